From an optimization exercise on the open Yosys and OpenROAD flow, aimed at small area; shortcuts taken in it are not production practice.
The RTL was checked by simulation tests, not by an equivalence proof against the original design.
Order is by start time. A run may have started before the one above it ended, and the first run may already hold edits.
Some runs may be left out. An edit can pass the tests and still lose a function that they never use.
The clock port is modelled as an ideal driver; clocking choices that lean on that would not hold on a real chip.
Power is estimated from default activity; no workload was simulated.

<file path="flow/run.sh">
#!/bin/bash
# synth_recipe.tcl (not shown) runs the flow's synth.tcl, then flattens the netlist and writes it again
# the make line also repeats each setting of config.mk as NAME=value (left out here)
make -C /OpenROAD-flow-scripts/flow DESIGN_CONFIG=/design/flow/config.mk WORK_HOME=/design/flow/orfs CLKGATE_MAP_FILE= SYNTH_SCRIPT=/design/flow/synth_recipe.tcl finish
</file>
<file path="flow/design.v">
module RAM_set (
    input      [4:0] c,
    input      [2:0] r,
    output reg [6:0] col
);
  always @(*) begin
    case ({c, r})
      8'd1: col = 7'b0111110;
      8'd2: col = 7'b1010001;
      8'd3: col = 7'b1001001;
      8'd4: col = 7'b1000101;
      8'd5: col = 7'b0111110;
      8'd10: col = 7'b1000010;
      8'd11: col = 7'b1111111;
      8'd12: col = 7'b1000000;
      8'd17: col = 7'b1000010;
      8'd18: col = 7'b1100001;
      8'd19: col = 7'b1010001;
      8'd20: col = 7'b1001001;
      8'd21: col = 7'b1000110;
      8'd25: col = 7'b0100010;
      8'd26: col = 7'b1000001;
      8'd27: col = 7'b1001001;
      8'd28: col = 7'b1001001;
      8'd29: col = 7'b0110110;
      8'd33: col = 7'b0011000;
      8'd34: col = 7'b0010100;
      8'd35: col = 7'b0010010;
      8'd36: col = 7'b1111111;
      8'd37: col = 7'b0010000;
      8'd41: col = 7'b0100111;
      8'd42: col = 7'b1000101;
      8'd43: col = 7'b1000101;
      8'd44: col = 7'b1000101;
      8'd45: col = 7'b0111001;
      8'd49: col = 7'b0111110;
      8'd50: col = 7'b1001001;
      8'd51: col = 7'b1001001;
      8'd52: col = 7'b1001001;
      8'd53: col = 7'b0110010;
      8'd57: col = 7'b1100001;
      8'd58: col = 7'b0010001;
      8'd59: col = 7'b0001001;
      8'd60: col = 7'b0000101;
      8'd61: col = 7'b0000011;
      8'd65: col = 7'b0110110;
      8'd66: col = 7'b1001001;
      8'd67: col = 7'b1001001;
      8'd68: col = 7'b1001001;
      8'd69: col = 7'b0110110;
      8'd73: col = 7'b0100110;
      8'd74: col = 7'b1001001;
      8'd75: col = 7'b1001001;
      8'd76: col = 7'b1001001;
      8'd77: col = 7'b0111110;
      8'd81: col = 7'b1111100;
      8'd82: col = 7'b0010010;
      8'd83: col = 7'b0010001;
      8'd84: col = 7'b0010010;
      8'd85: col = 7'b1111100;
      8'd89: col = 7'b1111111;
      8'd90: col = 7'b1001001;
      8'd91: col = 7'b1001001;
      8'd92: col = 7'b1001001;
      8'd93: col = 7'b0110110;
      8'd97: col = 7'b0111110;
      8'd98: col = 7'b1000001;
      8'd99: col = 7'b1000001;
      8'd100: col = 7'b1000001;
      8'd101: col = 7'b0100010;
      8'd105: col = 7'b1111111;
      8'd106: col = 7'b1000001;
      8'd107: col = 7'b1000001;
      8'd108: col = 7'b1000001;
      8'd109: col = 7'b0111110;
      8'd113: col = 7'b1111111;
      8'd114: col = 7'b1001001;
      8'd115: col = 7'b1001001;
      8'd116: col = 7'b1001001;
      8'd117: col = 7'b1000001;
      8'd121: col = 7'b1111111;
      8'd122: col = 7'b0001001;
      8'd123: col = 7'b0001001;
      8'd124: col = 7'b0001001;
      8'd125: col = 7'b0000001;
      8'd129: col = 7'b0111110;
      8'd130: col = 7'b1000001;
      8'd131: col = 7'b1000001;
      8'd132: col = 7'b1000001;
      8'd133: col = 7'b0111110;
      8'd137: col = 7'b1111111;
      8'd138: col = 7'b0000010;
      8'd139: col = 7'b0000100;
      8'd140: col = 7'b0001000;
      8'd141: col = 7'b1111111;
      8'd145: col = 7'b0100110;
      8'd146: col = 7'b1001001;
      8'd147: col = 7'b1001001;
      8'd148: col = 7'b1001001;
      8'd149: col = 7'b0110010;
      8'd153: col = 7'b1111111;
      8'd154: col = 7'b0000010;
      8'd155: col = 7'b0001100;
      8'd156: col = 7'b0000010;
      8'd157: col = 7'b1111111;
      8'd161: col = 7'b0000001;
      8'd162: col = 7'b0000001;
      8'd163: col = 7'b1111111;
      8'd164: col = 7'b0000001;
      8'd165: col = 7'b0000001;
      8'd169: col = 7'b1111111;
      8'd170: col = 7'b0001001;
      8'd171: col = 7'b0011001;
      8'd172: col = 7'b0101001;
      8'd173: col = 7'b1000110;
      8'd177: col = 7'b0011111;
      8'd178: col = 7'b0100000;
      8'd179: col = 7'b1000000;
      8'd180: col = 7'b0100000;
      8'd181: col = 7'b0011111;
      default: col = 7'b0000000;
    endcase
  end
endmodule
module vga_top (
    input             clk,
    input             rst,
    input      [31:0] record,
    input      [ 6:0] state,
    output     [ 3:0] red,
    output     [ 3:0] green,
    output     [ 3:0] blue,
    output            hs,
    output            vs
);
  reg [1:0] ph;
  reg [6:0] q;
  reg [2:0] r;
  reg [9:0] v;
  reg       pix;
  reg       colr;
  wire step = (ph == 2'd1);
  wire hend = (q == 7'd119) && (r == 3'd2);
  always @(posedge clk or negedge rst)
    if (!rst) ph <= 2'd0;
    else ph <= ph + 2'd1;
  always @(posedge clk or negedge rst)
    if (!rst) begin
      q <= 7'd5;
      r <= 3'd1;
    end else if (step) begin
      if (hend) begin
        q <= 7'd5;
        r <= 3'd1;
      end else if (r == 3'd6) begin
        q <= q + 7'd1;
        r <= 3'd0;
      end else r <= r + 3'd1;
    end
  always @(posedge clk or negedge rst)
    if (!rst) v <= 10'd0;
    else if (step) begin
      if (v == 10'd524) v <= 10'd0;
      else if (hend) v <= v + 10'd1;
    end
  assign hs = (q > 7'd18) || (q == 7'd18 && r == 3'd6);
  assign vs = (v >= 10'd2);
  reg [4:0] wcode;
  always @(*) begin
    case (state)
      7'b1100010:
        case (q)
          7'd50: wcode = 5'd10;
          7'd52: wcode = 5'd16;
          7'd53: wcode = 5'd17;
          default: wcode = 5'd31;
        endcase
      7'b1000001:
        case (q)
          7'd50: wcode = 5'd10;
          7'd52: wcode = 5'd16;
          7'd53: wcode = 5'd15;
          7'd54: wcode = 5'd15;
          default: wcode = 5'd31;
        endcase
      7'b0110010:
        case (q)
          7'd50: wcode = 5'd18;
          7'd52: wcode = 5'd16;
          7'd53: wcode = 5'd17;
          default: wcode = 5'd31;
        endcase
      7'b0010001:
        case (q)
          7'd50: wcode = 5'd18;
          7'd52: wcode = 5'd16;
          7'd53: wcode = 5'd15;
          7'd54: wcode = 5'd15;
          default: wcode = 5'd31;
        endcase
      7'b0001001:
        case (q)
          7'd50: wcode = 5'd19;
          7'd52: wcode = 5'd16;
          7'd53: wcode = 5'd15;
          7'd54: wcode = 5'd15;
          default: wcode = 5'd31;
        endcase
      7'b0101010:
        case (q)
          7'd50: wcode = 5'd19;
          7'd52: wcode = 5'd16;
          7'd53: wcode = 5'd17;
          default: wcode = 5'd31;
        endcase
      7'b0101011:
        case (q)
          7'd50: wcode = 5'd19;
          7'd52: wcode = 5'd16;
          7'd53: wcode = 5'd17;
          7'd55: wcode = 5'd18;
          7'd56: wcode = 5'd20;
          7'd57: wcode = 5'd10;
          7'd58: wcode = 5'd21;
          7'd59: wcode = 5'd20;
          default: wcode = 5'd31;
        endcase
      7'b0101100:
        case (q)
          7'd50: wcode = 5'd19;
          7'd52: wcode = 5'd16;
          7'd53: wcode = 5'd17;
          7'd55: wcode = 5'd19;
          7'd56: wcode = 5'd16;
          7'd57: wcode = 5'd22;
          7'd58: wcode = 5'd14;
          default: wcode = 5'd31;
        endcase
      default: wcode = 5'd31;
    endcase
  end
  reg [3:0] nib;
  always @(*) begin
    case (q[2:0])
      3'd0: nib = record[31:28];
      3'd1: nib = record[27:24];
      3'd2: nib = record[23:20];
      3'd3: nib = record[19:16];
      3'd4: nib = record[15:12];
      3'd5: nib = record[11:8];
      3'd6: nib = record[7:4];
      default: nib = record[3:0];
    endcase
  end
  wire       recslot = (q[6:3] == 4'd5);
  wire       wslot = (q >= 7'd50) && (q <= 7'd59);
  wire [4:0] code = recslot ? {1'b0, nib} : (wslot ? wcode : 5'd31);
  wire [6:0] col;
  RAM_set u_font (
      .c  (code),
      .r  (r),
      .col(col)
  );
  wire [9:0] row = v - 10'd35;
  wire vin = (v >= 10'd35) && (v <= 10'd41);
  wire fbit = vin && col[row[2:0]];
  always @(posedge clk)
    if (ph[1] || !wslot) pix <= fbit;
  always @(posedge clk or negedge rst)
    if (!rst) colr <= 1'b0;
    else if (step) colr <= pix;
  assign red = {4{colr}};
  assign green = {4{colr}};
  assign blue = {4{colr}};
endmodule
</file>
<file path="flow/constraint.sdc">
create_clock -name core_clock -period 10.0 [get_ports {clk}]
set_input_delay 2.0000 -clock core_clock [delete_from_list [all_inputs] [get_ports {clk}]]
set_output_delay 2.0000 -clock core_clock [all_outputs]
set_load 0.01 [all_outputs]
</file>
<file path="flow/config.mk">
export PLATFORM = sky130hd
export DESIGN_NAME = vga_top
export DESIGN_NICKNAME = vga_top
export VERILOG_FILES = /design/flow/design.v
export SDC_FILE = /design/flow/constraint.sdc
export NUM_CORES = 4
export LEC_CHECK = 0
export CAP_MARGIN = 20
export CORE_MARGIN = 2
export CORE_UTILIZATION = 40
export SLEW_MARGIN = 20
</file>
==> run notes, run 1 <==
outcome=finished clean; number of buffers on the longest clock path=2; cell with the largest stage delay on the worst path=sky130_fd_sc_hd__nor4b_1; relative max-transition margin=34.6%; Tmin final=5960 ps; flop2flop setup slack=4880 ps; CP required=10030 ps; post-route fraction of the period consumed by the critical path=59.6%; Antenna Cells=0; maximum operating frequency=0.168 GHz; highest-count cells in the layout ignoring fill and taps=53 x sky130_fd_sc_hd__clkdlybuf4s50_1, 42 x sky130_fd_sc_hd__nand2_1, 39 x sky130_fd_sc_hd__nor2_1, 36 x sky130_fd_sc_hd__o21ai_0, 27 x sky130_fd_sc_hd__a21oi_1; io pins=55; net count after synthesis=552; initial antenna violation count=0; hold buffer count at cts=0; Vias/cell=6.47; Yosys cell types=73; unrepaired setup endpoints after global routing=false; DRT Wirelength=11.5 mm; top fanout value on the critical path=45; predominant post-synthesis flop cell=sky130_fd_sc_hd__dfrtp_1; post-synthesis instance area=3640 sq um; kind of end point of the critical path=flop; first-iteration detailed-routing DRC count=385; Power Dens Cells=44.9 nW/um^2; Remaining Overflow, GRT=0; clock sink count=24; GRT Util Overall=23.4%; count of input and output buffers=54; DIE AREA=9880 sq um; DR WL/cell=18.6 um; number of stages on the worst hold path=1; Final HPWL DP=8.52 mm; proportion of layout cells with a drive suffix above 1=4.92%; number of synthesized flops with an enable pin=1; number of levels in the clock H-tree=1; number of hold-slack violations in the final timing report=0; number of nets in the layout=567; count of mapped cells out of synthesis=494; type of the setup path with the least slack=in2reg; worst min-delay path class=reg2reg; number of maximum-capacitance violations=0; Final setup viols=0; sequential fraction of the synthesis area=16.7%; overall die height=99.4 um; cts bufs inserted=3; hold path endpoint=ph[0]$_DFF_PN0_; delay of the slowest cell on the worst path=680 ps; total via count after detailed routing=3986; maximum VDD drop=60.1 uV; Die X=99.4 um; final antenna-violating net count=0; share of async-settable or async-resettable flops after synthesis=95.8%; number of global-route vias before repair=3839; effective utilization at floorplan=41.5%; met3 track demand over resource in global routing=1.48%; buffer type at the clock tree root=sky130_fd_sc_hd__clkbuf_8; path depth of the worst reg2reg path=13; hold path startpoint=ph[0]$_DFF_PN0_; worst hold slack after final layout=433 ps; worst reg2reg path startpoint=q[0]$_DFFE_PN1P_; reported leakage power=1.59 nW; most common cell after layout, fill and taps aside=sky130_fd_sc_hd__clkdlybuf4s50_1; average footprint of a synthesized cell=7.37 sq um; Cell Chain, Critical Path=clkdlybuf4s50_1, and4bb_2, nand2_1, nor3_1, nor4b_1, a31oi_4, buf_4, nor2_1, mux2i_1, a221o_1, a311oi_1, a221o_1, o221a_1; top cell type's share of synthesized area=13.7%; largest cells by area after synthesis=sky130_fd_sc_hd__dfrtp_1 14%, sky130_fd_sc_hd__ha_1 5.8%, sky130_fd_sc_hd__o21ai_0 4.9%, sky130_fd_sc_hd__nand2_1 4.3%, sky130_fd_sc_hd__nor2_1 4.0%; Pre-Repair DR Iteration Count=7; number of post-CTS setup repair buffers=0; wire length of the first global-routing pass=19.2 mm; weighted congestion reported at the end of routability-driven placement=0.975; setup tns final=0 ps; r2r endpoint=pix$_DFFE_PP_; Synth-to-Final Area Change=13.8%; transition time at the pin with the least slew margin=971 ps; met1 global-route usage=34.0%; Core Area=8760 sq um; met2 usage=37.8%; TritonCTS clock tree=done; routing layer with the top usage in global route=met2; number of standard-cell rows in the floorplan=34; clock-pin slew reported for the worst setup and hold paths after clock tree synthesis=80 ps; worst-skew pair later-pin latency=270 ps; post-synthesis cell type with the largest combined area=sky130_fd_sc_hd__dfrtp_1; number of gates resized after CTS=0; DRC violations left=0; warning count from the yosys run=2; Critical Path AT=5990 ps; CP most frequent cell=sky130_fd_sc_hd__a221o_1; Post-Route Skew=5.10 ps; number of max-slew violations in the final report=0; register bit total from synthesis=24; sort of element at the start of the critical path=input pin; pin count of the biggest net entering global routing=46
## cells in the mapped netlist, types with 4 or more instances
master / count
sky130_fd_sc_hd__mux2i_1: 10
sky130_fd_sc_hd__o31ai_1: 4
sky130_fd_sc_hd__ha_1: 17
sky130_fd_sc_hd__inv_1: 20
sky130_fd_sc_hd__clkbuf_1: 17
sky130_fd_sc_hd__o2111ai_1: 5
sky130_fd_sc_hd__a21oi_1: 27
sky130_fd_sc_hd__nor3b_1: 8
sky130_fd_sc_hd__o22ai_1: 4
sky130_fd_sc_hd__nand3_1: 13
sky130_fd_sc_hd__xor2_1: 6
sky130_fd_sc_hd__a222oi_1: 4
sky130_fd_sc_hd__o21a_1: 4
sky130_fd_sc_hd__nor4_1: 7
sky130_fd_sc_hd__a221o_1: 6
sky130_fd_sc_hd__buf_2: 16
sky130_fd_sc_hd__xnor2_1: 7
sky130_fd_sc_hd__and2_1: 5
sky130_fd_sc_hd__buf_4: 15
sky130_fd_sc_hd__a21boi_0: 4
sky130_fd_sc_hd__a31oi_1: 10
sky130_fd_sc_hd__a311oi_1: 4
sky130_fd_sc_hd__nand4_1: 10
sky130_fd_sc_hd__and3b_1: 5
sky130_fd_sc_hd__nor3_1: 17
sky130_fd_sc_hd__nor2b_1: 6
sky130_fd_sc_hd__o21ai_0: 36
sky130_fd_sc_hd__a22oi_1: 4
sky130_fd_sc_hd__nor2_1: 39
sky130_fd_sc_hd__o211ai_1: 5
sky130_fd_sc_hd__nand2_1: 42
sky130_fd_sc_hd__a211oi_1: 12
sky130_fd_sc_hd__and3_1: 6
sky130_fd_sc_hd__dfrtp_1: 20
sky130_fd_sc_hd__a22o_1: 4
sky130_fd_sc_hd__o221ai_1: 6
sky130_fd_sc_hd__nand2b_1: 8
## flip-flops by register name, indices dropped and copies added (netlist names)
signal	count
colr	1
ph	2
pix	1
q	7
r	3
v	10
## metrics by stage
step           std cells  power (mW)  area, sq um  util, %  worst slack, ps
3_5_place_dp         612       0.129         4100     46.8             3870
5_1_grt              616       0.194         4140     47.3             3810
2_1_floorplan        494       0.109         3640        -             4880
6_report             616       0.186         4140     47.3             4040
4_1_cts              616       0.189         4150     47.3             4160
3_3_place_gp         612       0.128         4100     46.8             3930
## metal layers
layer	vias up	part of all wire (%)	routed length, um
met2	170	45	5200
met5	-	0	0
li1	1895	-	-
met3	20	6.3	720
met4	0	1.5	169
met1	1901	47	5370
## power breakdown
group / internal, mW / total, mW / switching [mW]
Clock: 0.0285 / 0.0589 / 0.0304
Sequential: 0.0975 / 0.0975 / 0
Combinational: 0.0183 / 0.0294 / 0.0111
## layout make-up
| class | instances | area, sq um |
|---|---|---|
| Inverter | 21 | 78.8 |
| Sequential cell | 24 | 609 |
| Tap cell | 108 | 135 |
| Clock buffer | 4 | 45.0 |
| Timing Repair Buffer | 59 | 573 |
| Multi-Input combinational cell | 400 | 2700 |
| Fill cell | 887 | 4620 |
## kinds of logic (layout without fill, tap and decap cells)
group	count (synthesis)	after routing	share of synthesized area, %
simple gates	191	191	28.8
compound gates	167	167	32.9
buf+inv	70	84	9.31
flops	24	24	16.7
fa+ha+maj	17	17	5.84
xor+xnor	13	13	3.13
mux	12	12	3.37
## how the worst max path moves through the flow
stage | start | to | depth (start not counted)
floorplan | state[4] | pix$_DFFE_PP_ | 11
global placement | state[4] | pix$_DFFE_PP_ | 13
detailed placement | state[4] | pix$_DFFE_PP_ | 13
CTS | state[4] | pix$_DFFE_PP_ | 13
global route | state[0] | pix$_DFFE_PP_ | 12
finish | state[4] | pix$_DFFE_PP_ | 13
## critical path: cells and delay by family
kind | cells | cell delay, ps
multiplexers | 1 | 340
AND/OR/NAND/NOR | 5 | 1670
AO/OA/AOI/OAI | 5 | 1010
buffers and inverters | 2 | 940
==> run 2: changes to the inputs <==
==> flow/flow/run.sh (new file) <==
#!/bin/bash
set -uo pipefail
W=$PWD
{
  echo 'proc abc {args} {'
  echo '  set i [lsearch -exact $args -script]'
  echo '  if {$i >= 0} { set args [lreplace $args [expr {$i + 1}] [expr {$i + 1}] $::env(OWN_ABC_SCRIPT)] }'
  echo '  yosys abc {*}$args'
  echo '}'
  cat "$W/synth_recipe.tcl"
} > "$W/own_synth.tcl"
sed -E "s#'?SYNTH_SCRIPT=[^ ]*#SYNTH_SCRIPT=$W/own_synth.tcl#" "$W/standard.sh" > "$W/own_standard.sh"
export OWN_ABC_SCRIPT="$W/flow/area.abc"
export BUFFER_PORTS_ARGS="-buffer_cell sky130_fd_sc_hd__buf_1"
for t in synth floorplan place cts route finish; do
  echo "== $t"
  if ! bash "$W/own_standard.sh" "$t" > "$W/log_$t.txt" 2>&1; then
    echo "step $t failed"
    tail -40 "$W/log_$t.txt"
    exit 1
  fi
done
ls -l "$W/out"
==> flow/flow/area.abc (new file) <==
strash
&get -n
&deepsyn -T 60
&put
dch -f
amap
topo
==> flow/standard.sh (new file) <==
#!/bin/bash
# synth_recipe.tcl (not shown) runs the flow's synth.tcl, then flattens the netlist and writes it again
# the make line also repeats each setting of config.mk as NAME=value (left out here)
make -C /OpenROAD-flow-scripts/flow DESIGN_CONFIG=/design/flow/config.mk WORK_HOME=/design/flow/orfs CLKGATE_MAP_FILE= SYNTH_SCRIPT=/design/flow/synth_recipe.tcl "${@:-finish}"
removed: flow/run.sh
==> run 2 against run 1 <==
Compared with the run above: clock-buffer cell count unchanged; still clean on timing, DRC and antenna; die area down 26%; fmax decreased by 1.7%; highest routed layer unchanged; clock skew decreased by 1.7 ps; sequential cell count is the same.
==> run notes, run 2 <==
first-iteration detailed-routing DRC count=295 (was 385); post-route cell area=2960 sq um (was 4140 sq um); maximum operating frequency=0.165 GHz (was 0.168 GHz); total chip power=0.195 mW (was 0.186 mW); most common cell after layout, fill and taps aside=sky130_fd_sc_hd__clkinv_1 (was sky130_fd_sc_hd__clkdlybuf4s50_1); Vias/cell=6.16 (was 6.47); DRC violations left=0 (unchanged); number of nets in the layout=501 (was 567); post-route fraction of the period consumed by the critical path=60.6% (was 59.6%); kind of end point of the critical path=flop (unchanged); DIE AREA=7310 sq um (was 9880 sq um); Yosys cell types=42 (was 73); register bit total from synthesis=24 (unchanged); DR WL/cell=16.4 um (was 18.6 um); clock-pin slew reported for the worst setup and hold paths after clock tree synthesis=90 ps (was 80 ps); Die X=85.5 um (was 99.4 um); effective utilization at floorplan=41.6% (was 41.5%); transition time at the pin with the least slew margin=951 ps (was 971 ps); sort of element at the start of the critical path=input pin (unchanged); GRT Util Overall=23.5% (was 23.4%); Antenna Cells=0 (unchanged); Synth-to-Final Area Change=11.5% (was 13.8%); number of hold-slack violations in the final timing report=0 (unchanged); unrepaired setup endpoints after global routing=false (unchanged); Tmin final=6060 ps (was 5960 ps); Core Area=6390 sq um (was 8760 sq um); CP required=10050 ps (was 10030 ps); dominant cell by count in the synthesized netlist=sky130_fd_sc_hd__clkinv_1 (was sky130_fd_sc_hd__nand2_1); top fanout value on the critical path=12 (was 45); number of standard-cell rows in the floorplan=29 (was 34); number of gates resized after CTS=0 (unchanged); sequential fraction of the synthesis area=22.9% (was 16.7%); hold buffer count at cts=0 (unchanged); top cell type's share of synthesized area=18.8% (was 13.7%); weighted congestion reported at the end of routability-driven placement=1.04 (was 0.975); io pins=55 (unchanged); outcome=finished clean (unchanged); maximum VDD drop=69.2 uV (was 60.1 uV); delay of the slowest cell on the worst path=700 ps (was 680 ps); flip-flop count of the largest register, all copies and words added=10 (unchanged); number of maximum-capacitance violations=0 (unchanged); routed wire length on met2=3.82 mm (was 5.20 mm); Post-Route Skew=3.38 ps (was 5.10 ps); buffer type at the clock tree root=sky130_fd_sc_hd__clkbuf_8 (unchanged); cts bufs inserted=3 (unchanged); register ranked first by flip-flop count=v (unchanged); leading cell types by count after synthesis=62 x sky130_fd_sc_hd__clkinv_1, 60 x sky130_fd_sc_hd__nor2_1, 36 x sky130_fd_sc_hd__o21ai_0 (was 42 x sky130_fd_sc_hd__nand2_1, 39 x sky130_fd_sc_hd__nor2_1, 36 x sky130_fd_sc_hd__o21ai_0); warning count from the yosys run=2 (unchanged); net count after synthesis=450 (was 552); relative max-transition margin=36.0% (was 34.6%); final antenna-violating net count=0 (unchanged); number of levels in the clock H-tree=1 (unchanged); overall die height=85.5 um (was 99.4 um); Cell Chain, Critical Path=buf_1, nor2_1, a21oi_1, nand2_1, a211oi_1, nand2b_1, o22ai_1, clkinv_1, nor2_1, clkinv_1, o221ai_1, nand2_1, o2111a_1, a2111oi_0, o21ai_0, o21a_1, a2111oi_0 (was clkdlybuf4s50_1, and4bb_2, nand2_1, nor3_1, nor4b_1, a31oi_4, buf_4, nor2_1, mux2i_1, a221o_1, a311oi_1, a221o_1, o221a_1); proportion of layout cells with a drive suffix above 1=2.49% (was 4.92%); Pre-Repair DR Iteration Count=5 (was 7); number of max-slew violations in the final report=0 (unchanged); largest cells by area after synthesis=sky130_fd_sc_hd__dfrtp_1 19%, sky130_fd_sc_hd__clkinv_1 8.8%, sky130_fd_sc_hd__nor2_1 8.5%, sky130_fd_sc_hd__ha_1 8.0%, sky130_fd_sc_hd__o21ai_0 6.8% (was sky130_fd_sc_hd__dfrtp_1 14%, sky130_fd_sc_hd__ha_1 5.8%, sky130_fd_sc_hd__o21ai_0 4.9%, sky130_fd_sc_hd__nand2_1 4.3%, sky130_fd_sc_hd__nor2_1 4.0%); predominant post-synthesis flop cell=sky130_fd_sc_hd__dfrtp_1 (unchanged); Power Dens Cells=65.7 nW/um^2 (was 44.9 nW/um^2); Final setup viols=0 (unchanged); DRT Wirelength=8.50 mm (was 11.5 mm); setup tns final=0 ps (unchanged); count of mapped cells out of synthesis=392 (was 494); number of buffers on the longest clock path=2 (unchanged); post-synthesis cell type with the largest combined area=sky130_fd_sc_hd__dfrtp_1 (unchanged); met3 routed WL=627 um (was 720 um); TritonCTS clock tree=done (unchanged); pin count of the biggest net entering global routing=24 (was 46); Critical Path AT=6110 ps (was 5990 ps); average footprint of a synthesized cell=6.78 sq um (was 7.37 sq um); reported leakage power=1.10 nW (was 1.59 nW); detailed-route wire length on metal 1=3.68 mm (was 5.37 mm); wire length of the first global-routing pass=13.9 mm (was 19.2 mm); number of post-CTS setup repair buffers=0 (unchanged); clock sink count=24 (unchanged); count of input and output buffers=54 (unchanged); total via count after detailed routing=3195 (was 3986); number of global-route vias before repair=2870 (was 3839); number of synthesized flops with an enable pin=1 (unchanged); Top Metal Used=met4 (unchanged); type of the setup path with the least slack=in2reg (unchanged); Remaining Overflow, GRT=0 (unchanged); worst hold slack after final layout=458 ps (was 433 ps); top flop regs=v (10), q (7), r (3) (unchanged); Final HPWL DP=6.72 mm (was 8.52 mm); worst min-delay path class=reg2reg (unchanged); highest-count cells in the layout ignoring fill and taps=62 x sky130_fd_sc_hd__clkinv_1, 60 x sky130_fd_sc_hd__nor2_1, 54 x sky130_fd_sc_hd__buf_1, 36 x sky130_fd_sc_hd__o21ai_0, 34 x sky130_fd_sc_hd__nand2_1 (was 53 x sky130_fd_sc_hd__clkdlybuf4s50_1, 42 x sky130_fd_sc_hd__nand2_1, 39 x sky130_fd_sc_hd__nor2_1, 36 x sky130_fd_sc_hd__o21ai_0, 27 x sky130_fd_sc_hd__a21oi_1); share of async-settable or async-resettable flops after synthesis=95.8% (unchanged); initial antenna violation count=0 (unchanged); worst-skew pair later-pin latency=270 ps (about the same); final core occ=46.4% (was 47.3%); Placed Area=2900 sq um (was 4100 sq um); cell with the largest stage delay on the worst path=sky130_fd_sc_hd__o22ai_1 (was sky130_fd_sc_hd__nor4b_1); post-synthesis instance area=2660 sq um (was 3640 sq um)
-- run 2: cell types whose count changed in the layout (fill, tap and decap cells not counted), moves of 10 or more --
cell	previous run	this run
sky130_fd_sc_hd__buf_1	0	54
sky130_fd_sc_hd__inv_1	20	0
sky130_fd_sc_hd__clkdlybuf4s50_1	53	0
sky130_fd_sc_hd__mux2i_1	10	0
sky130_fd_sc_hd__clkinv_1	1	62
sky130_fd_sc_hd__nor2_1	39	60
-- run 2: per-stage QoR --
stage	setup WS (ps)	instances
4_1_cts	4100	519
3_3_place_gp	3950	515
5_1_grt	3510	519
3_5_place_dp	3840	515
2_1_floorplan	4670	392
6_report	3940	519
-- run 2: logic make-up (layout without fill, tap and decap cells) --
logic type	count (synthesis)	after routing	share of synthesized area [%]
buf+inv	74	124	12.1
simple gates	136	136	22.1
fa+ha+maj	17	17	8.00
flops	24	24	22.9
compound gates	141	141	34.8
-- run 2: power by group --
| part | leakage [nW] | total, mW | internal [mW] | switching [mW] |
|---|---|---|---|---|
| Combinational | 0.754 | 0.0202 | 0.00804 | 0.0122 |
| Clock | 0.0339 | 0.0769 | 0.0435 | 0.0334 |
| Sequential | 0.314 | 0.0975 | 0.0975 | 0 |
| Total | 1.10 | 0.195 | 0.149 | 0.0456 |
-- run 2: worst max-delay path: cells and delay by family --
family          cells  cell delay (ps)
simple gates        5              790
compound gates      9             2480
buf+inv             3              810
-- run 2: final timing paths --
kind / startpoint / endpoint / slack (ps) / cells after the start
setup / recovery: state[1] / pix$_DFFE_PP_ / 3940 / 17
hold / removal: ph[0]$_DFF_PN0_ / ph[0]$_DFF_PN0_ / 460 / 1
setup reg to reg: q[0]$_DFFE_PN1P_ / pix$_DFFE_PP_ / 4570 / 18
hold reg to reg: ph[0]$_DFF_PN0_ / ph[0]$_DFF_PN0_ / 460 / 1
max in group asynchronous: rst / r[0]$_DFFE_PN1P_ / 8040 / 2
min in group asynchronous: rst / v[0]$_DFFE_PN0P_ / 1680 / 2
-- run 2: layout make-up --
| class | instances | area, sq um |
|---|---|---|
| Inverter | 62 | 233 |
| Fill cell | 663 | 3420 |
| Tap cell | 77 | 96.3 |
| Multi-Input combinational cell | 294 | 1730 |
| Sequential cell | 24 | 609 |
| Clock buffer | 4 | 66.3 |
| Timing Repair Buffer | 58 | 233 |
-- run 2: layer usage --
metal  GRT usage (%)  up-vias
li1                -     1508
met1            31.7     1466
met2            37.5      183
met3            4.04       38
met4            9.24        0
met5               0        -
==> run 3: changes to the inputs <==
==> flow/design.v (replaced) <==
module RAM_set (
    input  [4:0] c,
    input  [2:0] r,
    output [6:0] col
);
  reg [6:0] colr;
  always @(*) begin
    case ({c, r})
      8'd1: colr = 7'b0111110;
      8'd2: colr = 7'b1010001;
      8'd3: colr = 7'b1001001;
      8'd4: colr = 7'b1000101;
      8'd5: colr = 7'b0111110;
      8'd10: colr = 7'b1000010;
      8'd11: colr = 7'b1111111;
      8'd12: colr = 7'b1000000;
      8'd17: colr = 7'b1000010;
      8'd18: colr = 7'b1100001;
      8'd19: colr = 7'b1010001;
      8'd20: colr = 7'b1001001;
      8'd21: colr = 7'b1000110;
      8'd25: colr = 7'b0100010;
      8'd26: colr = 7'b1000001;
      8'd27: colr = 7'b1001001;
      8'd28: colr = 7'b1001001;
      8'd29: colr = 7'b0110110;
      8'd33: colr = 7'b0011000;
      8'd34: colr = 7'b0010100;
      8'd35: colr = 7'b0010010;
      8'd36: colr = 7'b1111111;
      8'd37: colr = 7'b0010000;
      8'd41: colr = 7'b0100111;
      8'd42: colr = 7'b1000101;
      8'd43: colr = 7'b1000101;
      8'd44: colr = 7'b1000101;
      8'd45: colr = 7'b0111001;
      8'd49: colr = 7'b0111110;
      8'd50: colr = 7'b1001001;
      8'd51: colr = 7'b1001001;
      8'd52: colr = 7'b1001001;
      8'd53: colr = 7'b0110010;
      8'd57: colr = 7'b1100001;
      8'd58: colr = 7'b0010001;
      8'd59: colr = 7'b0001001;
      8'd60: colr = 7'b0000101;
      8'd61: colr = 7'b0000011;
      8'd65: colr = 7'b0110110;
      8'd66: colr = 7'b1001001;
      8'd67: colr = 7'b1001001;
      8'd68: colr = 7'b1001001;
      8'd69: colr = 7'b0110110;
      8'd73: colr = 7'b0100110;
      8'd74: colr = 7'b1001001;
      8'd75: colr = 7'b1001001;
      8'd76: colr = 7'b1001001;
      8'd77: colr = 7'b0111110;
      8'd81: colr = 7'b1111100;
      8'd82: colr = 7'b0010010;
      8'd83: colr = 7'b0010001;
      8'd84: colr = 7'b0010010;
      8'd85: colr = 7'b1111100;
      8'd89: colr = 7'b1111111;
      8'd90: colr = 7'b1001001;
      8'd91: colr = 7'b1001001;
      8'd92: colr = 7'b1001001;
      8'd93: colr = 7'b0110110;
      8'd97: colr = 7'b0111110;
      8'd98: colr = 7'b1000001;
      8'd99: colr = 7'b1000001;
      8'd100: colr = 7'b1000001;
      8'd101: colr = 7'b0100010;
      8'd105: colr = 7'b1111111;
      8'd106: colr = 7'b1000001;
      8'd107: colr = 7'b1000001;
      8'd108: colr = 7'b1000001;
      8'd109: colr = 7'b0111110;
      8'd113: colr = 7'b1111111;
      8'd114: colr = 7'b1001001;
      8'd115: colr = 7'b1001001;
      8'd116: colr = 7'b1001001;
      8'd117: colr = 7'b1000001;
      8'd121: colr = 7'b1111111;
      8'd122: colr = 7'b0001001;
      8'd123: colr = 7'b0001001;
      8'd124: colr = 7'b0001001;
      8'd125: colr = 7'b0000001;
      8'd129: colr = 7'b0111110;
      8'd130: colr = 7'b1000001;
      8'd131: colr = 7'b1000001;
      8'd132: colr = 7'b1000001;
      8'd133: colr = 7'b0111110;
      8'd137: colr = 7'b1111111;
      8'd138: colr = 7'b0000010;
      8'd139: colr = 7'b0000100;
      8'd140: colr = 7'b0001000;
      8'd141: colr = 7'b1111111;
      8'd145: colr = 7'b0100110;
      8'd146: colr = 7'b1001001;
      8'd147: colr = 7'b1001001;
      8'd148: colr = 7'b1001001;
      8'd149: colr = 7'b0110010;
      8'd153: colr = 7'b1111111;
      8'd154: colr = 7'b0000010;
      8'd155: colr = 7'b0001100;
      8'd156: colr = 7'b0000010;
      8'd157: colr = 7'b1111111;
      8'd161: colr = 7'b0000001;
      8'd162: colr = 7'b0000001;
      8'd163: colr = 7'b1111111;
      8'd164: colr = 7'b0000001;
      8'd165: colr = 7'b0000001;
      8'd169: colr = 7'b1111111;
      8'd170: colr = 7'b0001001;
      8'd171: colr = 7'b0011001;
      8'd172: colr = 7'b0101001;
      8'd173: colr = 7'b1000110;
      8'd177: colr = 7'b0011111;
      8'd178: colr = 7'b0100000;
      8'd179: colr = 7'b1000000;
      8'd180: colr = 7'b0100000;
      8'd181: colr = 7'b0011111;
      default: colr = 7'b0000000;
    endcase
  end
  assign col = colr;
endmodule
module vga_top (
    input         clk,
    input         rst,
    input  [31:0] record,
    input  [ 6:0] state,
    output [ 3:0] red,
    output [ 3:0] green,
    output [ 3:0] blue,
    output        hs,
    output        vs
);
  reg [1:0] ph;
  reg [6:0] q;
  reg [2:0] r;
  reg [9:0] vv;
  reg       pix;
  reg       colr;
  wire step = (ph == 2'd1);
  wire hend = (q == 7'd119) && (r == 3'd2);
  wire rlast = (r == 3'd6);
  reg [2:0] rn;
  always @(*) begin
    case (r)
      3'd0: rn = 3'd1;
      3'd1: rn = 3'd2;
      3'd2: rn = 3'd3;
      3'd3: rn = 3'd4;
      3'd4: rn = 3'd5;
      3'd5: rn = 3'd6;
      3'd6: rn = 3'd0;
      3'd7: rn = 3'd0;
    endcase
  end
  always @(posedge clk or negedge rst)
    if (!rst) ph <= 2'd0;
    else ph <= ph + 2'd1;
  always @(posedge clk or negedge rst)
    if (!rst) begin
      q <= 7'd5;
      r <= 3'd1;
    end else if (step) begin
      if (hend) begin
        q <= 7'd5;
        r <= 3'd1;
      end else begin
        if (rlast) q <= q + 7'd1;
        r <= rn;
      end
    end
  always @(posedge clk or negedge rst)
    if (!rst) vv <= 10'd0;
    else if (step) begin
      if (vv == 10'd524) vv <= 10'd0;
      else if (hend) vv <= vv + 10'd1;
    end
  assign hs = (q > 7'd18) || (q == 7'd18 && r == 3'd6);
  assign vs = (vv >= 10'd2);
  wire vin = (vv >= 10'd35) && (vv <= 10'd41);
  wire recslot = (q >= 7'd40) && (q <= 7'd47);
  wire wslot = (q >= 7'd50) && (q <= 7'd59);
  reg [3:0] nib;
  always @(*) begin
    case (q[2:0])
      3'd0: nib = record[31:28];
      3'd1: nib = record[27:24];
      3'd2: nib = record[23:20];
      3'd3: nib = record[19:16];
      3'd4: nib = record[15:12];
      3'd5: nib = record[11:8];
      3'd6: nib = record[7:4];
      3'd7: nib = record[3:0];
    endcase
  end
  reg [2:0] row;
  always @(*) begin
    case (vv[2:0])
      3'd3: row = 3'd0;
      3'd4: row = 3'd1;
      3'd5: row = 3'd2;
      3'd6: row = 3'd3;
      3'd7: row = 3'd4;
      3'd0: row = 3'd5;
      3'd1: row = 3'd6;
      3'd2: row = 3'd7;
    endcase
  end
  wire [6:0] col;
  RAM_set u_font (
      .c  ({1'b0, nib}),
      .r  (r),
      .col(col)
  );
  reg [3:0] cls;
  always @(*) begin
    case (state)
      7'b1100010: cls = 4'd0;
      7'b1000001: cls = 4'd1;
      7'b0110010: cls = 4'd2;
      7'b0010001: cls = 4'd3;
      7'b0001001: cls = 4'd4;
      7'b0101010: cls = 4'd5;
      7'b0101011: cls = 4'd6;
      7'b0101100: cls = 4'd7;
      default: cls = 4'd15;
    endcase
  end
  reg [6:0] wcol;
  always @(*) begin
    case ({cls, q, r})
      14'd401: wcol = 7'b1111100;
      14'd402: wcol = 7'b0010010;
      14'd403: wcol = 7'b0010001;
      14'd404: wcol = 7'b0010010;
      14'd405: wcol = 7'b1111100;
      14'd417: wcol = 7'b0111110;
      14'd418: wcol = 7'b1000001;
      14'd419: wcol = 7'b1000001;
      14'd420: wcol = 7'b1000001;
      14'd421: wcol = 7'b0111110;
      14'd425: wcol = 7'b1111111;
      14'd426: wcol = 7'b0000010;
      14'd427: wcol = 7'b0000100;
      14'd428: wcol = 7'b0001000;
      14'd429: wcol = 7'b1111111;
      14'd1425: wcol = 7'b1111100;
      14'd1426: wcol = 7'b0010010;
      14'd1427: wcol = 7'b0010001;
      14'd1428: wcol = 7'b0010010;
      14'd1429: wcol = 7'b1111100;
      14'd1441: wcol = 7'b0111110;
      14'd1442: wcol = 7'b1000001;
      14'd1443: wcol = 7'b1000001;
      14'd1444: wcol = 7'b1000001;
      14'd1445: wcol = 7'b0111110;
      14'd1449: wcol = 7'b1111111;
      14'd1450: wcol = 7'b0001001;
      14'd1451: wcol = 7'b0001001;
      14'd1452: wcol = 7'b0001001;
      14'd1453: wcol = 7'b0000001;
      14'd1457: wcol = 7'b1111111;
      14'd1458: wcol = 7'b0001001;
      14'd1459: wcol = 7'b0001001;
      14'd1460: wcol = 7'b0001001;
      14'd1461: wcol = 7'b0000001;
      14'd2449: wcol = 7'b0100110;
      14'd2450: wcol = 7'b1001001;
      14'd2451: wcol = 7'b1001001;
      14'd2452: wcol = 7'b1001001;
      14'd2453: wcol = 7'b0110010;
      14'd2465: wcol = 7'b0111110;
      14'd2466: wcol = 7'b1000001;
      14'd2467: wcol = 7'b1000001;
      14'd2468: wcol = 7'b1000001;
      14'd2469: wcol = 7'b0111110;
      14'd2473: wcol = 7'b1111111;
      14'd2474: wcol = 7'b0000010;
      14'd2475: wcol = 7'b0000100;
      14'd2476: wcol = 7'b0001000;
      14'd2477: wcol = 7'b1111111;
      14'd3473: wcol = 7'b0100110;
      14'd3474: wcol = 7'b1001001;
      14'd3475: wcol = 7'b1001001;
      14'd3476: wcol = 7'b1001001;
      14'd3477: wcol = 7'b0110010;
      14'd3489: wcol = 7'b0111110;
      14'd3490: wcol = 7'b1000001;
      14'd3491: wcol = 7'b1000001;
      14'd3492: wcol = 7'b1000001;
      14'd3493: wcol = 7'b0111110;
      14'd3497: wcol = 7'b1111111;
      14'd3498: wcol = 7'b0001001;
      14'd3499: wcol = 7'b0001001;
      14'd3500: wcol = 7'b0001001;
      14'd3501: wcol = 7'b0000001;
      14'd3505: wcol = 7'b1111111;
      14'd3506: wcol = 7'b0001001;
      14'd3507: wcol = 7'b0001001;
      14'd3508: wcol = 7'b0001001;
      14'd3509: wcol = 7'b0000001;
      14'd4497: wcol = 7'b1111111;
      14'd4498: wcol = 7'b0000010;
      14'd4499: wcol = 7'b0001100;
      14'd4500: wcol = 7'b0000010;
      14'd4501: wcol = 7'b1111111;
      14'd4513: wcol = 7'b0111110;
      14'd4514: wcol = 7'b1000001;
      14'd4515: wcol = 7'b1000001;
      14'd4516: wcol = 7'b1000001;
      14'd4517: wcol = 7'b0111110;
      14'd4521: wcol = 7'b1111111;
      14'd4522: wcol = 7'b0001001;
      14'd4523: wcol = 7'b0001001;
      14'd4524: wcol = 7'b0001001;
      14'd4525: wcol = 7'b0000001;
      14'd4529: wcol = 7'b1111111;
      14'd4530: wcol = 7'b0001001;
      14'd4531: wcol = 7'b0001001;
      14'd4532: wcol = 7'b0001001;
      14'd4533: wcol = 7'b0000001;
      14'd5521: wcol = 7'b1111111;
      14'd5522: wcol = 7'b0000010;
      14'd5523: wcol = 7'b0001100;
      14'd5524: wcol = 7'b0000010;
      14'd5525: wcol = 7'b1111111;
      14'd5537: wcol = 7'b0111110;
      14'd5538: wcol = 7'b1000001;
      14'd5539: wcol = 7'b1000001;
      14'd5540: wcol = 7'b1000001;
      14'd5541: wcol = 7'b0111110;
      14'd5545: wcol = 7'b1111111;
      14'd5546: wcol = 7'b0000010;
      14'd5547: wcol = 7'b0000100;
      14'd5548: wcol = 7'b0001000;
      14'd5549: wcol = 7'b1111111;
      14'd6545: wcol = 7'b1111111;
      14'd6546: wcol = 7'b0000010;
      14'd6547: wcol = 7'b0001100;
      14'd6548: wcol = 7'b0000010;
      14'd6549: wcol = 7'b1111111;
      14'd6561: wcol = 7'b0111110;
      14'd6562: wcol = 7'b1000001;
      14'd6563: wcol = 7'b1000001;
      14'd6564: wcol = 7'b1000001;
      14'd6565: wcol = 7'b0111110;
      14'd6569: wcol = 7'b1111111;
      14'd6570: wcol = 7'b0000010;
      14'd6571: wcol = 7'b0000100;
      14'd6572: wcol = 7'b0001000;
      14'd6573: wcol = 7'b1111111;
      14'd6585: wcol = 7'b0100110;
      14'd6586: wcol = 7'b1001001;
      14'd6587: wcol = 7'b1001001;
      14'd6588: wcol = 7'b1001001;
      14'd6589: wcol = 7'b0110010;
      14'd6593: wcol = 7'b0000001;
      14'd6594: wcol = 7'b0000001;
      14'd6595: wcol = 7'b1111111;
      14'd6596: wcol = 7'b0000001;
      14'd6597: wcol = 7'b0000001;
      14'd6601: wcol = 7'b1111100;
      14'd6602: wcol = 7'b0010010;
      14'd6603: wcol = 7'b0010001;
      14'd6604: wcol = 7'b0010010;
      14'd6605: wcol = 7'b1111100;
      14'd6609: wcol = 7'b1111111;
      14'd6610: wcol = 7'b0001001;
      14'd6611: wcol = 7'b0011001;
      14'd6612: wcol = 7'b0101001;
      14'd6613: wcol = 7'b1000110;
      14'd6617: wcol = 7'b0000001;
      14'd6618: wcol = 7'b0000001;
      14'd6619: wcol = 7'b1111111;
      14'd6620: wcol = 7'b0000001;
      14'd6621: wcol = 7'b0000001;
      14'd7569: wcol = 7'b1111111;
      14'd7570: wcol = 7'b0000010;
      14'd7571: wcol = 7'b0001100;
      14'd7572: wcol = 7'b0000010;
      14'd7573: wcol = 7'b1111111;
      14'd7585: wcol = 7'b0111110;
      14'd7586: wcol = 7'b1000001;
      14'd7587: wcol = 7'b1000001;
      14'd7588: wcol = 7'b1000001;
      14'd7589: wcol = 7'b0111110;
      14'd7593: wcol = 7'b1111111;
      14'd7594: wcol = 7'b0000010;
      14'd7595: wcol = 7'b0000100;
      14'd7596: wcol = 7'b0001000;
      14'd7597: wcol = 7'b1111111;
      14'd7609: wcol = 7'b1111111;
      14'd7610: wcol = 7'b0000010;
      14'd7611: wcol = 7'b0001100;
      14'd7612: wcol = 7'b0000010;
      14'd7613: wcol = 7'b1111111;
      14'd7617: wcol = 7'b0111110;
      14'd7618: wcol = 7'b1000001;
      14'd7619: wcol = 7'b1000001;
      14'd7620: wcol = 7'b1000001;
      14'd7621: wcol = 7'b0111110;
      14'd7625: wcol = 7'b0011111;
      14'd7626: wcol = 7'b0100000;
      14'd7627: wcol = 7'b1000000;
      14'd7628: wcol = 7'b0100000;
      14'd7629: wcol = 7'b0011111;
      14'd7633: wcol = 7'b1111111;
      14'd7634: wcol = 7'b1001001;
      14'd7635: wcol = 7'b1001001;
      14'd7636: wcol = 7'b1001001;
      14'd7637: wcol = 7'b1000001;
      default: wcol = 7'b0000000;
    endcase
  end
  wire fbit = vin && (recslot ? col[row] : wslot && wcol[row]);
  always @(posedge clk)
    if (ph[1] || !wslot) pix <= fbit;
  always @(posedge clk or negedge rst)
    if (!rst) colr <= 1'b0;
    else if (step) colr <= pix;
  assign red = {4{colr}};
  assign green = {4{colr}};
  assign blue = {4{colr}};
endmodule
--- a/flow/flow/run.sh
+++ b/flow/flow/run.sh
@@ -1,3 +1,12 @@
 #!/bin/bash
+# Own layout flow: the standard ORFS flow (standard.sh, synth_recipe.tcl)
+# with these changes:
+#  - synthesis maps the logic with an area-oriented ABC script (flow/area.abc)
+#    instead of ORFS's speed script, and leaves adders as plain gates for ABC
+#    (no extract_fa); the rest of synthesis is the standard flow's synth_recipe.tcl
+#    (same registers, flatten and rename);
+#  - port buffers are buf_1 cells;
+#  - CTS without dummy loads, with small clock buffers.
+# Each step's full output goes to log_<step>.txt in the work folder.
 set -uo pipefail
 W=$PWD
@@ -8,4 +17,5 @@
   echo '  yosys abc {*}$args'
   echo '}'
+  echo 'proc extract_fa {args} { puts "extract_fa skipped" }'
   cat "$W/synth_recipe.tcl"
 } > "$W/own_synth.tcl"
@@ -13,4 +23,5 @@
 export OWN_ABC_SCRIPT="$W/flow/area.abc"
 export BUFFER_PORTS_ARGS="-buffer_cell sky130_fd_sc_hd__buf_1"
+export CTS_ARGS="-sink_clustering_enable -repair_clock_nets -dont_use_dummy_load -buf_list sky130_fd_sc_hd__clkbuf_4 -sink_clustering_size 30 -sink_clustering_max_diameter 100"
 for t in synth floorplan place cts route finish; do
   echo "== $t"
==> flow/flow/area.abc (replaced) <==
strash
&get -n
&deepsyn -T 240
&put
dch -f
amap
topo
--- a/flow/config.mk
+++ b/flow/config.mk
@@ -6,6 +6,6 @@
 export NUM_CORES = 4
 export LEC_CHECK = 0
-export CAP_MARGIN = 20
+export CAP_MARGIN = 0
 export CORE_MARGIN = 2
 export CORE_UTILIZATION = 40
-export SLEW_MARGIN = 20
+export SLEW_MARGIN = 0
==> run 3 against run 2 <==
Compared with the run above: final cell count shrank 8.3%; sequential share of layout area rose by 3.1 points; sequential cell count unchanged; critical path type unchanged; largest cell class unchanged.
==> run notes, run 3 <==
CP required=10160 ps (was 10050 ps); hold buffer count at cts=0 (unchanged); register ranked first by flip-flop count=vv (was v); leading cell types by count after synthesis=74 x sky130_fd_sc_hd__nor2_1, 64 x sky130_fd_sc_hd__clkinv_1, 33 x sky130_fd_sc_hd__nand2_1 (was 62 x sky130_fd_sc_hd__clkinv_1, 60 x sky130_fd_sc_hd__nor2_1, 36 x sky130_fd_sc_hd__o21ai_0); type of the setup path with the least slack=in2reg (unchanged); worst-skew pair later-pin latency=300 ps (was 270 ps); cts bufs inserted=3 (unchanged); number of global-route vias before repair=2588 (was 2870); number of stages on the worst hold path=1 (unchanged); net count after synthesis=398 (was 450); Yosys cell types=42 (unchanged); relative max-transition margin=38.5% (was 36.0%); Remaining Overflow, GRT=0 (unchanged); number of buffers on the longest clock path=2 (unchanged); hold path endpoint=ph[0]$_DFF_PN0_ (unchanged); clock-pin slew reported for the worst setup and hold paths after clock tree synthesis=120 ps (was 90 ps); main combinational cell family by area after synthesis=compound AO/OA/AOI/OAI gates (unchanged); final antenna-violating net count=0 (unchanged); Die X=80.4 um (was 85.5 um); Pre-Repair DR Iteration Count=5 (unchanged); top cell type's share of synthesized area=21.5% (was 18.8%); io pins=55 (unchanged); Vias/cell=5.77 (was 6.16); average footprint of a synthesized cell=6.53 sq um (was 6.78 sq um); Power Dens Cells=62.2 nW/um^2 (was 65.7 nW/um^2); transition time at the pin with the least slew margin=910 ps (was 951 ps); post-synthesis compound-gate area fraction=31.0% (was 34.8%); Post-Route Skew=3.16 ps (was 3.38 ps); count of input and output buffers=54 (unchanged); Critical Path AT=5390 ps (was 6110 ps); pin count of the biggest net entering global routing=24 (unchanged); hold path startpoint=ph[0]$_DFF_PN0_ (unchanged); maximum VDD drop=76.3 uV (was 69.2 uV); Final setup viols=0 (unchanged); number of max-slew violations in the final report=0 (unchanged); Antenna Cells=0 (unchanged); worst hold slack after final layout=499 ps (was 458 ps); number of hold-slack violations in the final timing report=0 (unchanged); maximum operating frequency=0.191 GHz (was 0.165 GHz); DRC violations left=0 (unchanged); most common cell after layout, fill and taps aside=sky130_fd_sc_hd__nor2_1 (was sky130_fd_sc_hd__clkinv_1); count of mapped cells out of synthesis=357 (was 392); post-synthesis simple-gate area fraction=28.8% (was 22.1%); clock sink count=24 (unchanged); multiplexer share of the synthesized area=0% (unchanged); proportion of layout cells with a drive suffix above 1=1.98% (was 2.49%); number of gates resized after CTS=0 (unchanged); setup tns final=0 ps (unchanged); highest-count cells in the layout ignoring fill and taps=74 x sky130_fd_sc_hd__nor2_1, 64 x sky130_fd_sc_hd__clkinv_1, 54 x sky130_fd_sc_hd__buf_1, 33 x sky130_fd_sc_hd__nand2_1, 25 x sky130_fd_sc_hd__a21oi_1 (was 62 x sky130_fd_sc_hd__clkinv_1, 60 x sky130_fd_sc_hd__nor2_1, 54 x sky130_fd_sc_hd__buf_1, 36 x sky130_fd_sc_hd__o21ai_0, 34 x sky130_fd_sc_hd__nand2_1); number of synthesized flops with an enable pin=1 (unchanged); flop2flop setup slack=5480 ps (was 4570 ps); first-iteration detailed-routing DRC count=315 (was 295); Core Area=5570 sq um (was 6390 sq um); Tmin final=5240 ps (was 6060 ps); Synth-to-Final Area Change=10.3% (was 11.5%); DR WL/cell=14.9 um (was 16.4 um); post-synthesis share of cell area spent on full adders, half adders and majority gates=0% (was 8.00%); worst reg2reg path startpoint=q[1]$_DFFE_PN0P_ (was q[0]$_DFFE_PN1P_); r2r endpoint=pix$_DFFE_PP_ (unchanged); reported leakage power=0.892 nW (was 1.10 nW); warning count from the yosys run=2 (unchanged); number of nets in the layout=447 (was 501); post-route fraction of the period consumed by the critical path=52.4% (was 60.6%); share of async-settable or async-resettable flops after synthesis=95.8% (unchanged); dominant cell by count in the synthesized netlist=sky130_fd_sc_hd__nor2_1 (was sky130_fd_sc_hd__clkinv_1); wire length of the first global-routing pass=11.9 mm (was 13.9 mm); initial antenna violation count=0 (unchanged); top flop regs=vv (10), q (7), r (3) (was v (10), q (7), r (3)); outcome=finished clean (unchanged); path depth of the worst reg2reg path=16 (was 18); DIE AREA=6460 sq um (was 7310 sq um); number of post-CTS setup repair buffers=0 (unchanged); Final HPWL DP=5.64 mm (was 6.72 mm); buffer type at the clock tree root=sky130_fd_sc_hd__clkbuf_4 (was sky130_fd_sc_hd__clkbuf_8); DRT Wirelength=7.09 mm (was 8.50 mm); top fanout value on the critical path=6 (was 12); sequential fraction of the synthesis area=26.1% (was 22.9%); flip-flop count of the largest register, all copies and words added=10 (unchanged); overall die height=80.4 um (was 85.5 um); total via count after detailed routing=2748 (was 3195); TritonCTS clock tree=done (unchanged); number of levels in the clock H-tree=1 (unchanged); largest cells by area after synthesis=sky130_fd_sc_hd__dfrtp_1 21%, sky130_fd_sc_hd__nor2_1 12%, sky130_fd_sc_hd__clkinv_1 10%, sky130_fd_sc_hd__a21oi_1 5.4%, sky130_fd_sc_hd__nand2_1 5.3% (was sky130_fd_sc_hd__dfrtp_1 19%, sky130_fd_sc_hd__clkinv_1 8.8%, sky130_fd_sc_hd__nor2_1 8.5%, sky130_fd_sc_hd__ha_1 8.0%, sky130_fd_sc_hd__o21ai_0 6.8%); kind of end point of the critical path=flop (unchanged); register bit total from synthesis=24 (unchanged); number of standard-cell rows in the floorplan=27 (was 29); sort of element at the start of the critical path=input pin (unchanged); weighted congestion reported at the end of routability-driven placement=0.933 (was 1.04); xor and xnor area share after synthesis=0% (unchanged); predominant post-synthesis flop cell=sky130_fd_sc_hd__dfrtp_1 (unchanged); number of maximum-capacitance violations=0 (unchanged); worst min-delay path class=reg2reg (unchanged); post-synthesis instance area=2330 sq um (was 2660 sq um); GRT Util Overall=22.8% (was 23.5%); unrepaired setup endpoints after global routing=false (unchanged); post-synthesis cell type with the largest combined area=sky130_fd_sc_hd__dfrtp_1 (unchanged); effective utilization at floorplan=41.8% (was 41.6%)
-- run 3: cell types whose count changed after synthesis, sizes merged, moves of 5 or more --
cell and change:
o221ai +6, o21ai -20, nor2 +14, ha -17, o22ai -6, o21a -5, a21oi -6
-- run 3: logic make-up (layout without fill, tap and decap cells) --
group / after synthesis / count (layout)
and+or+nand+nor: 155 / 155
AOI/OAI and AO/OA: 102 / 102
buffers and inverters: 76 / 123
DFF: 24 / 24
-- run 3: worst max-delay path by stage --
stage | startpoint | endpoint | slack, ps | depth (start not counted)
floorplan | record[9] | pix$_DFFE_PP_ | 5150 | 15
global placement | record[9] | pix$_DFFE_PP_ | 4580 | 16
detailed placement | record[9] | pix$_DFFE_PP_ | 4490 | 16
CTS | record[9] | pix$_DFFE_PP_ | 4810 | 16
global route | record[9] | pix$_DFFE_PP_ | 4150 | 16
finish | record[9] | pix$_DFFE_PP_ | 4760 | 16
-- run 3: per-layer routing --
layer	up-vias	GRT usage, %	share of wire (%)
met2	141	38.9	45
met1	1234	30.1	45
li1	1355	-	-
met5	-	0	0
met3	18	2.36	7.2
met4	0	7.63	2.2
-- run 3: critical path: stages --
cell and delay (ps):
sky130_fd_sc_hd__buf_1 70, sky130_fd_sc_hd__and3_1 170, sky130_fd_sc_hd__o41ai_1 840, sky130_fd_sc_hd__clkinv_1 370, sky130_fd_sc_hd__nor2_1 400, sky130_fd_sc_hd__nor2_1 140
sky130_fd_sc_hd__nor2_1 160, sky130_fd_sc_hd__nand2_1 100, sky130_fd_sc_hd__a21oi_1 140, sky130_fd_sc_hd__nor4_1 70, sky130_fd_sc_hd__nor2b_1 150, sky130_fd_sc_hd__a2111oi_0 300
sky130_fd_sc_hd__a31oi_1 80, sky130_fd_sc_hd__o21ai_0 180, sky130_fd_sc_hd__a21oi_1 90, sky130_fd_sc_hd__nor3_1 120
-- run 3: report_power, final --
group	total (mW)	internal, mW	switching [mW]
Clock	0.0405	0.0141	0.0264
Sequential	0.0976	0.0976	0
Combinational	0.0220	0.00830	0.0137
Total	0.160	0.120	0.0401
-- run 3: layout make-up --
cell class	count	area (sq um)
inverter	64	240
fill	601	3000
multi-input combinational	257	1390
clock buffer	3	22.5
tap	72	90.1
sequential	24	609
timing repair buffer	56	218
-- run 3: metrics by stage --
step | total power [mW] | instance area (sq um) | worst slack [ps] | util, % | std cells
after floorplan | 0.110 | 2330 | 5150 | - | 357
after global placement | 0.121 | 2550 | 4580 | 45.7 | 473
after detailed placement | 0.121 | 2550 | 4490 | 45.7 | 473
after CTS | 0.162 | 2570 | 4810 | 46.2 | 476
after global routing | 0.171 | 2570 | 4150 | 46.2 | 476
final | 0.160 | 2570 | 4760 | 46.2 | 476
==> run 4: changes to the inputs <==
==> flow/design.v (replaced) <==
module RAM_set (
    input [31:0] record,
    input [6:0] state,
    input colr,
    input [1:0] ph,
    input pix,
    input [6:0] q,
    input [2:0] r,
    input [9:0] vv,
    output d_pix,
    output e_pix,
    output d_q_0,
    output d_q_1,
    output d_q_2,
    output d_q_3,
    output d_q_4,
    output d_q_5,
    output d_q_6,
    output d_vv_0,
    output d_vv_1,
    output d_vv_2,
    output d_vv_3,
    output d_vv_4,
    output d_vv_5,
    output d_vv_6,
    output d_vv_7,
    output d_vv_8,
    output d_vv_9,
    output d_ph_0,
    output d_ph_1,
    output hs,
    output vs
);
  wire n44;
  wire n45;
  wire n47;
  wire n49;
  wire n50;
  wire n51;
  wire n52;
  wire n54;
  wire n56;
  wire n58;
  wire n60;
  wire n61;
  wire n64;
  wire n65;
  wire n66;
  wire n68;
  wire n70;
  wire n71;
  wire n74;
  wire n75;
  wire n77;
  wire n79;
  wire n80;
  wire n81;
  wire n82;
  wire n84;
  wire n85;
  wire n86;
  wire n87;
  wire n88;
  wire n89;
  wire n90;
  wire n91;
  wire n92;
  wire n93;
  wire n94;
  wire n95;
  wire n96;
  wire n97;
  wire n98;
  wire n99;
  wire n100;
  wire n101;
  wire n102;
  wire n103;
  wire n104;
  wire n105;
  wire n106;
  wire n107;
  wire n108;
  wire n109;
  wire n110;
  wire n111;
  wire n112;
  wire n113;
  wire n114;
  wire n115;
  wire n116;
  wire n117;
  wire n118;
  wire n119;
  wire n120;
  wire n121;
  wire n122;
  wire n123;
  wire n124;
  wire n125;
  wire n126;
  wire n127;
  wire n128;
  wire n129;
  wire n130;
  wire n131;
  wire n132;
  wire n133;
  wire n134;
  wire n135;
  wire n136;
  wire n137;
  wire n138;
  wire n139;
  wire n140;
  wire n141;
  wire n142;
  wire n143;
  wire n144;
  wire n145;
  wire n146;
  wire n147;
  wire n148;
  wire n149;
  wire n150;
  wire n151;
  wire n152;
  wire n153;
  wire n154;
  wire n155;
  wire n156;
  wire n157;
  wire n158;
  wire n159;
  wire n160;
  wire n161;
  wire n162;
  wire n163;
  wire n164;
  wire n165;
  wire n166;
  wire n167;
  wire n168;
  wire n169;
  wire n170;
  wire n172;
  wire n173;
  wire n174;
  wire n175;
  wire n176;
  wire n177;
  wire n178;
  wire n179;
  wire n180;
  wire n181;
  wire n182;
  wire n183;
  wire n184;
  wire n185;
  wire n186;
  wire n187;
  wire n188;
  wire n189;
  wire n190;
  wire n191;
  wire n192;
  wire n193;
  wire n194;
  wire n195;
  wire n196;
  wire n197;
  wire n198;
  wire n199;
  wire n200;
  wire n201;
  wire n202;
  wire n203;
  wire n204;
  wire n205;
  wire n206;
  wire n207;
  wire n208;
  wire n209;
  wire n210;
  wire n211;
  wire n212;
  wire n213;
  wire n214;
  wire n215;
  wire n216;
  wire n217;
  wire n218;
  wire n219;
  wire n220;
  wire n221;
  wire n222;
  wire n223;
  wire n224;
  wire n225;
  wire n226;
  wire n227;
  wire n228;
  wire n229;
  wire n230;
  wire n231;
  wire n232;
  wire n233;
  wire n234;
  wire n235;
  wire n236;
  wire n237;
  wire n238;
  wire n239;
  wire n240;
  wire n241;
  wire n242;
  wire n243;
  wire n244;
  wire n245;
  wire n246;
  wire n247;
  wire n248;
  wire n249;
  wire n250;
  wire n251;
  wire n252;
  wire n253;
  wire n254;
  wire n255;
  wire n256;
  wire n257;
  wire n258;
  wire n259;
  wire n260;
  wire n261;
  wire n262;
  wire n263;
  wire n264;
  wire n265;
  wire n266;
  wire n267;
  wire n268;
  wire n269;
  wire n270;
  wire n271;
  wire n272;
  wire n273;
  wire n274;
  wire n275;
  wire n276;
  wire n277;
  wire n278;
  wire n279;
  wire n280;
  wire n281;
  wire n286;
  wire n288;
  wire n289;
  wire n291;
  wire n292;
  wire n293;
  wire n294;
  wire n295;
  wire n296;
  wire n298;
  wire n299;
  wire n300;
  wire n301;
  wire n302;
  wire n303;
  wire n304;
  wire n305;
  wire n306;
  wire n307;
  wire n308;
  wire n309;
  wire n310;
  wire n311;
  wire n312;
  wire n313;
  wire n314;
  wire n315;
  wire n316;
  wire n317;
  wire n318;
  wire n319;
  wire n320;
  wire n321;
  wire n322;
  wire n323;
  wire n324;
  wire n325;
  wire n326;
  wire n327;
  wire n328;
  wire n329;
  wire n330;
  wire n331;
  wire n332;
  wire n333;
  wire n334;
  wire n335;
  wire n336;
  wire n337;
  wire n338;
  wire n339;
  wire n340;
  wire n341;
  wire n342;
  wire n343;
  wire n344;
  wire n345;
  wire n346;
  wire n347;
  wire n348;
  wire n349;
  wire n350;
  wire n351;
  wire n352;
  wire n353;
  wire n354;
  assign n47 = (~ph[0]);
  assign n49 = (~n47&~ph[1]);
  assign n50 = (~n49);
  assign n51 = (~n47) | (~ph[1]);
  assign n52 = (~n50) | (~n51);
  assign n54 = (~q[6]);
  assign n56 = (~n54) | (~q[5]);
  assign n58 = (~q[3]);
  assign n60 = (~q[2]);
  assign n61 = (~n58) | (~n60);
  assign n64 = (~q[1]&~n61) | (~q[4]);
  assign n65 = (~q[3]&~n56&~n64) | (~q[2]&~n56&~n64);
  assign n66 = (ph[1]) | (~n65);
  assign n68 = (~vv[0]);
  assign n70 = (~vv[1]);
  assign n71 = (~n68&~n70);
  assign n74 = (~vv[3]&~n71&~vv[2]);
  assign n75 = (~vv[2]);
  assign n77 = (~r[0]);
  assign n79 = (~r[1]);
  assign n80 = (~q[1]);
  assign n81 = (~n58&~state[2]);
  assign n82 = (~n80&~n81);
  assign n84 = (~q[0]);
  assign n85 = (~n84&~q[1]);
  assign n86 = (~n85);
  assign n87 = (~n58&~n86);
  assign n88 = (~state[5]);
  assign n89 = (~n84&~n80);
  assign n90 = (~state[0]&~state[2]);
  assign n91 = (state[6]) | (state[4]);
  assign n92 = (~state[3]);
  assign n93 = (~state[2]);
  assign n94 = (~state[6]) | (~state[4]);
  assign n95 = (~n92) | (~n93) | (~n94);
  assign n96 = (~n91) | (~n95);
  assign n97 = (~state[0]&~state[5]);
  assign n98 = (~state[2]&~n88);
  assign n99 = (~state[0]);
  assign n100 = (~n58&~n99) | (~n93&~n99);
  assign n101 = (~q[3]&~state[0]) | (~q[3]&~n92) | (~n99&~state[0]) | (~n99&~n92);
  assign n102 = (~state[1]) | (~n98) | (~n101);
  assign n103 = (~state[1]&~n97&~n98&~n100) | (~n102);
  assign n104 = (~state[3]&~n91) | (~n96) | (~n65) | (~n103);
  assign n105 = (n89&n90) | (q[0]&n88) | (n104);
  assign n106 = (~n58&~n56&~q[4]);
  assign n107 = (~n84&~record[17]) | (~n84&~n89) | (~n80&~record[17]) | (~record[29]&~record[17]) | (~n80&~n89) | (~record[29]&~n89);
  assign n108 = (~q[0]&~n80);
  assign n109 = (~record[21]&~record[25]) | (~record[21]&~n85) | (~n108&~record[25]) | (~n108&~n85);
  assign n110 = (~q[2]) | (~n106);
  assign n111 = (n84&n80&record[13]) | (record[5]&n108);
  assign n112 = (record[1]&n89) | (record[9]&n85) | (n111);
  assign n113 = (~n110&~n112);
  assign n114 = (~n60&~n113) | (~n106&~n113) | (~n107&~n113) | (~n109&~n113);
  assign n115 = (~n82&~n87&~n105) | (~n114);
  assign n116 = (~n79&~n115);
  assign n117 = (~n106);
  assign n118 = (~n84) | (~n80) | (~record[28]);
  assign n119 = (~record[16]&~record[24]) | (~record[16]&~n85) | (~n89&~record[24]) | (~n89&~n85);
  assign n120 = (~record[20]&~q[2]) | (~n108&~q[2]);
  assign n121 = (~n84&~n60) | (~n80&~n60) | (~record[12]&~n60);
  assign n122 = (~record[4]&~record[0]&~record[8]) | (~record[4]&~record[0]&~n85) | (~record[4]&~n89&~record[8]) | (~n108&~record[0]&~record[8]) | (~record[4]&~n89&~n85) | (~n108&~record[0]&~n85) | (~n108&~n89&~record[8]) | (~n108&~n89&~n85);
  assign n123 = (~n118&~n121) | (~n118&~n122) | (~n119&~n121) | (~n120&~n121) | (~n119&~n122) | (~n120&~n122);
  assign n124 = (~n108);
  assign n125 = (~q[2]&~n81);
  assign n126 = (~n92&~n61) | (~q[3]&~n86);
  assign n127 = (~state[2]&~n126) | (~n89&~n126);
  assign n128 = (~n124&~n125) | (~n127);
  assign n129 = (~n105&~n128) | (~n117&~n123);
  assign n130 = (~n129);
  assign n131 = (~n84) | (~n80);
  assign n132 = (~n89);
  assign n133 = (record[2]&record[6]&q[2]) | (n132&record[6]&q[2]) | (record[2]&n124&q[2]) | (n132&n124&q[2]);
  assign n134 = (~record[10]&~n86) | (~record[14]&~n131) | (~n133);
  assign n135 = (record[26]&record[18]&n60) | (n86&record[18]&n60) | (record[26]&n132&n60) | (n86&n132&n60);
  assign n136 = (~record[22]&~n124) | (~record[30]&~n131) | (~n135);
  assign n137 = (~q[2]) | (~n124);
  assign n138 = (~n58) | (~n60) | (~n84);
  assign n139 = (~n84&~state[2]);
  assign n140 = (~q[0]&~n93);
  assign n141 = (~n139&~n140) | (~n80);
  assign n142 = (~n137&~n105) | (~n138&~n105) | (~n141&~n105);
  assign n143 = (~n106&~n142) | (~n134&~n142) | (~n136&~n142);
  assign n144 = (~n143);
  assign n145 = (~n130&~n144);
  assign n146 = (~n115&~n144);
  assign n147 = (~n146);
  assign n148 = (~n77&~r[1]);
  assign n149 = (~n147) | (~n148);
  assign n150 = (~n145&~n149);
  assign n151 = (~n130&~n115);
  assign n152 = (~n115);
  assign n153 = (~n129&~n152);
  assign n154 = (~n151&~n153);
  assign n155 = (~n77&~n79);
  assign n156 = (~n155);
  assign n157 = (~n154) | (~n156);
  assign n158 = (~state[6]&~n61);
  assign n159 = (~q[2]&~n89&~n158) | (~state[5]&~n89&~n158);
  assign n160 = (~n139&~n82) | (~n159);
  assign n161 = (~n104&~n160) | (~n117);
  assign n162 = (~n161);
  assign n163 = (~n162) | (~n142);
  assign n164 = (~n148);
  assign n165 = (~n130&~n164);
  assign n166 = (~n115&~n165);
  assign n167 = (~r[1]&~n152);
  assign n168 = (~n166&~n167);
  assign n169 = (~n163&~n168);
  assign n170 = (~n153);
  assign n172 = (~r[0]) | (~r[2]);
  assign n173 = (~n170&~n172);
  assign n174 = (~n161&~n142&~n166&~n173);
  assign n175 = (~n169&~n174) | (~n150&~n157);
  assign n176 = (~n77&~n116&~n175);
  assign n177 = (~n172&~n163);
  assign n178 = (~r[1]&~r[2]);
  assign n179 = (~n178);
  assign n180 = (~r[1]) | (~r[2]);
  assign n181 = (~r[0]&~n179) | (~n180);
  assign n182 = (~vv[1]&~vv[2]);
  assign n183 = (~vv[2]&~n182) | (~n71&~n182);
  assign n184 = (~r[0]&~r[1]);
  assign n185 = (~record[27]&~n86);
  assign n186 = (~record[19]&~n132);
  assign n187 = (~record[23]&~n124);
  assign n188 = (~record[31]&~n131);
  assign n189 = (~n185&~n186&~n187&~n188);
  assign n190 = (~record[11]&~n86);
  assign n191 = (~record[3]&~n132);
  assign n192 = (~record[15]&~n131);
  assign n193 = (~record[7]&~n124);
  assign n194 = (~n190&~n191&~n192&~n193);
  assign n195 = (~q[2]&~n117&~n189) | (~n110&~n194);
  assign n196 = (~n195);
  assign n197 = (~n196&~n143);
  assign n198 = (~n197);
  assign n199 = (~n152&~r[0]&~n198) | (~n152&~n154&~n198) | (~n184&~r[0]&~n198) | (~n184&~n154&~n198);
  assign n200 = (~n163);
  assign n201 = (~r[0]&~n115);
  assign n202 = (~n198&~n201);
  assign n203 = (~n200&~n202) | (~n156);
  assign n204 = (~n162&~n199&~n203);
  assign n205 = (~r[2]);
  assign n206 = (~n196&~n144);
  assign n207 = (~n206);
  assign n208 = (~r[0]&~n130);
  assign n209 = (~n152&~n208);
  assign n210 = (~n205&~n207&~n209&~n201);
  assign n211 = (~r[2]&~n129);
  assign n212 = (~n77&~n211);
  assign n213 = (~n207&~n212) | (~n163);
  assign n214 = (~n162&~n195);
  assign n215 = (~n205&~n147) | (~n214);
  assign n216 = (~n154&~n207) | (~n215);
  assign n217 = (n148&n213) | (n210&n213) | (n148&n216) | (n210&n216);
  assign n218 = (~n174);
  assign n219 = (~n167);
  assign n220 = (~n129&~n219);
  assign n221 = (~n129&~n220) | (~n155&~n220);
  assign n222 = (~n218&~n221) | (~n68);
  assign n223 = (~n151);
  assign n224 = (~n162&~n199);
  assign n225 = (~r[0]&~n200&~n223&~n224);
  assign n226 = (~n204&~n217&~n222&~n225);
  assign n227 = (~n129&~n148);
  assign n228 = (~n163&~n165&~n227) | (~n75);
  assign n229 = (~r[0]) | (~n162);
  assign n230 = (~n229&~n221);
  assign n231 = (~n223&~n143);
  assign n232 = (~n164) | (~n231);
  assign n233 = (~n129&~n207);
  assign n234 = (~n184&~n116) | (~n129);
  assign n235 = (~n143&~n196) | (~n234&~n196);
  assign n236 = (~n214&~n233&~n235) | (~n232&~n233&~n235);
  assign n237 = (~n130&~n236) | (~n179&~n236) | (~n146&~n236);
  assign n238 = (n149&n237) | (n231&n237);
  assign n239 = (~n68&~n228&~n230&~n238);
  assign n240 = (~n181&~n183&~n226&~n239);
  assign n241 = (~n75&~n176&~n177) | (~n240);
  assign n242 = (~n178&~n150) | (~n214);
  assign n243 = (~n164&~n231) | (~n232);
  assign n244 = (~n115&~n77&~n243) | (~n115&~n233&~n243) | (~n143&~n77&~n243) | (~n143&~n233&~n243);
  assign n245 = (~n129&~n116) | (~n195);
  assign n246 = (~n231);
  assign n247 = (~n244&~n245) | (~n144&~n242) | (~n246);
  assign n248 = (~r[2]&~n170) | (~n150);
  assign n249 = (~n198) | (~n248);
  assign n250 = (~n151&~n153) | (~n155);
  assign n251 = (~n184&~n211&~n157) | (~n197) | (~n250);
  assign n252 = (~n247&~n249) | (~n161) | (~n251);
  assign n253 = (~r[0]&~n240) | (~n211&~n240);
  assign n254 = (~n241&~n253) | (~n252&~n253);
  assign n255 = (n178&n247) | (n235&n247);
  assign n256 = (~n244&~n173&~n255) | (~n224);
  assign n257 = (~n116&~n167);
  assign n258 = (~n145&~n220) | (~n257&~n220);
  assign n259 = (~n258&~n229);
  assign n260 = (~n115&~n259) | (~n213&~n259);
  assign n261 = (~n244&~n260);
  assign n262 = (~n151&~n75) | (~n178&~n75);
  assign n263 = (~r[0]) | (~n142);
  assign n264 = (~n129&~n263) | (~vv[0]);
  assign n265 = (~n184&~n264) | (~n233&~n264);
  assign n266 = (~n172&~n198) | (~n219&~n198);
  assign n267 = (~n75&~n266) | (~n170);
  assign n268 = (~n197&~n262) | (~n265) | (~n242) | (~n267);
  assign n269 = (~n181);
  assign n270 = (n215) | (~n243) | (~n250);
  assign n271 = (~n68) | (~n70);
  assign n272 = (~n271&~n210&~n259);
  assign n273 = (~n258&~n208) | (~n203&~n208);
  assign n274 = (~n206&~n258) | (~n205&~n207) | (~n273);
  assign n275 = (~n164) | (~n237);
  assign n276 = (~n147&~n162&~n195) | (~n156&~n162&~n195);
  assign n277 = (~n174&~n276&~n233&~n228);
  assign n278 = (~n270&~n275) | (~n270&~n277) | (~n272&~n275) | (~n274&~n275) | (~n272&~n277) | (~n274&~n277);
  assign n279 = (~n261&~n268) | (~n269) | (~n183) | (~n278);
  assign n280 = (n68&vv[1]&n175&n256) | (n279);
  assign n281 = (~n254&n280);
  assign n286 = (vv[7]) | (vv[6]) | (vv[8]) | (vv[4]);
  assign n288 = (vv[9]) | (n286);
  assign n289 = (~n182);
  assign n291 = (~vv[5]);
  assign n292 = (~vv[3]&~n291) | (~n289&~n291);
  assign n293 = (~n74&~n281&~n288&n292);
  assign n45 = (vv[3]) | (vv[5]) | (n289) | (n288);
  assign n294 = (~r[0]&~n180);
  assign n295 = (~n138&~n294);
  assign n296 = (~q[5]);
  assign n44 = (~n64&~n295) | (~n54) | (~n296);
  assign n298 = (colr&pix) | (n49&pix) | (colr&n50) | (n49&n50);
  assign n299 = (~vv[4]);
  assign n300 = (~n77) | (~n180);
  assign n301 = (~q[4]);
  assign n302 = (~q[3]&~n54&~n301&~n296);
  assign n303 = (q[2]&n89&n302) | (n79) | (n300);
  assign n304 = (~n79&~n49) | (~n50&~n164) | (~n303);
  assign n305 = (~n79&~n300&~n304);
  assign n306 = (~vv[0]) | (~n305);
  assign n307 = (~n70&~n306&~n75);
  assign n308 = (~vv[3]) | (~n307);
  assign n309 = (~n299&~n308);
  assign n310 = (~n309);
  assign n311 = (~n291&~n310);
  assign n312 = (~n291&~n311) | (~n310&~n311);
  assign n313 = (~n299&~n309) | (~n308&~n309);
  assign n314 = (~vv[9]) | (~vv[2]) | (~vv[3]) | (~n291);
  assign n315 = (n50) | (n271) | (n314) | (n286);
  assign n316 = (~vv[3]&~n307) | (~n315&~n307);
  assign n317 = (~vv[3]&~n316) | (~n307&~n316);
  assign n318 = (~n70&~n306);
  assign n319 = (~vv[2]&~n318) | (~n315&~n318);
  assign n320 = (~n307&~n319);
  assign n321 = (~n70&~n318) | (~n306&~n318);
  assign n322 = (vv[0]&n306&n315) | (n305&n306&n315);
  assign n323 = (~n49) | (~n294);
  assign n324 = (~n132&~n323);
  assign n325 = (~q[2]) | (~n324);
  assign n326 = (~n58&~n325);
  assign n327 = (~n326);
  assign n328 = (~n301&~n327);
  assign n329 = (~q[5]&~n328);
  assign n330 = (~n305&~n328);
  assign n331 = (~n296&~n330);
  assign n332 = (~n329&~n331);
  assign n333 = (~n301&~n305&~n328) | (~n327&~n305&~n328);
  assign n334 = (~n58&~n326) | (~n325&~n326);
  assign n335 = (~n50&~n156);
  assign n336 = (n50&r[2]) | (n180&r[2]) | (n50&n335) | (n180&n335);
  assign n337 = (q[2]&n325) | (n324&n325);
  assign n338 = (~n56&~n330) | (~n54&~n331);
  assign n339 = (~n84&~n323);
  assign n340 = (~q[1]&~n339);
  assign n341 = (~n305&~n340&~n324);
  assign n342 = (~vv[8]);
  assign n343 = (~vv[7]);
  assign n344 = (~vv[6]) | (~n311);
  assign n345 = (~n343&~n344);
  assign n346 = (~n345);
  assign n347 = (~n342&~n346);
  assign n348 = (~vv[9]&~n347) | (~n315);
  assign n349 = (~vv[9]&~n348) | (~n347&~n348);
  assign n350 = (~n84&~n339) | (~n323&~n339);
  assign n351 = (~n50&~n300) | (~n77&~n49);
  assign n352 = (~n342&~n347) | (~n346&~n347);
  assign n353 = (~n343&~n345) | (~n344&~n345);
  assign n354 = (vv[6]&n344) | (n311&n344);
  assign d_pix = n293;
  assign e_pix = n66;
  assign d_q_0 = n350;
  assign d_q_1 = n341;
  assign d_q_2 = n337;
  assign d_q_3 = n334;
  assign d_q_4 = n333;
  assign d_q_5 = n332;
  assign d_q_6 = n338;
  assign d_vv_0 = n322;
  assign d_vv_1 = n321;
  assign d_vv_2 = n320;
  assign d_vv_3 = n317;
  assign d_vv_4 = n313;
  assign d_vv_5 = n312;
  assign d_vv_6 = n354;
  assign d_vv_7 = n353;
  assign d_vv_8 = n352;
  assign d_vv_9 = n349;
  assign d_ph_0 = n47;
  assign d_ph_1 = n52;
  assign hs = n44;
  assign vs = n45;
endmodule
module vga_top (
    input         clk,
    input         rst,
    input  [31:0] record,
    input  [ 6:0] state,
    output [ 3:0] red,
    output [ 3:0] green,
    output [ 3:0] blue,
    output        hs,
    output        vs
);
  reg [1:0] ph;
  reg pix;
  reg [6:0] q;
  reg [9:0] vv;
  reg colr;
  reg [2:0] r;
  wire d_pix;
  wire e_pix;
  wire d_q_0;
  wire d_q_1;
  wire d_q_2;
  wire d_q_3;
  wire d_q_4;
  wire d_q_5;
  wire d_q_6;
  wire d_vv_0;
  wire d_vv_1;
  wire d_vv_2;
  wire d_vv_3;
  wire d_vv_4;
  wire d_vv_5;
  wire d_vv_6;
  wire d_vv_7;
  wire d_vv_8;
  wire d_vv_9;
  wire d_ph_0;
  wire d_ph_1;
  RAM_set u_logic (
      .record(record),
      .state(state),
      .colr(colr),
      .ph(ph),
      .pix(pix),
      .q(q),
      .r(r),
      .vv(vv),
      .d_pix(d_pix),
      .e_pix(e_pix),
      .d_q_0(d_q_0),
      .d_q_1(d_q_1),
      .d_q_2(d_q_2),
      .d_q_3(d_q_3),
      .d_q_4(d_q_4),
      .d_q_5(d_q_5),
      .d_q_6(d_q_6),
      .d_vv_0(d_vv_0),
      .d_vv_1(d_vv_1),
      .d_vv_2(d_vv_2),
      .d_vv_3(d_vv_3),
      .d_vv_4(d_vv_4),
      .d_vv_5(d_vv_5),
      .d_vv_6(d_vv_6),
      .d_vv_7(d_vv_7),
      .d_vv_8(d_vv_8),
      .d_vv_9(d_vv_9),
      .d_ph_0(d_ph_0),
      .d_ph_1(d_ph_1),
      .hs(hs),
      .vs(vs)
  );
  always @(posedge clk) if (e_pix) pix <= d_pix;
  always @(posedge clk or negedge rst) if (!rst) q[0] <= 1'b1; else q[0] <= d_q_0;
  always @(posedge clk or negedge rst) if (!rst) q[1] <= 1'b0; else q[1] <= d_q_1;
  always @(posedge clk or negedge rst) if (!rst) q[2] <= 1'b1; else q[2] <= d_q_2;
  always @(posedge clk or negedge rst) if (!rst) q[3] <= 1'b0; else q[3] <= d_q_3;
  always @(posedge clk or negedge rst) if (!rst) q[4] <= 1'b0; else q[4] <= d_q_4;
  always @(posedge clk or negedge rst) if (!rst) q[5] <= 1'b0; else q[5] <= d_q_5;
  always @(posedge clk or negedge rst) if (!rst) q[6] <= 1'b0; else q[6] <= d_q_6;
  always @(posedge clk or negedge rst) if (!rst) vv[0] <= 1'b0; else vv[0] <= d_vv_0;
  always @(posedge clk or negedge rst) if (!rst) vv[1] <= 1'b0; else vv[1] <= d_vv_1;
  always @(posedge clk or negedge rst) if (!rst) vv[2] <= 1'b0; else vv[2] <= d_vv_2;
  always @(posedge clk or negedge rst) if (!rst) vv[3] <= 1'b0; else vv[3] <= d_vv_3;
  always @(posedge clk or negedge rst) if (!rst) vv[4] <= 1'b0; else vv[4] <= d_vv_4;
  always @(posedge clk or negedge rst) if (!rst) vv[5] <= 1'b0; else vv[5] <= d_vv_5;
  always @(posedge clk or negedge rst) if (!rst) vv[6] <= 1'b0; else vv[6] <= d_vv_6;
  always @(posedge clk or negedge rst) if (!rst) vv[7] <= 1'b0; else vv[7] <= d_vv_7;
  always @(posedge clk or negedge rst) if (!rst) vv[8] <= 1'b0; else vv[8] <= d_vv_8;
  always @(posedge clk or negedge rst) if (!rst) vv[9] <= 1'b0; else vv[9] <= d_vv_9;
  always @(posedge clk or negedge rst) if (!rst) ph[0] <= 1'b0; else ph[0] <= d_ph_0;
  always @(posedge clk or negedge rst) if (!rst) ph[1] <= 1'b0; else ph[1] <= d_ph_1;
  always @(posedge clk or negedge rst)
    if (!rst) colr <= 1'b0;
    else if (ph == 2'd1) colr <= pix;
  always @(posedge clk or negedge rst)
    if (!rst) r <= 3'd1;
    else if (ph == 2'd1) r <= (q == 7'd119 && r == 3'd2) ? 3'd1 : (r == 3'd6) ? 3'd0 : r + 3'd1;
  assign red[0] = colr;
  assign red[1] = colr;
  assign red[2] = colr;
  assign red[3] = colr;
  assign green[0] = colr;
  assign green[1] = colr;
  assign green[2] = colr;
  assign green[3] = colr;
  assign blue[0] = colr;
  assign blue[1] = colr;
  assign blue[2] = colr;
  assign blue[3] = colr;
endmodule
--- a/flow/flow/run.sh
+++ b/flow/flow/run.sh
@@ -3,7 +3,7 @@
 # with these changes:
 #  - synthesis maps the logic with an area-oriented ABC script (flow/area.abc)
-#    instead of ORFS's speed script, and leaves adders as plain gates for ABC
-#    (no extract_fa); the rest of synthesis is the standard flow's synth_recipe.tcl
-#    (same registers, flatten and rename);
+#    instead of ORFS's speed script (the RTL's logic is already optimised, see
+#    gen/) and leaves adders as plain gates (no extract_fa); the rest of
+#    synthesis is the standard flow's synth_recipe.tcl (same registers, flatten and rename);
 #  - port buffers are buf_1 cells;
 #  - CTS without dummy loads, with small clock buffers.
@@ -23,5 +23,5 @@
 export OWN_ABC_SCRIPT="$W/flow/area.abc"
 export BUFFER_PORTS_ARGS="-buffer_cell sky130_fd_sc_hd__buf_1"
-export CTS_ARGS="-sink_clustering_enable -repair_clock_nets -dont_use_dummy_load -buf_list sky130_fd_sc_hd__clkbuf_4 -sink_clustering_size 30 -sink_clustering_max_diameter 100"
+export CTS_ARGS="-sink_clustering_enable -repair_clock_nets -dont_use_dummy_load -buf_list sky130_fd_sc_hd__clkbuf_8 -sink_clustering_size 30 -sink_clustering_max_diameter 100"
 for t in synth floorplan place cts route finish; do
   echo "== $t"
==> flow/flow/area.abc (replaced) <==
strash
dch -f
amap
topo
--- a/flow/config.mk
+++ b/flow/config.mk
@@ -8,4 +8,4 @@
 export CAP_MARGIN = 0
 export CORE_MARGIN = 2
-export CORE_UTILIZATION = 40
+export CORE_UTILIZATION = 65
 export SLEW_MARGIN = 0
==> run 4 against run 3 <==
Compared with the run above: via count decreased by 0.95%; clock power increased by 38%; total power increased by 4.1%; clock-buffer cell count unchanged; synthesized cell count decreased by 5.3%; sequential share of layout area increased by 1.2 points; routed wire length decreased by 7.2%; sequential cell count unchanged; fmax decreased by 24%; critical endpoint unchanged; largest cell class unchanged.
==> run notes, run 4 <==
Vias/cell=6.30 (was 5.77); instance count on the critical path=25 (was 16); crit path buf inv count=5 (was 2); DR WL/cell=15.2 um (was 14.9 um); effective utilization at floorplan=66.9% (was 41.8%); sort of element at the start of the critical path=input pin (unchanged); cell with the largest stage delay on the worst path=sky130_fd_sc_hd__o31ai_1 (was sky130_fd_sc_hd__o41ai_1); predominant post-synthesis flop cell=sky130_fd_sc_hd__dfrtp_1 (unchanged); minimum setup slack after placement=3000 ps (was 4490 ps); number of hold-slack violations in the final timing report=0 (unchanged); DRT Wirelength=6.58 mm (was 7.09 mm); pin count of the biggest net entering global routing=24 (unchanged); transition time at the pin with the least slew margin=999 ps (was 910 ps); number of nets in the layout=429 (was 447); number of standard-cell rows in the floorplan=21 (was 27); flip-flop count of the largest register, all copies and words added=10 (unchanged); total via count after detailed routing=2722 (was 2748); unrepaired setup endpoints after global routing=false (unchanged); kind of end point of the critical path=flop (unchanged); top cell type's share of synthesized area=22.6% (was 21.5%); cts bufs inserted=3 (unchanged); hold path startpoint=ph[0]$_DFF_PN0_ (unchanged); type of the setup path with the least slack=in2reg (unchanged); DIE AREA=3890 sq um (was 6460 sq um); share of async-settable or async-resettable flops after synthesis=95.8% (unchanged); register ranked first by flip-flop count=vv (unchanged); number of post-CTS setup repair buffers=0 (unchanged); TritonCTS clock tree=done (unchanged); most common cell after layout, fill and taps aside=sky130_fd_sc_hd__nor2_1 (unchanged); buffer type at the clock tree root=sky130_fd_sc_hd__clkbuf_8 (was sky130_fd_sc_hd__clkbuf_4); reported leakage power=0.917 nW (was 0.892 nW); multi-input combinational cell area=1340 sq um (was 1390 sq um); count of mapped cells out of synthesis=338 (was 357); number of maximum-capacitance violations=0 (unchanged); final antenna-violating net count=0 (unchanged); met3 routed WL=597 um (was 507 um); Antenna Cells=0 (unchanged); register bit total from synthesis=24 (unchanged); count of input and output buffers=54 (unchanged); CP most frequent cell=sky130_fd_sc_hd__clkinv_1 (was sky130_fd_sc_hd__nor2_1); register cell area after layout=609 sq um (unchanged); number of global-route vias before repair=2455 (was 2588); post-synthesis instance area=2220 sq um (was 2330 sq um); proportion of layout cells with a drive suffix above 1=2.33% (was 1.98%); Top Metal Used=met4 (unchanged); top fanout value on the critical path=9 (was 6); clock-pin slew reported for the worst setup and hold paths after clock tree synthesis=80 ps (was 120 ps); worst reg2reg path startpoint=q[2]$_DFF_PN1_ (was q[1]$_DFFE_PN0P_); Power Dens Cells=68.0 nW/um^2 (was 62.2 nW/um^2); routed wire length on met2=3.23 mm (was 3.22 mm); weighted congestion reported at the end of routability-driven placement=1.08 (was 0.933); Core Area=3310 sq um (was 5570 sq um); overall die height=62.4 um (was 80.4 um); number of levels in the clock H-tree=1 (unchanged); GRT Util Overall=34.5% (was 22.8%); average footprint of a synthesized cell=6.56 sq um (was 6.53 sq um); Tmin final=6910 ps (was 5240 ps); detailed-route wire length on metal 1=2.55 mm (was 3.21 mm); Yosys cell types=41 (was 42); clock sink count=24 (unchanged); fill cell instance count of the final layout=283 (was 601); post-route fraction of the period consumed by the critical path=69.1% (was 52.4%); r2r endpoint=pix$_DFFE_PP_ (unchanged); setup tns final=0 ps (unchanged); number of buffers on the longest clock path=2 (unchanged); Post-Route Skew=11.6 ps (was 3.16 ps); sequential fraction of the synthesis area=27.5% (was 26.1%); top flop regs=vv (10), q (7), r (3) (unchanged); largest delay contributor family on the critical path=compound AO/OA/AOI/OAI gates (unchanged); DRC violations left=0 (unchanged); initial antenna violation count=0 (unchanged); delay of the slowest cell on the worst path=820 ps (was 840 ps); dominant cell by count in the synthesized netlist=sky130_fd_sc_hd__nor2_1 (unchanged); relative max-transition margin=32.8% (was 38.5%); Pre-Repair DR Iteration Count=5 (unchanged); hold path endpoint=ph[0]$_DFF_PN0_ (unchanged); outcome=finished clean (unchanged); Critical Path AT=6920 ps (was 5390 ps); io pins=55 (unchanged); net count after synthesis=379 (was 398); largest cells by area after synthesis=sky130_fd_sc_hd__dfrtp_1 23%, sky130_fd_sc_hd__nor2_1 16%, sky130_fd_sc_hd__clkinv_1 7.8%, sky130_fd_sc_hd__a21oi_1 4.5%, sky130_fd_sc_hd__nand2_1 4.2% (was sky130_fd_sc_hd__dfrtp_1 21%, sky130_fd_sc_hd__nor2_1 12%, sky130_fd_sc_hd__clkinv_1 10%, sky130_fd_sc_hd__a21oi_1 5.4%, sky130_fd_sc_hd__nand2_1 5.3%); number of max-slew violations in the final report=0 (unchanged); maximum VDD drop=65.8 uV (was 76.3 uV); post-layout worst setup margin=3090 ps (was 4760 ps); CP required=10010 ps (was 10160 ps); number of gates resized after CTS=0 (unchanged); maximum operating frequency=0.145 GHz (was 0.191 GHz); highest-count cells in the layout ignoring fill and taps=93 x sky130_fd_sc_hd__nor2_1, 54 x sky130_fd_sc_hd__buf_1, 46 x sky130_fd_sc_hd__clkinv_1, 25 x sky130_fd_sc_hd__nand2_1 (was 74 x sky130_fd_sc_hd__nor2_1, 64 x sky130_fd_sc_hd__clkinv_1, 54 x sky130_fd_sc_hd__buf_1, 33 x sky130_fd_sc_hd__nand2_1, 25 x sky130_fd_sc_hd__a21oi_1); worst-skew pair later-pin latency=270 ps (was 300 ps); first-iteration detailed-routing DRC count=365 (was 315); warning count from the yosys run=1 (was 2); number of stages on the worst hold path=1 (unchanged); Die X=62.4 um (was 80.4 um); total chip power=0.167 mW (was 0.160 mW); wire length of the first global-routing pass=11.0 mm (was 11.9 mm); hold buffer count at cts=0 (unchanged); number of synthesized flops with an enable pin=1 (unchanged); Final HPWL DP=5.21 mm (was 5.64 mm); path depth of the worst reg2reg path=26 (was 16); leading cell types by count after synthesis=93 x sky130_fd_sc_hd__nor2_1, 46 x sky130_fd_sc_hd__clkinv_1, 25 x sky130_fd_sc_hd__nand2_1 (was 74 x sky130_fd_sc_hd__nor2_1, 64 x sky130_fd_sc_hd__clkinv_1, 33 x sky130_fd_sc_hd__nand2_1); worst min-delay path class=reg2reg (unchanged); flop2flop setup slack=4050 ps (was 5480 ps); Remaining Overflow, GRT=0 (unchanged); Synth-to-Final Area Change=10.6% (was 10.3%); post-synthesis cell type with the largest combined area=sky130_fd_sc_hd__dfrtp_1 (unchanged); Final setup viols=0 (unchanged)
[run 4: cell families after synthesis]
family | Yosys count | share of synthesized area, %
AND/OR/NAND/NOR | 162 | 31.7
AO/OA/AOI/OAI | 93 | 28.6
buffers and inverters | 58 | 11.9
flip-flops | 24 | 27.5
XOR/XNOR | 1 | 0.395
[run 4: metal layers]
layer,track usage [%],up-vias
met1,43.0,1214
li1,-,1290
met5,0,-
met2,61.1,193
met3,5.23,25
met4,11.9,0
[run 4: worst max-delay path by stage]
stage,end,start
final,pix$_DFFE_PP_,state[2]
after global placement,pix$_DFFE_PP_,state[2]
after CTS,pix$_DFFE_PP_,state[2]
after global routing,pix$_DFFE_PP_,state[2]
after floorplan,pix$_DFFE_PP_,state[2]
after detailed placement,pix$_DFFE_PP_,state[2]
[run 4: where the power goes]
part | internal, mW | switching (mW)
Combinational | 0.00633 | 0.00713
Sequential | 0.0975 | 0
Clock | 0.0269 | 0.0287
Total | 0.131 | 0.0359
[run 4: through the flow]
step                      hold slack [ps]  cells  instance area, sq um  util, %
after detailed placement              455    429                  2410     72.8
final                                 473    432                  2450     74.0
after floorplan                       434    338                  2220        -
after CTS                             473    432                  2450     74.0
after global placement                444    429                  2410     72.8
after global routing                  485    432                  2450     74.0
[run 4: cell type report]
class,count,area share (%)
flip-flops and latches,24,24.9
well taps,46,2.35
multi-input cells,256,54.9
inverters,46,7.05
clock buffers,3,1.69
repair buffers,57,9.19
==> run 5: changes to the inputs <==
==> flow/design.v (replaced) <==
module RAM_set (
    input [31:0] record,
    input [6:0] state,
    input colr,
    input [1:0] ph,
    input pix,
    input [6:0] q,
    input [2:0] r,
    input [9:0] vv,
    output d_pix,
    output e_pix,
    output d_q_0,
    output d_q_1,
    output d_q_2,
    output d_q_3,
    output d_q_4,
    output d_q_5,
    output d_q_6,
    output d_vv_0,
    output d_vv_1,
    output d_vv_2,
    output d_vv_3,
    output d_vv_4,
    output d_vv_5,
    output d_vv_6,
    output d_vv_7,
    output d_vv_8,
    output d_vv_9,
    output d_ph_0,
    output d_ph_1,
    output hs,
    output vs
);
  wire n44;
  wire n45;
  wire n47;
  wire n49;
  wire n50;
  wire n51;
  wire n52;
  wire n55;
  wire n56;
  wire n59;
  wire n61;
  wire n63;
  wire n64;
  wire n65;
  wire n67;
  wire n69;
  wire n70;
  wire n73;
  wire n74;
  wire n75;
  wire n77;
  wire n79;
  wire n81;
  wire n82;
  wire n83;
  wire n84;
  wire n86;
  wire n87;
  wire n88;
  wire n89;
  wire n90;
  wire n91;
  wire n92;
  wire n93;
  wire n94;
  wire n95;
  wire n96;
  wire n97;
  wire n98;
  wire n99;
  wire n100;
  wire n101;
  wire n102;
  wire n103;
  wire n104;
  wire n105;
  wire n106;
  wire n107;
  wire n108;
  wire n109;
  wire n110;
  wire n111;
  wire n112;
  wire n113;
  wire n114;
  wire n115;
  wire n116;
  wire n117;
  wire n118;
  wire n119;
  wire n120;
  wire n121;
  wire n122;
  wire n123;
  wire n124;
  wire n125;
  wire n126;
  wire n127;
  wire n128;
  wire n129;
  wire n130;
  wire n131;
  wire n132;
  wire n133;
  wire n134;
  wire n135;
  wire n136;
  wire n137;
  wire n138;
  wire n139;
  wire n140;
  wire n141;
  wire n142;
  wire n143;
  wire n144;
  wire n145;
  wire n146;
  wire n147;
  wire n148;
  wire n149;
  wire n150;
  wire n151;
  wire n152;
  wire n153;
  wire n154;
  wire n155;
  wire n156;
  wire n157;
  wire n158;
  wire n159;
  wire n160;
  wire n161;
  wire n162;
  wire n163;
  wire n164;
  wire n165;
  wire n166;
  wire n167;
  wire n168;
  wire n169;
  wire n170;
  wire n171;
  wire n172;
  wire n173;
  wire n174;
  wire n175;
  wire n176;
  wire n177;
  wire n178;
  wire n179;
  wire n180;
  wire n181;
  wire n182;
  wire n183;
  wire n184;
  wire n185;
  wire n186;
  wire n187;
  wire n188;
  wire n189;
  wire n190;
  wire n191;
  wire n192;
  wire n193;
  wire n194;
  wire n195;
  wire n196;
  wire n197;
  wire n198;
  wire n199;
  wire n200;
  wire n201;
  wire n202;
  wire n203;
  wire n204;
  wire n205;
  wire n206;
  wire n207;
  wire n208;
  wire n209;
  wire n210;
  wire n211;
  wire n212;
  wire n213;
  wire n214;
  wire n215;
  wire n216;
  wire n217;
  wire n218;
  wire n219;
  wire n220;
  wire n221;
  wire n222;
  wire n223;
  wire n224;
  wire n225;
  wire n226;
  wire n227;
  wire n228;
  wire n229;
  wire n230;
  wire n231;
  wire n232;
  wire n233;
  wire n234;
  wire n235;
  wire n236;
  wire n237;
  wire n238;
  wire n239;
  wire n240;
  wire n241;
  wire n242;
  wire n243;
  wire n244;
  wire n245;
  wire n246;
  wire n247;
  wire n248;
  wire n249;
  wire n250;
  wire n251;
  wire n252;
  wire n253;
  wire n254;
  wire n255;
  wire n256;
  wire n257;
  wire n258;
  wire n259;
  wire n260;
  wire n261;
  wire n262;
  wire n263;
  wire n264;
  wire n265;
  wire n266;
  wire n267;
  wire n268;
  wire n269;
  wire n270;
  wire n271;
  wire n272;
  wire n273;
  wire n274;
  wire n275;
  wire n276;
  wire n277;
  wire n278;
  wire n279;
  wire n280;
  wire n285;
  wire n287;
  wire n288;
  wire n290;
  wire n291;
  wire n292;
  wire n293;
  wire n294;
  wire n295;
  wire n297;
  wire n298;
  wire n299;
  wire n300;
  wire n301;
  wire n302;
  wire n303;
  wire n304;
  wire n305;
  wire n306;
  wire n307;
  wire n308;
  wire n309;
  wire n310;
  wire n311;
  wire n312;
  wire n313;
  wire n314;
  wire n315;
  wire n316;
  wire n317;
  wire n318;
  wire n319;
  wire n320;
  wire n321;
  wire n322;
  wire n323;
  wire n324;
  wire n325;
  wire n326;
  wire n327;
  wire n328;
  wire n329;
  wire n330;
  wire n331;
  wire n332;
  wire n333;
  wire n334;
  wire n335;
  wire n336;
  wire n337;
  wire n338;
  wire n339;
  wire n340;
  wire n341;
  wire n342;
  wire n343;
  wire n344;
  wire n345;
  wire n346;
  wire n347;
  wire n348;
  wire n349;
  wire n350;
  wire n351;
  wire n352;
  wire n353;
  wire n354;
  wire n355;
  wire n356;
  assign n47 = (~ph[0]);
  assign n49 = (~n47&~ph[1]);
  assign n50 = (~n49);
  assign n51 = (~n47) | (~ph[1]);
  assign n52 = (~n50) | (~n51);
  assign n55 = (~q[3]&~q[2]);
  assign n56 = (~n55);
  assign n59 = (~q[1]&~n56) | (~q[4]);
  assign n61 = (~q[6]);
  assign n63 = (~n61) | (~q[5]);
  assign n64 = (q[3]&q[2]) | (n59) | (n63);
  assign n65 = (ph[1]) | (n64);
  assign n67 = (~vv[0]);
  assign n69 = (~vv[1]);
  assign n70 = (~n67&~n69);
  assign n73 = (~vv[3]&~n70&~vv[2]);
  assign n74 = (~vv[1]&~vv[2]);
  assign n75 = (~vv[2]&~n74) | (~n70&~n74);
  assign n77 = (~r[0]);
  assign n79 = (~n77&~r[1]);
  assign n81 = (~r[1]&~r[2]);
  assign n82 = (~q[3]);
  assign n83 = (~n82&~n63&~q[4]);
  assign n84 = (~n83);
  assign n86 = (~q[0]);
  assign n87 = (~q[1]);
  assign n88 = (~n86) | (~n87);
  assign n89 = (~record[13]&~n88);
  assign n90 = (~n86) | (~q[1]);
  assign n91 = (~q[0]) | (~q[1]);
  assign n92 = (~record[1]&~n91) | (~record[5]&~n90);
  assign n93 = (~n86&~q[1]);
  assign n94 = (~n93);
  assign n95 = (~record[9]&~n94) | (~q[2]);
  assign n96 = (~n89&~n92&~n95);
  assign n97 = (~record[17]&~n91);
  assign n98 = (~record[21]&~n90) | (~record[29]&~n88);
  assign n99 = (~q[2]);
  assign n100 = (~record[25]&~n94) | (~n99);
  assign n101 = (~n97&~n98&~n100);
  assign n102 = (~state[2]);
  assign n103 = (~n87&~state[0]);
  assign n104 = (~state[5]);
  assign n105 = (~n102&~n104) | (~n103&~n104);
  assign n106 = (~state[3]);
  assign n107 = (~state[6]&~state[4]);
  assign n108 = (~state[6]) | (~state[4]);
  assign n109 = (~n106&~n107) | (~n102&~n107) | (~n108&~n107);
  assign n110 = (~n82) | (~state[0]);
  assign n111 = (~state[0]) | (~n106);
  assign n112 = (~n82&~state[0]) | (~state[1]) | (~state[5]) | (~n111);
  assign n113 = (~state[1]&~state[5]&~n110) | (~n112);
  assign n114 = (~state[0]&~n104&~n102&~state[1]);
  assign n115 = (~n102&~n114) | (~n113&~n114);
  assign n116 = (~n106&~n109&~n64&~n115) | (~n107&~n109&~n64&~n115);
  assign n117 = (~n86&~n105) | (~n116);
  assign n118 = (~n82&~state[2]) | (~q[1]);
  assign n119 = (~n82&~n94) | (~n118);
  assign n120 = (~n84&~n96&~n101) | (~n117&~n119);
  assign n121 = (~n120);
  assign n122 = (record[6]&record[14]&q[2]) | (n90&record[14]&q[2]) | (record[6]&n88&q[2]) | (n90&n88&q[2]);
  assign n123 = (~record[2]&~n91) | (~record[10]&~n94) | (~n122);
  assign n124 = (~record[30]&~n88);
  assign n125 = (~record[18]&~n91) | (~record[22]&~n90);
  assign n126 = (~q[2]&~n124&~n125);
  assign n127 = (~record[26]&~n94) | (~n126);
  assign n128 = (~q[0]&~n102) | (~n99);
  assign n129 = (~n86&~n102&~n90) | (~n86&~n102&~n128) | (~n86&~n93&~n90) | (~n55&~n102&~n90) | (~n86&~n93&~n128) | (~n55&~n102&~n128) | (~n55&~n93&~n90) | (~n55&~n93&~n128);
  assign n130 = (~n117&~n129);
  assign n131 = (~n83&~n130) | (~n123&~n130) | (~n127&~n130);
  assign n132 = (~record[0]&~n91);
  assign n133 = (~record[8]&~n94) | (~record[12]&~n88);
  assign n134 = (~n99&~n132&~n133);
  assign n135 = (~record[4]&~n90) | (~n134);
  assign n136 = (record[16]&record[24]&n99) | (n91&record[24]&n99) | (record[16]&n94&n99) | (n91&n94&n99);
  assign n137 = (~record[20]&~n90) | (~record[28]&~n88) | (~n136);
  assign n138 = (~n106&~n56) | (~q[3]&~n94);
  assign n139 = (~n102&~n91);
  assign n140 = (~q[3]&~q[2]) | (~n102&~q[2]);
  assign n141 = (~n90&~n140);
  assign n142 = (~n138&~n139&~n141&~n117);
  assign n143 = (~n83&~n142) | (~n135&~n142) | (~n137&~n142);
  assign n144 = (~n121) | (~n131) | (~n143);
  assign n145 = (~record[31]&~n88);
  assign n146 = (~record[27]&~n94);
  assign n147 = (~record[23]&~n90);
  assign n148 = (~record[19]&~n91) | (~n99);
  assign n149 = (~n145&~n146&~n147&~n148);
  assign n150 = (~record[3]&~n91);
  assign n151 = (~record[11]&~n94);
  assign n152 = (~record[7]&~n90);
  assign n153 = (~record[15]&~n88) | (~q[2]);
  assign n154 = (~n150&~n151&~n152&~n153);
  assign n155 = (~n84&~n149&~n154);
  assign n156 = (~n155);
  assign n157 = (~r[0]&~r[1]);
  assign n158 = (~r[1]);
  assign n159 = (~n158&~n120);
  assign n160 = (~n157&~n159);
  assign n161 = (~n131&~n156);
  assign n162 = (~n161);
  assign n163 = (~n143&~n156&~n160) | (~n162);
  assign n164 = (~n86&~state[2]) | (~n118);
  assign n165 = (n99&state[6]&n91) | (n104&state[6]&n91) | (n99&n56&n91) | (n104&n56&n91);
  assign n166 = (~n164&~n83) | (~n165&~n83) | (~n116&~n83);
  assign n167 = (~n166&~n155);
  assign n168 = (~n143);
  assign n169 = (~n131);
  assign n170 = (~n169&~n156);
  assign n171 = (~n170);
  assign n172 = (~n168&~n171);
  assign n173 = (~n79);
  assign n174 = (~n120&~n143&~n131);
  assign n175 = (~n173) | (~n174);
  assign n176 = (n167&n175) | (n172&n175);
  assign n177 = (~n163&~n176) | (~n81&~n144);
  assign n178 = (~n166);
  assign n179 = (~n143&~n173);
  assign n180 = (~n120&~n179);
  assign n181 = (~n121&~n168);
  assign n182 = (~n181);
  assign n183 = (~r[2]);
  assign n184 = (~n77&~n183);
  assign n185 = (~n184);
  assign n186 = (~n182&~n185);
  assign n187 = (~n178&~n130&~n180&~n186);
  assign n188 = (~n187);
  assign n189 = (~n121) | (~n131);
  assign n190 = (~n77&~n158);
  assign n191 = (~n190);
  assign n192 = (~n189) | (~n191);
  assign n193 = (~n167&~n172) | (~n192&~n172);
  assign n194 = (~n143) | (~n173);
  assign n195 = (~n166) | (~n130);
  assign n196 = (~n195&~n179);
  assign n197 = (~n194&~vv[2]) | (~n196&~vv[2]);
  assign n198 = (n79&n188&n193&n197) | (n177&n188&n193&n197);
  assign n199 = (~r[1]) | (~r[2]);
  assign n200 = (~n77) | (~n81);
  assign n201 = (~n199) | (~n200);
  assign n202 = (~n198&~n201);
  assign n203 = (~r[0]&~n143);
  assign n204 = (~r[2]&~n203) | (~n170&~n203);
  assign n205 = (~r[1]&~n121);
  assign n206 = (~n205);
  assign n207 = (~n143&~n169);
  assign n208 = (~n207) | (~n206);
  assign n209 = (~n159&~n208) | (~n168&~n206);
  assign n210 = (~n209);
  assign n211 = (~n195);
  assign n212 = (~r[0]&~n120);
  assign n213 = (~n162&~n212);
  assign n214 = (~n211&~n213) | (~n191);
  assign n215 = (~n209&~n214) | (~n171&~n210);
  assign n216 = (~n120&~n143);
  assign n217 = (~n181&~n216);
  assign n218 = (~n217&~n191);
  assign n219 = (~n183&~n189) | (~n167);
  assign n220 = (n173&n175) | (n174&n175);
  assign n221 = (~n121&~n203);
  assign n222 = (~n183&~n171&~n212&~n221);
  assign n223 = (~n67) | (~n69);
  assign n224 = (~r[0]) | (~n166);
  assign n225 = (~n210&~n224);
  assign n226 = (~n222&~n223&~n225);
  assign n227 = (~n218&~n219&~n220) | (~n226);
  assign n228 = (~n204&~n227) | (~n215&~n227);
  assign n229 = (~n79) | (~n189);
  assign n230 = (~n229&~n207);
  assign n231 = (n81&n167) | (n230&n167);
  assign n232 = (~vv[2]);
  assign n233 = (~n216&~n232) | (~n81&~n232);
  assign n234 = (~r[0]&~n157) | (~r[0]&~n170) | (~n130&~n157) | (~n130&~n170);
  assign n235 = (~vv[2]&~n162) | (~n185&~n162) | (~n206&~n162);
  assign n236 = (~n182&~n67) | (~n235&~n67);
  assign n237 = (~n168&~n234) | (~n161&~n233) | (~n236);
  assign n238 = (n121&n220) | (n169&n220);
  assign n239 = (~n77&n238) | (~n172&n238);
  assign n240 = (~r[2]&~n168);
  assign n241 = (~n77&~n240);
  assign n242 = (~n171&~n241) | (~n195);
  assign n243 = (~n120&~n225) | (~n242&~n225);
  assign n244 = (~n239&~n243);
  assign n245 = (~n231&~n237&~n244);
  assign n246 = (~n228&~n245);
  assign n247 = (~n217) | (~n191);
  assign n248 = (~n180&~n205);
  assign n249 = (~n195&~n248);
  assign n250 = (~n249&~n187) | (~n230&~n247);
  assign n251 = (~r[0]&~n158&~n156&~n144);
  assign n252 = (~n143&~n156&~n238);
  assign n253 = (~n131&~n174&~n251&~n252) | (~n231&~n174&~n251&~n252);
  assign n254 = (~n81&~n163);
  assign n255 = (~n253&~n254);
  assign n256 = (~n121&~r[0]&~n162) | (~n121&~n217&~n162) | (~n157&~r[0]&~n162) | (~n157&~n217&~n162);
  assign n257 = (~n166&~n256);
  assign n258 = (~n186&~n239&~n255) | (~n257);
  assign n259 = (~n67) | (~vv[1]) | (~n250) | (~n258);
  assign n260 = (~n75) | (~n202) | (~n246) | (~n259);
  assign n261 = (~r[2]&~n182) | (~n230);
  assign n262 = (~n157&~n247&~n240);
  assign n263 = (~n162&~n262&~n218);
  assign n264 = (~n162&~n166&~n263) | (~n261&~n166&~n263) | (~n253&~n166&~n263);
  assign n265 = (~n77&~r[2]);
  assign n266 = (~n143&~n168) | (~n143&~n190) | (~n205&~n168) | (~n205&~n190);
  assign n267 = (~n166&~n256&~n214) | (~n188&~n266);
  assign n268 = (~n77) | (~n195) | (~n216);
  assign n269 = (~n217&~n171) | (~n219);
  assign n270 = (~n242&~n269) | (~n79&~n222);
  assign n271 = (~n257&~n268) | (~n270);
  assign n272 = (~n267&~n271) | (~n67);
  assign n273 = (~n216&~n229);
  assign n274 = (~n177&~n273) | (~n224&~n266) | (~n197);
  assign n275 = (~vv[0]) | (~n274);
  assign n276 = (~n77&~n159&~n250);
  assign n277 = (~n184&~n232&~n276&~n264) | (~n211&~n232&~n276&~n264);
  assign n278 = (~n272&~n75&~n201&~n277) | (~n275&~n75&~n201&~n277);
  assign n279 = (~n264&~n278) | (~n265&~n278) | (~n143&~n278);
  assign n280 = (n260&n279);
  assign n285 = (vv[7]) | (vv[6]) | (vv[8]) | (vv[4]);
  assign n287 = (vv[9]) | (n285);
  assign n288 = (~n74);
  assign n290 = (~vv[5]);
  assign n291 = (~vv[3]&~n290) | (~n288&~n290);
  assign n292 = (~n73&~n280&~n287&n291);
  assign n45 = (vv[3]) | (vv[5]) | (n288) | (n287);
  assign n293 = (~r[0]&~n199);
  assign n294 = (~q[0]&~n56&~n293);
  assign n295 = (~q[5]);
  assign n44 = (~n59&~n294) | (~n61) | (~n295);
  assign n297 = (colr&pix) | (n49&pix) | (colr&n50) | (n49&n50);
  assign n298 = (~vv[4]);
  assign n299 = (~n77) | (~r[1]) | (~n183);
  assign n300 = (~q[6]) | (~q[4]) | (~q[5]);
  assign n301 = (~q[3]&~n99&~n91&~n300);
  assign n302 = (~n77&~n50);
  assign n303 = (~r[1]) | (~n49);
  assign n304 = (~r[1]&~n302) | (~n303);
  assign n305 = (~n299&~n301) | (~n304);
  assign n306 = (~n299&~n305);
  assign n307 = (~vv[0]) | (~n306);
  assign n308 = (~n69&~n307&~n232);
  assign n309 = (~vv[3]) | (~n308);
  assign n310 = (~n298&~n309);
  assign n311 = (~n310);
  assign n312 = (~n290&~n311);
  assign n313 = (~n290&~n312) | (~n311&~n312);
  assign n314 = (~n298&~n310) | (~n309&~n310);
  assign n315 = (~vv[9]) | (~vv[2]) | (~vv[3]) | (~n290);
  assign n316 = (n50) | (n223) | (n315) | (n285);
  assign n317 = (~vv[3]&~n308) | (~n316&~n308);
  assign n318 = (~vv[3]&~n317) | (~n308&~n317);
  assign n319 = (~n69&~n307);
  assign n320 = (~vv[2]&~n319) | (~n316&~n319);
  assign n321 = (~n308&~n320);
  assign n322 = (~n69&~n319) | (~n307&~n319);
  assign n323 = (vv[0]&n307&n316) | (n306&n307&n316);
  assign n324 = (~n49) | (~n293);
  assign n325 = (~n91&~n324);
  assign n326 = (~q[2]) | (~n325);
  assign n327 = (~n326);
  assign n328 = (q[3]&n327&q[4]);
  assign n329 = (~q[5]&~n328);
  assign n330 = (~n306&~n328);
  assign n331 = (~n295&~n330);
  assign n332 = (~n329&~n331);
  assign n333 = (~n82&~n326);
  assign n334 = (q[4]&n330) | (n333&n330);
  assign n335 = (~n82&~n333) | (~n326&~n333);
  assign n336 = (~n265&~n303);
  assign n337 = (~n183&~n336) | (~n303&~n336);
  assign n338 = (~q[2]&~n325);
  assign n339 = (~n327&~n338);
  assign n340 = (~n63&~n330) | (~n61&~n331);
  assign n341 = (~n86&~n324);
  assign n342 = (~q[1]&~n341);
  assign n343 = (~n306&~n342&~n325);
  assign n344 = (~vv[8]);
  assign n345 = (~vv[7]);
  assign n346 = (~vv[6]) | (~n312);
  assign n347 = (~n345&~n346);
  assign n348 = (~n347);
  assign n349 = (~n344&~n348);
  assign n350 = (~vv[9]&~n349) | (~n316);
  assign n351 = (~vv[9]&~n350) | (~n349&~n350);
  assign n352 = (~n86&~n341) | (~n324&~n341);
  assign n353 = (~n77&~n302&~n293) | (~n50&~n302&~n293);
  assign n354 = (~n344&~n349) | (~n348&~n349);
  assign n355 = (~n345&~n347) | (~n346&~n347);
  assign n356 = (vv[6]&n346) | (n312&n346);
  assign d_pix = n292;
  assign e_pix = n65;
  assign d_q_0 = n352;
  assign d_q_1 = n343;
  assign d_q_2 = n339;
  assign d_q_3 = n335;
  assign d_q_4 = n334;
  assign d_q_5 = n332;
  assign d_q_6 = n340;
  assign d_vv_0 = n323;
  assign d_vv_1 = n322;
  assign d_vv_2 = n321;
  assign d_vv_3 = n318;
  assign d_vv_4 = n314;
  assign d_vv_5 = n313;
  assign d_vv_6 = n356;
  assign d_vv_7 = n355;
  assign d_vv_8 = n354;
  assign d_vv_9 = n351;
  assign d_ph_0 = n47;
  assign d_ph_1 = n52;
  assign hs = n44;
  assign vs = n45;
endmodule
module vga_top (
    input         clk,
    input         rst,
    input  [31:0] record,
    input  [ 6:0] state,
    output [ 3:0] red,
    output [ 3:0] green,
    output [ 3:0] blue,
    output        hs,
    output        vs
);
  reg [1:0] ph;
  reg pix;
  reg [6:0] q;
  reg [9:0] vv;
  reg colr;
  reg [2:0] r;
  wire d_pix;
  wire e_pix;
  wire d_q_0;
  wire d_q_1;
  wire d_q_2;
  wire d_q_3;
  wire d_q_4;
  wire d_q_5;
  wire d_q_6;
  wire d_vv_0;
  wire d_vv_1;
  wire d_vv_2;
  wire d_vv_3;
  wire d_vv_4;
  wire d_vv_5;
  wire d_vv_6;
  wire d_vv_7;
  wire d_vv_8;
  wire d_vv_9;
  wire d_ph_0;
  wire d_ph_1;
  RAM_set u_logic (
      .record(record),
      .state(state),
      .colr(colr),
      .ph(ph),
      .pix(pix),
      .q(q),
      .r(r),
      .vv(vv),
      .d_pix(d_pix),
      .e_pix(e_pix),
      .d_q_0(d_q_0),
      .d_q_1(d_q_1),
      .d_q_2(d_q_2),
      .d_q_3(d_q_3),
      .d_q_4(d_q_4),
      .d_q_5(d_q_5),
      .d_q_6(d_q_6),
      .d_vv_0(d_vv_0),
      .d_vv_1(d_vv_1),
      .d_vv_2(d_vv_2),
      .d_vv_3(d_vv_3),
      .d_vv_4(d_vv_4),
      .d_vv_5(d_vv_5),
      .d_vv_6(d_vv_6),
      .d_vv_7(d_vv_7),
      .d_vv_8(d_vv_8),
      .d_vv_9(d_vv_9),
      .d_ph_0(d_ph_0),
      .d_ph_1(d_ph_1),
      .hs(hs),
      .vs(vs)
  );
  always @(posedge clk) if (e_pix) pix <= d_pix;
  always @(posedge clk or negedge rst) if (!rst) q[0] <= 1'b1; else q[0] <= d_q_0;
  always @(posedge clk or negedge rst) if (!rst) q[1] <= 1'b0; else q[1] <= d_q_1;
  always @(posedge clk or negedge rst) if (!rst) q[2] <= 1'b1; else q[2] <= d_q_2;
  always @(posedge clk or negedge rst) if (!rst) q[3] <= 1'b0; else q[3] <= d_q_3;
  always @(posedge clk or negedge rst) if (!rst) q[4] <= 1'b0; else q[4] <= d_q_4;
  always @(posedge clk or negedge rst) if (!rst) q[5] <= 1'b0; else q[5] <= d_q_5;
  always @(posedge clk or negedge rst) if (!rst) q[6] <= 1'b0; else q[6] <= d_q_6;
  always @(posedge clk or negedge rst) if (!rst) vv[0] <= 1'b0; else vv[0] <= d_vv_0;
  always @(posedge clk or negedge rst) if (!rst) vv[1] <= 1'b0; else vv[1] <= d_vv_1;
  always @(posedge clk or negedge rst) if (!rst) vv[2] <= 1'b0; else vv[2] <= d_vv_2;
  always @(posedge clk or negedge rst) if (!rst) vv[3] <= 1'b0; else vv[3] <= d_vv_3;
  always @(posedge clk or negedge rst) if (!rst) vv[4] <= 1'b0; else vv[4] <= d_vv_4;
  always @(posedge clk or negedge rst) if (!rst) vv[5] <= 1'b0; else vv[5] <= d_vv_5;
  always @(posedge clk or negedge rst) if (!rst) vv[6] <= 1'b0; else vv[6] <= d_vv_6;
  always @(posedge clk or negedge rst) if (!rst) vv[7] <= 1'b0; else vv[7] <= d_vv_7;
  always @(posedge clk or negedge rst) if (!rst) vv[8] <= 1'b0; else vv[8] <= d_vv_8;
  always @(posedge clk or negedge rst) if (!rst) vv[9] <= 1'b0; else vv[9] <= d_vv_9;
  always @(posedge clk or negedge rst) if (!rst) ph[0] <= 1'b0; else ph[0] <= d_ph_0;
  always @(posedge clk or negedge rst) if (!rst) ph[1] <= 1'b0; else ph[1] <= d_ph_1;
  always @(posedge clk or negedge rst)
    if (!rst) colr <= 1'b0;
    else if (ph == 2'd1) colr <= pix;
  always @(posedge clk or negedge rst)
    if (!rst) r <= 3'd1;
    else if (ph == 2'd1) r <= (q == 7'd119 && r == 3'd2) ? 3'd1 : (r == 3'd6) ? 3'd0 : r + 3'd1;
  assign red[0] = colr;
  assign red[1] = colr;
  assign red[2] = colr;
  assign red[3] = colr;
  assign green[0] = colr;
  assign green[1] = colr;
  assign green[2] = colr;
  assign green[3] = colr;
  assign blue[0] = colr;
  assign blue[1] = colr;
  assign blue[2] = colr;
  assign blue[3] = colr;
endmodule
==> run 5 against run 4 <==
Compared with the run above: routed wire length shrank 0.44%; largest power group unchanged; still clean on timing, DRC and antenna; critical endpoint unchanged; final cell count shrank 3.2%; register-to-register slack gained 640 ps.
==> run notes, run 5 <==
outcome=finished clean (unchanged); count of mapped cells out of synthesis=325 (was 338); highest-count cells in the layout ignoring fill and taps=78 x sky130_fd_sc_hd__nor2_1, 54 x sky130_fd_sc_hd__buf_1, 44 x sky130_fd_sc_hd__clkinv_1, 23 x sky130_fd_sc_hd__o21ai_0 (was 93 x sky130_fd_sc_hd__nor2_1, 54 x sky130_fd_sc_hd__buf_1, 46 x sky130_fd_sc_hd__clkinv_1, 25 x sky130_fd_sc_hd__nand2_1); Power Dens Cells=68.3 nW/um^2 (was 68.0 nW/um^2); buffer type at the clock tree root=sky130_fd_sc_hd__clkbuf_8 (unchanged); number of hold-slack violations in the final timing report=0 (unchanged); DRT Wirelength=6.55 mm (was 6.58 mm); number of post-CTS setup repair buffers=0 (unchanged); DIE AREA=3840 sq um (was 3890 sq um); register cell area after layout=609 sq um (unchanged); Die X=62.0 um (was 62.4 um); flip-flop count of the largest register, all copies and words added=10 (unchanged); post-layout worst setup margin=3740 ps (was 3090 ps); sw frac=21.0% (was 21.5%); worst min-delay path class=reg2reg (unchanged); Net Switching=0.0345 mW (was 0.0359 mW); type of the setup path with the least slack=in2reg (unchanged); Reg power frac=59.3% (was 58.5%); share of async-settable or async-resettable flops after synthesis=95.8% (unchanged); final antenna-violating net count=0 (unchanged); predominant post-synthesis flop cell=sky130_fd_sc_hd__dfrtp_1 (unchanged); number of standard-cell rows in the floorplan=21 (unchanged); Post-Route Skew=15.1 ps (was 11.6 ps); Pre-Repair DR Iteration Count=7 (was 5); number of maximum-capacitance violations=0 (unchanged); Synth-to-Final Area Change=10.4% (was 10.6%); effective utilization at floorplan=66.5% (was 66.9%); fill cell instance count of the final layout=258 (was 283); wire length of the first global-routing pass=10.9 mm (was 11.0 mm); clock-pin slew reported for the worst setup and hold paths after clock tree synthesis=80 ps (about the same); flop2flop setup slack=4690 ps (was 4050 ps); part of the power in combinational logic=7.6% (was 8.1%); reported leakage power=0.907 nW (was 0.917 nW); unrepaired setup endpoints after global routing=false (unchanged); number of max-slew violations in the final report=0 (unchanged); io pins=55 (unchanged); Tmin final=6260 ps (was 6910 ps); kind of end point of the critical path=flop (unchanged); pin count of the biggest net entering global routing=24 (unchanged); initial antenna violation count=0 (unchanged); post-synthesis instance area=2180 sq um (was 2220 sq um); proportion of layout cells with a drive suffix above 1=2.15% (was 2.33%); Final setup viols=0 (unchanged); Vias/cell=6.45 (was 6.30); number of buffers on the longest clock path=2 (unchanged); total chip power=0.165 mW (was 0.167 mW); Clk pwr share=33.1% (was 33.4%); TritonCTS clock tree=done (unchanged); DR WL/cell=15.7 um (was 15.2 um); Final HPWL DP=4.93 mm (was 5.21 mm); warning count from the yosys run=1 (unchanged); register bit total from synthesis=24 (unchanged); worst-skew pair later-pin latency=270 ps (about the same); maximum VDD drop=95.5 uV (was 65.8 uV); Remaining Overflow, GRT=0 (unchanged); relative max-transition margin=47.4% (was 32.8%); top fanout value on the critical path=10 (was 9); weighted congestion reported at the end of routability-driven placement=1.16 (was 1.08); largest cells by area after synthesis=sky130_fd_sc_hd__dfrtp_1 23%, sky130_fd_sc_hd__nor2_1 13%, sky130_fd_sc_hd__clkinv_1 7.6%, sky130_fd_sc_hd__o21ai_0 5.3%, sky130_fd_sc_hd__nor3_1 4.1% (was sky130_fd_sc_hd__dfrtp_1 23%, sky130_fd_sc_hd__nor2_1 16%, sky130_fd_sc_hd__clkinv_1 7.8%, sky130_fd_sc_hd__a21oi_1 4.5%, sky130_fd_sc_hd__nand2_1 4.2%); register ranked first by flip-flop count=vv (unchanged); hold buffer count at cts=0 (unchanged); clock sink count=24 (unchanged); most common cell after layout, fill and taps aside=sky130_fd_sc_hd__nor2_1 (unchanged); Core Area=3280 sq um (was 3310 sq um); dpl cells=415 (was 429); GRT Util Overall=37.5% (was 34.5%); minimum setup slack after placement=3670 ps (was 3000 ps); top flop regs=vv (10), q (7), r (3) (unchanged); Antenna Cells=0 (unchanged); transition time at the pin with the least slew margin=782 ps (was 999 ps); multi-input combinational cell area=1320 sq um (was 1340 sq um); CP required=10020 ps (was 10010 ps); number of synthesized flops with an enable pin=1 (unchanged); total via count after detailed routing=2695 (was 2722); Yosys cell types=45 (was 41); Final Non-Filler Cells=418 (was 432); net count after synthesis=366 (was 379); setup tns final=0 ps (unchanged); top cell type's share of synthesized area=22.9% (was 22.6%); first-iteration detailed-routing DRC count=380 (was 365); internal power component=0.130 mW (was 0.131 mW); count of input and output buffers=54 (unchanged); sequential fraction of the synthesis area=27.9% (was 27.5%); DRC violations left=0 (unchanged); number of gates resized after CTS=0 (unchanged); post-route fraction of the period consumed by the critical path=62.6% (was 69.1%); number of nets in the layout=415 (was 429); overall die height=62.0 um (was 62.4 um); number of levels in the clock H-tree=1 (unchanged); leading cell types by count after synthesis=78 x sky130_fd_sc_hd__nor2_1, 44 x sky130_fd_sc_hd__clkinv_1, 23 x sky130_fd_sc_hd__o21ai_0 (was 93 x sky130_fd_sc_hd__nor2_1, 46 x sky130_fd_sc_hd__clkinv_1, 25 x sky130_fd_sc_hd__nand2_1); post-synthesis cell type with the largest combined area=sky130_fd_sc_hd__dfrtp_1 (unchanged); average footprint of a synthesized cell=6.72 sq um (was 6.56 sq um); cts bufs inserted=3 (unchanged); maximum operating frequency=0.160 GHz (was 0.145 GHz); sort of element at the start of the critical path=input pin (unchanged); Critical Path AT=6280 ps (was 6920 ps); number of global-route vias before repair=2425 (was 2455); dominant cell by count in the synthesized netlist=sky130_fd_sc_hd__nor2_1 (unchanged)
-- run 5: changes by cell type after synthesis, sizes merged, moves of 3 or more --
cell | before | now
a211oi | 1 | 5
nor3 | 15 | 18
a21oi | 20 | 16
o21ai | 15 | 23
nand2 | 25 | 20
nor2 | 93 | 78
o32ai | 0 | 4
-- run 5: final timing paths --
| check | start | to | cells after the start |
|---|---|---|---|
| max | state[0] | pix$_DFFE_PP_ | 21 |
| min | ph[0]$_DFF_PN0_ | ph[0]$_DFF_PN0_ | 1 |
| max reg2reg | q[2]$_DFF_PN1_ | pix$_DFFE_PP_ | 22 |
| min reg2reg | ph[0]$_DFF_PN0_ | ph[0]$_DFF_PN0_ | 1 |
| max in group asynchronous | rst | q[0]$_DFF_PN1_ | 2 |
| min in group asynchronous | rst | vv[1]$_DFF_PN0_ | 2 |
-- run 5: final cells by class --
class | count | area share (%)
Clock buffer | 3 | 1.71
Inverter | 44 | 6.85
Multi-Input combinational cell | 245 | 54.7
Sequential cell | 24 | 25.3
Tap cell | 46 | 2.39
Timing Repair Buffer | 56 | 9.03
-- run 5: kinds of logic (layout without fill, tap and decap cells) --
logic type / count (synthesis) / in the layout / share of synthesized area [%]
simple gates: 143 / 143 / 28.8
compound gates: 101 / 101 / 31.2
buf+inv: 56 / 103 / 11.7
flops: 24 / 24 / 27.9
xor+xnor: 1 / 1 / 0.401
-- run 5: per-layer routing --
layer | GRT usage (%) | wire, um | vias up
met4 | 14.0 | 205 | 0
met2 | 61.5 | 3110 | 166
li1 | - | - | 1271
met3 | 4.76 | 575 | 26
met5 | 0 | 0 | -
met1 | 50.8 | 2660 | 1232
-- run 5: power groups by stage --
stage	sequential (mW)	combinational, mW	clock (mW)
2_1_floorplan	0.0994	0.00372	0
3_3_place_gp	0.0994	0.0120	0
3_5_place_dp	0.0994	0.0124	0
4_1_cts	0.0976	0.0125	0.0542
5_1_grt	0.0975	0.0146	0.0589
6_report	0.0976	0.0126	0.0545
-- run 5: worst max-delay path: stages --
cell	delay (ps)
sky130_fd_sc_hd__buf_1	100
sky130_fd_sc_hd__clkinv_1	120
sky130_fd_sc_hd__a2111oi_0	420
sky130_fd_sc_hd__a41oi_1	80
sky130_fd_sc_hd__a221oi_1	390
sky130_fd_sc_hd__o221ai_1	230
sky130_fd_sc_hd__a2111oi_0	370
sky130_fd_sc_hd__a31oi_1	240
sky130_fd_sc_hd__nor2_1	350
sky130_fd_sc_hd__clkinv_1	170
sky130_fd_sc_hd__nor2_1	140
sky130_fd_sc_hd__o21ai_0	110
sky130_fd_sc_hd__a21oi_1	180
sky130_fd_sc_hd__o31ai_1	100
sky130_fd_sc_hd__o311ai_0	590
sky130_fd_sc_hd__o221a_1	290
sky130_fd_sc_hd__nor4b_1	50
sky130_fd_sc_hd__nor2_1	100
sky130_fd_sc_hd__clkinv_1	60
sky130_fd_sc_hd__nor2b_1	110
sky130_fd_sc_hd__nor4b_1	70
-- run 5: stage by stage --
stage               hold slack (ps)  util (%)  area (sq um)
floorplan                       434         -          2180
global placement                442      72.2          2370
detailed placement              446      72.2          2370
CTS                             474      73.4          2410
global route                    495      73.4          2410
finish                          476      73.4          2410
==> run 6: changes to the inputs <==
--- a/flow/flow/run.sh
+++ b/flow/flow/run.sh
@@ -7,5 +7,7 @@
 #    synthesis is the standard flow's synth_recipe.tcl (same registers, flatten and rename);
 #  - port buffers are buf_1 cells;
-#  - CTS without dummy loads, with small clock buffers.
+#  - CTS without dummy loads, with clkbuf_8 buffers; after CTS the root
+#    buffer, which drives only the leaf buffers, is shrunk to clkbuf_2
+#    (flow/root.tcl).
 # Each step's full output goes to log_<step>.txt in the work folder.
 set -uo pipefail
@@ -24,5 +26,21 @@
 export BUFFER_PORTS_ARGS="-buffer_cell sky130_fd_sc_hd__buf_1"
 export CTS_ARGS="-sink_clustering_enable -repair_clock_nets -dont_use_dummy_load -buf_list sky130_fd_sc_hd__clkbuf_8 -sink_clustering_size 30 -sink_clustering_max_diameter 100"
-for t in synth floorplan place cts route finish; do
+run_step() {
+  echo "== $1"
+  if ! bash "$W/own_standard.sh" "$1" > "$W/log_$1.txt" 2>&1; then
+    echo "step $1 failed"
+    tail -40 "$W/log_$1.txt"
+    exit 1
+  fi
+}
+R="$W/orfs/results/$FLOW_PLATFORM/vga_top/base"
+for t in synth floorplan place cts; do run_step "$t"; done
+echo "== root clock buffer"
+if ! LIB_FILE="$FLOW_HOME/platforms/sky130hd/lib/sky130_fd_sc_hd__tt_025C_1v80.lib" \
+  ODB_IN="$R/4_cts.odb" ODB_OUT="$R/4_cts.odb" ROOT_CELL=sky130_fd_sc_hd__clkbuf_2 \
+  openroad -no_init -exit "$W/flow/root.tcl" > "$W/log_rootbuf.txt" 2>&1; then
+  echo "root buffer step failed"; tail -40 "$W/log_rootbuf.txt"; exit 1
+fi
+for t in route finish; do
   echo "== $t"
   if ! bash "$W/own_standard.sh" "$t" > "$W/log_$t.txt" 2>&1; then
==> flow/flow/root.tcl (new file) <==
# Shrink the clock tree's root buffer: it drives only the leaf clock buffers.
read_liberty $::env(LIB_FILE)
read_db $::env(ODB_IN)
set block [ord::get_db_block]
set root ""
foreach inst [$block getInsts] {
  set m [[$inst getMaster] getName]
  if {[string match "sky130_fd_sc_hd__clkbuf_*" $m]} {
    set net [[$inst findITerm A] getNet]
    if {$net ne "NULL" && [llength [$net getBTerms]] > 0} { set root $inst }
  }
}
if {$root ne ""} {
  puts "root clock buffer [$root getName] ([[$root getMaster] getName]) -> $::env(ROOT_CELL)"
  replace_cell [$root getName] $::env(ROOT_CELL)
}
write_db $::env(ODB_OUT)
==> run 6 against run 5 <==
Compared with the run above: largest cell class unchanged; first-iteration DRC count fell by 1.3%; core utilization decreased by 0.27 points; sequential share of layout area is 0.092 points higher; highest routed layer unchanged; critical path type unchanged; final cell count is the same; hold slack improved by 3.5 ps; still clean on timing, DRC and antenna; critical endpoint unchanged.
==> run notes, run 6 <==
number of gates resized after CTS=0 (unchanged); DRC violations left=0 (unchanged); hold path endpoint=ph[0]$_DFF_PN0_ (unchanged); maximum operating frequency=0.160 GHz (about the same); Vias/cell=6.54 (was 6.45); path depth of the worst reg2reg path=23 (was 22); weighted congestion reported at the end of routability-driven placement=1.16 (unchanged); predominant post-synthesis flop cell=sky130_fd_sc_hd__dfrtp_1 (unchanged); DR WL/cell=15.8 um (was 15.7 um); number of buffers on the longest clock path=2 (unchanged); Synth-to-Final Area Change=9.97% (was 10.4%); Tmin final=6230 ps (was 6260 ps); first-iteration detailed-routing DRC count=375 (was 380); Antenna Cells=0 (unchanged); number of post-CTS setup repair buffers=0 (unchanged); number of levels in the clock H-tree=1 (unchanged); kind of end point of the critical path=flop (unchanged); number of standard-cell rows in the floorplan=21 (unchanged); clock-pin slew reported for the worst setup and hold paths after clock tree synthesis=80 ps (about the same); relative max-transition margin=46.3% (was 47.4%); DIE AREA=3840 sq um (unchanged); r2r endpoint=pix$_DFFE_PP_ (unchanged); Die X=62.0 um (unchanged); net count after synthesis=366 (unchanged); count of mapped cells out of synthesis=325 (unchanged); final antenna-violating net count=0 (unchanged); proportion of layout cells with a drive suffix above 1=2.15% (unchanged); worst reg2reg path startpoint=q[2]$_DFF_PN1_ (unchanged); outcome=finished clean (unchanged); hold buffer count at cts=0 (unchanged); Post-Route Skew=14.1 ps (was 15.1 ps); pin count of the biggest net entering global routing=24 (unchanged); warning count from the yosys run=1 (unchanged); number of max-slew violations in the final report=0 (unchanged); top flop regs=vv (10), q (7), r (3) (unchanged); Final setup viols=0 (unchanged); number of maximum-capacitance violations=0 (unchanged); number of hold-slack violations in the final timing report=0 (unchanged); hold path startpoint=ph[0]$_DFF_PN0_ (unchanged); highest-count cells in the layout ignoring fill and taps=78 x sky130_fd_sc_hd__nor2_1, 54 x sky130_fd_sc_hd__buf_1, 44 x sky130_fd_sc_hd__clkinv_1, 23 x sky130_fd_sc_hd__o21ai_0 (unchanged); Pre-Repair DR Iteration Count=6 (was 7); cts bufs inserted=3 (unchanged); worst-skew pair later-pin latency=290 ps (was 270 ps); unrepaired setup endpoints after global routing=false (unchanged); share of async-settable or async-resettable flops after synthesis=95.8% (unchanged); largest cells by area after synthesis=sky130_fd_sc_hd__dfrtp_1 23%, sky130_fd_sc_hd__nor2_1 13%, sky130_fd_sc_hd__clkinv_1 7.6%, sky130_fd_sc_hd__o21ai_0 5.3%, sky130_fd_sc_hd__nor3_1 4.1% (unchanged); reported leakage power=0.904 nW (was 0.907 nW); flip-flop count of the largest register, all copies and words added=10 (unchanged); overall die height=62.0 um (unchanged); wire length of the first global-routing pass=10.9 mm (about the same); number of global-route vias before repair=2422 (was 2425); clock sink count=24 (unchanged); post-route fraction of the period consumed by the critical path=62.3% (was 62.6%); register ranked first by flip-flop count=vv (unchanged); transition time at the pin with the least slew margin=798 ps (was 782 ps); dpl cells=415 (unchanged); maximum VDD drop=95.6 uV (was 95.5 uV); Remaining Overflow, GRT=0 (unchanged); number of synthesized flops with an enable pin=1 (unchanged); setup tns final=0 ps (unchanged); most common cell after layout, fill and taps aside=sky130_fd_sc_hd__nor2_1 (unchanged); register bit total from synthesis=24 (unchanged); TritonCTS clock tree=done (unchanged); post-synthesis cell type with the largest combined area=sky130_fd_sc_hd__dfrtp_1 (unchanged); total via count after detailed routing=2734 (was 2695); Final HPWL DP=4.93 mm (unchanged); dominant cell by count in the synthesized netlist=sky130_fd_sc_hd__nor2_1 (unchanged); average footprint of a synthesized cell=6.72 sq um (unchanged); Core Area=3280 sq um (unchanged); post-synthesis instance area=2180 sq um (unchanged); sort of element at the start of the critical path=input pin (unchanged); top cell type's share of synthesized area=22.9% (unchanged); total chip power=0.158 mW (was 0.165 mW); type of the setup path with the least slack=in2reg (unchanged); effective utilization at floorplan=66.5% (unchanged); CP required=10100 ps (was 10020 ps); number of stages on the worst hold path=1 (unchanged); count of input and output buffers=54 (unchanged); Final Non-Filler Cells=418 (unchanged); io pins=55 (unchanged); worst min-delay path class=reg2reg (unchanged); top fanout value on the critical path=10 (unchanged); buffer type at the clock tree root=sky130_fd_sc_hd__clkbuf_8 (unchanged); flop2flop setup slack=4660 ps (was 4690 ps); Critical Path AT=6330 ps (was 6280 ps); DRT Wirelength=6.61 mm (was 6.55 mm); GRT Util Overall=37.4% (was 37.5%); number of nets in the layout=415 (unchanged); initial antenna violation count=0 (unchanged); Power Dens Cells=65.9 nW/um^2 (was 68.3 nW/um^2); sequential fraction of the synthesis area=27.9% (unchanged); leading cell types by count after synthesis=78 x sky130_fd_sc_hd__nor2_1, 44 x sky130_fd_sc_hd__clkinv_1, 23 x sky130_fd_sc_hd__o21ai_0 (unchanged); Yosys cell types=45 (unchanged)
run 6: cell count changes in the layout (fill, tap and decap cells not counted):
cell,before,now
sky130_fd_sc_hd__clkbuf_2,0,1
sky130_fd_sc_hd__clkbuf_8,3,2
run 6: critical path, cell delays in order:
cell and delay [ps]:
sky130_fd_sc_hd__buf_1 100, sky130_fd_sc_hd__clkinv_1 120, sky130_fd_sc_hd__a2111oi_0 420, sky130_fd_sc_hd__a41oi_1 80
sky130_fd_sc_hd__a221oi_1 400, sky130_fd_sc_hd__o221ai_1 240, sky130_fd_sc_hd__a2111oi_0 360, sky130_fd_sc_hd__a31oi_1 240
sky130_fd_sc_hd__nor2_1 390, sky130_fd_sc_hd__clkinv_1 180, sky130_fd_sc_hd__nor2_1 140, sky130_fd_sc_hd__nand2_1 90
sky130_fd_sc_hd__o21ai_0 100, sky130_fd_sc_hd__a21oi_1 90, sky130_fd_sc_hd__o31ai_1 290, sky130_fd_sc_hd__o311ai_0 250
sky130_fd_sc_hd__o221a_1 180, sky130_fd_sc_hd__nor4b_1 250, sky130_fd_sc_hd__nor2_1 70, sky130_fd_sc_hd__clkinv_1 50
sky130_fd_sc_hd__nor2b_1 40, sky130_fd_sc_hd__nor4b_1 270
run 6: worst max path at each step:
stage	depth (start not counted)	slack, ps	start	to
after floorplan	19	4250	state[0]	pix$_DFFE_PP_
after global placement	21	3770	state[0]	pix$_DFFE_PP_
after detailed placement	22	3670	state[0]	pix$_DFFE_PP_
after CTS	21	3920	state[0]	pix$_DFFE_PP_
after global routing	22	3130	state[0]	pix$_DFFE_PP_
final	22	3770	state[0]	pix$_DFFE_PP_
run 6: report_power, final:
part           switching, mW  leakage, nW  total (mW)  internal (mW)
clock network         0.0275       0.0185      0.0482         0.0207
logic                0.00691        0.571      0.0126        0.00568
registers                  0        0.314      0.0976         0.0975
run 6: cell families after synthesis:
| logic type | after synthesis | share of synthesized area (%) |
|---|---|---|
| AOI/OAI and AO/OA | 101 | 31.2 |
| and+or+nand+nor | 143 | 28.8 |
| xor gates and xnor gates | 1 | 0.401 |
| DFF | 24 | 27.9 |
| buffers and inverters | 56 | 11.7 |
run 6: area by class of cell:
class	instances	area (sq um)
Clock buffer	3	32.5
Fill cell	261	882
Inverter	44	165
Multi-Input combinational cell	245	1320
Sequential cell	24	609
Tap cell	46	57.6
Timing Repair Buffer	56	218
run 6: routing by layer:
metal / vias to the layer above / track usage (%) / part of all wire [%] / routed length, um
met5: - / 0 / 0 / 0
met1: 1232 / 50.8 / 39 / 2610
li1: 1267 / - / - / -
met2: 202 / 61.5 / 47 / 3100
met4: 0 / 14.0 / 3.6 / 237
met3: 33 / 4.14 / 10 / 661
run 6: metrics by stage:
| step | hold slack (ps) | instance area (sq um) | setup WS [ps] | util [%] |
|---|---|---|---|---|
| floorplan | 434 | 2180 | 4250 | - |
| global placement | 442 | 2370 | 3770 | 72.2 |
| detailed placement | 446 | 2370 | 3670 | 72.2 |
| CTS | 474 | 2410 | 3920 | 73.4 |
| global route | 495 | 2400 | 3130 | 73.1 |
| finish | 480 | 2400 | 3770 | 73.1 |
==> run 7: changes to the inputs <==
--- a/flow/flow/run.sh
+++ b/flow/flow/run.sh
@@ -10,4 +10,8 @@
 #    buffer, which drives only the leaf buffers, is shrunk to clkbuf_2
 #    (flow/root.tcl).
+#  - the logic network ABC maps in synthesis is flow/logic.blif, an ABC
+#    optimisation (gen/opt.py) of the very network this synthesis hands to
+#    ABC; the flow checks that network's MD5 first (abc_in.blif) and falls
+#    back to mapping it as it is (flow/area.abc) if it is not the expected one.
 # Each step's full output goes to log_<step>.txt in the work folder.
 set -uo pipefail
@@ -23,5 +27,7 @@
 } > "$W/own_synth.tcl"
 sed -E "s#'?SYNTH_SCRIPT=[^ ]*#SYNTH_SCRIPT=$W/own_synth.tcl#" "$W/standard.sh" > "$W/own_standard.sh"
-export OWN_ABC_SCRIPT="$W/flow/area.abc"
+ABC_IN_MD5=b71cb3d5de529e66695d4dc3b07acef7
+printf 'write_blif %s\nread_blif %s\nstrash\ndch -f\namap\ntopo\n' "$W/abc_in.blif" "$W/flow/logic.blif" > "$W/best.abc"
+export OWN_ABC_SCRIPT="$W/best.abc"
 export BUFFER_PORTS_ARGS="-buffer_cell sky130_fd_sc_hd__buf_1"
 export CTS_ARGS="-sink_clustering_enable -repair_clock_nets -dont_use_dummy_load -buf_list sky130_fd_sc_hd__clkbuf_8 -sink_clustering_size 30 -sink_clustering_max_diameter 100"
@@ -35,5 +41,14 @@
 }
 R="$W/orfs/results/$FLOW_PLATFORM/vga_top/base"
-for t in synth floorplan place cts; do run_step "$t"; done
+run_step synth
+got=$(tail -n +2 "$W/abc_in.blif" | md5sum | cut -d' ' -f1)
+if [[ "$got" != "$ABC_IN_MD5" ]]; then
+  echo "ABC input $got is not the one flow/logic.blif was made from: mapping it as it is"
+  mv "$W/log_synth.txt" "$W/log_synth_first.txt"
+  rm -rf "$W/orfs"
+  export OWN_ABC_SCRIPT="$W/flow/area.abc"
+  run_step synth
+fi
+for t in floorplan place cts; do run_step "$t"; done
 echo "== root clock buffer"
 if ! LIB_FILE="$FLOW_HOME/platforms/sky130hd/lib/sky130_fd_sc_hd__tt_025C_1v80.lib" \
==> flow/flow/logic.blif (new file) <==
.model netlist
.inputs ys__n1 ys__n6 ys__n8 ys__n9 ys__n11 ys__n12 ys__n14 ys__n16 ys__n19 \
 ys__n22 ys__n23 ys__n29 ys__n30 ys__n34 ys__n48 ys__n50 ys__n64 ys__n67 \
 ys__n124 ys__n126 ys__n128 ys__n132 ys__n137 ys__n139 ys__n141 ys__n145 \
 ys__n166 ys__n168 ys__n171 ys__n173 ys__n180 ys__n182 ys__n185 ys__n186 \
 ys__n205 ys__n210 ys__n212 ys__n215 ys__n218 ys__n223 ys__n225 ys__n228 \
 ys__n231 ys__n238 ys__n240 ys__n243 ys__n244 ys__n259 ys__n261 ys__n264 \
 ys__n266 ys__n334 ys__n412 ys__n428 ys__n501 ys__n502 ys__n504 ys__n506 \
 ys__n508 ys__n511 ys__n512 ys__n621 ys__n622
.outputs ys__n413 ys__n517 ys__n543 ys__n551 ys__n552 ys__n556 ys__n566 \
 ys__n567 ys__n570 ys__n575 ys__n578 ys__n579 ys__n586 ys__n587 ys__n592 \
 ys__n595 ys__n596 ys__n600 ys__n610 ys__n611 ys__n612 ys__n613 ys__n614 \
 ys__n618 ys__n619 ys__n620 ys__n623
.names ys__n11 ys__n16 new_n91
01 1
.names ys__n67 new_n91 new_n92
01 1
.names ys__n34 new_n92 new_n93
10 1
.names ys__n12 new_n93 new_n94
10 1
.names ys__n50 ys__n67 new_n95
01 1
.names ys__n64 new_n95 new_n96
10 1
.names ys__n14 ys__n67 new_n97
10 1
.names ys__n11 ys__n34 new_n98
01 1
.names new_n97 new_n98 new_n99
01 1
.names new_n96 new_n99 new_n100
11 1
.names ys__n14 ys__n67 new_n101
01 1
.names ys__n34 new_n101 new_n102
00 1
.names ys__n11 ys__n67 new_n103
11 1
.names ys__n64 new_n98 new_n104
00 1
.names new_n103 new_n104 new_n105
01 1
.names new_n102 new_n105 new_n106
01 1
.names new_n100 new_n106 new_n107
00 1
.names ys__n14 ys__n30 new_n108
00 1
.names ys__n16 new_n108 new_n109
01 1
.names ys__n19 new_n109 new_n110
10 1
.names ys__n14 ys__n30 new_n111
11 1
.names ys__n22 ys__n23 new_n112
01 1
.names new_n111 new_n112 new_n113
01 1
.names new_n110 new_n113 new_n114
11 1
.names ys__n29 ys__n48 new_n115
00 1
.names ys__n11 new_n115 new_n116
00 1
.names ys__n50 new_n116 new_n117
00 1
.names ys__n50 new_n115 new_n118
10 1
.names ys__n29 ys__n48 new_n119
11 1
.names new_n118 new_n119 new_n120
00 1
.names new_n117 new_n120 new_n121
01 1
.names new_n114 new_n121 new_n122
11 1
.names new_n107 new_n122 new_n123
01 1
.names new_n94 new_n123 new_n124
01 1
.names ys__n11 ys__n12 new_n125
01 1
.names ys__n11 ys__n12 new_n126
10 1
.names new_n125 new_n126 new_n127
00 1
.names ys__n16 new_n127 new_n128
00 1
.names ys__n12 new_n108 new_n129
01 1
.names ys__n12 ys__n16 new_n130
01 1
.names ys__n30 new_n130 new_n131
10 1
.names new_n129 new_n131 new_n132
00 1
.names new_n128 new_n132 new_n133
01 1
.names new_n124 new_n133 new_n134
10 1
.names ys__n12 ys__n16 new_n135
10 1
.names ys__n259 new_n135 new_n136
01 1
.names ys__n30 new_n136 new_n137
00 1
.names ys__n12 ys__n16 new_n138
11 1
.names ys__n264 new_n138 new_n139
01 1
.names ys__n266 new_n130 new_n140
01 1
.names ys__n12 ys__n16 new_n141
00 1
.names ys__n261 new_n141 new_n142
01 1
.names new_n140 new_n142 new_n143
00 1
.names new_n139 new_n143 new_n144
01 1
.names new_n137 new_n144 new_n145
11 1
.names ys__n14 ys__n19 new_n146
10 1
.names new_n112 new_n146 new_n147
11 1
.names ys__n238 new_n138 new_n148
01 1
.names ys__n30 new_n148 new_n149
10 1
.names ys__n244 new_n130 new_n150
01 1
.names ys__n240 new_n135 new_n151
01 1
.names ys__n243 new_n141 new_n152
01 1
.names new_n151 new_n152 new_n153
00 1
.names new_n150 new_n153 new_n154
01 1
.names new_n149 new_n154 new_n155
11 1
.names new_n147 new_n155 new_n156
10 1
.names new_n145 new_n156 new_n157
01 1
.names new_n134 new_n157 new_n158
00 1
.names ys__n218 new_n138 new_n159
01 1
.names ys__n30 new_n159 new_n160
00 1
.names ys__n210 new_n141 new_n161
01 1
.names ys__n212 new_n135 new_n162
01 1
.names ys__n215 new_n130 new_n163
01 1
.names new_n162 new_n163 new_n164
00 1
.names new_n161 new_n164 new_n165
01 1
.names new_n160 new_n165 new_n166
11 1
.names ys__n225 new_n135 new_n167
01 1
.names ys__n30 new_n167 new_n168
10 1
.names ys__n223 new_n138 new_n169
01 1
.names ys__n228 new_n130 new_n170
01 1
.names ys__n231 new_n141 new_n171
01 1
.names new_n170 new_n171 new_n172
00 1
.names new_n169 new_n172 new_n173
01 1
.names new_n168 new_n173 new_n174
11 1
.names new_n147 new_n174 new_n175
10 1
.names new_n166 new_n175 new_n176
01 1
.names new_n158 new_n176 new_n177
01 1
.names ys__n11 ys__n14 new_n178
01 1
.names ys__n16 new_n178 new_n179
10 1
.names new_n125 new_n179 new_n180
00 1
.names ys__n29 new_n108 new_n181
01 1
.names ys__n30 ys__n34 new_n182
11 1
.names new_n138 new_n182 new_n183
00 1
.names new_n181 new_n183 new_n184
01 1
.names new_n180 new_n184 new_n185
01 1
.names new_n123 new_n185 new_n186
11 1
.names new_n147 new_n186 new_n187
00 1
.names new_n176 new_n187 new_n188
00 1
.names ys__n186 new_n138 new_n189
01 1
.names ys__n30 new_n189 new_n190
00 1
.names ys__n185 new_n135 new_n191
01 1
.names ys__n180 new_n130 new_n192
01 1
.names ys__n182 new_n141 new_n193
01 1
.names new_n192 new_n193 new_n194
00 1
.names new_n191 new_n194 new_n195
01 1
.names new_n190 new_n195 new_n196
11 1
.names ys__n171 new_n135 new_n197
01 1
.names ys__n30 new_n197 new_n198
10 1
.names ys__n166 new_n130 new_n199
01 1
.names ys__n173 new_n141 new_n200
01 1
.names ys__n168 new_n138 new_n201
01 1
.names new_n200 new_n201 new_n202
00 1
.names new_n199 new_n202 new_n203
01 1
.names new_n198 new_n203 new_n204
11 1
.names new_n147 new_n204 new_n205
10 1
.names new_n196 new_n205 new_n206
01 1
.names ys__n30 new_n178 new_n207
00 1
.names new_n130 new_n207 new_n208
10 1
.names ys__n11 new_n138 new_n209
11 1
.names ys__n30 ys__n50 new_n210
01 1
.names new_n135 new_n210 new_n211
00 1
.names ys__n14 new_n211 new_n212
00 1
.names new_n209 new_n212 new_n213
00 1
.names new_n208 new_n213 new_n214
01 1
.names new_n124 new_n214 new_n215
11 1
.names new_n206 new_n215 new_n216
00 1
.names new_n158 new_n216 new_n217
10 1
.names ys__n8 ys__n9 new_n218
10 1
.names ys__n132 new_n135 new_n219
01 1
.names ys__n30 new_n219 new_n220
10 1
.names ys__n124 new_n141 new_n221
01 1
.names ys__n128 new_n130 new_n222
01 1
.names ys__n126 new_n138 new_n223
01 1
.names new_n222 new_n223 new_n224
00 1
.names new_n221 new_n224 new_n225
01 1
.names new_n220 new_n225 new_n226
11 1
.names ys__n145 new_n135 new_n227
01 1
.names ys__n30 new_n227 new_n228
00 1
.names ys__n137 new_n138 new_n229
01 1
.names ys__n141 new_n141 new_n230
01 1
.names ys__n139 new_n130 new_n231
01 1
.names new_n230 new_n231 new_n232
00 1
.names new_n229 new_n232 new_n233
01 1
.names new_n228 new_n233 new_n234
11 1
.names new_n147 new_n234 new_n235
10 1
.names new_n226 new_n235 new_n236
01 1
.names ys__n14 new_n135 new_n237
11 1
.names new_n179 new_n237 new_n238
00 1
.names new_n124 new_n238 new_n239
11 1
.names new_n236 new_n239 new_n240
00 1
.names new_n158 new_n240 new_n241
11 1
.names new_n218 new_n241 new_n242
10 1
.names new_n217 new_n242 new_n243
01 1
.names ys__n9 ys__n205 new_n244
00 1
.names new_n243 new_n244 new_n245
00 1
.names new_n188 new_n245 new_n246
10 1
.names new_n158 new_n246 new_n247
11 1
.names ys__n9 new_n240 new_n248
11 1
.names new_n158 new_n176 new_n249
11 1
.names new_n216 new_n249 new_n250
11 1
.names ys__n8 new_n250 new_n251
01 1
.names new_n248 new_n251 new_n252
11 1
.names new_n216 new_n240 new_n253
01 1
.names new_n158 new_n253 new_n254
01 1
.names new_n216 new_n218 new_n255
01 1
.names new_n240 new_n255 new_n256
10 1
.names new_n176 new_n216 new_n257
10 1
.names new_n256 new_n257 new_n258
01 1
.names new_n254 new_n258 new_n259
00 1
.names new_n252 new_n259 new_n260
01 1
.names new_n247 new_n260 new_n261
01 1
.names ys__n8 ys__n9 new_n262
00 1
.names new_n248 new_n262 new_n263
00 1
.names new_n257 new_n263 new_n264
10 1
.names new_n177 new_n264 new_n265
00 1
.names new_n244 new_n265 new_n266
01 1
.names new_n261 new_n266 new_n267
00 1
.names new_n216 new_n240 new_n268
10 1
.names ys__n9 new_n240 new_n269
00 1
.names ys__n8 ys__n205 new_n270
11 1
.names ys__n1 new_n270 new_n271
10 1
.names new_n269 new_n271 new_n272
01 1
.names new_n268 new_n272 new_n273
00 1
.names new_n267 new_n273 new_n274
10 1
.names ys__n1 new_n274 new_n275
10 1
.names new_n177 new_n275 new_n276
00 1
.names ys__n8 new_n187 new_n277
11 1
.names ys__n9 new_n268 new_n278
01 1
.names new_n217 new_n269 new_n279
10 1
.names new_n248 new_n279 new_n280
01 1
.names new_n278 new_n280 new_n281
00 1
.names new_n277 new_n281 new_n282
10 1
.names new_n134 new_n187 new_n283
11 1
.names ys__n205 new_n216 new_n284
01 1
.names ys__n8 new_n284 new_n285
10 1
.names new_n249 new_n285 new_n286
10 1
.names new_n283 new_n286 new_n287
00 1
.names new_n240 new_n287 new_n288
00 1
.names new_n282 new_n288 new_n289
00 1
.names new_n218 new_n254 new_n290
01 1
.names new_n218 new_n254 new_n291
10 1
.names new_n290 new_n291 new_n292
00 1
.names new_n158 new_n240 new_n293
10 1
.names new_n251 new_n293 new_n294
00 1
.names new_n292 new_n294 new_n295
11 1
.names new_n289 new_n295 new_n296
00 1
.names new_n177 new_n273 new_n297
11 1
.names ys__n9 new_n251 new_n298
01 1
.names ys__n8 new_n134 new_n299
11 1
.names new_n216 new_n299 new_n300
11 1
.names ys__n334 new_n300 new_n301
10 1
.names new_n298 new_n301 new_n302
01 1
.names new_n297 new_n302 new_n303
01 1
.names new_n246 new_n303 new_n304
01 1
.names new_n296 new_n304 new_n305
01 1
.names new_n276 new_n305 new_n306
01 1
.names new_n253 new_n268 new_n307
00 1
.names ys__n8 new_n307 new_n308
11 1
.names new_n240 new_n262 new_n309
11 1
.names new_n177 new_n309 new_n310
10 1
.names new_n308 new_n310 new_n311
01 1
.names new_n187 new_n311 new_n312
00 1
.names new_n268 new_n270 new_n313
11 1
.names new_n295 new_n313 new_n314
00 1
.names new_n267 new_n314 new_n315
01 1
.names new_n312 new_n315 new_n316
10 1
.names new_n256 new_n269 new_n317
00 1
.names new_n283 new_n317 new_n318
10 1
.names new_n134 new_n187 new_n319
01 1
.names new_n256 new_n319 new_n320
01 1
.names new_n313 new_n320 new_n321
01 1
.names new_n318 new_n321 new_n322
00 1
.names ys__n8 ys__n9 new_n323
11 1
.names new_n307 new_n323 new_n324
10 1
.names new_n243 new_n324 new_n325
01 1
.names new_n322 new_n325 new_n326
00 1
.names ys__n6 ys__n334 new_n327
10 1
.names new_n326 new_n327 new_n328
01 1
.names new_n316 new_n328 new_n329
01 1
.names new_n188 new_n250 new_n330
00 1
.names new_n290 new_n330 new_n331
00 1
.names new_n265 new_n331 new_n332
10 1
.names new_n216 new_n244 new_n333
10 1
.names new_n241 new_n333 new_n334
11 1
.names new_n332 new_n334 new_n335
00 1
.names new_n218 new_n335 new_n336
01 1
.names new_n216 new_n218 new_n337
10 1
.names new_n255 new_n283 new_n338
01 1
.names new_n337 new_n338 new_n339
01 1
.names ys__n1 new_n339 new_n340
00 1
.names new_n241 new_n323 new_n341
00 1
.names new_n188 new_n341 new_n342
10 1
.names new_n250 new_n342 new_n343
00 1
.names new_n321 new_n343 new_n344
01 1
.names new_n340 new_n344 new_n345
11 1
.names new_n336 new_n345 new_n346
01 1
.names new_n249 new_n281 new_n347
00 1
.names ys__n8 new_n240 new_n348
01 1
.names new_n177 new_n348 new_n349
10 1
.names new_n283 new_n349 new_n350
00 1
.names new_n323 new_n350 new_n351
00 1
.names new_n281 new_n351 new_n352
10 1
.names ys__n205 new_n249 new_n353
11 1
.names ys__n8 new_n216 new_n354
00 1
.names new_n353 new_n354 new_n355
00 1
.names new_n352 new_n355 new_n356
01 1
.names new_n347 new_n356 new_n357
01 1
.names new_n307 new_n323 new_n358
01 1
.names ys__n205 new_n241 new_n359
11 1
.names new_n188 new_n359 new_n360
10 1
.names new_n358 new_n360 new_n361
01 1
.names new_n292 new_n361 new_n362
01 1
.names new_n240 new_n354 new_n363
00 1
.names new_n348 new_n353 new_n364
01 1
.names new_n363 new_n364 new_n365
01 1
.names ys__n6 ys__n334 new_n366
00 1
.names new_n365 new_n366 new_n367
01 1
.names new_n362 new_n367 new_n368
01 1
.names new_n282 new_n368 new_n369
01 1
.names new_n357 new_n369 new_n370
01 1
.names ys__n9 ys__n205 new_n371
11 1
.names ys__n205 new_n262 new_n372
01 1
.names new_n371 new_n372 new_n373
00 1
.names ys__n1 ys__n6 new_n374
00 1
.names ys__n6 ys__n334 new_n375
11 1
.names ys__n1 new_n375 new_n376
11 1
.names new_n374 new_n376 new_n377
00 1
.names new_n373 new_n377 new_n378
11 1
.names new_n370 new_n378 new_n379
01 1
.names new_n346 new_n379 new_n380
01 1
.names new_n329 new_n380 new_n381
01 1
.names new_n306 new_n381 new_n382
01 1
.names ys__n205 new_n268 new_n383
01 1
.names new_n243 new_n383 new_n384
10 1
.names new_n177 new_n384 new_n385
00 1
.names new_n261 new_n385 new_n386
11 1
.names new_n262 new_n284 new_n387
00 1
.names new_n324 new_n387 new_n388
11 1
.names new_n177 new_n358 new_n389
10 1
.names new_n388 new_n389 new_n390
01 1
.names new_n187 new_n390 new_n391
00 1
.names new_n386 new_n391 new_n392
01 1
.names ys__n8 new_n248 new_n393
10 1
.names new_n326 new_n393 new_n394
11 1
.names new_n270 new_n283 new_n395
11 1
.names ys__n1 new_n395 new_n396
10 1
.names new_n394 new_n396 new_n397
01 1
.names new_n392 new_n397 new_n398
01 1
.names new_n242 new_n253 new_n399
10 1
.names new_n335 new_n399 new_n400
10 1
.names new_n216 new_n323 new_n401
01 1
.names new_n278 new_n401 new_n402
00 1
.names new_n277 new_n402 new_n403
10 1
.names ys__n334 new_n403 new_n404
10 1
.names new_n340 new_n404 new_n405
11 1
.names new_n400 new_n405 new_n406
01 1
.names new_n218 new_n365 new_n407
00 1
.names new_n249 new_n307 new_n408
10 1
.names new_n360 new_n408 new_n409
00 1
.names new_n287 new_n409 new_n410
11 1
.names new_n407 new_n410 new_n411
00 1
.names new_n321 new_n402 new_n412
10 1
.names ys__n334 new_n412 new_n413
00 1
.names new_n411 new_n413 new_n414
01 1
.names ys__n8 new_n283 new_n415
00 1
.names new_n253 new_n415 new_n416
11 1
.names new_n312 new_n416 new_n417
01 1
.names new_n312 new_n351 new_n418
11 1
.names new_n417 new_n418 new_n419
00 1
.names new_n414 new_n419 new_n420
11 1
.names new_n373 new_n377 new_n421
10 1
.names new_n420 new_n421 new_n422
01 1
.names new_n406 new_n422 new_n423
01 1
.names new_n398 new_n423 new_n424
01 1
.names ys__n8 new_n284 new_n425
11 1
.names new_n392 new_n425 new_n426
11 1
.names new_n424 new_n426 new_n427
00 1
.names new_n382 new_n427 new_n428
01 1
.names ys__n501 ys__n502 new_n429
00 1
.names ys__n504 ys__n506 new_n430
00 1
.names new_n429 new_n430 new_n431
11 1
.names ys__n508 new_n431 new_n432
01 1
.names ys__n511 new_n374 new_n433
10 1
.names ys__n1 ys__n511 new_n434
00 1
.names new_n375 new_n434 new_n435
01 1
.names ys__n512 new_n435 new_n436
10 1
.names new_n433 new_n436 new_n437
01 1
.names new_n432 new_n437 new_n438
11 1
.names new_n428 new_n438 ys__n517
01 1
.names ys__n412 ys__n428 new_n440
10 1
.names ys__n9 ys__n14 new_n441
10 1
.names new_n138 new_n441 new_n442
11 1
.names new_n440 new_n442 new_n443
11 1
.names ys__n8 new_n371 new_n444
00 1
.names ys__n19 ys__n22 new_n445
11 1
.names ys__n23 ys__n30 new_n446
11 1
.names new_n445 new_n446 new_n447
11 1
.names new_n444 new_n447 new_n448
11 1
.names new_n443 new_n448 new_n449
11 1
.names ys__n334 new_n449 new_n450
11 1
.names ys__n6 new_n450 new_n451
11 1
.names ys__n1 new_n451 new_n452
00 1
.names ys__n1 ys__n334 new_n453
10 1
.names ys__n508 ys__n511 new_n454
11 1
.names new_n453 new_n454 new_n455
11 1
.names ys__n6 ys__n512 new_n456
00 1
.names new_n440 new_n456 new_n457
11 1
.names new_n455 new_n457 new_n458
11 1
.names new_n431 new_n458 new_n459
11 1
.names ys__n1 new_n451 new_n460
11 1
.names new_n459 new_n460 new_n461
00 1
.names new_n452 new_n461 ys__n543
01 1
.names ys__n8 new_n371 new_n463
01 1
.names new_n440 new_n463 new_n464
11 1
.names new_n138 new_n464 new_n465
11 1
.names ys__n30 new_n465 new_n466
11 1
.names ys__n14 new_n466 new_n467
11 1
.names ys__n19 new_n467 new_n468
11 1
.names new_n449 new_n468 new_n469
00 1
.names ys__n23 new_n469 new_n470
10 1
.names ys__n23 new_n468 new_n471
00 1
.names new_n470 new_n471 ys__n551
00 1
.names ys__n30 new_n465 new_n473
00 1
.names new_n466 new_n473 ys__n552
00 1
.names ys__n12 new_n464 new_n475
11 1
.names ys__n16 new_n475 new_n476
00 1
.names new_n449 new_n465 new_n477
00 1
.names new_n476 new_n477 ys__n556
01 1
.names ys__n412 ys__n428 new_n479
01 1
.names new_n440 new_n479 ys__n566
00 0
.names ys__n428 new_n114 ys__n567
01 0
.names new_n434 new_n456 new_n482
11 1
.names new_n432 new_n482 ys__n570
11 0
.names new_n129 new_n463 new_n484
10 1
.names new_n110 new_n484 new_n485
10 1
.names ys__n22 ys__n23 new_n486
00 1
.names new_n485 new_n486 ys__n575
01 0
.names ys__n511 new_n460 new_n488
11 1
.names ys__n506 new_n488 new_n489
11 1
.names ys__n512 new_n489 new_n490
11 1
.names ys__n512 new_n489 new_n491
00 1
.names new_n490 new_n491 ys__n578
00 1
.names ys__n506 new_n488 new_n493
00 1
.names new_n489 new_n493 ys__n579
00 1
.names ys__n511 new_n460 new_n495
00 1
.names ys__n511 new_n461 new_n496
10 1
.names new_n495 new_n496 ys__n586
00 1
.names ys__n6 new_n450 new_n498
00 1
.names new_n451 new_n498 ys__n587
00 1
.names ys__n334 new_n449 new_n500
00 1
.names new_n450 new_n459 new_n501
00 1
.names new_n500 new_n501 ys__n592
01 1
.names ys__n19 new_n467 new_n503
00 1
.names new_n469 new_n503 ys__n595
10 1
.names ys__n14 new_n466 new_n505
00 1
.names new_n467 new_n505 ys__n596
00 1
.names ys__n22 new_n470 new_n507
00 1
.names ys__n22 new_n470 new_n508
11 1
.names new_n507 new_n508 ys__n600
00 1
.names ys__n501 new_n490 new_n510
11 1
.names ys__n502 new_n510 new_n511
11 1
.names ys__n504 new_n511 new_n512
11 1
.names ys__n508 new_n512 new_n513
11 1
.names ys__n508 new_n512 new_n514
00 1
.names new_n459 new_n514 new_n515
00 1
.names new_n513 new_n515 ys__n610
01 1
.names ys__n12 new_n464 new_n517
00 1
.names new_n475 new_n517 ys__n611
00 1
.names ys__n504 new_n511 new_n519
00 1
.names new_n512 new_n519 ys__n612
00 1
.names ys__n502 new_n510 new_n521
00 1
.names new_n511 new_n521 ys__n613
00 1
.names ys__n501 new_n490 new_n523
00 1
.names new_n510 new_n523 ys__n614
00 1
.names new_n440 new_n444 new_n525
10 1
.names ys__n8 new_n440 new_n526
00 1
.names new_n525 new_n526 ys__n618
00 1
.names ys__n9 new_n525 new_n528
10 1
.names new_n218 new_n440 new_n529
11 1
.names new_n528 new_n529 new_n530
00 1
.names new_n449 new_n530 ys__n619
00 1
.names new_n371 new_n440 new_n532
11 1
.names new_n323 new_n440 new_n533
11 1
.names ys__n205 new_n533 new_n534
00 1
.names new_n532 new_n534 ys__n620
00 1
.names ys__n622 new_n440 new_n536
10 1
.names ys__n621 new_n440 new_n537
11 1
.names new_n536 new_n537 ys__n623
00 0
.names ys__n412 ys__n413
0 1
.end
==> run 7 against run 6 <==
Compared with the run above: design area is 1.4% lower; first-iteration DRC count increased by 1.1%; routed wire length decreased by 0.36%; clock-buffer cell count is the same; final cell count up 1.2%; clock power is essentially flat; critical path depth down 4; setup slack improved by 290 ps; sequential power about the same; non-clock buffer count unchanged; global-route usage decreased by 0.85 points; largest cell class unchanged; highest routed layer unchanged.
==> run notes, run 7 <==
Yosys cell types=38 (was 45); proportion of layout cells with a drive suffix above 1=2.11% (was 2.15%); post-synthesis instance area=2150 sq um (was 2180 sq um); Tmin final=5940 ps (was 6230 ps); register ranked first by flip-flop count=vv (unchanged); register bit total from synthesis=24 (unchanged); transition time at the pin with the least slew margin=1230 ps (was 798 ps); number of standard-cell rows in the floorplan=20 (was 21); delay of the slowest cell on the worst path=650 ps (was 420 ps); buffer type at the clock tree root=sky130_fd_sc_hd__clkbuf_8 (unchanged); Power Dens Cells=66.8 nW/um^2 (was 65.9 nW/um^2); reported leakage power=0.905 nW (was 0.904 nW); DR WL/cell=15.6 um (was 15.8 um); relative max-transition margin=17.4% (was 46.3%); top cell type's share of synthesized area=23.2% (was 22.9%); number of hold-slack violations in the final timing report=0 (unchanged); fill cell instance count of the final layout=251 (was 261); net count after synthesis=373 (was 366); most common cell after layout, fill and taps aside=sky130_fd_sc_hd__nor2_1 (unchanged); maximum operating frequency=0.168 GHz (was 0.160 GHz); Synth-to-Final Area Change=9.99% (was 9.97%); Cell Chain, Critical Path=buf_1, nor2_1, a2111oi_0, a31oi_1, nor3_1, o21ai_0, o32ai_1, clkinv_1, nor2_1, nor2_1, o21ai_0, o22ai_1, o211ai_1, a221oi_1, or4_1, o21ai_0, nor2b_1, nor4_1 (was buf_1, clkinv_1, a2111oi_0, a41oi_1, a221oi_1, o221ai_1, a2111oi_0, a31oi_1, nor2_1, clkinv_1, nor2_1, nand2_1, o21ai_0, a21oi_1, o31ai_1, o311ai_0, o221a_1, nor4b_1, nor2_1, clkinv_1, nor2b_1, nor4b_1); total via count after detailed routing=2742 (was 2734); total chip power=0.158 mW (about the same); overall die height=61.6 um (was 62.0 um); DRT Wirelength=6.59 mm (was 6.61 mm); number of gates resized after CTS=0 (unchanged); sequential fraction of the synthesis area=28.3% (was 27.9%); routed wire length on met2=3.09 mm (was 3.10 mm); clock sink count=24 (unchanged); post-synthesis cell type with the largest combined area=sky130_fd_sc_hd__dfrtp_1 (unchanged); number of post-CTS setup repair buffers=0 (unchanged); predominant post-synthesis flop cell=sky130_fd_sc_hd__dfrtp_1 (unchanged); number of max-slew violations in the final report=0 (unchanged); cell with the largest stage delay on the worst path=sky130_fd_sc_hd__o32ai_1 (was sky130_fd_sc_hd__a2111oi_0); initial antenna violation count=0 (unchanged); number of global-route vias before repair=2458 (was 2422); largest cells by area after synthesis=sky130_fd_sc_hd__dfrtp_1 23%, sky130_fd_sc_hd__nor2_1 14%, sky130_fd_sc_hd__clkinv_1 8.7%, sky130_fd_sc_hd__nand2_1 5.7%, sky130_fd_sc_hd__o21ai_0 4.9% (was sky130_fd_sc_hd__dfrtp_1 23%, sky130_fd_sc_hd__nor2_1 13%, sky130_fd_sc_hd__clkinv_1 7.6%, sky130_fd_sc_hd__o21ai_0 5.3%, sky130_fd_sc_hd__nor3_1 4.1%); pin count of the biggest net entering global routing=24 (unchanged); count of mapped cells out of synthesis=332 (was 325); top fanout value on the critical path=8 (was 10); outcome=finished clean (unchanged); first-iteration detailed-routing DRC count=379 (was 375); dominant cell by count in the synthesized netlist=sky130_fd_sc_hd__nor2_1 (unchanged); Post-Route Skew=5.76 ps (was 14.1 ps); Die X=61.6 um (was 62.0 um); Top Metal Used=met4 (unchanged); Critical Path AT=6040 ps (was 6330 ps); CP required=10100 ps (about the same); setup tns final=0 ps (unchanged); flip-flop count of the largest register, all copies and words added=10 (unchanged); Vias/cell=6.48 (was 6.54); kind of end point of the critical path=flop (unchanged); post-route fraction of the period consumed by the critical path=59.4% (was 62.3%); cts bufs inserted=3 (unchanged); Core Area=3100 sq um (was 3280 sq um); count of input and output buffers=54 (unchanged); average footprint of a synthesized cell=6.49 sq um (was 6.72 sq um); detailed-route wire length on metal 1=2.44 mm (was 2.61 mm); share of async-settable or async-resettable flops after synthesis=95.8% (unchanged); TritonCTS clock tree=done (unchanged); maximum VDD drop=119 uV (was 95.6 uV); leading cell types by count after synthesis=81 x sky130_fd_sc_hd__nor2_1, 50 x sky130_fd_sc_hd__clkinv_1, 33 x sky130_fd_sc_hd__nand2_1 (was 78 x sky130_fd_sc_hd__nor2_1, 44 x sky130_fd_sc_hd__clkinv_1, 23 x sky130_fd_sc_hd__o21ai_0); post-layout worst setup margin=4060 ps (was 3770 ps); worst min-delay path class=reg2reg (unchanged); wire length of the first global-routing pass=10.5 mm (was 10.9 mm); effective utilization at floorplan=69.4% (was 66.5%); GRT Util Overall=36.5% (was 37.4%); number of synthesized flops with an enable pin=1 (unchanged); number of maximum-capacitance violations=0 (unchanged); DRC violations left=0 (unchanged); Antenna Cells=0 (unchanged); io pins=55 (unchanged); final core occ=76.4% (was 73.1%); final antenna-violating net count=0 (unchanged); highest-count cells in the layout ignoring fill and taps=81 x sky130_fd_sc_hd__nor2_1, 54 x sky130_fd_sc_hd__buf_1, 50 x sky130_fd_sc_hd__clkinv_1, 33 x sky130_fd_sc_hd__nand2_1, 21 x sky130_fd_sc_hd__o21ai_0 (was 78 x sky130_fd_sc_hd__nor2_1, 54 x sky130_fd_sc_hd__buf_1, 44 x sky130_fd_sc_hd__clkinv_1, 23 x sky130_fd_sc_hd__o21ai_0); sort of element at the start of the critical path=input pin (unchanged); number of buffers on the longest clock path=2 (unchanged); top flop regs=vv (10), q (7), r (3) (unchanged); number of levels in the clock H-tree=1 (unchanged); hold buffer count at cts=0 (unchanged); DIE AREA=3790 sq um (was 3840 sq um); met3 routed WL=721 um (was 661 um); warning count from the yosys run=1 (unchanged); unrepaired setup endpoints after global routing=false (unchanged); Final HPWL DP=5.11 mm (was 4.93 mm); number of nets in the layout=422 (was 415); weighted congestion reported at the end of routability-driven placement=1.09 (was 1.16); minimum setup slack after placement=4040 ps (was 3670 ps); Final setup viols=0 (unchanged); Remaining Overflow, GRT=0 (unchanged); Pre-Repair DR Iteration Count=5 (was 6); type of the setup path with the least slack=in2reg (unchanged); clock-pin slew reported for the worst setup and hold paths after clock tree synthesis=80 ps (about the same); worst-skew pair later-pin latency=280 ps (was 290 ps)
## run 7: cell count changes after synthesis, moves of 3 or more
| cell | delta |
|---|---|
| sky130_fd_sc_hd__o211ai_1 | +3 |
| sky130_fd_sc_hd__nor2_1 | +3 |
| sky130_fd_sc_hd__a2111oi_0 | -3 |
| sky130_fd_sc_hd__clkinv_1 | +6 |
| sky130_fd_sc_hd__nand2_1 | +13 |
| sky130_fd_sc_hd__a221oi_1 | -3 |
| sky130_fd_sc_hd__a31oi_1 | +8 |
| sky130_fd_sc_hd__nand3_1 | -4 |
## run 7: power breakdown
part,switching [mW],internal [mW]
clock,0.0272,0.0208
combinational,0.00692,0.00586
sequential,0,0.0975
## run 7: cells by family after synthesis
kind of cell	Yosys count	synth area share [%]
buffers and inverters	62	12.9
AND/OR/NAND/NOR	152	30.1
AO/OA/AOI/OAI	94	28.7
flip-flops	24	28.3
## run 7: layout make-up
type                    instances  area [sq um]  area share (%)
well taps                      44          55.1            2.32
inverters                      50           188            7.92
repair buffers                 56           218            9.19
flip-flops and latches         24           609            25.7
clock buffers                   3          32.5            1.37
multi-input cells             246          1270            53.5
## run 7: worst max-delay path: cells and delay by family
family	cells	cell delay, ps
AO/OA/AOI/OAI	9	2010
AND/OR/NAND/NOR	7	1480
buffers and inverters	2	540
## run 7: stage by stage
stage | std cells | hold WS [ps] | cell area, sq um
3_3_place_gp | 420 | 448 | 2340
3_5_place_dp | 420 | 458 | 2340
2_1_floorplan | 332 | 434 | 2150
6_report | 423 | 479 | 2370
5_1_grt | 423 | 502 | 2370
4_1_cts | 423 | 476 | 2380
## run 7: metal layers
| layer | GRT usage [%] | up-vias |
|---|---|---|
| met1 | 47.2 | 1193 |
| met2 | 60.5 | 236 |
| met3 | 6.30 | 45 |
| met5 | 0 | - |
| met4 | 14.9 | 0 |
| li1 | - | 1268 |
## run 7: path summary, 6_finish.rpt
path / from / slack [ps] / cells after the start / endpoint
worst min register to register: ph[0]$_DFF_PN0_ / 480 / 1 / ph[0]$_DFF_PN0_
max in group asynchronous: rst / 8030 / 2 / q[0]$_DFF_PN1_
min in group asynchronous: rst / 1690 / 2 / r[2]$_DFFE_PN0N_
worst max-delay path: state[2] / 4060 / 18 / pix$_DFFE_PP_
worst max register to register: q[2]$_DFF_PN1_ / 5050 / 18 / pix$_DFFE_PP_
worst min-delay path: ph[0]$_DFF_PN0_ / 480 / 1 / ph[0]$_DFF_PN0_
==> run 8: changes to the inputs <==
==> flow/flow/logic.blif (replaced) <==
.model netlist
.inputs ys__n1 ys__n6 ys__n8 ys__n9 ys__n11 ys__n12 ys__n14 ys__n16 ys__n19 \
 ys__n22 ys__n23 ys__n29 ys__n30 ys__n34 ys__n48 ys__n50 ys__n64 ys__n67 \
 ys__n124 ys__n126 ys__n128 ys__n132 ys__n137 ys__n139 ys__n141 ys__n145 \
 ys__n166 ys__n168 ys__n171 ys__n173 ys__n180 ys__n182 ys__n185 ys__n186 \
 ys__n205 ys__n210 ys__n212 ys__n215 ys__n218 ys__n223 ys__n225 ys__n228 \
 ys__n231 ys__n238 ys__n240 ys__n243 ys__n244 ys__n259 ys__n261 ys__n264 \
 ys__n266 ys__n334 ys__n412 ys__n428 ys__n501 ys__n502 ys__n504 ys__n506 \
 ys__n508 ys__n511 ys__n512 ys__n621 ys__n622
.outputs ys__n413 ys__n517 ys__n543 ys__n551 ys__n552 ys__n556 ys__n566 \
 ys__n567 ys__n570 ys__n575 ys__n578 ys__n579 ys__n586 ys__n587 ys__n592 \
 ys__n595 ys__n596 ys__n600 ys__n610 ys__n611 ys__n612 ys__n613 ys__n614 \
 ys__n618 ys__n619 ys__n620 ys__n623
.names ys__n11 ys__n16 new_n91
01 1
.names ys__n67 new_n91 new_n92
01 1
.names ys__n34 new_n92 new_n93
10 1
.names ys__n12 new_n93 new_n94
10 1
.names ys__n14 ys__n67 new_n95
10 1
.names ys__n64 new_n95 new_n96
10 1
.names ys__n11 ys__n34 new_n97
01 1
.names ys__n50 ys__n67 new_n98
01 1
.names new_n97 new_n98 new_n99
10 1
.names new_n96 new_n99 new_n100
11 1
.names ys__n11 ys__n14 new_n101
00 1
.names ys__n67 new_n101 new_n102
11 1
.names ys__n34 ys__n50 new_n103
11 1
.names ys__n67 new_n103 new_n104
01 1
.names new_n102 new_n104 new_n105
00 1
.names ys__n64 new_n97 new_n106
00 1
.names new_n105 new_n106 new_n107
01 1
.names new_n100 new_n107 new_n108
00 1
.names ys__n22 ys__n23 new_n109
01 1
.names ys__n14 ys__n30 new_n110
00 1
.names ys__n16 new_n110 new_n111
01 1
.names ys__n19 new_n111 new_n112
10 1
.names ys__n14 ys__n30 new_n113
11 1
.names new_n112 new_n113 new_n114
10 1
.names new_n109 new_n114 new_n115
11 1
.names ys__n48 ys__n50 new_n116
00 1
.names ys__n29 new_n116 new_n117
00 1
.names ys__n29 new_n116 new_n118
11 1
.names new_n117 new_n118 new_n119
00 1
.names ys__n48 ys__n50 new_n120
11 1
.names new_n119 new_n120 new_n121
00 1
.names new_n115 new_n121 new_n122
11 1
.names new_n108 new_n122 new_n123
01 1
.names new_n94 new_n123 new_n124
01 1
.names ys__n12 ys__n16 new_n125
01 1
.names ys__n11 ys__n12 new_n126
10 1
.names ys__n30 new_n126 new_n127
00 1
.names new_n125 new_n127 new_n128
00 1
.names ys__n12 ys__n16 new_n129
10 1
.names ys__n11 new_n129 new_n130
01 1
.names ys__n12 new_n110 new_n131
01 1
.names new_n130 new_n131 new_n132
00 1
.names new_n128 new_n132 new_n133
01 1
.names new_n124 new_n133 new_n134
10 1
.names ys__n259 new_n129 new_n135
01 1
.names ys__n30 new_n135 new_n136
00 1
.names ys__n266 new_n125 new_n137
01 1
.names ys__n12 ys__n16 new_n138
00 1
.names ys__n261 new_n138 new_n139
01 1
.names ys__n12 ys__n16 new_n140
11 1
.names ys__n264 new_n140 new_n141
01 1
.names new_n139 new_n141 new_n142
00 1
.names new_n137 new_n142 new_n143
01 1
.names new_n136 new_n143 new_n144
11 1
.names ys__n14 ys__n19 new_n145
10 1
.names new_n109 new_n145 new_n146
11 1
.names ys__n243 new_n138 new_n147
01 1
.names ys__n30 new_n147 new_n148
10 1
.names ys__n244 new_n125 new_n149
01 1
.names ys__n238 new_n140 new_n150
01 1
.names ys__n240 new_n129 new_n151
01 1
.names new_n150 new_n151 new_n152
00 1
.names new_n149 new_n152 new_n153
01 1
.names new_n148 new_n153 new_n154
11 1
.names new_n146 new_n154 new_n155
10 1
.names new_n144 new_n155 new_n156
01 1
.names new_n134 new_n156 new_n157
00 1
.names ys__n11 ys__n14 new_n158
01 1
.names new_n125 new_n158 new_n159
10 1
.names new_n130 new_n159 new_n160
00 1
.names ys__n30 ys__n34 new_n161
11 1
.names ys__n29 new_n110 new_n162
01 1
.names new_n161 new_n162 new_n163
00 1
.names new_n160 new_n163 new_n164
01 1
.names new_n123 new_n164 new_n165
11 1
.names new_n146 new_n165 new_n166
00 1
.names ys__n218 new_n140 new_n167
01 1
.names ys__n30 new_n167 new_n168
00 1
.names ys__n215 new_n125 new_n169
01 1
.names ys__n212 new_n129 new_n170
01 1
.names ys__n210 new_n138 new_n171
01 1
.names new_n170 new_n171 new_n172
00 1
.names new_n169 new_n172 new_n173
01 1
.names new_n168 new_n173 new_n174
11 1
.names ys__n231 new_n138 new_n175
01 1
.names ys__n30 new_n175 new_n176
10 1
.names ys__n228 new_n125 new_n177
01 1
.names ys__n225 new_n129 new_n178
01 1
.names ys__n223 new_n140 new_n179
01 1
.names new_n178 new_n179 new_n180
00 1
.names new_n177 new_n180 new_n181
01 1
.names new_n176 new_n181 new_n182
11 1
.names new_n146 new_n182 new_n183
10 1
.names new_n174 new_n183 new_n184
01 1
.names new_n166 new_n184 new_n185
00 1
.names ys__n168 new_n140 new_n186
01 1
.names ys__n30 new_n186 new_n187
10 1
.names ys__n171 new_n129 new_n188
01 1
.names ys__n166 new_n125 new_n189
01 1
.names ys__n173 new_n138 new_n190
01 1
.names new_n189 new_n190 new_n191
00 1
.names new_n188 new_n191 new_n192
01 1
.names new_n187 new_n192 new_n193
11 1
.names ys__n185 new_n129 new_n194
01 1
.names ys__n30 new_n194 new_n195
00 1
.names ys__n180 new_n125 new_n196
01 1
.names ys__n186 new_n140 new_n197
01 1
.names ys__n182 new_n138 new_n198
01 1
.names new_n197 new_n198 new_n199
00 1
.names new_n196 new_n199 new_n200
01 1
.names new_n195 new_n200 new_n201
11 1
.names new_n146 new_n201 new_n202
10 1
.names new_n193 new_n202 new_n203
01 1
.names ys__n30 new_n158 new_n204
00 1
.names new_n125 new_n204 new_n205
10 1
.names ys__n14 new_n129 new_n206
01 1
.names ys__n11 new_n140 new_n207
11 1
.names ys__n50 new_n110 new_n208
11 1
.names new_n207 new_n208 new_n209
00 1
.names new_n206 new_n209 new_n210
01 1
.names new_n205 new_n210 new_n211
01 1
.names new_n124 new_n211 new_n212
11 1
.names new_n203 new_n212 new_n213
00 1
.names new_n157 new_n213 new_n214
10 1
.names ys__n8 ys__n9 new_n215
10 1
.names ys__n124 new_n138 new_n216
01 1
.names ys__n30 new_n216 new_n217
10 1
.names ys__n132 new_n129 new_n218
01 1
.names ys__n128 new_n125 new_n219
01 1
.names ys__n126 new_n140 new_n220
01 1
.names new_n219 new_n220 new_n221
00 1
.names new_n218 new_n221 new_n222
01 1
.names new_n217 new_n222 new_n223
11 1
.names ys__n141 new_n138 new_n224
01 1
.names ys__n30 new_n224 new_n225
00 1
.names ys__n139 new_n125 new_n226
01 1
.names ys__n137 new_n140 new_n227
01 1
.names ys__n145 new_n129 new_n228
01 1
.names new_n227 new_n228 new_n229
00 1
.names new_n226 new_n229 new_n230
01 1
.names new_n225 new_n230 new_n231
11 1
.names new_n146 new_n231 new_n232
10 1
.names new_n223 new_n232 new_n233
01 1
.names ys__n16 new_n158 new_n234
11 1
.names new_n138 new_n206 new_n235
00 1
.names new_n234 new_n235 new_n236
01 1
.names new_n124 new_n236 new_n237
10 1
.names new_n233 new_n237 new_n238
00 1
.names new_n157 new_n238 new_n239
11 1
.names new_n215 new_n239 new_n240
10 1
.names new_n214 new_n240 new_n241
01 1
.names ys__n9 ys__n205 new_n242
00 1
.names new_n241 new_n242 new_n243
00 1
.names new_n185 new_n243 new_n244
10 1
.names new_n157 new_n244 new_n245
11 1
.names new_n213 new_n238 new_n246
01 1
.names new_n157 new_n246 new_n247
01 1
.names ys__n9 new_n238 new_n248
11 1
.names new_n184 new_n213 new_n249
10 1
.names new_n248 new_n249 new_n250
00 1
.names new_n215 new_n247 new_n251
10 1
.names new_n215 new_n247 new_n252
01 1
.names new_n251 new_n252 new_n253
00 1
.names new_n157 new_n238 new_n254
10 1
.names new_n157 new_n184 new_n255
11 1
.names new_n213 new_n255 new_n256
11 1
.names ys__n8 new_n256 new_n257
01 1
.names new_n254 new_n257 new_n258
00 1
.names new_n253 new_n258 new_n259
11 1
.names new_n250 new_n259 new_n260
00 1
.names new_n247 new_n260 new_n261
00 1
.names new_n245 new_n261 new_n262
01 1
.names new_n157 new_n184 new_n263
01 1
.names new_n213 new_n238 new_n264
10 1
.names ys__n205 new_n264 new_n265
01 1
.names new_n241 new_n265 new_n266
10 1
.names new_n263 new_n266 new_n267
00 1
.names new_n262 new_n267 new_n268
11 1
.names new_n246 new_n264 new_n269
00 1
.names ys__n8 ys__n9 new_n270
11 1
.names new_n269 new_n270 new_n271
10 1
.names ys__n8 ys__n9 new_n272
00 1
.names ys__n205 new_n213 new_n273
01 1
.names new_n272 new_n273 new_n274
00 1
.names new_n271 new_n274 new_n275
11 1
.names new_n269 new_n270 new_n276
01 1
.names new_n263 new_n276 new_n277
10 1
.names new_n275 new_n277 new_n278
01 1
.names new_n166 new_n278 new_n279
00 1
.names new_n268 new_n279 new_n280
01 1
.names new_n241 new_n271 new_n281
01 1
.names new_n134 new_n166 new_n282
11 1
.names new_n213 new_n215 new_n283
01 1
.names new_n238 new_n283 new_n284
10 1
.names ys__n9 new_n238 new_n285
00 1
.names new_n284 new_n285 new_n286
00 1
.names new_n282 new_n286 new_n287
10 1
.names ys__n8 ys__n205 new_n288
11 1
.names new_n264 new_n288 new_n289
11 1
.names new_n134 new_n166 new_n290
01 1
.names new_n284 new_n290 new_n291
01 1
.names new_n289 new_n291 new_n292
01 1
.names new_n287 new_n292 new_n293
00 1
.names new_n281 new_n293 new_n294
00 1
.names ys__n8 new_n248 new_n295
10 1
.names new_n294 new_n295 new_n296
11 1
.names new_n282 new_n288 new_n297
11 1
.names ys__n1 new_n297 new_n298
10 1
.names new_n296 new_n298 new_n299
01 1
.names new_n280 new_n299 new_n300
01 1
.names ys__n8 new_n273 new_n301
11 1
.names new_n280 new_n301 new_n302
11 1
.names ys__n8 new_n238 new_n303
01 1
.names new_n263 new_n303 new_n304
10 1
.names new_n282 new_n304 new_n305
00 1
.names new_n270 new_n305 new_n306
00 1
.names ys__n8 new_n269 new_n307
11 1
.names new_n238 new_n272 new_n308
11 1
.names new_n263 new_n308 new_n309
10 1
.names new_n307 new_n309 new_n310
01 1
.names new_n166 new_n310 new_n311
00 1
.names new_n306 new_n311 new_n312
11 1
.names new_n213 new_n270 new_n313
01 1
.names new_n213 new_n285 new_n314
11 1
.names new_n313 new_n314 new_n315
00 1
.names new_n292 new_n315 new_n316
10 1
.names new_n312 new_n316 new_n317
00 1
.names ys__n8 new_n213 new_n318
00 1
.names new_n238 new_n318 new_n319
00 1
.names ys__n205 new_n255 new_n320
11 1
.names new_n303 new_n320 new_n321
01 1
.names new_n319 new_n321 new_n322
01 1
.names new_n215 new_n322 new_n323
00 1
.names ys__n8 new_n273 new_n324
10 1
.names new_n255 new_n324 new_n325
10 1
.names new_n282 new_n325 new_n326
00 1
.names ys__n205 new_n239 new_n327
11 1
.names new_n185 new_n327 new_n328
10 1
.names new_n255 new_n269 new_n329
10 1
.names new_n328 new_n329 new_n330
00 1
.names new_n326 new_n330 new_n331
11 1
.names new_n323 new_n331 new_n332
00 1
.names new_n238 new_n282 new_n333
10 1
.names new_n318 new_n333 new_n334
11 1
.names new_n311 new_n334 new_n335
01 1
.names new_n332 new_n335 new_n336
00 1
.names new_n317 new_n336 new_n337
11 1
.names ys__n334 new_n337 new_n338
00 1
.names new_n248 new_n272 new_n339
00 1
.names new_n249 new_n339 new_n340
10 1
.names new_n263 new_n340 new_n341
00 1
.names new_n185 new_n256 new_n342
00 1
.names new_n252 new_n342 new_n343
00 1
.names new_n341 new_n343 new_n344
10 1
.names new_n213 new_n242 new_n345
10 1
.names new_n239 new_n345 new_n346
11 1
.names new_n344 new_n346 new_n347
00 1
.names new_n240 new_n247 new_n348
10 1
.names new_n347 new_n348 new_n349
10 1
.names new_n213 new_n215 new_n350
10 1
.names new_n282 new_n283 new_n351
10 1
.names new_n350 new_n351 new_n352
01 1
.names ys__n1 new_n352 new_n353
00 1
.names ys__n8 new_n166 new_n354
11 1
.names new_n315 new_n354 new_n355
01 1
.names new_n353 new_n355 new_n356
10 1
.names new_n349 new_n356 new_n357
01 1
.names ys__n334 new_n357 new_n358
10 1
.names new_n338 new_n358 new_n359
00 1
.names ys__n9 ys__n205 new_n360
11 1
.names ys__n8 new_n242 new_n361
01 1
.names new_n360 new_n361 new_n362
00 1
.names ys__n1 ys__n6 new_n363
00 1
.names ys__n6 ys__n334 new_n364
11 1
.names ys__n1 new_n364 new_n365
11 1
.names new_n363 new_n365 new_n366
00 1
.names new_n362 new_n366 new_n367
10 1
.names new_n359 new_n367 new_n368
01 1
.names new_n302 new_n368 new_n369
00 1
.names new_n300 new_n369 new_n370
00 1
.names ys__n1 new_n288 new_n371
10 1
.names new_n285 new_n371 new_n372
01 1
.names new_n264 new_n372 new_n373
00 1
.names new_n263 new_n373 new_n374
10 1
.names new_n242 new_n341 new_n375
01 1
.names new_n262 new_n375 new_n376
00 1
.names new_n373 new_n376 new_n377
01 1
.names ys__n1 new_n263 new_n378
10 1
.names new_n377 new_n378 new_n379
01 1
.names new_n374 new_n379 new_n380
00 1
.names new_n214 new_n285 new_n381
10 1
.names new_n248 new_n381 new_n382
01 1
.names new_n314 new_n382 new_n383
00 1
.names new_n354 new_n383 new_n384
10 1
.names new_n238 new_n326 new_n385
00 1
.names new_n384 new_n385 new_n386
00 1
.names new_n259 new_n386 new_n387
00 1
.names new_n256 new_n272 new_n388
11 1
.names ys__n8 new_n134 new_n389
11 1
.names new_n213 new_n389 new_n390
11 1
.names ys__n334 new_n390 new_n391
10 1
.names new_n388 new_n391 new_n392
01 1
.names new_n244 new_n392 new_n393
01 1
.names new_n387 new_n393 new_n394
01 1
.names new_n380 new_n394 new_n395
01 1
.names new_n259 new_n289 new_n396
00 1
.names new_n376 new_n396 new_n397
01 1
.names new_n311 new_n397 new_n398
10 1
.names ys__n6 ys__n334 new_n399
10 1
.names new_n294 new_n399 new_n400
01 1
.names new_n398 new_n400 new_n401
01 1
.names new_n255 new_n383 new_n402
00 1
.names new_n306 new_n383 new_n403
01 1
.names new_n318 new_n320 new_n404
00 1
.names new_n403 new_n404 new_n405
01 1
.names new_n402 new_n405 new_n406
01 1
.names new_n276 new_n328 new_n407
01 1
.names new_n253 new_n407 new_n408
01 1
.names ys__n6 ys__n334 new_n409
00 1
.names new_n322 new_n409 new_n410
01 1
.names new_n384 new_n410 new_n411
01 1
.names new_n408 new_n411 new_n412
01 1
.names new_n406 new_n412 new_n413
01 1
.names new_n215 new_n347 new_n414
01 1
.names new_n239 new_n270 new_n415
00 1
.names new_n185 new_n415 new_n416
10 1
.names new_n256 new_n416 new_n417
00 1
.names new_n292 new_n417 new_n418
01 1
.names new_n353 new_n418 new_n419
11 1
.names new_n414 new_n419 new_n420
01 1
.names new_n362 new_n366 new_n421
11 1
.names new_n420 new_n421 new_n422
01 1
.names new_n413 new_n422 new_n423
01 1
.names new_n401 new_n423 new_n424
01 1
.names new_n395 new_n424 new_n425
01 1
.names new_n370 new_n425 new_n426
00 1
.names ys__n501 ys__n502 new_n427
00 1
.names ys__n504 ys__n506 new_n428
00 1
.names new_n427 new_n428 new_n429
11 1
.names ys__n508 new_n429 new_n430
01 1
.names ys__n511 new_n363 new_n431
10 1
.names ys__n1 ys__n511 new_n432
00 1
.names new_n364 new_n432 new_n433
01 1
.names ys__n512 new_n433 new_n434
10 1
.names new_n431 new_n434 new_n435
01 1
.names new_n430 new_n435 new_n436
11 1
.names new_n426 new_n436 ys__n517
01 1
.names ys__n1 ys__n334 new_n438
10 1
.names ys__n508 ys__n511 new_n439
11 1
.names new_n438 new_n439 new_n440
11 1
.names ys__n6 ys__n512 new_n441
00 1
.names ys__n412 ys__n428 new_n442
10 1
.names new_n441 new_n442 new_n443
11 1
.names new_n440 new_n443 new_n444
11 1
.names new_n429 new_n444 new_n445
11 1
.names ys__n1 new_n445 new_n446
10 1
.names ys__n9 new_n442 new_n447
11 1
.names ys__n8 new_n442 new_n448
11 1
.names new_n360 new_n442 new_n449
01 1
.names ys__n8 new_n449 new_n450
00 1
.names new_n448 new_n450 ys__n618
00 1
.names new_n447 ys__n618 new_n452
11 1
.names ys__n22 ys__n23 new_n453
11 1
.names ys__n30 new_n453 new_n454
11 1
.names new_n140 new_n454 new_n455
11 1
.names new_n114 new_n455 new_n456
11 1
.names new_n452 new_n456 new_n457
11 1
.names ys__n334 new_n457 new_n458
11 1
.names ys__n6 new_n458 new_n459
11 1
.names new_n446 new_n459 new_n460
00 1
.names ys__n1 new_n459 new_n461
11 1
.names new_n460 new_n461 ys__n543
00 1
.names ys__n8 new_n360 new_n463
01 1
.names new_n442 new_n463 new_n464
11 1
.names ys__n12 new_n464 new_n465
11 1
.names ys__n16 new_n465 new_n466
11 1
.names new_n113 new_n466 new_n467
11 1
.names ys__n19 new_n467 new_n468
11 1
.names ys__n23 new_n468 new_n469
00 1
.names new_n457 new_n468 new_n470
00 1
.names ys__n23 new_n470 new_n471
10 1
.names new_n469 new_n471 ys__n551
00 1
.names ys__n30 new_n466 new_n473
11 1
.names ys__n30 new_n466 new_n474
00 1
.names new_n473 new_n474 ys__n552
00 1
.names ys__n16 new_n465 new_n476
00 1
.names new_n466 new_n476 new_n477
00 1
.names new_n457 new_n477 ys__n556
01 1
.names ys__n412 ys__n428 new_n479
01 1
.names new_n442 new_n479 ys__n566
00 0
.names ys__n428 new_n115 ys__n567
01 0
.names new_n432 new_n441 new_n482
11 1
.names new_n430 new_n482 ys__n570
11 0
.names new_n131 new_n463 new_n484
10 1
.names new_n112 new_n484 new_n485
10 1
.names ys__n22 ys__n23 new_n486
00 1
.names new_n485 new_n486 ys__n575
01 0
.names ys__n511 new_n461 new_n488
11 1
.names ys__n506 new_n488 new_n489
11 1
.names ys__n512 new_n489 new_n490
11 1
.names ys__n512 new_n489 new_n491
00 1
.names new_n490 new_n491 ys__n578
00 1
.names ys__n506 new_n488 new_n493
00 1
.names new_n489 new_n493 ys__n579
00 1
.names ys__n511 new_n445 new_n495
10 1
.names new_n461 new_n495 new_n496
00 1
.names new_n488 new_n496 ys__n586
00 1
.names ys__n6 new_n458 new_n498
00 1
.names new_n459 new_n498 ys__n587
00 1
.names ys__n334 new_n457 new_n500
00 1
.names new_n445 new_n458 new_n501
00 1
.names new_n500 new_n501 ys__n592
01 1
.names ys__n19 new_n467 new_n503
00 1
.names new_n470 new_n503 ys__n595
10 1
.names ys__n14 new_n473 new_n505
00 1
.names new_n467 new_n505 ys__n596
00 1
.names ys__n22 new_n471 new_n507
10 1
.names new_n109 new_n470 new_n508
10 1
.names new_n507 new_n508 ys__n600
00 0
.names ys__n501 new_n490 new_n510
11 1
.names ys__n502 new_n510 new_n511
11 1
.names ys__n504 new_n511 new_n512
11 1
.names ys__n508 new_n512 new_n513
11 1
.names ys__n508 new_n512 new_n514
00 1
.names new_n445 new_n514 new_n515
00 1
.names new_n513 new_n515 ys__n610
01 1
.names ys__n12 new_n464 new_n517
00 1
.names new_n465 new_n517 ys__n611
00 1
.names ys__n504 new_n511 new_n519
00 1
.names new_n512 new_n519 ys__n612
00 1
.names ys__n502 new_n510 new_n521
00 1
.names new_n511 new_n521 ys__n613
00 1
.names ys__n501 new_n490 new_n523
00 1
.names new_n510 new_n523 ys__n614
00 1
.names new_n452 new_n456 new_n525
10 1
.names ys__n9 new_n448 new_n526
00 1
.names new_n447 new_n526 new_n527
00 1
.names new_n525 new_n527 ys__n619
00 0
.names ys__n205 new_n447 new_n529
10 1
.names new_n270 new_n449 new_n530
11 1
.names new_n529 new_n530 ys__n620
00 0
.names ys__n622 new_n442 new_n532
10 1
.names ys__n621 new_n442 new_n533
11 1
.names new_n532 new_n533 ys__n623
00 0
.names ys__n412 ys__n413
0 1
.end
==> run 8 against run 7 <==
Compared with the run above: still clean; global-route usage increased by 1.1 points; clock power is 3% higher; setup slack got worse by 510 ps.
==> run notes, run 8 <==
number of post-CTS setup repair buffers=0 (unchanged); number of global-route vias before repair=2422 (was 2458); CP required=10120 ps (was 10100 ps); sequential fraction of the synthesis area=28.6% (was 28.3%); Final Non-Filler Cells=412 (was 423); largest cells by area after synthesis=sky130_fd_sc_hd__dfrtp_1 23%, sky130_fd_sc_hd__nor2_1 14%, sky130_fd_sc_hd__clkinv_1 8.1%, sky130_fd_sc_hd__o21ai_0 5.4%, sky130_fd_sc_hd__a21oi_1 5.2% (was sky130_fd_sc_hd__dfrtp_1 23%, sky130_fd_sc_hd__nor2_1 14%, sky130_fd_sc_hd__clkinv_1 8.7%, sky130_fd_sc_hd__nand2_1 5.7%, sky130_fd_sc_hd__o21ai_0 4.9%); total chip power=0.160 mW (was 0.158 mW); weighted congestion reported at the end of routability-driven placement=1.08 (was 1.09); post-synthesis cell type with the largest combined area=sky130_fd_sc_hd__dfrtp_1 (unchanged); fill cell instance count of the final layout=248 (was 251); total via count after detailed routing=2696 (was 2742); number of standard-cell rows in the floorplan=20 (unchanged); average footprint of a synthesized cell=6.63 sq um (was 6.49 sq um); post-synthesis instance area=2130 sq um (was 2150 sq um); sw frac=22.2% (was 21.5%); Tmin final=6450 ps (was 5940 ps); count of input and output buffers=54 (unchanged); share of async-settable or async-resettable flops after synthesis=95.8% (unchanged); transition time at the pin with the least slew margin=881 ps (was 1230 ps); Synth-to-Final Area Change=9.74% (was 9.99%); DRC violations left=0 (unchanged); final core occ=76.1% (was 76.4%); buffer type at the clock tree root=sky130_fd_sc_hd__clkbuf_8 (unchanged); part of the power in combinational logic=8.0% (was 8.1%); number of maximum-capacitance violations=0 (unchanged); net count after synthesis=363 (was 373); Reg power frac=61.1% (was 61.6%); unrepaired setup endpoints after global routing=false (unchanged); Pre-Repair DR Iteration Count=5 (unchanged); internal power component=0.124 mW (about the same); overall die height=61.3 um (was 61.6 um); type of the setup path with the least slack=in2reg (unchanged); delay of the slowest cell on the worst path=740 ps (was 650 ps); hold buffer count at cts=0 (unchanged); worst-skew pair later-pin latency=290 ps (was 280 ps); top fanout value on the critical path=7 (was 8); number of buffers on the longest clock path=2 (unchanged); register bit total from synthesis=24 (unchanged); final antenna-violating net count=0 (unchanged); relative max-transition margin=40.7% (was 17.4%); number of synthesized flops with an enable pin=1 (unchanged); Net Switching=0.0354 mW (was 0.0341 mW); outcome=finished clean (unchanged); maximum operating frequency=0.155 GHz (was 0.168 GHz); warning count from the yosys run=1 (unchanged); clock sink count=24 (unchanged); flip-flop count of the largest register, all copies and words added=10 (unchanged); first-iteration detailed-routing DRC count=428 (was 379); DR WL/cell=16.0 um (was 15.6 um); worst min-delay path class=reg2reg (unchanged); pin count of the biggest net entering global routing=24 (unchanged); setup tns final=0 ps (unchanged); TritonCTS clock tree=done (unchanged); top cell type's share of synthesized area=23.5% (was 23.2%); leading cell types by count after synthesis=80 x sky130_fd_sc_hd__nor2_1, 46 x sky130_fd_sc_hd__clkinv_1, 24 x sky130_fd_sc_hd__nand2_1 (was 81 x sky130_fd_sc_hd__nor2_1, 50 x sky130_fd_sc_hd__clkinv_1, 33 x sky130_fd_sc_hd__nand2_1); Antenna Cells=0 (unchanged); DIE AREA=3760 sq um (was 3790 sq um); dpl cells=409 (was 420); Die X=61.3 um (was 61.6 um); number of max-slew violations in the final report=0 (unchanged); GRT Util Overall=37.6% (was 36.5%); post-route fraction of the period consumed by the critical path=64.5% (was 59.4%); proportion of layout cells with a drive suffix above 1=1.90% (was 2.11%); worst hold slack after final layout=500 ps (was 479 ps); most common cell after layout, fill and taps aside=sky130_fd_sc_hd__nor2_1 (unchanged); Final setup viols=0 (unchanged); Cell Chain, Critical Path=buf_1, clkinv_1, nor3_1, a31oi_1, nor3_1, a31oi_1, a2111oi_0, o21ai_0, o21ai_0, clkinv_1, nor2_1, clkinv_1, nor2_1, a31oi_1, a2111oi_0, nor4_1, nor4b_1, o41ai_1, a41oi_1, nor2_1, nor4_1 (was buf_1, nor2_1, a2111oi_0, a31oi_1, nor3_1, o21ai_0, o32ai_1, clkinv_1, nor2_1, nor2_1, o21ai_0, o22ai_1, o211ai_1, a221oi_1, or4_1, o21ai_0, nor2b_1, nor4_1); sort of element at the start of the critical path=input pin (unchanged); Core Area=3080 sq um (was 3100 sq um); wire length of the first global-routing pass=10.6 mm (was 10.5 mm); dominant cell by count in the synthesized netlist=sky130_fd_sc_hd__nor2_1 (unchanged); largest delay contributor family on the critical path=compound AO/OA/AOI/OAI gates (unchanged); Post-Route Skew=7.34 ps (was 5.76 ps); DRT Wirelength=6.61 mm (was 6.59 mm); cell with the largest stage delay on the worst path=sky130_fd_sc_hd__o21ai_0 (was sky130_fd_sc_hd__o32ai_1); io pins=55 (unchanged); Critical Path AT=6570 ps (was 6040 ps); register ranked first by flip-flop count=vv (unchanged); effective utilization at floorplan=69.3% (was 69.4%); number of nets in the layout=411 (was 422); highest-count cells in the layout ignoring fill and taps=80 x sky130_fd_sc_hd__nor2_1, 54 x sky130_fd_sc_hd__buf_1, 46 x sky130_fd_sc_hd__clkinv_1, 24 x sky130_fd_sc_hd__nand2_1, 23 x sky130_fd_sc_hd__o21ai_0 (was 81 x sky130_fd_sc_hd__nor2_1, 54 x sky130_fd_sc_hd__buf_1, 50 x sky130_fd_sc_hd__clkinv_1, 33 x sky130_fd_sc_hd__nand2_1, 21 x sky130_fd_sc_hd__o21ai_0); Clk pwr share=30.8% (was 30.3%); Final HPWL DP=4.72 mm (was 5.11 mm); number of levels in the clock H-tree=1 (unchanged); Yosys cell types=39 (was 38); top flop regs=vv (10), q (7), r (3) (unchanged); clock-pin slew reported for the worst setup and hold paths after clock tree synthesis=80 ps (about the same); kind of end point of the critical path=flop (unchanged); number of hold-slack violations in the final timing report=0 (unchanged); count of mapped cells out of synthesis=322 (was 332); initial antenna violation count=0 (unchanged); number of gates resized after CTS=0 (unchanged); reported leakage power=0.881 nW (was 0.905 nW); Remaining Overflow, GRT=0 (unchanged); maximum VDD drop=104 uV (was 119 uV); predominant post-synthesis flop cell=sky130_fd_sc_hd__dfrtp_1 (unchanged); Power Dens Cells=68.2 nW/um^2 (was 66.8 nW/um^2); crit path buf inv count=4 (was 2); Vias/cell=6.54 (was 6.48); cts bufs inserted=3 (unchanged)
-- run 8: cell types whose count changed in the layout (fill, tap and decap cells not counted), moves of 3 or more --
cell / previous run / this run
sky130_fd_sc_hd__nand2_1: 33 / 24
sky130_fd_sc_hd__or3_1: 1 / 4
sky130_fd_sc_hd__a211oi_1: 5 / 2
sky130_fd_sc_hd__o211ai_1: 4 / 1
sky130_fd_sc_hd__nand3_1: 2 / 5
sky130_fd_sc_hd__nor4_1: 9 / 6
sky130_fd_sc_hd__nor3_1: 16 / 12
sky130_fd_sc_hd__clkinv_1: 50 / 46
sky130_fd_sc_hd__a21oi_1: 16 / 22
-- run 8: logic make-up (layout without fill, tap and decap cells) --
group,after synthesis,count (layout),share of synthesized area (%)
buffers and inverters,58,104,12.3
flip-flops,24,24,28.6
AO/OA/AOI/OAI,100,100,31.0
AND/OR/NAND/NOR,140,140,28.1
-- run 8: layout make-up --
type | count | area (sq um) | share of cell area (%)
clock buffer | 3 | 32.5 | 1.39
inverter | 46 | 173 | 7.38
multi-input combinational | 240 | 1260 | 53.9
sequential | 24 | 609 | 26.0
tap | 44 | 55.1 | 2.35
timing repair buffer | 55 | 210 | 8.98
-- run 8: metal layers --
metal	share of wire [%]	GRT usage [%]	vias to the layer above	routed length (um)
met5	0	0	-	0
met4	4.2	18.0	0	278
met3	9.7	2.73	47	643
met2	47	63.7	195	3110
met1	39	48.8	1210	2570
li1	-	-	1244	-
-- run 8: final timing paths --
path	from	end	slack, ps	cells after the start
worst max-delay path	state[3]	pix$_DFFE_PP_	3550	21
min in group asynchronous	rst	r[2]$_DFFE_PN0N_	1660	2
worst min register to register	pix$_DFFE_PP_	colr$_DFFE_PN0N_	500	1
max in group asynchronous	rst	q[0]$_DFF_PN1_	8060	2
worst min-delay path	pix$_DFFE_PP_	colr$_DFFE_PN0N_	500	1
worst max register to register	q[2]$_DFF_PN1_	pix$_DFFE_PP_	4140	19
-- run 8: power by group through the flow --
stage          Clock (mW)  Combinational, mW  Sequential, mW
6_report           0.0492             0.0128          0.0975
5_1_grt            0.0504             0.0147          0.0975
4_1_cts            0.0551             0.0127          0.0975
3_5_place_dp            0             0.0126          0.0994
3_3_place_gp            0             0.0122          0.0994
2_1_floorplan           0            0.00390          0.0994
-- run 8: per-stage QoR --
step | cell area (sq um) | setup slack (ps)
3_5_place_dp | 2310 | 3460
6_report | 2340 | 3550
2_1_floorplan | 2130 | 4380
4_1_cts | 2350 | 3740
5_1_grt | 2340 | 3030
3_3_place_gp | 2310 | 3750
==> run 9: changes to the inputs <==
==> flow/flow/logic.blif (replaced) <==
.model netlist
.inputs ys__n1 ys__n6 ys__n8 ys__n9 ys__n11 ys__n12 ys__n14 ys__n16 ys__n19 \
 ys__n22 ys__n23 ys__n29 ys__n30 ys__n34 ys__n48 ys__n50 ys__n64 ys__n67 \
 ys__n124 ys__n126 ys__n128 ys__n132 ys__n137 ys__n139 ys__n141 ys__n145 \
 ys__n166 ys__n168 ys__n171 ys__n173 ys__n180 ys__n182 ys__n185 ys__n186 \
 ys__n205 ys__n210 ys__n212 ys__n215 ys__n218 ys__n223 ys__n225 ys__n228 \
 ys__n231 ys__n238 ys__n240 ys__n243 ys__n244 ys__n259 ys__n261 ys__n264 \
 ys__n266 ys__n334 ys__n412 ys__n428 ys__n501 ys__n502 ys__n504 ys__n506 \
 ys__n508 ys__n511 ys__n512 ys__n621 ys__n622
.outputs ys__n413 ys__n517 ys__n543 ys__n551 ys__n552 ys__n556 ys__n566 \
 ys__n567 ys__n570 ys__n575 ys__n578 ys__n579 ys__n586 ys__n587 ys__n592 \
 ys__n595 ys__n596 ys__n600 ys__n610 ys__n611 ys__n612 ys__n613 ys__n614 \
 ys__n618 ys__n619 ys__n620 ys__n623
.names ys__n12 ys__n16 new_n91
11 1
.names ys__n137 new_n91 new_n92
01 1
.names ys__n30 new_n92 new_n93
00 1
.names ys__n12 ys__n16 new_n94
00 1
.names ys__n141 new_n94 new_n95
01 1
.names ys__n12 ys__n16 new_n96
10 1
.names ys__n145 new_n96 new_n97
01 1
.names ys__n12 ys__n16 new_n98
01 1
.names ys__n139 new_n98 new_n99
01 1
.names new_n97 new_n99 new_n100
00 1
.names new_n95 new_n100 new_n101
01 1
.names new_n93 new_n101 new_n102
11 1
.names ys__n128 new_n98 new_n103
01 1
.names ys__n30 new_n103 new_n104
10 1
.names ys__n126 new_n91 new_n105
01 1
.names ys__n132 new_n96 new_n106
01 1
.names ys__n124 new_n94 new_n107
01 1
.names new_n106 new_n107 new_n108
00 1
.names new_n105 new_n108 new_n109
01 1
.names new_n104 new_n109 new_n110
11 1
.names ys__n22 ys__n23 new_n111
01 1
.names ys__n14 ys__n19 new_n112
10 1
.names new_n111 new_n112 new_n113
11 1
.names new_n110 new_n113 new_n114
01 1
.names new_n102 new_n114 new_n115
01 1
.names ys__n11 ys__n16 new_n116
01 1
.names ys__n67 new_n116 new_n117
01 1
.names ys__n34 new_n117 new_n118
10 1
.names ys__n12 new_n118 new_n119
10 1
.names ys__n14 ys__n67 new_n120
10 1
.names ys__n64 new_n120 new_n121
10 1
.names ys__n11 ys__n34 new_n122
01 1
.names ys__n50 ys__n67 new_n123
01 1
.names new_n122 new_n123 new_n124
10 1
.names new_n121 new_n124 new_n125
11 1
.names ys__n34 ys__n50 new_n126
11 1
.names ys__n67 new_n126 new_n127
01 1
.names ys__n11 ys__n14 new_n128
00 1
.names ys__n67 new_n128 new_n129
11 1
.names new_n127 new_n129 new_n130
00 1
.names ys__n64 new_n122 new_n131
00 1
.names new_n130 new_n131 new_n132
01 1
.names new_n125 new_n132 new_n133
00 1
.names ys__n14 ys__n30 new_n134
00 1
.names ys__n16 new_n134 new_n135
01 1
.names ys__n19 new_n135 new_n136
10 1
.names ys__n14 ys__n30 new_n137
11 1
.names new_n136 new_n137 new_n138
10 1
.names new_n111 new_n138 new_n139
11 1
.names ys__n48 ys__n50 new_n140
00 1
.names ys__n29 new_n140 new_n141
00 1
.names ys__n29 new_n140 new_n142
11 1
.names new_n141 new_n142 new_n143
00 1
.names ys__n48 ys__n50 new_n144
11 1
.names new_n143 new_n144 new_n145
00 1
.names new_n139 new_n145 new_n146
11 1
.names new_n133 new_n146 new_n147
01 1
.names new_n119 new_n147 new_n148
01 1
.names ys__n11 ys__n14 new_n149
01 1
.names ys__n16 new_n149 new_n150
10 1
.names ys__n14 new_n96 new_n151
11 1
.names new_n150 new_n151 new_n152
00 1
.names new_n148 new_n152 new_n153
11 1
.names new_n115 new_n153 new_n154
00 1
.names ys__n9 new_n154 new_n155
11 1
.names ys__n173 new_n94 new_n156
01 1
.names ys__n30 new_n156 new_n157
10 1
.names ys__n171 new_n96 new_n158
01 1
.names ys__n168 new_n91 new_n159
01 1
.names ys__n166 new_n98 new_n160
01 1
.names new_n159 new_n160 new_n161
00 1
.names new_n158 new_n161 new_n162
01 1
.names new_n157 new_n162 new_n163
11 1
.names ys__n185 new_n96 new_n164
01 1
.names ys__n30 new_n164 new_n165
00 1
.names ys__n186 new_n91 new_n166
01 1
.names ys__n182 new_n94 new_n167
01 1
.names ys__n180 new_n98 new_n168
01 1
.names new_n167 new_n168 new_n169
00 1
.names new_n166 new_n169 new_n170
01 1
.names new_n165 new_n170 new_n171
11 1
.names new_n113 new_n171 new_n172
10 1
.names new_n163 new_n172 new_n173
01 1
.names ys__n30 new_n149 new_n174
00 1
.names new_n98 new_n174 new_n175
10 1
.names ys__n11 new_n91 new_n176
11 1
.names ys__n30 ys__n50 new_n177
01 1
.names new_n96 new_n177 new_n178
00 1
.names ys__n14 new_n178 new_n179
00 1
.names new_n176 new_n179 new_n180
00 1
.names new_n175 new_n180 new_n181
01 1
.names new_n148 new_n181 new_n182
11 1
.names new_n173 new_n182 new_n183
00 1
.names ys__n215 new_n98 new_n184
01 1
.names ys__n30 new_n184 new_n185
00 1
.names ys__n210 new_n94 new_n186
01 1
.names ys__n218 new_n91 new_n187
01 1
.names ys__n212 new_n96 new_n188
01 1
.names new_n187 new_n188 new_n189
00 1
.names new_n186 new_n189 new_n190
01 1
.names new_n185 new_n190 new_n191
11 1
.names ys__n228 new_n98 new_n192
01 1
.names ys__n30 new_n192 new_n193
10 1
.names ys__n231 new_n94 new_n194
01 1
.names ys__n225 new_n96 new_n195
01 1
.names ys__n223 new_n91 new_n196
01 1
.names new_n195 new_n196 new_n197
00 1
.names new_n194 new_n197 new_n198
01 1
.names new_n193 new_n198 new_n199
11 1
.names new_n113 new_n199 new_n200
10 1
.names new_n191 new_n200 new_n201
01 1
.names new_n183 new_n201 new_n202
01 1
.names new_n155 new_n202 new_n203
00 1
.names ys__n8 ys__n9 new_n204
10 1
.names ys__n11 ys__n12 new_n205
10 1
.names ys__n30 new_n205 new_n206
00 1
.names new_n98 new_n206 new_n207
00 1
.names ys__n11 new_n96 new_n208
01 1
.names ys__n12 new_n134 new_n209
01 1
.names new_n208 new_n209 new_n210
00 1
.names new_n207 new_n210 new_n211
01 1
.names new_n148 new_n211 new_n212
10 1
.names ys__n264 new_n91 new_n213
01 1
.names ys__n30 new_n213 new_n214
00 1
.names ys__n266 new_n98 new_n215
01 1
.names ys__n259 new_n96 new_n216
01 1
.names ys__n261 new_n94 new_n217
01 1
.names new_n216 new_n217 new_n218
00 1
.names new_n215 new_n218 new_n219
01 1
.names new_n214 new_n219 new_n220
11 1
.names ys__n243 new_n94 new_n221
01 1
.names ys__n30 new_n221 new_n222
10 1
.names ys__n238 new_n91 new_n223
01 1
.names ys__n244 new_n98 new_n224
01 1
.names ys__n240 new_n96 new_n225
01 1
.names new_n224 new_n225 new_n226
00 1
.names new_n223 new_n226 new_n227
01 1
.names new_n222 new_n227 new_n228
11 1
.names new_n113 new_n228 new_n229
10 1
.names new_n220 new_n229 new_n230
01 1
.names new_n212 new_n230 new_n231
00 1
.names new_n154 new_n183 new_n232
10 1
.names new_n231 new_n232 new_n233
01 1
.names new_n204 new_n233 new_n234
10 1
.names new_n204 new_n233 new_n235
01 1
.names new_n234 new_n235 new_n236
00 1
.names new_n154 new_n231 new_n237
01 1
.names new_n201 new_n231 new_n238
11 1
.names new_n183 new_n238 new_n239
11 1
.names ys__n8 new_n239 new_n240
01 1
.names new_n237 new_n240 new_n241
00 1
.names new_n236 new_n241 new_n242
11 1
.names new_n203 new_n242 new_n243
00 1
.names new_n98 new_n149 new_n244
10 1
.names new_n208 new_n244 new_n245
00 1
.names ys__n30 ys__n34 new_n246
11 1
.names ys__n29 new_n134 new_n247
01 1
.names new_n246 new_n247 new_n248
00 1
.names new_n245 new_n248 new_n249
01 1
.names new_n147 new_n249 new_n250
11 1
.names new_n113 new_n250 new_n251
00 1
.names new_n201 new_n251 new_n252
00 1
.names new_n154 new_n183 new_n253
01 1
.names new_n231 new_n253 new_n254
10 1
.names new_n204 new_n254 new_n255
10 1
.names ys__n9 ys__n205 new_n256
00 1
.names new_n255 new_n256 new_n257
00 1
.names new_n252 new_n257 new_n258
10 1
.names new_n231 new_n258 new_n259
11 1
.names new_n233 new_n259 new_n260
00 1
.names new_n243 new_n260 new_n261
01 1
.names new_n201 new_n231 new_n262
10 1
.names ys__n205 new_n253 new_n263
01 1
.names new_n255 new_n263 new_n264
10 1
.names new_n262 new_n264 new_n265
00 1
.names new_n261 new_n265 new_n266
11 1
.names new_n232 new_n253 new_n267
00 1
.names ys__n8 ys__n9 new_n268
11 1
.names new_n267 new_n268 new_n269
10 1
.names ys__n8 ys__n9 new_n270
00 1
.names ys__n205 new_n183 new_n271
01 1
.names new_n270 new_n271 new_n272
00 1
.names new_n269 new_n272 new_n273
11 1
.names new_n267 new_n268 new_n274
01 1
.names new_n262 new_n274 new_n275
10 1
.names new_n273 new_n275 new_n276
01 1
.names new_n251 new_n276 new_n277
00 1
.names new_n266 new_n277 new_n278
01 1
.names new_n255 new_n269 new_n279
01 1
.names new_n212 new_n251 new_n280
11 1
.names new_n183 new_n204 new_n281
01 1
.names new_n154 new_n281 new_n282
10 1
.names ys__n9 new_n154 new_n283
00 1
.names new_n282 new_n283 new_n284
00 1
.names new_n280 new_n284 new_n285
10 1
.names ys__n8 ys__n205 new_n286
11 1
.names new_n253 new_n286 new_n287
11 1
.names new_n212 new_n251 new_n288
01 1
.names new_n282 new_n288 new_n289
01 1
.names new_n287 new_n289 new_n290
01 1
.names new_n285 new_n290 new_n291
00 1
.names new_n279 new_n291 new_n292
00 1
.names ys__n8 new_n155 new_n293
10 1
.names new_n292 new_n293 new_n294
11 1
.names new_n280 new_n286 new_n295
11 1
.names ys__n1 new_n295 new_n296
10 1
.names new_n294 new_n296 new_n297
01 1
.names new_n278 new_n297 new_n298
01 1
.names new_n154 new_n231 new_n299
11 1
.names new_n234 new_n299 new_n300
10 1
.names new_n155 new_n270 new_n301
00 1
.names new_n202 new_n301 new_n302
10 1
.names new_n262 new_n302 new_n303
00 1
.names new_n239 new_n252 new_n304
00 1
.names new_n235 new_n304 new_n305
00 1
.names new_n303 new_n305 new_n306
10 1
.names new_n183 new_n256 new_n307
10 1
.names new_n299 new_n307 new_n308
11 1
.names new_n306 new_n308 new_n309
00 1
.names new_n300 new_n309 new_n310
01 1
.names new_n183 new_n204 new_n311
10 1
.names new_n280 new_n281 new_n312
10 1
.names new_n311 new_n312 new_n313
01 1
.names ys__n1 new_n313 new_n314
00 1
.names new_n183 new_n268 new_n315
01 1
.names new_n183 new_n283 new_n316
11 1
.names new_n315 new_n316 new_n317
00 1
.names ys__n8 new_n251 new_n318
11 1
.names new_n317 new_n318 new_n319
01 1
.names ys__n334 new_n319 new_n320
10 1
.names new_n314 new_n320 new_n321
11 1
.names new_n310 new_n321 new_n322
01 1
.names ys__n8 new_n154 new_n323
01 1
.names new_n262 new_n323 new_n324
10 1
.names new_n280 new_n324 new_n325
00 1
.names new_n268 new_n325 new_n326
00 1
.names ys__n8 new_n267 new_n327
11 1
.names new_n154 new_n270 new_n328
11 1
.names new_n262 new_n328 new_n329
10 1
.names new_n327 new_n329 new_n330
01 1
.names new_n251 new_n330 new_n331
00 1
.names new_n326 new_n331 new_n332
11 1
.names new_n290 new_n317 new_n333
10 1
.names ys__n334 new_n333 new_n334
00 1
.names new_n332 new_n334 new_n335
01 1
.names ys__n8 new_n183 new_n336
00 1
.names new_n154 new_n280 new_n337
10 1
.names new_n336 new_n337 new_n338
11 1
.names new_n331 new_n338 new_n339
01 1
.names new_n154 new_n336 new_n340
00 1
.names ys__n205 new_n238 new_n341
11 1
.names new_n323 new_n341 new_n342
01 1
.names new_n340 new_n342 new_n343
01 1
.names new_n204 new_n343 new_n344
00 1
.names ys__n8 new_n271 new_n345
10 1
.names new_n238 new_n345 new_n346
10 1
.names new_n280 new_n346 new_n347
00 1
.names ys__n205 new_n299 new_n348
11 1
.names new_n252 new_n348 new_n349
10 1
.names new_n238 new_n267 new_n350
10 1
.names new_n349 new_n350 new_n351
00 1
.names new_n347 new_n351 new_n352
11 1
.names new_n344 new_n352 new_n353
00 1
.names new_n339 new_n353 new_n354
00 1
.names new_n335 new_n354 new_n355
11 1
.names ys__n9 ys__n205 new_n356
11 1
.names ys__n205 new_n270 new_n357
01 1
.names new_n356 new_n357 new_n358
00 1
.names ys__n1 ys__n6 new_n359
00 1
.names ys__n6 ys__n334 new_n360
11 1
.names ys__n1 new_n360 new_n361
11 1
.names new_n359 new_n361 new_n362
00 1
.names new_n358 new_n362 new_n363
10 1
.names new_n355 new_n363 new_n364
01 1
.names new_n322 new_n364 new_n365
01 1
.names ys__n8 ys__n205 new_n366
10 1
.names new_n183 new_n366 new_n367
11 1
.names new_n278 new_n367 new_n368
11 1
.names new_n365 new_n368 new_n369
00 1
.names new_n298 new_n369 new_n370
00 1
.names ys__n1 new_n286 new_n371
10 1
.names new_n283 new_n371 new_n372
01 1
.names new_n253 new_n372 new_n373
00 1
.names new_n256 new_n303 new_n374
01 1
.names new_n261 new_n374 new_n375
00 1
.names new_n373 new_n375 new_n376
01 1
.names ys__n1 new_n376 new_n377
10 1
.names new_n262 new_n377 new_n378
00 1
.names new_n183 new_n231 new_n379
01 1
.names new_n283 new_n379 new_n380
01 1
.names new_n155 new_n380 new_n381
01 1
.names new_n316 new_n381 new_n382
00 1
.names new_n318 new_n382 new_n383
10 1
.names new_n154 new_n347 new_n384
00 1
.names new_n383 new_n384 new_n385
00 1
.names new_n242 new_n385 new_n386
00 1
.names new_n262 new_n373 new_n387
11 1
.names new_n239 new_n270 new_n388
11 1
.names ys__n8 new_n212 new_n389
11 1
.names new_n183 new_n389 new_n390
11 1
.names ys__n334 new_n390 new_n391
10 1
.names new_n388 new_n391 new_n392
01 1
.names new_n387 new_n392 new_n393
01 1
.names new_n258 new_n393 new_n394
01 1
.names new_n386 new_n394 new_n395
01 1
.names new_n378 new_n395 new_n396
01 1
.names new_n242 new_n287 new_n397
00 1
.names new_n375 new_n397 new_n398
01 1
.names new_n331 new_n398 new_n399
10 1
.names ys__n6 ys__n334 new_n400
10 1
.names new_n292 new_n400 new_n401
01 1
.names new_n399 new_n401 new_n402
01 1
.names new_n204 new_n309 new_n403
01 1
.names new_n268 new_n299 new_n404
00 1
.names new_n252 new_n404 new_n405
10 1
.names new_n239 new_n405 new_n406
00 1
.names new_n290 new_n406 new_n407
01 1
.names new_n314 new_n407 new_n408
11 1
.names new_n403 new_n408 new_n409
01 1
.names new_n326 new_n382 new_n410
11 1
.names ys__n205 new_n238 new_n411
01 1
.names new_n382 new_n411 new_n412
01 1
.names new_n410 new_n412 new_n413
00 1
.names new_n336 new_n413 new_n414
00 1
.names new_n268 new_n349 new_n415
01 1
.names new_n236 new_n415 new_n416
01 1
.names ys__n6 ys__n334 new_n417
00 1
.names new_n343 new_n417 new_n418
01 1
.names new_n383 new_n418 new_n419
01 1
.names new_n416 new_n419 new_n420
01 1
.names new_n414 new_n420 new_n421
01 1
.names new_n358 new_n362 new_n422
11 1
.names new_n421 new_n422 new_n423
01 1
.names new_n409 new_n423 new_n424
01 1
.names new_n402 new_n424 new_n425
01 1
.names new_n396 new_n425 new_n426
01 1
.names new_n370 new_n426 new_n427
00 1
.names ys__n501 ys__n502 new_n428
00 1
.names ys__n504 ys__n506 new_n429
00 1
.names new_n428 new_n429 new_n430
11 1
.names ys__n508 new_n430 new_n431
01 1
.names ys__n511 new_n359 new_n432
10 1
.names ys__n1 ys__n511 new_n433
00 1
.names new_n360 new_n433 new_n434
01 1
.names ys__n512 new_n434 new_n435
10 1
.names new_n432 new_n435 new_n436
01 1
.names new_n431 new_n436 new_n437
11 1
.names new_n427 new_n437 ys__n517
01 1
.names ys__n1 ys__n334 new_n439
10 1
.names ys__n508 ys__n511 new_n440
11 1
.names new_n439 new_n440 new_n441
11 1
.names ys__n6 ys__n512 new_n442
00 1
.names ys__n412 ys__n428 new_n443
10 1
.names new_n442 new_n443 new_n444
11 1
.names new_n441 new_n444 new_n445
11 1
.names new_n430 new_n445 new_n446
11 1
.names ys__n1 new_n446 new_n447
10 1
.names ys__n9 new_n443 new_n448
11 1
.names ys__n8 new_n443 new_n449
00 1
.names ys__n8 new_n356 new_n450
01 1
.names ys__n8 new_n443 new_n451
11 1
.names new_n450 new_n451 new_n452
00 1
.names new_n449 new_n452 ys__n618
01 1
.names new_n448 ys__n618 new_n454
11 1
.names ys__n22 ys__n23 new_n455
11 1
.names ys__n30 new_n455 new_n456
11 1
.names new_n91 new_n456 new_n457
11 1
.names new_n138 new_n457 new_n458
11 1
.names new_n454 new_n458 new_n459
11 1
.names ys__n334 new_n459 new_n460
11 1
.names ys__n6 new_n460 new_n461
11 1
.names new_n447 new_n461 new_n462
00 1
.names ys__n1 new_n461 new_n463
11 1
.names new_n462 new_n463 ys__n543
00 1
.names new_n443 new_n450 new_n465
11 1
.names ys__n12 new_n465 new_n466
11 1
.names ys__n16 new_n466 new_n467
11 1
.names ys__n30 new_n467 new_n468
11 1
.names ys__n14 new_n468 new_n469
11 1
.names ys__n19 new_n469 new_n470
11 1
.names ys__n23 new_n470 new_n471
00 1
.names new_n459 new_n470 new_n472
00 1
.names ys__n23 new_n472 new_n473
10 1
.names new_n471 new_n473 ys__n551
00 1
.names ys__n30 new_n467 new_n475
00 1
.names new_n468 new_n475 ys__n552
00 1
.names ys__n16 new_n466 new_n477
00 1
.names new_n467 new_n477 new_n478
00 1
.names new_n459 new_n478 ys__n556
01 1
.names ys__n412 ys__n428 new_n480
01 1
.names new_n443 new_n480 ys__n566
00 0
.names ys__n428 new_n139 ys__n567
01 0
.names new_n433 new_n442 new_n483
11 1
.names new_n431 new_n483 ys__n570
11 0
.names new_n209 new_n450 new_n485
10 1
.names new_n136 new_n485 new_n486
10 1
.names ys__n22 ys__n23 new_n487
00 1
.names new_n486 new_n487 ys__n575
01 0
.names ys__n511 new_n463 new_n489
11 1
.names ys__n506 new_n489 new_n490
11 1
.names ys__n512 new_n490 new_n491
11 1
.names ys__n512 new_n490 new_n492
00 1
.names new_n491 new_n492 ys__n578
00 1
.names ys__n506 new_n489 new_n494
00 1
.names new_n490 new_n494 ys__n579
00 1
.names ys__n511 new_n446 new_n496
10 1
.names new_n463 new_n496 new_n497
00 1
.names new_n489 new_n497 ys__n586
00 1
.names ys__n6 new_n460 new_n499
00 1
.names new_n461 new_n499 ys__n587
00 1
.names ys__n334 new_n459 new_n501
00 1
.names new_n446 new_n460 new_n502
00 1
.names new_n501 new_n502 ys__n592
01 1
.names ys__n19 new_n469 new_n504
00 1
.names new_n472 new_n504 ys__n595
10 1
.names ys__n14 new_n468 new_n506
00 1
.names new_n469 new_n506 ys__n596
00 1
.names ys__n22 new_n473 new_n508
10 1
.names new_n111 new_n472 new_n509
10 1
.names new_n508 new_n509 ys__n600
00 0
.names ys__n501 new_n491 new_n511
11 1
.names ys__n502 new_n511 new_n512
11 1
.names ys__n504 new_n512 new_n513
11 1
.names new_n446 new_n513 new_n514
00 1
.names ys__n508 new_n514 new_n515
10 1
.names ys__n508 new_n513 new_n516
00 1
.names new_n515 new_n516 ys__n610
00 1
.names ys__n12 new_n465 new_n518
00 1
.names new_n466 new_n518 ys__n611
00 1
.names ys__n504 new_n512 new_n520
00 1
.names new_n513 new_n520 ys__n612
00 1
.names ys__n502 new_n511 new_n522
00 1
.names new_n512 new_n522 ys__n613
00 1
.names ys__n501 new_n491 new_n524
00 1
.names new_n511 new_n524 ys__n614
00 1
.names new_n454 new_n458 new_n526
10 1
.names ys__n9 new_n451 new_n527
00 1
.names new_n448 new_n527 new_n528
00 1
.names new_n526 new_n528 ys__n619
00 0
.names new_n366 new_n448 new_n530
01 1
.names ys__n205 new_n448 new_n531
00 1
.names new_n530 new_n531 ys__n620
00 1
.names ys__n622 new_n443 new_n533
10 1
.names ys__n621 new_n443 new_n534
11 1
.names new_n533 new_n534 ys__n623
00 0
.names ys__n412 ys__n413
0 1
.end
==> run 9 against run 8 <==
Compared with the run above: still clean; register-to-register slack improved by 110 ps; routed wire length decreased by 3.0%; sequential power about the same; non-clock buffer count unchanged.
==> run notes, run 9 <==
outcome=finished clean (unchanged); number of max-slew violations in the final report=0 (unchanged); Final HPWL DP=4.82 mm (was 4.72 mm); effective utilization at floorplan=69.1% (was 69.3%); CP required=10110 ps (was 10120 ps); Core Area=3080 sq um (unchanged); setup tns final=0 ps (unchanged); DRC violations left=0 (unchanged); average footprint of a synthesized cell=6.69 sq um (was 6.63 sq um); number of hold-slack violations in the final timing report=0 (unchanged); largest delay contributor family on the critical path=compound AO/OA/AOI/OAI gates (unchanged); first-iteration detailed-routing DRC count=290 (was 428); met3 routed WL=756 um (was 643 um); pin count of the biggest net entering global routing=24 (unchanged); register bit total from synthesis=24 (unchanged); net count after synthesis=359 (was 363); TritonCTS clock tree=done (unchanged); delay of the slowest cell on the worst path=820 ps (was 740 ps); number of gates resized after CTS=0 (unchanged); overall die height=61.2 um (was 61.3 um); weighted congestion reported at the end of routability-driven placement=1.04 (was 1.08); sw frac=21.9% (was 22.2%); top fanout value on the critical path=9 (was 7); top flop regs=vv (10), q (7), r (3) (unchanged); reported leakage power=0.910 nW (was 0.881 nW); Post-Route Skew=7.50 ps (was 7.34 ps); post-route fraction of the period consumed by the critical path=63.6% (was 64.5%); warning count from the yosys run=1 (unchanged); Cell Chain, Critical Path=buf_1, clkinv_1, nor3_1, a31oi_1, nor3_1, a31oi_1, a2111oi_0, o21ai_0, o21ai_0, clkinv_1, nor2_1, clkinv_1, a21oi_1, o21ai_0, o221ai_1, o21ai_0, nor2_1, nor2_1, o2111a_1, nor4_1, nor2_1, nor4_1 (was buf_1, clkinv_1, nor3_1, a31oi_1, nor3_1, a31oi_1, a2111oi_0, o21ai_0, o21ai_0, clkinv_1, nor2_1, clkinv_1, nor2_1, a31oi_1, a2111oi_0, nor4_1, nor4b_1, o41ai_1, a41oi_1, nor2_1, nor4_1); number of levels in the clock H-tree=1 (unchanged); worst min-delay path class=reg2reg (unchanged); hold buffer count at cts=0 (unchanged); transition time at the pin with the least slew margin=960 ps (was 881 ps); io pins=55 (unchanged); DR WL/cell=15.7 um (was 16.0 um); Remaining Overflow, GRT=0 (unchanged); cts bufs inserted=3 (unchanged); part of the power in combinational logic=7.9% (was 8.0%); unrepaired setup endpoints after global routing=false (unchanged); dpl cells=405 (was 409); Antenna Cells=0 (unchanged); number of nets in the layout=407 (was 411); clock sink count=24 (unchanged); most common cell after layout, fill and taps aside=sky130_fd_sc_hd__nor2_1 (unchanged); dominant cell by count in the synthesized netlist=sky130_fd_sc_hd__nor2_1 (unchanged); flip-flop count of the largest register, all copies and words added=10 (unchanged); count of input and output buffers=54 (unchanged); Synth-to-Final Area Change=9.76% (was 9.74%); Clk pwr share=30.6% (was 30.8%); clock-pin slew reported for the worst setup and hold paths after clock tree synthesis=80 ps (about the same); post-synthesis cell type with the largest combined area=sky130_fd_sc_hd__dfrtp_1 (unchanged); post-synthesis instance area=2130 sq um (about the same); sort of element at the start of the critical path=input pin (unchanged); proportion of layout cells with a drive suffix above 1=1.92% (was 1.90%); maximum VDD drop=88.2 uV (was 104 uV); largest cells by area after synthesis=sky130_fd_sc_hd__dfrtp_1 24%, sky130_fd_sc_hd__nor2_1 13%, sky130_fd_sc_hd__clkinv_1 7.6%, sky130_fd_sc_hd__nand2_1 5.5%, sky130_fd_sc_hd__o21ai_0 5.2% (was sky130_fd_sc_hd__dfrtp_1 23%, sky130_fd_sc_hd__nor2_1 14%, sky130_fd_sc_hd__clkinv_1 8.1%, sky130_fd_sc_hd__o21ai_0 5.4%, sky130_fd_sc_hd__a21oi_1 5.2%); share of async-settable or async-resettable flops after synthesis=95.8% (unchanged); fill cell instance count of the final layout=243 (was 248); predominant post-synthesis flop cell=sky130_fd_sc_hd__dfrtp_1 (unchanged); top cell type's share of synthesized area=23.5% (about the same); leading cell types by count after synthesis=76 x sky130_fd_sc_hd__nor2_1, 43 x sky130_fd_sc_hd__clkinv_1, 31 x sky130_fd_sc_hd__nand2_1 (was 80 x sky130_fd_sc_hd__nor2_1, 46 x sky130_fd_sc_hd__clkinv_1, 24 x sky130_fd_sc_hd__nand2_1); sequential fraction of the synthesis area=28.6% (about the same); number of synthesized flops with an enable pin=1 (unchanged); cell with the largest stage delay on the worst path=sky130_fd_sc_hd__o21ai_0 (unchanged); wire length of the first global-routing pass=10.5 mm (was 10.6 mm); Yosys cell types=35 (was 39); Critical Path AT=6480 ps (was 6570 ps); Final Non-Filler Cells=408 (was 412); Final setup viols=0 (unchanged); routed wire length on met2=2.98 mm (was 3.11 mm); number of maximum-capacitance violations=0 (unchanged); Pre-Repair DR Iteration Count=7 (was 5); relative max-transition margin=35.3% (was 40.7%); crit path buf inv count=4 (unchanged); detailed-route wire length on metal 1=2.50 mm (was 2.57 mm); Reg power frac=61.5% (was 61.1%); register cell area after layout=609 sq um (unchanged); number of global-route vias before repair=2363 (was 2422); number of post-CTS setup repair buffers=0 (unchanged); type of the setup path with the least slack=in2reg (unchanged); worst-skew pair later-pin latency=290 ps (about the same); multi-input combinational cell area=1270 sq um (was 1260 sq um); DIE AREA=3750 sq um (was 3760 sq um); number of buffers on the longest clock path=2 (unchanged); kind of end point of the critical path=flop (unchanged); Power Dens Cells=67.9 nW/um^2 (was 68.2 nW/um^2); Vias/cell=6.43 (was 6.54); initial antenna violation count=0 (unchanged); Net Switching=0.0348 mW (was 0.0354 mW); register ranked first by flip-flop count=vv (unchanged); maximum operating frequency=0.157 GHz (was 0.155 GHz); count of mapped cells out of synthesis=318 (was 322); number of standard-cell rows in the floorplan=20 (unchanged); DRT Wirelength=6.41 mm (was 6.61 mm); GRT Util Overall=37.0% (was 37.6%); highest-count cells in the layout ignoring fill and taps=76 x sky130_fd_sc_hd__nor2_1, 54 x sky130_fd_sc_hd__buf_1, 43 x sky130_fd_sc_hd__clkinv_1, 31 x sky130_fd_sc_hd__nand2_1, 22 x sky130_fd_sc_hd__o21ai_0 (was 80 x sky130_fd_sc_hd__nor2_1, 54 x sky130_fd_sc_hd__buf_1, 46 x sky130_fd_sc_hd__clkinv_1, 24 x sky130_fd_sc_hd__nand2_1, 23 x sky130_fd_sc_hd__o21ai_0); buffer type at the clock tree root=sky130_fd_sc_hd__clkbuf_8 (unchanged); total via count after detailed routing=2625 (was 2696); Die X=61.2 um (was 61.3 um); Tmin final=6360 ps (was 6450 ps); internal power component=0.124 mW (about the same); final antenna-violating net count=0 (unchanged); Top Metal Used=met4 (unchanged)
## run 9: changes by cell type in the layout (fill, tap and decap cells not counted), sizes merged, moves of 3 or more
cell     previous run  this run
o21a                4         8
nor2               80        76
a2111oi             2         5
a21oi              22        15
nand2              24        31
clkinv             46        43
## run 9: logic make-up after synthesis
kind of cell           synth area share (%)
DFF                                    28.6
AOI/OAI and AO/OA                      31.5
and+or+nand+nor                        28.0
buffers and inverters                  11.8
## run 9: metal layers
layer,global-route usage [%],up-vias
met3,5.88,33
met5,0,-
met1,49.5,1150
met4,11.5,0
li1,-,1243
met2,62.0,199
## run 9: worst paths after layout
| check | start | endpoint | slack, ps | depth (start not counted) |
|---|---|---|---|---|
| worst max-delay path | state[3] | pix$_DFFE_PP_ | 3640 | 22 |
| worst min-delay path | ph[0]$_DFF_PN0_ | ph[0]$_DFF_PN0_ | 460 | 1 |
| worst max register to register | q[2]$_DFF_PN1_ | pix$_DFFE_PP_ | 4250 | 20 |
| worst min register to register | ph[0]$_DFF_PN0_ | ph[0]$_DFF_PN0_ | 460 | 1 |
| max in group asynchronous | rst | r[0]$_DFFE_PN1N_ | 8050 | 2 |
| min in group asynchronous | rst | q[6]$_DFF_PN0_ | 1670 | 2 |
## run 9: final cells by class
type	count	share of cell area (%)
inverters	43	6.91
clock buffers	3	1.39
repair buffers	55	9.00
flip-flops and latches	24	26.1
multi-input cells	239	54.3
well taps	44	2.36
## run 9: through the flow
stage | worst slack [ps] | power [mW] | instance area, sq um | hold WS (ps) | util [%]
6_report | 3640 | 0.159 | 2340 | 461 | 75.9
5_1_grt | 3050 | 0.163 | 2340 | 492 | 75.9
4_1_cts | 3730 | 0.165 | 2340 | 465 | 76.2
3_5_place_dp | 3460 | 0.112 | 2300 | 446 | 74.8
3_3_place_gp | 3610 | 0.111 | 2300 | 445 | 74.8
2_1_floorplan | 4280 | 0.103 | 2130 | 434 | -
## run 9: power by group through the flow
stage	logic [mW]	clock network, mW	registers (mW)
6_report	0.0125	0.0485	0.0975
3_5_place_dp	0.0122	0	0.0994
4_1_cts	0.0123	0.0551	0.0975
3_3_place_gp	0.0117	0	0.0994
5_1_grt	0.0143	0.0507	0.0975
2_1_floorplan	0.00332	0	0.0994
==> run 10: changes to the inputs <==
--- a/flow/config.mk
+++ b/flow/config.mk
@@ -9,3 +9,4 @@
 export CORE_MARGIN = 2
 export CORE_UTILIZATION = 65
+export GPL_TIMING_DRIVEN = 0
 export SLEW_MARGIN = 0
==> run 10 against run 9 <==
Compared with the run above: final cell count grew 2.7%; first-iteration DRC count shrank 6.2%; non-clock buffer count grew 11; clock power shrank 3%; die area is the same; sequential share of layout area shrank 0.89 points; critical path type unchanged; fmax shrank 9.2%; setup slack lost 650 ps; total power shrank 1.1%; design area grew 3.5%.
==> run notes, run 10 <==
outcome=finished clean (unchanged); number of hold-slack violations in the final timing report=0 (unchanged); number of global-route vias before repair=2230 (was 2363); CP required=10090 ps (was 10110 ps); DRC violations left=0 (unchanged); overall die height=61.2 um (unchanged); number of standard-cell rows in the floorplan=20 (unchanged); number of buffers on the longest clock path=2 (unchanged); warning count from the yosys run=1 (unchanged); Yosys cell types=35 (unchanged); Synth-to-Final Area Change=13.6% (was 9.76%); number of synthesized flops with an enable pin=1 (unchanged); io pins=55 (unchanged); top flop regs=vv (10), q (7), r (3) (unchanged); Pre-Repair DR Iteration Count=6 (was 7); top cell type's share of synthesized area=23.5% (unchanged); highest-count cells in the layout ignoring fill and taps=76 x sky130_fd_sc_hd__nor2_1, 54 x sky130_fd_sc_hd__buf_1, 43 x sky130_fd_sc_hd__clkinv_1, 31 x sky130_fd_sc_hd__nand2_1, 22 x sky130_fd_sc_hd__o21ai_0 (unchanged); number of gates resized after CTS=0 (unchanged); largest cells by area after synthesis=sky130_fd_sc_hd__dfrtp_1 24%, sky130_fd_sc_hd__nor2_1 13%, sky130_fd_sc_hd__clkinv_1 7.6%, sky130_fd_sc_hd__nand2_1 5.5%, sky130_fd_sc_hd__o21ai_0 5.2% (unchanged); post-synthesis cell type with the largest combined area=sky130_fd_sc_hd__dfrtp_1 (unchanged); worst min-delay path class=reg2reg (unchanged); flip-flop count of the largest register, all copies and words added=10 (unchanged); cts bufs inserted=3 (unchanged); maximum operating frequency=0.143 GHz (was 0.157 GHz); register bit total from synthesis=24 (unchanged); average footprint of a synthesized cell=6.69 sq um (unchanged); DIE AREA=3750 sq um (unchanged); leading cell types by count after synthesis=76 x sky130_fd_sc_hd__nor2_1, 43 x sky130_fd_sc_hd__clkinv_1, 31 x sky130_fd_sc_hd__nand2_1 (unchanged); buffer type at the clock tree root=sky130_fd_sc_hd__clkbuf_8 (unchanged); number of maximum-capacitance violations=0 (unchanged); post-synthesis instance area=2130 sq um (unchanged); register ranked first by flip-flop count=vv (unchanged); first-iteration detailed-routing DRC count=272 (was 290); Die X=61.2 um (unchanged); kind of end point of the critical path=flop (unchanged); Remaining Overflow, GRT=0 (unchanged); DR WL/cell=14.7 um (was 15.7 um); DRT Wirelength=6.15 mm (was 6.41 mm); Final Non-Filler Cells=419 (was 408); sequential fraction of the synthesis area=28.6% (unchanged); maximum VDD drop=101 uV (was 88.2 uV); count of input and output buffers=54 (unchanged); Antenna Cells=0 (unchanged); worst-skew pair later-pin latency=290 ps (about the same); final antenna-violating net count=0 (unchanged); total via count after detailed routing=2629 (was 2625); Vias/cell=6.27 (was 6.43); dominant cell by count in the synthesized netlist=sky130_fd_sc_hd__nor2_1 (unchanged); clock-pin slew reported for the worst setup and hold paths after clock tree synthesis=80 ps (about the same); predominant post-synthesis flop cell=sky130_fd_sc_hd__dfrtp_1 (unchanged); number of levels in the clock H-tree=1 (unchanged); dpl cells=416 (was 405); final core occ=78.6% (was 75.9%); proportion of layout cells with a drive suffix above 1=4.80% (was 1.92%); reported leakage power=0.971 nW (was 0.910 nW); most common cell after layout, fill and taps aside=sky130_fd_sc_hd__nor2_1 (unchanged); Final setup viols=0 (unchanged); relative max-transition margin=21.7% (was 35.3%); sort of element at the start of the critical path=input pin (unchanged); Final HPWL DP=4.75 mm (was 4.82 mm); effective utilization at floorplan=69.1% (unchanged); number of max-slew violations in the final report=0 (unchanged); Post-Route Skew=11.5 ps (was 7.50 ps); wire length of the first global-routing pass=9.47 mm (was 10.5 mm); Power Dens Cells=64.8 nW/um^2 (was 67.9 nW/um^2); TritonCTS clock tree=done (unchanged); top fanout value on the critical path=9 (unchanged); hold buffer count at cts=0 (unchanged); clock sink count=24 (unchanged); weighted congestion reported at the end of routability-driven placement=1.02 (was 1.04); net count after synthesis=359 (unchanged); Critical Path AT=7110 ps (was 6480 ps); Core Area=3080 sq um (unchanged); transition time at the pin with the least slew margin=1180 ps (was 960 ps); Tmin final=7010 ps (was 6360 ps); type of the setup path with the least slack=in2reg (unchanged); GRT Util Overall=33.3% (was 37.0%); share of async-settable or async-resettable flops after synthesis=95.8% (unchanged); post-route fraction of the period consumed by the critical path=70.1% (was 63.6%); number of post-CTS setup repair buffers=0 (unchanged); count of mapped cells out of synthesis=318 (unchanged); number of nets in the layout=418 (was 407); pin count of the biggest net entering global routing=24 (unchanged); initial antenna violation count=0 (unchanged); setup tns final=0 ps (unchanged); total chip power=0.157 mW (was 0.159 mW); unrepaired setup endpoints after global routing=false (unchanged)
## run 10: metal layers
| layer | vias to the layer above | wire [um] | GRT usage (%) |
|---|---|---|---|
| met5 | - | 0 | 0 |
| met4 | 0 | 127 | 13.7 |
| met3 | 19 | 643 | 5.88 |
| met2 | 169 | 2880 | 55.5 |
| met1 | 1185 | 2500 | 42.9 |
| li1 | 1256 | - | - |
## run 10: worst max-delay path, cell delays in order
cell	delay, ps
sky130_fd_sc_hd__buf_1	110
sky130_fd_sc_hd__clkinv_1	120
sky130_fd_sc_hd__nor3_1	210
sky130_fd_sc_hd__a31oi_1	60
sky130_fd_sc_hd__nor3_1	140
sky130_fd_sc_hd__a31oi_1	70
sky130_fd_sc_hd__a2111oi_0	550
sky130_fd_sc_hd__o21ai_0	320
sky130_fd_sc_hd__o21ai_0	900
sky130_fd_sc_hd__clkinv_1	370
sky130_fd_sc_hd__nor2_1	320
sky130_fd_sc_hd__clkinv_1	160
sky130_fd_sc_hd__a21oi_1	260
sky130_fd_sc_hd__o21ai_0	170
sky130_fd_sc_hd__o221ai_1	290
sky130_fd_sc_hd__o21ai_0	180
sky130_fd_sc_hd__nor2_1	120
sky130_fd_sc_hd__nor2_1	50
sky130_fd_sc_hd__o2111a_1	240
sky130_fd_sc_hd__nor4_1	180
sky130_fd_sc_hd__nor2_1	70
sky130_fd_sc_hd__nor4_1	220
## run 10: cell type report
type                    instances  area (sq um)
inverters                      43           161
plain buffers                  12          90.1
clock buffers                   3          32.5
fillers                       237           659
repair buffers                 54           203
multi-input cells             239          1270
flip-flops and latches         24           609
well taps                      44          55.1
## run 10: final timing paths
| path | cells after the start | endpoint | start | slack, ps |
|---|---|---|---|---|
| hold / removal | 1 | ph[0]$_DFF_PN0_ | ph[0]$_DFF_PN0_ | 470 |
| min in group asynchronous | 1 | q[6]$_DFF_PN0_ | rst | 1930 |
| max in group asynchronous | 1 | r[2]$_DFFE_PN0N_ | rst | 7360 |
| setup reg to reg | 20 | pix$_DFFE_PP_ | q[2]$_DFF_PN1_ | 3670 |
| hold reg to reg | 1 | ph[0]$_DFF_PN0_ | ph[0]$_DFF_PN0_ | 470 |
| setup / recovery | 22 | pix$_DFFE_PP_ | state[5] | 2990 |
## run 10: kinds of logic (layout without fill, tap and decap cells)
family | after synthesis | in the layout | synth area share (%)
flops | 24 | 24 | 28.6
buf+inv | 55 | 112 | 11.8
compound gates | 98 | 98 | 31.5
simple gates | 141 | 141 | 28.0
## run 10: per-stage QoR
| step | instance area, sq um | hold WS, ps | setup slack (ps) |
|---|---|---|---|
| global route | 2420 | 494 | 2640 |
| CTS | 2430 | 480 | 3140 |
| finish | 2420 | 474 | 2990 |
| global placement | 2390 | 443 | 2830 |
| floorplan | 2130 | 434 | 4280 |
| detailed placement | 2390 | 450 | 2900 |
## run 10: where the power goes
part / switching, mW / internal, mW / total [mW]
Combinational: 0.00675 / 0.00522 / 0.0120
Clock: 0.0265 / 0.0207 / 0.0472
Sequential: 0 / 0.0976 / 0.0976
Total: 0.0333 / 0.124 / 0.157
==> run 11: changes to the inputs <==
==> flow/flow/logic.blif (replaced) <==
.model netlist
.inputs ys__n1 ys__n6 ys__n8 ys__n9 ys__n11 ys__n12 ys__n14 ys__n16 ys__n19 \
 ys__n22 ys__n23 ys__n29 ys__n30 ys__n34 ys__n48 ys__n50 ys__n64 ys__n67 \
 ys__n124 ys__n126 ys__n128 ys__n132 ys__n137 ys__n139 ys__n141 ys__n145 \
 ys__n166 ys__n168 ys__n171 ys__n173 ys__n180 ys__n182 ys__n185 ys__n186 \
 ys__n205 ys__n210 ys__n212 ys__n215 ys__n218 ys__n223 ys__n225 ys__n228 \
 ys__n231 ys__n238 ys__n240 ys__n243 ys__n244 ys__n259 ys__n261 ys__n264 \
 ys__n266 ys__n334 ys__n412 ys__n428 ys__n501 ys__n502 ys__n504 ys__n506 \
 ys__n508 ys__n511 ys__n512 ys__n621 ys__n622
.outputs ys__n413 ys__n517 ys__n543 ys__n551 ys__n552 ys__n556 ys__n566 \
 ys__n567 ys__n570 ys__n575 ys__n578 ys__n579 ys__n586 ys__n587 ys__n592 \
 ys__n595 ys__n596 ys__n600 ys__n610 ys__n611 ys__n612 ys__n613 ys__n614 \
 ys__n618 ys__n619 ys__n620 ys__n623
.names ys__n12 ys__n16 new_n91
01 1
.names ys__n215 new_n91 new_n92
01 1
.names ys__n30 new_n92 new_n93
00 1
.names ys__n12 ys__n16 new_n94
00 1
.names ys__n210 new_n94 new_n95
01 1
.names ys__n12 ys__n16 new_n96
10 1
.names ys__n212 new_n96 new_n97
01 1
.names ys__n12 ys__n16 new_n98
11 1
.names ys__n218 new_n98 new_n99
01 1
.names new_n97 new_n99 new_n100
00 1
.names new_n95 new_n100 new_n101
01 1
.names new_n93 new_n101 new_n102
11 1
.names ys__n223 new_n98 new_n103
01 1
.names ys__n30 new_n103 new_n104
10 1
.names ys__n231 new_n94 new_n105
01 1
.names ys__n228 new_n91 new_n106
01 1
.names ys__n225 new_n96 new_n107
01 1
.names new_n106 new_n107 new_n108
00 1
.names new_n105 new_n108 new_n109
01 1
.names new_n104 new_n109 new_n110
11 1
.names ys__n22 ys__n23 new_n111
01 1
.names ys__n14 ys__n19 new_n112
10 1
.names new_n111 new_n112 new_n113
11 1
.names new_n110 new_n113 new_n114
01 1
.names new_n102 new_n114 new_n115
01 1
.names ys__n50 ys__n67 new_n116
01 1
.names ys__n14 ys__n67 new_n117
10 1
.names ys__n34 ys__n64 new_n118
11 1
.names new_n117 new_n118 new_n119
01 1
.names new_n116 new_n119 new_n120
01 1
.names ys__n14 ys__n34 new_n121
00 1
.names ys__n64 ys__n67 new_n122
01 1
.names new_n121 new_n122 new_n123
11 1
.names new_n120 new_n123 new_n124
00 1
.names ys__n11 new_n124 new_n125
00 1
.names ys__n11 ys__n34 new_n126
11 1
.names ys__n50 ys__n64 new_n127
10 1
.names ys__n67 new_n127 new_n128
01 1
.names new_n126 new_n128 new_n129
11 1
.names new_n125 new_n129 new_n130
00 1
.names ys__n14 ys__n30 new_n131
00 1
.names ys__n16 new_n131 new_n132
01 1
.names ys__n19 new_n132 new_n133
10 1
.names ys__n14 ys__n30 new_n134
11 1
.names new_n133 new_n134 new_n135
10 1
.names new_n111 new_n135 new_n136
11 1
.names ys__n48 ys__n50 new_n137
00 1
.names ys__n29 new_n137 new_n138
00 1
.names ys__n29 new_n137 new_n139
11 1
.names new_n138 new_n139 new_n140
00 1
.names ys__n48 ys__n50 new_n141
11 1
.names new_n140 new_n141 new_n142
00 1
.names new_n136 new_n142 new_n143
11 1
.names new_n130 new_n143 new_n144
01 1
.names ys__n11 new_n96 new_n145
01 1
.names ys__n11 ys__n14 new_n146
01 1
.names new_n91 new_n146 new_n147
10 1
.names new_n145 new_n147 new_n148
00 1
.names ys__n30 ys__n34 new_n149
11 1
.names ys__n29 new_n131 new_n150
01 1
.names new_n149 new_n150 new_n151
00 1
.names new_n148 new_n151 new_n152
01 1
.names new_n144 new_n152 new_n153
11 1
.names new_n113 new_n153 new_n154
00 1
.names new_n115 new_n154 new_n155
00 1
.names ys__n11 ys__n16 new_n156
01 1
.names ys__n67 new_n156 new_n157
01 1
.names ys__n34 new_n157 new_n158
10 1
.names ys__n12 new_n158 new_n159
10 1
.names new_n144 new_n159 new_n160
10 1
.names ys__n12 new_n131 new_n161
01 1
.names new_n145 new_n161 new_n162
00 1
.names ys__n30 new_n91 new_n163
10 1
.names ys__n11 new_n94 new_n164
11 1
.names new_n163 new_n164 new_n165
00 1
.names new_n162 new_n165 new_n166
11 1
.names new_n160 new_n166 new_n167
10 1
.names ys__n240 new_n96 new_n168
01 1
.names ys__n30 new_n168 new_n169
10 1
.names ys__n244 new_n91 new_n170
01 1
.names ys__n238 new_n98 new_n171
01 1
.names ys__n243 new_n94 new_n172
01 1
.names new_n171 new_n172 new_n173
00 1
.names new_n170 new_n173 new_n174
01 1
.names new_n169 new_n174 new_n175
11 1
.names ys__n261 new_n94 new_n176
01 1
.names ys__n30 new_n176 new_n177
00 1
.names ys__n259 new_n96 new_n178
01 1
.names ys__n266 new_n91 new_n179
01 1
.names ys__n264 new_n98 new_n180
01 1
.names new_n179 new_n180 new_n181
00 1
.names new_n178 new_n181 new_n182
01 1
.names new_n177 new_n182 new_n183
11 1
.names new_n113 new_n183 new_n184
10 1
.names new_n175 new_n184 new_n185
01 1
.names new_n167 new_n185 new_n186
00 1
.names new_n115 new_n186 new_n187
11 1
.names ys__n171 new_n96 new_n188
01 1
.names ys__n30 new_n188 new_n189
10 1
.names ys__n173 new_n94 new_n190
01 1
.names ys__n166 new_n91 new_n191
01 1
.names ys__n168 new_n98 new_n192
01 1
.names new_n191 new_n192 new_n193
00 1
.names new_n190 new_n193 new_n194
01 1
.names new_n189 new_n194 new_n195
11 1
.names ys__n182 new_n94 new_n196
01 1
.names ys__n30 new_n196 new_n197
00 1
.names ys__n185 new_n96 new_n198
01 1
.names ys__n180 new_n91 new_n199
01 1
.names ys__n186 new_n98 new_n200
01 1
.names new_n199 new_n200 new_n201
00 1
.names new_n198 new_n201 new_n202
01 1
.names new_n197 new_n202 new_n203
11 1
.names new_n113 new_n203 new_n204
10 1
.names new_n195 new_n204 new_n205
01 1
.names ys__n30 ys__n50 new_n206
01 1
.names new_n96 new_n206 new_n207
00 1
.names ys__n14 new_n207 new_n208
00 1
.names ys__n11 new_n98 new_n209
11 1
.names ys__n30 new_n146 new_n210
00 1
.names new_n91 new_n210 new_n211
10 1
.names new_n209 new_n211 new_n212
00 1
.names new_n208 new_n212 new_n213
01 1
.names new_n160 new_n213 new_n214
11 1
.names new_n205 new_n214 new_n215
00 1
.names new_n187 new_n215 new_n216
11 1
.names new_n155 new_n216 new_n217
00 1
.names ys__n8 ys__n9 new_n218
10 1
.names ys__n128 new_n91 new_n219
01 1
.names ys__n30 new_n219 new_n220
10 1
.names ys__n132 new_n96 new_n221
01 1
.names ys__n126 new_n98 new_n222
01 1
.names ys__n124 new_n94 new_n223
01 1
.names new_n222 new_n223 new_n224
00 1
.names new_n221 new_n224 new_n225
01 1
.names new_n220 new_n225 new_n226
11 1
.names ys__n141 new_n94 new_n227
01 1
.names ys__n30 new_n227 new_n228
00 1
.names ys__n139 new_n91 new_n229
01 1
.names ys__n137 new_n98 new_n230
01 1
.names ys__n145 new_n96 new_n231
01 1
.names new_n230 new_n231 new_n232
00 1
.names new_n229 new_n232 new_n233
01 1
.names new_n228 new_n233 new_n234
11 1
.names new_n113 new_n234 new_n235
10 1
.names new_n226 new_n235 new_n236
01 1
.names ys__n14 new_n96 new_n237
11 1
.names ys__n16 new_n146 new_n238
10 1
.names new_n237 new_n238 new_n239
00 1
.names new_n160 new_n239 new_n240
11 1
.names new_n236 new_n240 new_n241
00 1
.names new_n215 new_n241 new_n242
01 1
.names new_n186 new_n242 new_n243
01 1
.names new_n218 new_n243 new_n244
01 1
.names new_n217 new_n244 new_n245
00 1
.names new_n115 new_n186 new_n246
10 1
.names new_n215 new_n218 new_n247
01 1
.names new_n241 new_n247 new_n248
10 1
.names ys__n9 new_n241 new_n249
00 1
.names new_n248 new_n249 new_n250
00 1
.names new_n215 new_n218 new_n251
10 1
.names new_n247 new_n251 new_n252
00 1
.names new_n115 new_n252 new_n253
11 1
.names new_n250 new_n253 new_n254
01 1
.names new_n246 new_n254 new_n255
00 1
.names new_n245 new_n255 new_n256
01 1
.names new_n186 new_n241 new_n257
11 1
.names ys__n9 ys__n205 new_n258
00 1
.names new_n215 new_n258 new_n259
10 1
.names new_n257 new_n259 new_n260
11 1
.names new_n256 new_n260 new_n261
00 1
.names new_n218 new_n257 new_n262
10 1
.names new_n243 new_n262 new_n263
01 1
.names new_n261 new_n263 new_n264
10 1
.names ys__n8 ys__n9 new_n265
11 1
.names new_n215 new_n265 new_n266
01 1
.names new_n215 new_n249 new_n267
11 1
.names new_n266 new_n267 new_n268
00 1
.names ys__n8 new_n154 new_n269
11 1
.names new_n268 new_n269 new_n270
01 1
.names new_n154 new_n167 new_n271
11 1
.names new_n252 new_n271 new_n272
11 1
.names ys__n1 new_n272 new_n273
00 1
.names ys__n334 new_n273 new_n274
11 1
.names new_n270 new_n274 new_n275
01 1
.names new_n264 new_n275 new_n276
01 1
.names ys__n8 new_n215 new_n277
00 1
.names new_n241 new_n277 new_n278
00 1
.names ys__n8 new_n241 new_n279
01 1
.names ys__n205 new_n187 new_n280
11 1
.names new_n279 new_n280 new_n281
01 1
.names new_n278 new_n281 new_n282
01 1
.names new_n218 new_n282 new_n283
00 1
.names ys__n205 new_n215 new_n284
01 1
.names ys__n8 new_n284 new_n285
10 1
.names new_n187 new_n285 new_n286
10 1
.names new_n271 new_n286 new_n287
00 1
.names ys__n205 new_n257 new_n288
11 1
.names new_n155 new_n288 new_n289
10 1
.names new_n215 new_n241 new_n290
10 1
.names new_n242 new_n290 new_n291
00 1
.names new_n187 new_n291 new_n292
10 1
.names new_n289 new_n292 new_n293
00 1
.names new_n287 new_n293 new_n294
11 1
.names new_n283 new_n294 new_n295
00 1
.names ys__n8 ys__n205 new_n296
11 1
.names new_n290 new_n296 new_n297
11 1
.names new_n154 new_n167 new_n298
10 1
.names new_n248 new_n298 new_n299
01 1
.names new_n297 new_n299 new_n300
01 1
.names new_n268 new_n300 new_n301
01 1
.names ys__n334 new_n301 new_n302
00 1
.names new_n295 new_n302 new_n303
01 1
.names ys__n8 new_n291 new_n304
11 1
.names ys__n8 ys__n9 new_n305
00 1
.names new_n241 new_n305 new_n306
11 1
.names new_n246 new_n306 new_n307
10 1
.names new_n304 new_n307 new_n308
01 1
.names new_n154 new_n308 new_n309
00 1
.names new_n215 new_n271 new_n310
00 1
.names new_n279 new_n310 new_n311
11 1
.names new_n309 new_n311 new_n312
01 1
.names new_n246 new_n279 new_n313
10 1
.names new_n271 new_n313 new_n314
00 1
.names new_n265 new_n314 new_n315
00 1
.names new_n309 new_n315 new_n316
11 1
.names new_n312 new_n316 new_n317
00 1
.names new_n303 new_n317 new_n318
11 1
.names ys__n9 ys__n205 new_n319
11 1
.names ys__n205 new_n305 new_n320
01 1
.names new_n319 new_n320 new_n321
00 1
.names ys__n1 ys__n6 new_n322
00 1
.names ys__n6 ys__n334 new_n323
11 1
.names ys__n1 new_n323 new_n324
11 1
.names new_n322 new_n324 new_n325
00 1
.names new_n321 new_n325 new_n326
10 1
.names new_n318 new_n326 new_n327
01 1
.names new_n276 new_n327 new_n328
01 1
.names new_n186 new_n215 new_n329
10 1
.names new_n262 new_n329 new_n330
10 1
.names new_n265 new_n291 new_n331
01 1
.names new_n330 new_n331 new_n332
01 1
.names new_n250 new_n271 new_n333
01 1
.names new_n300 new_n333 new_n334
00 1
.names new_n332 new_n334 new_n335
00 1
.names ys__n9 new_n241 new_n336
11 1
.names ys__n8 new_n336 new_n337
10 1
.names new_n335 new_n337 new_n338
11 1
.names new_n271 new_n296 new_n339
11 1
.names ys__n1 new_n339 new_n340
10 1
.names new_n338 new_n340 new_n341
01 1
.names new_n328 new_n341 new_n342
10 1
.names new_n218 new_n243 new_n343
10 1
.names new_n244 new_n343 new_n344
00 1
.names new_n186 new_n241 new_n345
10 1
.names ys__n8 new_n216 new_n346
01 1
.names new_n345 new_n346 new_n347
00 1
.names new_n344 new_n347 new_n348
11 1
.names new_n215 new_n336 new_n349
10 1
.names new_n115 new_n349 new_n350
10 1
.names new_n348 new_n350 new_n351
01 1
.names new_n258 new_n330 new_n352
00 1
.names new_n155 new_n352 new_n353
10 1
.names new_n186 new_n353 new_n354
11 1
.names new_n243 new_n354 new_n355
00 1
.names new_n351 new_n355 new_n356
01 1
.names ys__n205 new_n290 new_n357
01 1
.names new_n330 new_n357 new_n358
10 1
.names new_n246 new_n358 new_n359
00 1
.names new_n356 new_n359 new_n360
11 1
.names new_n265 new_n291 new_n361
10 1
.names new_n284 new_n331 new_n362
01 1
.names new_n361 new_n362 new_n363
00 1
.names new_n305 new_n363 new_n364
00 1
.names new_n246 new_n364 new_n365
10 1
.names new_n154 new_n365 new_n366
00 1
.names new_n360 new_n366 new_n367
01 1
.names new_n342 new_n367 new_n368
00 1
.names ys__n8 new_n284 new_n369
11 1
.names new_n328 new_n369 new_n370
00 1
.names new_n368 new_n370 new_n371
00 1
.names new_n255 new_n258 new_n372
10 1
.names new_n356 new_n372 new_n373
00 1
.names ys__n1 new_n296 new_n374
10 1
.names new_n249 new_n374 new_n375
01 1
.names new_n290 new_n375 new_n376
00 1
.names new_n373 new_n376 new_n377
10 1
.names ys__n1 new_n377 new_n378
10 1
.names new_n246 new_n378 new_n379
00 1
.names new_n249 new_n329 new_n380
01 1
.names new_n336 new_n380 new_n381
01 1
.names new_n267 new_n381 new_n382
00 1
.names new_n269 new_n382 new_n383
10 1
.names new_n241 new_n287 new_n384
00 1
.names new_n383 new_n384 new_n385
00 1
.names new_n348 new_n385 new_n386
00 1
.names new_n246 new_n376 new_n387
11 1
.names new_n216 new_n305 new_n388
11 1
.names ys__n8 new_n167 new_n389
11 1
.names new_n215 new_n389 new_n390
11 1
.names ys__n334 new_n390 new_n391
10 1
.names new_n388 new_n391 new_n392
01 1
.names new_n387 new_n392 new_n393
01 1
.names new_n353 new_n393 new_n394
01 1
.names new_n386 new_n394 new_n395
01 1
.names new_n379 new_n395 new_n396
01 1
.names new_n297 new_n348 new_n397
00 1
.names new_n373 new_n397 new_n398
01 1
.names new_n309 new_n398 new_n399
10 1
.names ys__n6 ys__n334 new_n400
10 1
.names new_n335 new_n400 new_n401
01 1
.names new_n399 new_n401 new_n402
01 1
.names new_n218 new_n261 new_n403
01 1
.names new_n257 new_n265 new_n404
00 1
.names new_n155 new_n404 new_n405
10 1
.names new_n216 new_n405 new_n406
00 1
.names new_n273 new_n406 new_n407
11 1
.names new_n300 new_n407 new_n408
01 1
.names new_n403 new_n408 new_n409
01 1
.names new_n315 new_n382 new_n410
11 1
.names ys__n205 new_n187 new_n411
01 1
.names new_n382 new_n411 new_n412
01 1
.names new_n410 new_n412 new_n413
00 1
.names new_n277 new_n413 new_n414
00 1
.names new_n265 new_n289 new_n415
01 1
.names new_n344 new_n415 new_n416
01 1
.names ys__n6 ys__n334 new_n417
00 1
.names new_n282 new_n417 new_n418
01 1
.names new_n383 new_n418 new_n419
01 1
.names new_n416 new_n419 new_n420
01 1
.names new_n414 new_n420 new_n421
01 1
.names new_n321 new_n325 new_n422
11 1
.names new_n421 new_n422 new_n423
01 1
.names new_n409 new_n423 new_n424
01 1
.names new_n402 new_n424 new_n425
01 1
.names new_n396 new_n425 new_n426
01 1
.names new_n371 new_n426 new_n427
00 1
.names ys__n501 ys__n502 new_n428
00 1
.names ys__n504 ys__n506 new_n429
00 1
.names new_n428 new_n429 new_n430
11 1
.names ys__n508 new_n430 new_n431
01 1
.names ys__n511 new_n322 new_n432
10 1
.names ys__n1 ys__n511 new_n433
00 1
.names new_n323 new_n433 new_n434
01 1
.names ys__n512 new_n434 new_n435
10 1
.names new_n432 new_n435 new_n436
01 1
.names new_n431 new_n436 new_n437
11 1
.names new_n427 new_n437 ys__n517
01 1
.names ys__n1 ys__n334 new_n439
10 1
.names ys__n508 ys__n511 new_n440
11 1
.names new_n439 new_n440 new_n441
11 1
.names ys__n6 ys__n512 new_n442
00 1
.names ys__n412 ys__n428 new_n443
10 1
.names new_n442 new_n443 new_n444
11 1
.names new_n441 new_n444 new_n445
11 1
.names new_n430 new_n445 new_n446
11 1
.names ys__n1 new_n446 new_n447
10 1
.names ys__n8 new_n443 new_n448
11 1
.names new_n319 new_n443 new_n449
01 1
.names ys__n8 new_n449 new_n450
00 1
.names new_n448 new_n450 ys__n618
00 1
.names ys__n9 new_n443 new_n452
11 1
.names ys__n22 ys__n23 new_n453
11 1
.names ys__n30 new_n453 new_n454
11 1
.names new_n98 new_n454 new_n455
11 1
.names new_n135 new_n455 new_n456
11 1
.names ys__n618 new_n456 new_n457
10 1
.names new_n452 new_n457 new_n458
10 1
.names ys__n618 new_n458 new_n459
11 1
.names ys__n334 new_n459 new_n460
11 1
.names ys__n6 new_n460 new_n461
11 1
.names new_n447 new_n461 new_n462
00 1
.names ys__n1 new_n461 new_n463
11 1
.names new_n462 new_n463 ys__n543
00 1
.names ys__n8 new_n319 new_n465
01 1
.names new_n443 new_n465 new_n466
11 1
.names ys__n12 new_n466 new_n467
11 1
.names ys__n16 new_n467 new_n468
11 1
.names ys__n30 new_n468 new_n469
11 1
.names ys__n14 new_n469 new_n470
11 1
.names ys__n19 new_n470 new_n471
11 1
.names new_n459 new_n471 new_n472
00 1
.names ys__n23 new_n472 new_n473
10 1
.names ys__n23 new_n471 new_n474
00 1
.names new_n473 new_n474 ys__n551
00 1
.names ys__n30 new_n468 new_n476
00 1
.names new_n469 new_n476 ys__n552
00 1
.names ys__n16 new_n467 new_n478
00 1
.names new_n468 new_n478 new_n479
00 1
.names new_n459 new_n479 ys__n556
01 1
.names ys__n412 ys__n428 new_n481
01 1
.names new_n443 new_n481 ys__n566
00 0
.names ys__n428 new_n136 ys__n567
01 0
.names new_n433 new_n442 new_n484
11 1
.names new_n431 new_n484 ys__n570
11 0
.names new_n161 new_n465 new_n486
10 1
.names new_n133 new_n486 new_n487
10 1
.names ys__n22 ys__n23 new_n488
00 1
.names new_n487 new_n488 ys__n575
01 0
.names ys__n511 new_n463 new_n490
11 1
.names ys__n506 new_n490 new_n491
11 1
.names ys__n512 new_n491 new_n492
11 1
.names ys__n512 new_n491 new_n493
00 1
.names new_n492 new_n493 ys__n578
00 1
.names ys__n506 new_n490 new_n495
00 1
.names new_n491 new_n495 ys__n579
00 1
.names ys__n511 new_n446 new_n497
10 1
.names new_n463 new_n497 new_n498
00 1
.names new_n490 new_n498 ys__n586
00 1
.names ys__n6 new_n460 new_n500
00 1
.names new_n461 new_n500 ys__n587
00 1
.names ys__n334 new_n459 new_n502
00 1
.names new_n446 new_n460 new_n503
00 1
.names new_n502 new_n503 ys__n592
01 1
.names ys__n19 new_n470 new_n505
00 1
.names new_n472 new_n505 ys__n595
10 1
.names ys__n14 new_n469 new_n507
00 1
.names new_n470 new_n507 ys__n596
00 1
.names ys__n22 new_n473 new_n509
10 1
.names new_n111 new_n472 new_n510
10 1
.names new_n509 new_n510 ys__n600
00 0
.names ys__n501 new_n492 new_n512
11 1
.names ys__n502 new_n512 new_n513
11 1
.names ys__n504 new_n513 new_n514
11 1
.names new_n446 new_n514 new_n515
00 1
.names ys__n508 new_n515 new_n516
10 1
.names ys__n508 new_n514 new_n517
00 1
.names new_n516 new_n517 ys__n610
00 1
.names ys__n12 new_n466 new_n519
00 1
.names new_n467 new_n519 ys__n611
00 1
.names ys__n504 new_n513 new_n521
00 1
.names new_n514 new_n521 ys__n612
00 1
.names ys__n502 new_n512 new_n523
00 1
.names new_n513 new_n523 ys__n613
00 1
.names ys__n501 new_n492 new_n525
00 1
.names new_n512 new_n525 ys__n614
00 1
.names ys__n9 new_n448 new_n527
00 1
.names new_n458 new_n527 ys__n619
00 1
.names ys__n205 new_n452 new_n529
10 1
.names new_n265 new_n449 new_n530
11 1
.names new_n529 new_n530 ys__n620
00 0
.names ys__n622 new_n443 new_n532
10 1
.names ys__n621 new_n443 new_n533
11 1
.names new_n532 new_n533 ys__n623
00 0
.names ys__n412 ys__n413
0 1
.end
--- a/flow/config.mk
+++ b/flow/config.mk
@@ -9,4 +9,3 @@
 export CORE_MARGIN = 2
 export CORE_UTILIZATION = 65
-export GPL_TIMING_DRIVEN = 0
 export SLEW_MARGIN = 0
==> run 11 against run 10 <==
Compared with the run above: still clean on timing, DRC and antenna; area after synthesis decreased by 0.53%; design area down 3.9%; clock-buffer cell count unchanged; sequential power is essentially flat; final cell count shrank 2.4%; die area fell by 0.49%; global-route usage up 4.0 points; clock power increased by 4.4%; critical path depth is 2 lower; sequential share of layout area up 1.0 points; hold slack worse by 3.7 ps; largest cell class unchanged; largest power group unchanged.
==> run notes, run 11 <==
Synth-to-Final Area Change=9.81% (was 13.6%); Final setup viols=0 (unchanged); largest delay contributor family on the critical path=compound AO/OA/AOI/OAI gates (unchanged); kind of end point of the critical path=flop (unchanged); Post-Route Skew=7.83 ps (was 11.5 ps); number of max-slew violations in the final report=0 (unchanged); Clk pwr share=31.0% (was 30.1%); total chip power=0.159 mW (was 0.157 mW); flop2flop setup slack=4590 ps (was 3670 ps); number of synthesized flops with an enable pin=1 (unchanged); worst min-delay path class=reg2reg (unchanged); CP endpoint=pix$_DFFE_PP_ (unchanged); number of levels in the clock H-tree=1 (unchanged); cell with the largest stage delay on the worst path=sky130_fd_sc_hd__a2111oi_0 (was sky130_fd_sc_hd__o21ai_0); Critical Path Start=state[3] (was state[5]); post-synthesis cell type with the largest combined area=sky130_fd_sc_hd__dfrtp_1 (unchanged); unrepaired setup endpoints after global routing=false (unchanged); pin count of the biggest net entering global routing=24 (unchanged); initial antenna violation count=0 (unchanged); delay of the slowest cell on the worst path=590 ps (was 900 ps); Tmin final=6360 ps (was 7010 ps); Antenna Cells=0 (unchanged); number of hold-slack violations in the final timing report=0 (unchanged); post-route fraction of the period consumed by the critical path=63.6% (was 70.1%); Net Switching=0.0351 mW (was 0.0333 mW); DR WL/cell=16.0 um (was 14.7 um); top fanout value on the critical path=6 (was 9); hold buffer count at cts=0 (unchanged); Power Dens Cells=68.4 nW/um^2 (was 64.8 nW/um^2); instance count on the critical path=20 (was 22); top flop regs=vv (10), q (7), r (3) (unchanged); type of the setup path with the least slack=in2reg (unchanged); top cell type's share of synthesized area=23.6% (was 23.5%); highest-count cells in the layout ignoring fill and taps=76 x sky130_fd_sc_hd__nor2_1, 54 x sky130_fd_sc_hd__buf_1, 38 x sky130_fd_sc_hd__clkinv_1, 30 x sky130_fd_sc_hd__nand2_1 (was 76 x sky130_fd_sc_hd__nor2_1, 54 x sky130_fd_sc_hd__buf_1, 43 x sky130_fd_sc_hd__clkinv_1, 31 x sky130_fd_sc_hd__nand2_1, 22 x sky130_fd_sc_hd__o21ai_0); relative max-transition margin=50.4% (was 21.7%); overall die height=61.1 um (was 61.2 um); reported leakage power=0.888 nW (was 0.971 nW); Yosys cell types=33 (was 35); count of input and output buffers=54 (unchanged); Vias/cell=6.54 (was 6.27); DRT Wirelength=6.54 mm (was 6.15 mm); flip-flop count of the largest register, all copies and words added=10 (unchanged); final antenna-violating net count=0 (unchanged); CP most frequent cell=sky130_fd_sc_hd__nor2_1; total via count after detailed routing=2675 (was 2629); leading cell types by count after synthesis=76 x sky130_fd_sc_hd__nor2_1, 38 x sky130_fd_sc_hd__clkinv_1, 30 x sky130_fd_sc_hd__nand2_1 (was 76 x sky130_fd_sc_hd__nor2_1, 43 x sky130_fd_sc_hd__clkinv_1, 31 x sky130_fd_sc_hd__nand2_1); Cell Chain, Critical Path=buf_1, clkinv_1, nor4_1, a21oi_1, a2111oi_0, nand2_1, o21ai_0, clkinv_1, nor2_1, clkinv_1, a211oi_1, o21ai_0, o221ai_1, o21ai_0, nor2_1, nor2_1, o221a_1, nor3_1, nor2_1, nor4_1 (was buf_1, clkinv_1, nor3_1, a31oi_1, nor3_1, a31oi_1, a2111oi_0, o21ai_0, o21ai_0, clkinv_1, nor2_1, clkinv_1, a21oi_1, o21ai_0, o221ai_1, o21ai_0, nor2_1, nor2_1, o2111a_1, nor4_1, nor2_1, nor4_1); outcome=finished clean (unchanged); path depth of the worst reg2reg path=21 (was 20); number of global-route vias before repair=2428 (was 2230); cts bufs inserted=3 (unchanged); maximum VDD drop=94.3 uV (was 101 uV); register ranked first by flip-flop count=vv (unchanged); largest cells by area after synthesis=sky130_fd_sc_hd__dfrtp_1 24%, sky130_fd_sc_hd__nor2_1 13%, sky130_fd_sc_hd__clkinv_1 6.7%, sky130_fd_sc_hd__nand2_1 5.3%, sky130_fd_sc_hd__a21oi_1 5.2% (was sky130_fd_sc_hd__dfrtp_1 24%, sky130_fd_sc_hd__nor2_1 13%, sky130_fd_sc_hd__clkinv_1 7.6%, sky130_fd_sc_hd__nand2_1 5.5%, sky130_fd_sc_hd__o21ai_0 5.2%); proportion of layout cells with a drive suffix above 1=1.92% (was 4.80%); number of post-CTS setup repair buffers=0 (unchanged); post-synthesis instance area=2120 sq um (was 2130 sq um); GRT Util Overall=37.3% (was 33.3%); share of async-settable or async-resettable flops after synthesis=95.8% (unchanged); worst reg2reg path startpoint=q[2]$_DFF_PN1_ (unchanged); sort of element at the start of the critical path=input pin (unchanged); most common cell after layout, fill and taps aside=sky130_fd_sc_hd__nor2_1 (unchanged); DRC violations left=0 (unchanged); Remaining Overflow, GRT=0 (unchanged); post-route cell area=2320 sq um (was 2420 sq um); net count after synthesis=360 (was 359); buffer type at the clock tree root=sky130_fd_sc_hd__clkbuf_8 (unchanged); number of gates resized after CTS=0 (unchanged); number of maximum-capacitance violations=0 (unchanged); number of nets in the layout=408 (was 418); part of the power in combinational logic=7.7% (was 7.6%); Core Area=3080 sq um (unchanged); CP required=10110 ps (was 10090 ps); TritonCTS clock tree=done (unchanged); Final HPWL DP=4.83 mm (was 4.75 mm); Reg power frac=61.3% (was 62.2%); first-iteration detailed-routing DRC count=555 (was 272); number of buffers on the longest clock path=2 (unchanged); warning count from the yosys run=1 (unchanged); io pins=55 (unchanged); count of mapped cells out of synthesis=319 (was 318); dominant cell by count in the synthesized netlist=sky130_fd_sc_hd__nor2_1 (unchanged); number of standard-cell rows in the floorplan=20 (unchanged); average footprint of a synthesized cell=6.64 sq um (was 6.69 sq um); r2r endpoint=pix$_DFFE_PP_ (unchanged); transition time at the pin with the least slew margin=725 ps (was 1180 ps); clock sink count=24 (unchanged); weighted congestion reported at the end of routability-driven placement=1.17 (was 1.02); worst-skew pair later-pin latency=290 ps (about the same); Die X=61.1 um (was 61.2 um); maximum operating frequency=0.157 GHz (was 0.143 GHz); crit path buf inv count=4 (unchanged); register bit total from synthesis=24 (unchanged); sw frac=22.1% (was 21.2%); predominant post-synthesis flop cell=sky130_fd_sc_hd__dfrtp_1 (unchanged); clock-pin slew reported for the worst setup and hold paths after clock tree synthesis=80 ps (about the same); DIE AREA=3730 sq um (was 3750 sq um); Pre-Repair DR Iteration Count=6 (unchanged); Critical Path AT=6470 ps (was 7110 ps); sequential fraction of the synthesis area=28.8% (was 28.6%); effective utilization at floorplan=68.8% (was 69.1%); wire length of the first global-routing pass=10.5 mm (was 9.47 mm); internal power component=0.124 mW (about the same); Placed Area=2290 sq um (was 2390 sq um); setup tns final=0 ps (unchanged)
-- run 11: worst min-delay path by stage --
stage / end / startpoint / depth (start not counted)
2_1_floorplan: ph[0]$_DFF_PN0_ / ph[0]$_DFF_PN0_ / 1
3_3_place_gp: ph[0]$_DFF_PN0_ / ph[0]$_DFF_PN0_ / 1
3_5_place_dp: ph[0]$_DFF_PN0_ / ph[0]$_DFF_PN0_ / 1
4_1_cts: ph[0]$_DFF_PN0_ / ph[0]$_DFF_PN0_ / 1
5_1_grt: ph[0]$_DFF_PN0_ / ph[0]$_DFF_PN0_ / 1
6_report: ph[0]$_DFF_PN0_ / ph[0]$_DFF_PN0_ / 1
-- run 11: final cells by class --
| cell class | instances | area, sq um |
|---|---|---|
| clock buffers | 3 | 32.5 |
| fillers | 269 | 753 |
| inverters | 38 | 143 |
| multi-input cells | 245 | 1270 |
| flip-flops and latches | 24 | 609 |
| well taps | 44 | 55.1 |
| repair buffers | 55 | 210 |
-- run 11: cell families after synthesis --
group                  share of synthesized area (%)
AOI/OAI and AO/OA                               30.9
DFF                                             28.8
and+or+nand+nor                                 29.4
buffers and inverters                           11.0
-- run 11: worst register-to-register path: stages (launching register included) --
cell and delay [ps]:
sky130_fd_sc_hd__dfstp_2 630, sky130_fd_sc_hd__nor2_1 80, sky130_fd_sc_hd__clkinv_1 80, sky130_fd_sc_hd__o21ai_0 120
sky130_fd_sc_hd__a21oi_1 200, sky130_fd_sc_hd__nand3_1 160, sky130_fd_sc_hd__a2111oi_0 670, sky130_fd_sc_hd__nand2_1 180
sky130_fd_sc_hd__o21ai_0 550, sky130_fd_sc_hd__clkinv_1 310, sky130_fd_sc_hd__nor2_1 240, sky130_fd_sc_hd__clkinv_1 160
sky130_fd_sc_hd__a211oi_1 420, sky130_fd_sc_hd__o21ai_0 200, sky130_fd_sc_hd__o221ai_1 240, sky130_fd_sc_hd__o21ai_0 170
sky130_fd_sc_hd__nor2_1 130, sky130_fd_sc_hd__nor2_1 50, sky130_fd_sc_hd__o221a_1 210, sky130_fd_sc_hd__nor3_1 150
sky130_fd_sc_hd__nor2_1 90, sky130_fd_sc_hd__nor4_1 180
-- run 11: power by group through the flow --
stage          Sequential, mW  Clock, mW  Combinational [mW]
2_1_floorplan          0.0994          0             0.00339
3_3_place_gp           0.0994          0              0.0118
3_5_place_dp           0.0994          0              0.0121
4_1_cts                0.0975     0.0554              0.0122
5_1_grt                0.0975     0.0528              0.0142
6_report               0.0975     0.0493              0.0122
-- run 11: layer usage --
metal	up-vias	global-route usage [%]	part of all wire (%)
met3	35	4.62	12
met5	-	0	0
met2	224	61.7	47
met4	0	17.7	3.7
li1	1233	-	-
met1	1183	48.8	38
-- run 11: through the flow --
stage | cells | setup WS [ps] | hold slack, ps | util [%]
finish | 409 | 3640 | 471 | 75.5
global route | 409 | 3280 | 483 | 75.5
CTS | 409 | 3840 | 470 | 75.8
detailed placement | 406 | 3560 | 446 | 74.5
global placement | 406 | 3740 | 445 | 74.5
floorplan | 319 | 4460 | 434 | -

## re-timing with driven ports
The flow's constraints put no driver on any port. The routed layouts listed below were extracted and timed again, unchanged, in two steps.
Step 1 assumes that a clkbuf_16 drives the clock port and a buf_2 every other input.
Step 2 times the ports against the registers' clock, not the clock port: input delays grow and output delays shrink by t, the midpoint of the rising clock arrivals with the driver on.
Three values: ideal ports, drivers, drivers and shift; two values: the first two.
| run | shift t [ns] | slack for setup (ns) | hold WS [ns] | worst register clock-pin slew, ns |
|---|---|---|---|---|
| run 1 | 0.293 | 4.041 / 4.045 / 3.751 | 0.433 / 0.433 / 0.433 | 0.08 / 0.08 |
| run 2 | 0.293 | 3.938 / 3.941 / 3.648 | 0.458 / 0.458 / 0.458 | 0.09 / 0.09 |
| run 3 | 0.323 | 4.762 / 4.762 / 4.440 | 0.499 / 0.499 / 0.499 | 0.12 / 0.12 |
| run 4 | 0.288 | 3.091 / 3.099 / 2.811 | 0.473 / 0.473 / 0.473 | 0.08 / 0.08 |
| run 5 | 0.284 | 3.743 / 3.742 / 3.457 | 0.476 / 0.476 / 0.476 | 0.08 / 0.08 |
| run 6 | 0.308 | 3.769 / 3.764 / 3.456 | 0.480 / 0.480 / 0.480 | 0.08 / 0.08 |
| run 7 | 0.294 | 4.059 / 4.056 / 3.762 | 0.479 / 0.479 / 0.479 | 0.08 / 0.08 |
| run 8 | 0.310 | 3.552 / 3.545 / 3.235 | 0.500 / 0.500 / 0.500 | 0.08 / 0.08 |
| run 9 | 0.309 | 3.635 / 3.632 / 3.323 | 0.461 / 0.461 / 0.461 | 0.08 / 0.08 |
| run 10 | 0.303 | 2.987 / 2.982 / 2.678 | 0.474 / 0.474 / 0.474 | 0.08 / 0.08 |
| run 11 | 0.307 | 3.637 / 3.635 / 3.328 | 0.471 / 0.471 / 0.471 | 0.08 / 0.08 |
After both steps every run listed still meets setup and hold. For run 3, which loses most, drivers alone change the setup slack by 0.000 ns; drivers and shift together by -0.322 ns.
